Source: an optimization exercise on an open RTL-to-GDS flow (aim: small area). Production flows keep margins and buffers that such runs may drop.
Only simulation tests tie the RTL to the original design; equivalence was not proved.
Order is by start time. A run may have started before the one above it ended, and the first run may already hold edits.
Not every run is shown, and edits may drop behaviour that the tests do not exercise.
No driver is modelled on the clock port, so clocking that relies on it looks cheaper here than on a real chip.
Power figures rest on the tool's default switching activity, not on a simulated workload.

**design/flow/run.sh**
```bash
#!/bin/bash
# synth_recipe.tcl (not shown) runs the flow's synth.tcl, then flattens the netlist and writes it again
# the make line also repeats each setting of config.mk as NAME=value (left out here)
make -C /OpenROAD-flow-scripts/flow DESIGN_CONFIG=/design/flow/config.mk WORK_HOME=/design/flow/orfs CLKGATE_MAP_FILE= SYNTH_SCRIPT=/design/flow/synth_recipe.tcl finish
```
**design/flow/design.v**
```verilog
`timescale 1ns / 1ps
module lcd_display #(parameter cnt1ms = 2)(
    input clk,
    input reset,
    input set_time,
    input [11:0] set_year,
    input [4:0] set_month,
    input [7:0] set_day,
    input [4:0] set_hour,
    input [5:0] set_min,
    input [5:0] set_sec,
    output reg lcd_e,
    output lcd_rs,
    output lcd_rw,
    output reg [7:0] lcd_data
    );
    reg   [31:0] cnt_clk;
    reg    [4:0] cnt_4ms, cnt_100ms, cnt_line;
    reg   [11:0] cnt_2sec;
    reg          tick_1ms, tick_4ms, tick_100ms, tick_2sec, tick_line;
    reg    [3:0] lcd_routine;
    reg          fast_tick1s;
    parameter delay_100ms      = 0;
    parameter function_set     = 1;
    parameter entry_mode       = 2;
    parameter disp_on          = 3;
    parameter disp_line1       = 4;
    parameter disp_line2       = 5;
    parameter disp_line3       = 6;
    parameter disp_line4       = 7;
    parameter start_clear      = 8;
    parameter address_line1=8'b1000_0000;
    parameter address_line2=8'b1100_0000;
    parameter address_line3=8'b1000_0000;
    parameter address_line4=8'b1100_0000;
    always @(posedge clk)begin
        if(!reset)begin
            cnt_clk<=32'b0;
            tick_1ms<=1'b0;
        end
        else begin
            if(cnt_clk==cnt1ms-1)begin
                cnt_clk<=0;
                tick_1ms<=1;
            end
            else begin
                cnt_clk<=cnt_clk+1;
                tick_1ms<=0;
            end
        end
    end
    always @(posedge clk)begin
        if(!reset)begin
            cnt_4ms<=0;
            tick_4ms<=0;
        end
        else begin
            if(tick_1ms)begin
                if(cnt_4ms==3)begin
                    cnt_4ms<=0;
                    tick_4ms<=1;
                end
                else begin
                    cnt_4ms<=cnt_4ms+1;
                end
            end
            else tick_4ms<=0;
        end
    end
    always @(posedge clk)begin
        if(!reset)begin
            cnt_100ms<=0;
            tick_100ms<=0;
        end
        else begin
            if(lcd_routine==delay_100ms)begin
                if(tick_4ms)begin
                    if(cnt_100ms==24)begin
                        cnt_100ms<=0;
                        tick_100ms<=1;
                    end
                    else begin
                        cnt_100ms<=cnt_100ms+1;
                    end
                end
            end
            else tick_100ms<=0;
        end
    end
    always @(posedge clk)begin
        if(!reset)begin
            cnt_line<=0;
            tick_line<=0;
        end
        else begin
            if((lcd_routine==disp_line1)||(lcd_routine==disp_line2)||(lcd_routine==disp_line3)||(lcd_routine==disp_line4))begin
                if(tick_4ms)begin
                    if(cnt_line==16)begin
                        cnt_line<=0;
                        tick_line<=1;
                    end
                    else begin
                        cnt_line<=cnt_line+1;
                    end
                end
                else tick_line<=0;
            end
            else begin
                cnt_line<=0;
                tick_line<=0;
            end
        end
    end
    always @(posedge clk)begin
        if(!reset) lcd_routine<=start_clear;
        else begin
            case(lcd_routine)
                delay_100ms     :  if(tick_100ms)  lcd_routine<=function_set;     
                function_set    :  if(tick_4ms)    lcd_routine<=entry_mode;       
                entry_mode      :  if(tick_4ms)    lcd_routine<=disp_on;          
                disp_on         :  if(tick_4ms)    lcd_routine<=disp_line1;       
                disp_line1      :  if(tick_line)   lcd_routine<=disp_line2;       
                disp_line2      :  if(tick_line)   lcd_routine<=disp_line3;       
                disp_line3      :  if(tick_line)   lcd_routine<=disp_line4;       
                disp_line4      :  if(tick_line)   lcd_routine<=disp_line1;     
                start_clear     :  if(tick_4ms)    lcd_routine<=delay_100ms;      
            endcase
        end
    end
    assign lcd_rw=0;
    assign lcd_rs=(cnt_line!=0)&&((lcd_routine==disp_line1)||(lcd_routine==disp_line2)||(lcd_routine==disp_line3)||(lcd_routine==disp_line4));
    always @(posedge clk)begin
        if(!reset)begin
            lcd_data<=8'b0000_0000;
            lcd_e<=0;
        end
        else begin
            if(tick_1ms)begin
                case(lcd_routine)
                    start_clear : begin
                        lcd_data<=8'b0000_0001;
                        if(cnt_4ms==1) lcd_e<=1;
                        else lcd_e<=0;
                    end
                    delay_100ms : begin
                        lcd_data<=8'b0000_0000;
                        if(cnt_4ms==1) lcd_e<=1;
                        else lcd_e<=0;
                    end
                    function_set : begin
                        lcd_data<=8'b0011_1000;
                        if(cnt_4ms==1) lcd_e<=1;
                        else lcd_e<=0;
                    end
                    entry_mode : begin
                        lcd_data<=8'b0000_0110;
                        if(cnt_4ms==1) lcd_e<=1;
                        else lcd_e<=0;
                    end
                    disp_on : begin
                        lcd_data<=8'b0000_1100;
                        if(cnt_4ms==1) lcd_e<=1;
                        else lcd_e<=0;
                    end
                    disp_line1 : begin
                        if(!cnt_line) lcd_data<=address_line1;
                        else lcd_data<=get_char(0,cnt_line-1);
                        if(cnt_4ms==1) lcd_e<=1;
                        else lcd_e<=0;
                    end
                    disp_line2 : begin
                        if(!cnt_line) lcd_data<=address_line2;
                        else lcd_data<=get_char(1,cnt_line-1);
                        if(cnt_4ms==1) lcd_e<=1;
                        else lcd_e<=0;
                    end
                    disp_line3 : begin
                        if(!cnt_line) lcd_data<=address_line3;
                        else lcd_data<=get_char(0,cnt_line-1);
                        if(cnt_4ms==1) lcd_e<=1;
                        else lcd_e<=0;
                    end
                    disp_line4 : begin
                        if(!cnt_line) lcd_data<=address_line4;
                        else lcd_data<=get_char(1,cnt_line-1);
                        if(cnt_4ms==1) lcd_e<=1;
                        else lcd_e<=0;
                    end
                endcase
            end
        end
    end
    reg [11:0] year;
    reg [4:0]  month;
    reg [7:0]  day;
    reg [4:0]  hour;
    reg [5:0]  min;
    reg [5:0]  sec;
    always @(posedge clk) begin
        if (!reset) begin
            year  <= 12'd2024;
            month <= 5'd1;
            day   <= 8'd1;
            hour  <= 5'd0;
            min   <= 6'd0;
            sec   <= 6'd0;
        end else if (set_time) begin
            year  <= set_year;
            month <= set_month;
            day   <= set_day;
            hour  <= set_hour;
            min   <= set_min;
            sec   <= set_sec;
        end else if (fast_tick1s) begin                  
            if (sec == 59) begin sec <= 0;
                if (min == 59) begin min <= 0;
                    if (hour == 23) begin hour <= 0;
                        if (day == days_in_month(month)) begin day <= 1;
                            if (month == 12) begin month <= 1; year <= year + 1; end
                            else month <= month + 1;
                        end else day <= day + 1;
                    end else hour <= hour + 1;
                end else min <= min + 1;
            end else sec <= sec + 1;
        end
    end
    function [7:0] days_in_month;
        input [4:0] m;
        begin
            case (m)
                1,3,5,7,8,10,12: days_in_month = 31;
                4,6,9,11:        days_in_month = 30;
                2:               days_in_month = 28;
                default:         days_in_month = 31;
            endcase
        end
    endfunction
    localparam [7:0] CG_SPACE  = 8'h20;  
    localparam [7:0] CG_DIGIT0 = 8'h30;  
    localparam [7:0] CG_SLASH  = 8'h2F;  
    localparam [7:0] CG_COLON  = 8'h3A;  
    function [7:0] get_char;
        input        line;        
        input [4:0]  idx;         
        begin
            if (!line) begin
                case (idx)
                    0:  get_char = CG_DIGIT0 + (year / 1000);
                    1:  get_char = CG_DIGIT0 + ((year / 100)   % 10);
                    2:  get_char = CG_DIGIT0 + ((year / 10)    % 10);
                    3:  get_char = CG_DIGIT0 + (year           % 10);
                    4:  get_char = CG_SLASH;
                    5:  get_char = CG_DIGIT0 + (month / 10);
                    6:  get_char = CG_DIGIT0 + (month % 10);
                    7:  get_char = CG_SLASH;
                    8:  get_char = CG_DIGIT0 + (day   / 10);
                    9:  get_char = CG_DIGIT0 + (day   % 10);
                    10: get_char = CG_SPACE;
                    11: get_char = CG_SPACE;
                    12: get_char = CG_SPACE;
                    13: get_char = CG_SPACE;
                    14: get_char = CG_SPACE;
                    15: get_char = CG_SPACE;                 
                    default: get_char = CG_SPACE;
                endcase
            end else begin
                case (idx)
                    0:  get_char = CG_DIGIT0 + (hour  / 10);
                    1:  get_char = CG_DIGIT0 + (hour  % 10);
                    2:  get_char = CG_COLON;
                    3:  get_char = CG_DIGIT0 + (min   / 10);
                    4:  get_char = CG_DIGIT0 + (min   % 10);
                    5:  get_char = CG_COLON;
                    6:  get_char = CG_DIGIT0 + (sec   / 10);
                    7:  get_char = CG_DIGIT0 + (sec   % 10);
                    8: get_char = CG_SPACE;
                    9: get_char = CG_SPACE;
                    10: get_char = CG_SPACE;
                    11: get_char = CG_SPACE;              
                    12: get_char = CG_SPACE;
                    13: get_char = CG_SPACE;
                    14: get_char = CG_SPACE;
                    15: get_char = CG_SPACE;
                    default: get_char = CG_SPACE;
                endcase
            end
        end
    endfunction
    reg [17:0] fast_sec_cnt;  
    always @(posedge clk) begin
      if (!reset) begin
        fast_sec_cnt  <= 0;
        fast_tick1s   <= 0;
      end else if (fast_sec_cnt == 100-1) begin
        fast_sec_cnt  <= 0;
        fast_tick1s   <= 1;    
      end else begin
        fast_sec_cnt  <= fast_sec_cnt + 1;
        fast_tick1s   <= 0;
      end
    end
endmodule
```
**design/flow/constraint.sdc**
```tcl
create_clock -name core_clock -period 15.0 [get_ports {clk}]
set_input_delay 3.0000 -clock core_clock [delete_from_list [all_inputs] [get_ports {clk}]]
set_output_delay 3.0000 -clock core_clock [all_outputs]
set_load 0.01 [all_outputs]
```
**design/flow/config.mk**
```make
export PLATFORM = sky130hd
export DESIGN_NAME = lcd_display
export DESIGN_NICKNAME = lcd_display
export VERILOG_FILES = /design/flow/design.v
export SDC_FILE = /design/flow/constraint.sdc
export NUM_CORES = 4
export LEC_CHECK = 0
export CAP_MARGIN = 20
export CORE_MARGIN = 2
export CORE_UTILIZATION = 40
export SLEW_MARGIN = 20
```
==> metrics.md, run 1 <==
| Metric | Value |
|---|---|
| Top_reg_cell synth | `dfxtp_1` |
| Mapped Area | `14300 µm²` |
| Die area | `37400 µm²` |
| Post-synth EDFFs | `0` |
| Setup TNS | `0 ns` |
| Largest net degree at the start of global routing | `43` |
| Std cell rows | `69` |
| Drt pass-1 iters | `8` |
| Status | `timing/DRC/antenna clean` |
| Top delay family on crit path | `compound AO/OA/AOI/OAI gates` |
| Total Routing Usage GR | `22.4%` |
| Layout area overhead | `8.69%` |
| RePlAce Congestion | `0.927` |
| CP bufs+invs | `2` |
| Synth cell types | `116` |
| Pleak | `5.59 nW` |
| Filler cells | `3665` |
| Routed vias/inst | `6.11` |
| Register area share after synthesis | `17.7%` |
| Antenna violations before repair | `0` |
| Worst min path class | `flip-flop to flip-flop` |
| Final Max Slew Viols | `0` |
| # diodes | `0` |
| Clock network fraction of design power | `31.2%` |
| Slowest-stage cell, CP | `dfxtp_1` |
| Synth warn | `1` |
| Top fanout value on the critical path | `23` |
| Max transition margin | `29.4%` |
| Avg Inst Size Synth | `7.02 µm²` |
| Logic gate share of total power | `41.1%` |
| Register area | `2540 µm²` |
| Clock Path Buffers | `2` |
| RSZ-0062 raised after global routing | `no` |
| Seq cells post-synth | `127` |
| Delay of the slowest critical-path stage | `0.89 ns` |
| TritonCTS Buffers | `17` |
| Internal Power | `0.793 mW` |
| Sw frac | `39.7%` |
| Worst Max-Slew Pin Slew | `1.04 ns` |
| Ys async rst share | `0%` |
| Root Buffer | `clkbuf_16` |
| Initial core utilization | `40.5%` |
| Avg WL per Cell | `17.3 µm` |
| HPWL Detailed | `31800 µm` |
| Kind of critical path | `flip-flop to flip-flop` |
| Htree depth | `4` |
| IO Count | `56` |
| CTS tree | `built` |
| Reg clk slew, reported paths | `0.06 ns` |
| Final setup vio count | `0` |
| Clock Latency Late Sink | `0.43 ns` |
| Most frequent cells in the layout | `nor2_1 (258), nand2_1 (186), a21oi_1 (153), dfxtp_1 (127), o21ai_0 (119)` |
| CP startpoint kind | `flip-flop` |
| Die height | `193 µm` |
| Commonest non-fill, non-tap cell in the layout | `nor2_1` |
| Final Hold Viols | `0` |
| Mapped Cells | `2043` |
| Syn_nets | `2149` |
| Cell area after placement | `15000 µm²` |
| First-pass GRT wire length | `71100 µm` |
| Max VDD drop | `0.0000694 V` |
| Grt ovf | `0` |
| Vias in the first global route | `13.9k` |
| Via count | `15.2k` |
| CP required | `15.32 ns` |
| Setup crit end kind | `flip-flop` |
| Max Fclk | `0.124 GHz` |
| Fin nets | `2115` |
| Pwr/cell area | `84.4 nW/µm²` |
| Post-route clock skew | `0.0130 ns` |
| Sink Count | `127` |
| Footprint of the multi-input gates | `11000 µm²` |
| Hold buffers post-CTS | `0` |
| Post-CTS setup buffers | `0` |
| Fin area | `15600 µm²` |
| Max_cap viols | `0` |
| Worst endpoint data arrival time | `8.37 ns` |
| ANT nets after route | `0` |
| Starting DRC count in detailed routing | `1101` |
| Routed WL | `42900 µm` |
| Sequential Power Share | `27.7%` |
| Tmin final | `8.05 ns` |
| Resize count post-CTS | `0` |
| P_sw | `0.522 mW` |
| Remaining DRCs | `0` |
| Port bufs | `54` |
| Tcrit/Tclk final | `53.7%` |
| Share of cells above drive strength 1 | `6.28%` |
| CORE AREA | `35400 µm²` |
| Die Wd | `193 µm` |
-- power by group through the flow --
stage               combinational (mW)  clock, mW  sequential (mW)
global route                     0.599      0.435            0.366
global placement                 0.526          0            0.371
detailed placement               0.527          0            0.371
floorplan                        0.425          0            0.360
CTS                              0.531      0.420            0.363
finish                           0.541      0.411            0.364
-- cells in the mapped netlist, drive strengths merged (26+ instances only) --
master  number  share of area [%]
a211oi      37                2.1
a21oi      155                5.5
a31oi       29                1.4
and3        31                1.4
buf         36                1.6
clkbuf      86                2.3
dfxtp      127                 18
ha          61                5.3
inv         70                1.8
nand2      188                5.0
nand2b      29                1.3
nand3       91                3.2
nand4       38                1.7
nor2       262                7.0
nor3        60                2.2
o211ai      39                2.1
o21ai      131                4.6
o22ai       26                1.1
xnor2       67                4.1
xor2        56                3.4
-- state kept, by name (all words and copies together) (netlist names), 4 cells and up, named ones only --
signal        cells
sec               6
cnt_4ms           5
fast_sec_cnt     18
month             5
lcd_data          8
hour              5
cnt_clk          32
cnt_line          5
min               6
day               8
year             12
cnt_100ms         5
lcd_routine       4
-- worst reg2reg max path, cell delays in order (launching register included) --
cell and delay (ns):
dfxtp_1 0.89, nor2_1 0.22, inv_2 0.15, ha_1 0.33
and2b_1 0.28, a21oi_1 0.14, a211o_1 0.33, a221o_1 0.43
nor3_2 0.47, a31oi_1 0.16, or2_1 0.33, o31ai_1 0.60
a221o_2 0.54, nor3_1 0.09, o311ai_1 0.31, o21a_1 0.36
o211ai_2 0.22, nor2_4 0.24, inv_1 0.11, ha_1 0.20
o21bai_1 0.15, a21oi_1 0.17, mux2_2 0.37, a2111o_1 0.46
a21o_1 0.17, a32o_1 0.24
-- metal layers --
metal / vias to the layer above / wire, µm / GRT usage, %
met3: 73 / 2180 / 3.03
met2: 464 / 19300 / 35.9
li1: 7537 / - / -
met4: 0 / 1120 / 7.63
met1: 7085 / 20300 / 30.8
met5: - / 0 / 0
-- final timing paths --
check	start	endpoint	slack (ns)	cells past startpoint
hold reg to reg	fast_sec_cnt[0]	fast_sec_cnt[0]	0.46	1
setup / recovery	year[10]	lcd_data[7]	6.95	25
setup reg to reg	year[10]	lcd_data[7]	6.95	25
hold / removal	fast_sec_cnt[0]	fast_sec_cnt[0]	0.46	1
-- layout make-up --
type                            count  area share (%)
Sequential cell                   127            16.3
Inverter                           74            1.78
Multi-Input combinational cell   1720            70.4
Timing Repair Buffer               69            4.13
Clock inverter                     13           0.883
Clock buffer                       18            2.75
Tap cell                          461            3.70
-- cell families after synthesis --
| group | count (synthesis) | share of synthesized area [%] |
|---|---|---|
| compound gates | 663 | 32.6 |
| xor+xnor | 123 | 7.51 |
| fa+ha+maj | 69 | 5.88 |
| buf+inv | 196 | 5.79 |
| flops | 127 | 17.7 |
| mux | 30 | 2.15 |
| other cells | 1 | 0.0262 |
| simple gates | 834 | 28.3 |
-- through the flow --
stage          instances  hold slack [ns]  worst slack [ns]  utilization (%)  total power [mW]
2_1_floorplan       2043            0.430              8.46                -             0.784
3_3_place_gp        2451            0.447              7.39             42.4             0.897
3_5_place_dp        2451            0.449              7.19             42.4             0.898
4_1_cts             2482            0.463              7.16             44.0              1.31
5_1_grt             2482            0.494              6.32             44.0              1.40
6_report            2482            0.457              6.95             44.0              1.32
==> inputs of run 2 (changes only) <==
==> design/flow/design.v (replaced) <==
`timescale 1ns / 1ps
module lcd_display #(parameter cnt1ms = 2)(
    input clk,
    input reset,
    input set_time,
    input [11:0] set_year,
    input [4:0] set_month,
    input [7:0] set_day,
    input [4:0] set_hour,
    input [5:0] set_min,
    input [5:0] set_sec,
    output lcd_e,
    output lcd_rs,
    output lcd_rw,
    output reg [7:0] lcd_data
    );
    reg [2:0] ph;
    reg [4:0] cnt;
    reg       lmode;
    reg       odd;
    reg [4:0] q;
    reg [11:0] year;
    reg [3:0]  month;
    reg [4:0]  day;
    reg [4:0]  hour;
    reg [5:0]  min;
    reg [5:0]  sec;
    assign lcd_rw = 1'b0;
    assign lcd_e  = (ph == 3'd2) || (ph == 3'd3);
    assign lcd_rs = lmode && (cnt != 5'd0);
    wire tick = (q == 5'd25) && (ph[1:0] == 2'b01);
    always @(posedge clk) begin
        if (!reset) begin
            ph    <= 3'd5;
            cnt   <= 5'd0;
            lmode <= 1'b0;
            odd   <= 1'b0;
            q     <= 5'd0;
        end else begin
            ph <= ph + 3'd1;
            if (ph == 3'd6) begin
                if (!lmode) begin
                    if (cnt == 5'd30) begin
                        lmode <= 1'b1;
                        cnt   <= 5'd1;
                    end else
                        cnt <= cnt + 5'd1;
                end else begin
                    if (cnt == 5'd16) cnt <= 5'd0;
                    else              cnt <= cnt + 5'd1;
                end
            end
            if (ph == 3'd7 && lmode && cnt == 5'd0)
                odd <= ~odd;
            if (ph[1:0] == 2'b00)
                q <= (q == 5'd25) ? 5'd1 : q + 5'd1;
        end
    end
    function [4:0] dim;
        input [3:0] m;
        begin
            case (m)
                4'd4, 4'd6, 4'd9, 4'd11: dim = 30;
                4'd2:                    dim = 28;
                default:                 dim = 31;
            endcase
        end
    endfunction
    always @(posedge clk) begin
        if (!reset) begin
            year  <= 12'd2024;
            month <= 4'd1;
            day   <= 5'd1;
            hour  <= 5'd0;
            min   <= 6'd0;
            sec   <= 6'd0;
        end else if (set_time) begin
            year  <= set_year;
            month <= set_month[3:0];
            day   <= set_day[4:0];
            hour  <= set_hour;
            min   <= set_min;
            sec   <= set_sec;
        end else if (tick) begin
            if (sec == 6'd59) begin sec <= 6'd0;
                if (min == 6'd59) begin min <= 6'd0;
                    if (hour == 5'd23) begin hour <= 5'd0;
                        if (day == dim(month)) begin day <= 5'd1;
                            if (month == 4'd12) begin month <= 4'd1; year <= year + 12'd1; end
                            else month <= month + 4'd1;
                        end else day <= day + 5'd1;
                    end else hour <= hour + 5'd1;
                end else min <= min + 6'd1;
            end else sec <= sec + 6'd1;
        end
    end
    wire [5:0] yhi = year / 7'd100;
    wire [6:0] ylo = year % 7'd100;
    reg [6:0] v;
    reg       units;
    wire [3:0] vt = v / 4'd10;
    wire [3:0] vu = v % 4'd10;
    reg       isdig;
    reg [7:0] ch;
    always @* begin
        v = 7'd0; units = 1'b0; isdig = 1'b0; ch = 8'h20;
        if (!odd) begin
            case (cnt)
                5'd1:  begin v = yhi;   units = 0; isdig = 1; end
                5'd2:  begin v = yhi;   units = 1; isdig = 1; end
                5'd3:  begin v = ylo;   units = 0; isdig = 1; end
                5'd4:  begin v = ylo;   units = 1; isdig = 1; end
                5'd5:  ch = 8'h2F;
                5'd6:  begin v = month; units = 0; isdig = 1; end
                5'd7:  begin v = month; units = 1; isdig = 1; end
                5'd8:  ch = 8'h2F;
                5'd9:  begin v = day;   units = 0; isdig = 1; end
                5'd10: begin v = day;   units = 1; isdig = 1; end
                default: ch = 8'h20;
            endcase
        end else begin
            case (cnt)
                5'd1:  begin v = hour;  units = 0; isdig = 1; end
                5'd2:  begin v = hour;  units = 1; isdig = 1; end
                5'd3:  ch = 8'h3A;
                5'd4:  begin v = min;   units = 0; isdig = 1; end
                5'd5:  begin v = min;   units = 1; isdig = 1; end
                5'd6:  ch = 8'h3A;
                5'd7:  begin v = sec;   units = 0; isdig = 1; end
                5'd8:  begin v = sec;   units = 1; isdig = 1; end
                default: ch = 8'h20;
            endcase
        end
        if (isdig)
            ch = {4'h3, units ? vu : vt};
    end
    reg [7:0] nd;
    always @* begin
        if (lmode) begin
            if (cnt == 5'd0) nd = {1'b1, odd, 6'd0};
            else             nd = ch;
        end else begin
            case (cnt)
                5'd1:  nd = 8'h01;
                5'd27: nd = (ph == 3'd7) ? 8'h00 : 8'h38;
                5'd28: nd = 8'h06;
                5'd29: nd = 8'h0C;
                5'd30: nd = 8'h80;
                default: nd = 8'h00;
            endcase
        end
    end
    always @(posedge clk) begin
        if (!reset)
            lcd_data <= 8'h00;
        else if (ph[0])
            lcd_data <= nd;
    end
endmodule
--- a/design/flow/config.mk
+++ b/design/flow/config.mk
@@ -6,4 +6,5 @@
 export NUM_CORES = 4
 export LEC_CHECK = 0
+export ABC_AREA = 1
 export CAP_MARGIN = 20
 export CORE_MARGIN = 2
==> run 2 against run 1 <==
  * Still clean
  * Routed wire length is 67% lower
  * Utilization is 4.2 points higher
  * Power is 59% lower
  * Combinational power is 74% lower
  * Non-clock buffer count is 16 lower
  * Critical path type is now input port to flip-flop
  * Highest routed layer unchanged
==> metrics.md, run 2 <==
| Metric | Value |
|---|---|
| Status | `timing/DRC/antenna clean` |
| Seq cells post-synth | `61 (-52%)` |
| Register area share after synthesis | `22.6% (+4.8 points)` |
| Delay of the slowest critical-path stage | `0.62 ns (-0.27 ns)` |
| Critical Path, Cell by Cell | `clkdlybuf4s50_1, buf_4, clkinv_1, nand2_1, inv_1, nor2_1, inv_1, nor2_1, clkinv_1, nor2_1, inv_1, nor2_1, inv_1, nor2_1, buf_4, clkinv_1, a21oi_1, o21ai_0, a21oi_1` |
| Kind of critical path | `input port to flip-flop` |
| Setup TNS | `0 ns (unchanged)` |
| ANT nets after route | `0 (unchanged)` |
| HPWL Detailed | `10500 µm (-67%)` |
| Die height | `120 µm (-38%)` |
| Layout area overhead | `18.0%` |
| Final Hold Viols | `0 (unchanged)` |
| Ys async rst share | `0% (unchanged)` |
| Slowest-stage cell, CP | `clkinv_1` |
| Worst hold slack | `0.484 ns (+0.0272 ns)` |
| Starting DRC count in detailed routing | `317 (-71%)` |
| Post-CTS setup buffers | `0 (unchanged)` |
| Htree depth | `3 (-1)` |
| Vias in the first global route | `4902 (-65%)` |
| Clock Path Buffers | `2 (unchanged)` |
| Most frequent cell after synthesis | `nand2_1` |
| Pleak | `2.82 nW (-50%)` |
| Endpoint, Worst Hold | `lcd_data[7]` |
| Fin area | `6380 µm² (-59%)` |
| Max VDD drop | `0.0000518 V (-25%)` |
| Post-synth EDFFs | `0 (unchanged)` |
| Total Routing Usage GR | `19.8% (-2.6 points)` |
| Final setup vio count | `0 (unchanged)` |
| Mapped Cells | `831 (-59%)` |
| Avg Inst Size Synth | `6.51 µm² (-7.3%)` |
| Antenna violations before repair | `0 (unchanged)` |
| Max reg flops | `12 (-63%)` |
| Worst Max-Slew Pin Slew | `0.800 ns (-0.245 ns)` |
| Worst R2R Start | `year[8]` |
| Die Wd | `120 µm (-38%)` |
| Routed vias/inst | `5.06 (-17%)` |
| RePlAce Congestion | `0.865 (-6.7%)` |
| Largest net degree at the start of global routing | `46 (+7.0%)` |
| Cell area after placement | `6070 µm² (-60%)` |
| Share of cells above drive strength 1 | `11.8% (+5.5 points)` |
| Most frequent cells in the layout | `nand2_1 (177), inv_1 (104), nor2_1 (81), dfxtp_1 (61), nand3_1 (52)` |
| CP bufs+invs | `10 (+8)` |
| Tcrit/Tclk final | `51.2% (-2.5 points)` |
| Top fanout value on the critical path | `45 (+96%)` |
| Initial core utilization | `40.8% (+0.33 points)` |
| CP required | `15.26 ns (-0.06 ns)` |
| Synth top area share | `22.6% (+4.8 points)` |
| Critical Path Source | `set_time` |
| Tmin final | `7.68 ns (-0.371 ns)` |
| Via count | `5341 (-65%)` |
| Port bufs | `50 (-7.4%)` |
| Die area | `14500 µm² (-61%)` |
| Hold Path Depth | `2 (+1)` |
| Final Max Slew Viols | `0 (unchanged)` |
| RR Endpoint | `lcd_data[1]` |
| Syn_nets | `900 (-58%)` |
| Max transition margin | `46.6% (+17 points)` |
| Worst min path class | `flip-flop to flip-flop` |
| Setup crit end kind | `flip-flop` |
| Total power | `0.536 mW (-59%)` |
| Root Buffer | `clkbuf_16` |
| Synth cell types | `51 (-56%)` |
| # diodes | `0 (unchanged)` |
| Top cells by count, synth | `nand2_1 (177), inv_1 (104), nor2_1 (81), dfxtp_1 (61), nand3_1 (52)` |
| Mapped Area | `5410 µm² (-62%)` |
| CP startpoint kind | `input port` |
| Avg WL per Cell | `13.2 µm (-24%)` |
| Synth warn | `1 (unchanged)` |
| Worst endpoint data arrival time | `7.94 ns (-0.43 ns)` |
| Top delay family on crit path | `buffers and inverters` |
| Post-route clock skew | `0.00557 ns (-0.00747 ns)` |
| Fin nets | `944 (-55%)` |
| Clock Latency Late Sink | `0.33 ns (-0.10 ns)` |
| Max Fclk | `0.130 GHz (+4.8%)` |
| Remaining DRCs | `0 (unchanged)` |
| Grt ovf | `0 (unchanged)` |
| R2R Setup Slk | `9.53 ns (+2.58 ns)` |
| RSZ-0062 raised after global routing | `no` |
| Reg clk slew, reported paths | `0.06 ns (about the same)` |
| Resize count post-CTS | `0 (unchanged)` |
| Util after Layout | `48.2% (+4.2 points)` |
| Pwr/cell area | `84.1 nW/µm² (-0.37%)` |
| Drt pass-1 iters | `5 (-3)` |
| Biggest regs | `year (12), lcd_data (8)` |
| Top_reg_cell synth | `dfxtp_1` |
| R2r worst-path depth | `50 (+100%)` |
| Std cell rows | `42 (-39%)` |
| Commonest non-fill, non-tap cell in the layout | `nand2_1` |
| Hold buffers post-CTS | `0 (unchanged)` |
| CP dominant cell by count | `nor2_1` |
| Yosys top cell by area | `dfxtp_1` |
| Biggest register | `year` |
| First-pass GRT wire length | `23600 µm (-67%)` |
| Max_cap viols | `0 (unchanged)` |
| CTS tree | `built` |
| CORE AREA | `13200 µm² (-63%)` |
| IO Count | `56 (unchanged)` |
| Hold Crit Start | `lcd_data[7]` |
| Area contributors post-synth | `dfxtp_1 (23%), nand2_1 (12%), inv_1 (7.2%), nor2_1 (5.6%), ha_1 (5.6%)` |
| TritonCTS Buffers | `9 (-8)` |
| Routed WL | `14000 µm (-67%)` |
| Sink Count | `61 (-52%)` |
-- run 2: power by group --
group | switching (mW) | internal [mW]
Combinational | 0.0880 | 0.0532
Sequential | 0.00735 | 0.169
Clock | 0.0770 | 0.142
Total | 0.172 | 0.364
-- run 2: worst reg2reg max path, delay by kind of cell, from the launching register on --
kind	cells	cell delay (ns)
adder cells (fa/ha/maj)	2	0.38
AND/OR/NAND/NOR	42	3.98
buffers and inverters	4	0.33
AO/OA/AOI/OAI	2	0.28
flip-flops	1	0.41
-- run 2: worst max path at each step --
stage	cells past startpoint	end	slack, ns
2_1_floorplan	17	year[11]	9.01
3_3_place_gp	17	year[9]	6.99
3_5_place_dp	19	year[11]	7.01
4_1_cts	19	year[11]	7.35
5_1_grt	17	year[9]	6.60
6_report	19	year[11]	7.32
-- run 2: layer usage --
metal | GRT usage, % | share of wire (%) | routed length, µm
met1 | 29.7 | 53 | 7390
met2 | 30.1 | 42 | 5910
met3 | 3.02 | 3.9 | 543
met4 | 3.71 | 0.77 | 108
met5 | 0 | 0 | 0
-- run 2: cell families after synthesis --
family	Yosys count	synth area share (%)
AND/OR/NAND/NOR	414	38.1
XOR/XNOR	26	4.21
buffers and inverters	139	9.85
AO/OA/AOI/OAI	166	19.6
flip-flops	61	22.6
other	1	0.0693
adder cells (fa/ha/maj)	24	5.55
-- run 2: area by class of cell --
class | count | area (µm²)
Clock buffer | 13 | 270
Tap cell | 176 | 220
Clock inverter | 3 | 42.5
Sequential cell | 61 | 1220
Multi-Input combinational cell | 631 | 3650
Timing Repair Buffer | 53 | 523
Fill cell | 1387 | 6860
Inverter | 119 | 449
-- run 2: metrics by stage --
stage	setup WS, ns	cells
after floorplan	9.01	831
after global placement	6.99	1040
after detailed placement	7.01	1040
after CTS	7.35	1056
after global routing	6.60	1056
final	7.32	1056
==> inputs of run 3 (changes only) <==
--- a/design/flow/config.mk
+++ b/design/flow/config.mk
@@ -10,3 +10,4 @@
 export CORE_MARGIN = 2
 export CORE_UTILIZATION = 40
+export CTS_BUF_LIST = sky130_fd_sc_hd__clkbuf_4
 export SLEW_MARGIN = 20
==> run 3 against run 2 <==
  * Clock skew is 0.011 ns higher
  * Power is 19% lower
  * Register-to-register slack hardly changed
  * Largest power group is now sequential cells
==> metrics.md, run 3 <==
| Metric | Value |
|---|---|
| Clock network fraction of design power | `26.9% (-14 points)` |
| Remaining DRCs | `0 (unchanged)` |
| Hold Crit Start | `lcd_data[7]` |
| Simple-gate share of the synthesized area | `38.1% (unchanged)` |
| Die Wd | `120 µm (unchanged)` |
| Kind of critical path | `input port to flip-flop` |
| Resize count post-CTS | `0 (unchanged)` |
| ANT nets after route | `0 (unchanged)` |
| Top_reg_cell synth | `dfxtp_1` |
| Final setup vio count | `0 (unchanged)` |
| Area contributors post-synth | `dfxtp_1 (23%), nand2_1 (12%), inv_1 (7.2%), nor2_1 (5.6%), ha_1 (5.6%)` |
| Clock Latency Late Sink | `0.41 ns (+0.08 ns)` |
| CTS tree | `built` |
| Seq cells post-synth | `61 (unchanged)` |
| RR Endpoint | `lcd_data[1]` |
| Tcrit/Tclk final | `50.8% (-0.43 points)` |
| Most frequent cell after synthesis | `nand2_1` |
| Max VDD drop | `0.0000330 V (-36%)` |
| Status | `timing/DRC/antenna clean` |
| CORE AREA | `13200 µm² (unchanged)` |
| CP startpoint kind | `input port` |
| Synth top area share | `22.6% (unchanged)` |
| Logic gate share of total power | `32.6% (+6.3 points)` |
| Routed vias/inst | `5.04 (-0.41%)` |
| Max transition margin | `44.8% (-1.8 points)` |
| Setup TNS | `0 ns (unchanged)` |
| Grt ovf | `0 (unchanged)` |
| Top cells by count, synth | `nand2_1 (177), inv_1 (104), nor2_1 (81), dfxtp_1 (61), nand3_1 (52)` |
| Post-synthesis compound-gate area fraction | `19.6% (unchanged)` |
| Avg WL per Cell | `13.2 µm (-0.40%)` |
| RSZ-0062 raised after global routing | `no` |
| Post-route clock skew | `0.0162 ns (+0.0106 ns)` |
| Routed WL | `13900 µm (-0.40%)` |
| Avg Inst Size Synth | `6.51 µm² (unchanged)` |
| Die height | `120 µm (unchanged)` |
| Post-Synth Adder-Cell Area | `5.55% (unchanged)` |
| Total Routing Usage GR | `19.6% (-0.20 points)` |
| Worst Max-Slew Pin Slew | `0.827 ns (+0.0269 ns)` |
| Largest family of logic cells by synthesized area | `simple AND/OR/NAND/NOR gates` |
| Port bufs | `50 (unchanged)` |
| Htree depth | `3 (unchanged)` |
| Setup crit end kind | `flip-flop` |
| Std cell rows | `42 (unchanged)` |
| IO Count | `56 (unchanged)` |
| Initial core utilization | `40.8% (unchanged)` |
| Register area share after synthesis | `22.6% (unchanged)` |
| Total power | `0.434 mW (-19%)` |
| Starting DRC count in detailed routing | `305 (-3.8%)` |
| Mapped Cells | `831 (unchanged)` |
| Sequential Power Share | `40.6% (+7.8 points)` |
| Worst min path class | `flip-flop to flip-flop` |
| Largest net degree at the start of global routing | `46 (unchanged)` |
| First-pass GRT wire length | `23500 µm (-0.67%)` |
| Root Buffer | `clkbuf_4` |
| Die area | `14500 µm² (unchanged)` |
| Most frequent cells in the layout | `nand2_1 (177), inv_1 (104), nor2_1 (81), dfxtp_1 (61), nand3_1 (52)` |
| Antenna violations before repair | `0 (unchanged)` |
| HPWL Detailed | `10500 µm (unchanged)` |
| Cell area after placement | `6070 µm² (unchanged)` |
| Fin nets | `944 (unchanged)` |
| Internal Power | `0.273 mW (-25%)` |
| Hold buffers post-CTS | `0 (unchanged)` |
| Mapped Area | `5410 µm² (unchanged)` |
| Via count | `5319 (-0.41%)` |
| Share of cells above drive strength 1 | `11.6% (-0.23 points)` |
| Biggest register | `year` |
| P_sw | `0.161 mW (-6.5%)` |
| Sw frac | `37.1% (+5.0 points)` |
| CP required | `15.34 ns (+0.08 ns)` |
| Ys async rst share | `0% (unchanged)` |
| Yosys top cell by area | `dfxtp_1` |
| Biggest regs | `year (12), lcd_data (8)` |
| Max Fclk | `0.131 GHz (+0.86%)` |
| Commonest non-fill, non-tap cell in the layout | `nand2_1` |
| R2R Setup Slk | `9.53 ns (about the same)` |
| XOR/XNOR share of the synthesized area | `4.21% (unchanged)` |
| Synth cell types | `51 (unchanged)` |
| Drt pass-1 iters | `5 (unchanged)` |
| R2r worst-path depth | `49 (-2.0%)` |
| Fin area | `6200 µm² (-2.9%)` |
| Pwr/cell area | `70.0 nW/µm² (-17%)` |
| Mux cell area share after synthesis | `0% (unchanged)` |
| Sink Count | `61 (unchanged)` |
| Final Max Slew Viols | `0 (unchanged)` |
| Hold Path Depth | `2 (unchanged)` |
| Top fanout value on the critical path | `45 (unchanged)` |
| Final Hold Viols | `0 (unchanged)` |
| Vias in the first global route | `4867 (-0.71%)` |
| Worst endpoint data arrival time | `7.95 ns (about the same)` |
| Post-synth EDFFs | `0 (unchanged)` |
| # diodes | `0 (unchanged)` |
| Endpoint, Worst Hold | `lcd_data[7]` |
| Max reg flops | `12 (unchanged)` |
| Worst R2R Start | `year[8]` |
| Syn_nets | `900 (unchanged)` |
| Clock Path Buffers | `2 (unchanged)` |
| Synth warn | `1 (unchanged)` |
| Tmin final | `7.62 ns (-0.0652 ns)` |
| Layout area overhead | `14.6%` |
| Worst hold slack | `0.491 ns (+0.00636 ns)` |
| RePlAce Congestion | `0.865 (unchanged)` |
| Pleak | `2.73 nW (-2.9%)` |
| Max_cap viols | `0 (unchanged)` |
| TritonCTS Buffers | `9 (unchanged)` |
| Post-CTS setup buffers | `0 (unchanged)` |
| Reg clk slew, reported paths | `0.11 ns (+0.05 ns)` |
## run 3: power groups by stage
stage / clock network (mW) / registers, mW / logic, mW
4_1_cts: 0.122 / 0.176 / 0.142
2_1_floorplan: 0 / 0.178 / 0.106
3_3_place_gp: 0 / 0.180 / 0.141
6_report: 0.117 / 0.176 / 0.141
3_5_place_dp: 0 / 0.180 / 0.141
5_1_grt: 0.129 / 0.177 / 0.161
## run 3: worst max-delay path by stage
stage	start	to	slack, ns	cells past startpoint
floorplan	set_time	year[11]	9.01	17
global placement	set_time	year[9]	6.99	17
detailed placement	set_time	year[11]	7.01	19
CTS	set_time	year[11]	7.45	19
global route	set_time	year[9]	6.71	17
finish	set_time	year[11]	7.38	19
## run 3: final cells by class
class / instances / area, µm²
fill: 1418 / 7050
multi-input combinational: 631 / 3650
sequential: 61 / 1220
timing repair buffer: 53 / 523
inverter: 119 / 449
tap: 176 / 220
clock buffer: 10 / 75.1
clock inverter: 6 / 53.8
## run 3: routing by layer
layer | up-vias | part of all wire [%] | global-route usage [%]
li1 | 2859 | - | -
met1 | 2341 | 52 | 29.6
met3 | 8 | 4.0 | 2.74
met4 | 0 | 0.71 | 3.49
met2 | 111 | 43 | 29.9
met5 | - | 0 | 0
## run 3: per-stage QoR
stage / setup slack, ns / util, % / cells
final: 7.38 / 46.8 / 1056
after detailed placement: 7.01 / 45.8 / 1040
after floorplan: 9.01 / - / 831
after global routing: 6.71 / 46.8 / 1056
after CTS: 7.45 / 46.8 / 1056
after global placement: 6.99 / 45.8 / 1040
## run 3: cells by family after synthesis
family / after synthesis
and+or+nand+nor: 414
AOI/OAI and AO/OA: 166
other: 1
xor gates and xnor gates: 26
buffers and inverters: 139
adders and majority gates: 24
DFF: 61
## run 3: worst max-delay path, cell delays in order
cell and delay (ns):
clkdlybuf4s50_1 0.45, buf_4 0.41, clkinv_1 0.62, nand2_1 0.44, inv_1 0.11, nor2_1 0.42
inv_1 0.17, nor2_1 0.20, clkinv_1 0.26, nor2_1 0.28, inv_1 0.19, nor2_1 0.20
inv_1 0.15, nor2_1 0.13, buf_4 0.22, clkinv_1 0.26, a21oi_1 0.19, o21ai_0 0.09
a21oi_1 0.13
==> inputs of run 4 (changes only) <==
--- a/design/flow/config.mk
+++ b/design/flow/config.mk
@@ -10,4 +10,4 @@
 export CORE_MARGIN = 2
 export CORE_UTILIZATION = 40
-export CTS_BUF_LIST = sky130_fd_sc_hd__clkbuf_4
+export CTS_BUF_LIST = sky130_fd_sc_hd__clkbuf_8
 export SLEW_MARGIN = 20
==> run 4 against run 3 <==
  * Area after synthesis unchanged
  * Clock-buffer cell count up 2
  * Highest routed layer unchanged
  * Die area unchanged
  * Register-to-register slack about the same
  * Clock power up 38%
  * Sequential share of layout area down 0.26 points
  * Maximum frequency down 0.94%
  * Flip-flop and latch count unchanged
  * Worst setup slack worse by 0.072 ns
  * Utilization up 0.62 points
==> metrics.md, run 4 <==
| Metric | Value |
|---|---|
| Reg clk slew, reported paths | `0.07 ns (-0.04 ns)` |
| Worst R2R Start | `year[8]` |
| Htree depth | `3 (unchanged)` |
| Pleak | `2.77 nW (+1.5%)` |
| Pwr/cell area | `76.1 nW/µm² (+8.7%)` |
| Final Max Slew Viols | `0 (unchanged)` |
| Tcrit/Tclk final | `51.3% (+0.48 points)` |
| R2r worst-path depth | `50 (+2.0%)` |
| Final setup vio count | `0 (unchanged)` |
| Most frequent cell after synthesis | `nand2_1` |
| Synth warn | `1 (unchanged)` |
| Mux cell area share after synthesis | `0% (unchanged)` |
| Worst endpoint data arrival time | `7.97 ns (+0.02 ns)` |
| Area contributors post-synth | `dfxtp_1 (23%), nand2_1 (12%), inv_1 (7.2%), nor2_1 (5.6%), ha_1 (5.6%)` |
| Starting DRC count in detailed routing | `329 (+7.9%)` |
| CP startpoint kind | `input port` |
| Hold buffers post-CTS | `0 (unchanged)` |
| Worst path depth | `19 (unchanged)` |
| Grt ovf | `0 (unchanged)` |
| Sink Count | `61 (unchanged)` |
| Remaining DRCs | `0 (unchanged)` |
| Slowest-stage cell, CP | `clkinv_1` |
| Register area share after synthesis | `22.6% (unchanged)` |
| CP required | `15.28 ns (-0.06 ns)` |
| Biggest register | `year` |
| Ys async rst share | `0% (unchanged)` |
| Worst Max-Slew Pin Slew | `0.809 ns (-0.0180 ns)` |
| Clock Path Buffers | `2 (unchanged)` |
| RR Endpoint | `lcd_data[1]` |
| Clock Latency Late Sink | `0.35 ns (-0.06 ns)` |
| Share of cells above drive strength 1 | `11.8% (+0.23 points)` |
| Biggest regs | `year (12), lcd_data (8)` |
| Critical Path, Cell by Cell | `clkdlybuf4s50_1, buf_4, clkinv_1, nand2_1, inv_1, nor2_1, inv_1, nor2_1, clkinv_1, nor2_1, inv_1, nor2_1, inv_1, nor2_1, buf_4, clkinv_1, a21oi_1, o21ai_0, a21oi_1` |
| Synth cell types | `51 (unchanged)` |
| Max Fclk | `0.130 GHz (-0.94%)` |
| Resize count post-CTS | `0 (unchanged)` |
| CORE AREA | `13200 µm² (unchanged)` |
| Die area | `14500 µm² (unchanged)` |
| Seq cells post-synth | `61 (unchanged)` |
| Max transition margin | `46.0% (+1.2 points)` |
| # diodes | `0 (unchanged)` |
| HPWL Detailed | `10500 µm (unchanged)` |
| Layout area overhead | `16.1%` |
| Setup TNS | `0 ns (unchanged)` |
| Synth top area share | `22.6% (unchanged)` |
| Top cells by count, synth | `nand2_1 (177), inv_1 (104), nor2_1 (81), dfxtp_1 (61), nand3_1 (52)` |
| Drt pass-1 iters | `5 (unchanged)` |
| Largest family of logic cells by synthesized area | `simple AND/OR/NAND/NOR gates` |
| CTS tree | `built` |
| Mapped Area | `5410 µm² (unchanged)` |
| End of the critical path | `year[11]` |
| RePlAce Congestion | `0.865 (unchanged)` |
| Final Hold Viols | `0 (unchanged)` |
| First-pass GRT wire length | `23500 µm (about the same)` |
| RSZ-0062 raised after global routing | `no` |
| TritonCTS Buffers | `9 (unchanged)` |
| Post-route clock skew | `0.00870 ns (-0.00746 ns)` |
| Delay of the slowest critical-path stage | `0.63 ns (about the same)` |
| Avg Inst Size Synth | `6.51 µm² (unchanged)` |
| Routed vias/inst | `5.02 (-0.43%)` |
| Total Routing Usage GR | `19.7% (+0.10 points)` |
| Port bufs | `50 (unchanged)` |
| Tmin final | `7.69 ns (+0.0723 ns)` |
| Worst min path class | `flip-flop to flip-flop` |
| Worst hold slack | `0.484 ns (-0.00632 ns)` |
| Antenna violations before repair | `0 (unchanged)` |
| Post-synth EDFFs | `0 (unchanged)` |
| IO Count | `56 (unchanged)` |
| Largest net degree at the start of global routing | `46 (unchanged)` |
| Die Wd | `120 µm (unchanged)` |
| Die height | `120 µm (unchanged)` |
| CP bufs+invs | `10 (unchanged)` |
| Syn_nets | `900 (unchanged)` |
| Setup crit end kind | `flip-flop` |
| ANT nets after route | `0 (unchanged)` |
| Initial core utilization | `40.8% (unchanged)` |
| CP dominant cell by count | `nor2_1` |
| Post-CTS setup buffers | `0 (unchanged)` |
| Root Buffer | `clkbuf_8` |
| Max VDD drop | `0.0000429 V (+30%)` |
| Critical Path Source | `set_time` |
| Yosys top cell by area | `dfxtp_1` |
| Top fanout value on the critical path | `45 (unchanged)` |
| Status | `timing/DRC/antenna clean` |
| Post-Synth Adder-Cell Area | `5.55% (unchanged)` |
| Fin nets | `944 (unchanged)` |
| Max reg flops | `12 (unchanged)` |
| Most frequent cells in the layout | `nand2_1 (177), inv_1 (105), nor2_1 (81), dfxtp_1 (61), nand3_1 (52)` |
| Top delay family on crit path | `buffers and inverters` |
| Std cell rows | `42 (unchanged)` |
| Top_reg_cell synth | `dfxtp_1` |
| Vias in the first global route | `4883 (+0.33%)` |
| Post-synthesis compound-gate area fraction | `19.6% (unchanged)` |
| Simple-gate share of the synthesized area | `38.1% (unchanged)` |
| Max_cap viols | `0 (unchanged)` |
| Routed WL | `13900 µm (+0.22%)` |
| Mapped Cells | `831 (unchanged)` |
| Via count | `5296 (-0.43%)` |
| Avg WL per Cell | `13.2 µm (+0.22%)` |
| Kind of critical path | `input port to flip-flop` |
| XOR/XNOR share of the synthesized area | `4.21% (unchanged)` |
| Commonest non-fill, non-tap cell in the layout | `nand2_1` |
| R2R Setup Slk | `9.53 ns (about the same)` |
run 4: cell counts after synthesis:
No cell type changed its count.
run 4: worst min-delay path by stage:
stage	endpoint	slack, ns	cells after the start	from
6_report	lcd_data[7]	0.48	2	lcd_data[7]
3_3_place_gp	lcd_data[7]	0.46	2	lcd_data[7]
2_1_floorplan	min[2]	0.47	2	min[2]
5_1_grt	lcd_data[7]	0.50	2	lcd_data[7]
4_1_cts	lcd_data[7]	0.49	2	lcd_data[7]
3_5_place_dp	lcd_data[7]	0.47	2	lcd_data[7]
run 4: metrics by stage:
stage | cell area (µm²) | cells | total power, mW | utilization [%] | setup WS, ns
detailed placement | 6070 | 1040 | 0.321 | 45.8 | 7.01
global route | 6280 | 1056 | 0.512 | 47.4 | 6.63
floorplan | 5410 | 831 | 0.284 | - | 9.01
finish | 6280 | 1056 | 0.478 | 47.4 | 7.31
global placement | 6070 | 1040 | 0.320 | 45.8 | 6.99
CTS | 6280 | 1056 | 0.484 | 47.4 | 7.38
run 4: worst register-to-register path, delay by kind of cell (launching register included):
family | cells | cell delay [ns]
buffers and inverters | 4 | 0.33
AO/OA/AOI/OAI | 2 | 0.28
adder cells (fa/ha/maj) | 2 | 0.38
AND/OR/NAND/NOR | 42 | 3.96
flip-flops | 1 | 0.42
run 4: logic make-up after synthesis:
kind of cell    after synthesis
xor+xnor                     26
flops                        61
simple gates                414
fa+ha+maj                    24
other cells                   1
buf+inv                     139
compound gates              166
run 4: final cells by class:
| class | count | area, µm² |
|---|---|---|
| multi-input cells | 631 | 3650 |
| clock buffers | 12 | 165 |
| inverters | 119 | 449 |
| repair buffers | 53 | 523 |
| well taps | 176 | 220 |
| fillers | 1401 | 6960 |
| flip-flops and latches | 61 | 1220 |
| clock inverters | 4 | 46.3 |
run 4: metal layers:
| metal | up-vias | track usage, % | part of all wire (%) |
|---|---|---|---|
| li1 | 2856 | - | - |
| met1 | 2336 | 29.4 | 53 |
| met2 | 96 | 30.2 | 43 |
| met3 | 8 | 2.74 | 3.0 |
| met4 | 0 | 4.00 | 0.73 |
| met5 | - | 0 | 0 |
run 4: report_power, final:
group / switching (mW) / internal, mW / leakage [nW]
clock network: 0.0711 / 0.0896 / 0.110
logic: 0.0881 / 0.0532 / 2.17
registers: 0.00737 / 0.169 / 0.498
==> inputs of run 5 (changes only) <==
==> design/flow/flow/run.sh (new file) <==
#!/bin/bash
# Own flow: the standard layout, with two changes.
#  1. Synthesis: the standard flow's synthesis script, but ABC maps the combinational
#     logic with a stronger area script (flow/area.abc) and Yosys's
#     full/half-adder extraction is skipped so ABC sees all the logic.
#     Registers are untouched (ABC runs without -dff), so their names,
#     count and cell types are those of the standard synthesis.
#  2. Port buffers are sky130_fd_sc_hd__buf_1 instead of the default choice.
set -euo pipefail
W=$(pwd)
F=$W/flow
cat > $W/own_synth.tcl <<EOT
proc abc {args} {
  set i [lsearch -exact \$args -script]
  if {\$i >= 0} { lset args [expr {\$i+1}] $F/area.abc }
  yosys abc {*}\$args
}
proc extract_fa {args} { }
source $W/synth_recipe.tcl
EOT
sed "s|SYNTH_SCRIPT=[^ ]*synth_recipe.tcl|SYNTH_SCRIPT=$W/own_synth.tcl|" $W/standard.sh > $W/own.sh
grep -q own_synth.tcl $W/own.sh
export BUFFER_PORTS_ARGS="-buffer_cell sky130_fd_sc_hd__buf_1"
bash $W/own.sh > $W/flow_make.log 2>&1
==> design/flow/flow/area.abc (new file) <==
strash
&get -n
&deepsyn -T 60
&put
dch -f
&get -n
&nf -R 1000
&put
topo
stime -c
==> design/flow/standard.sh (new file) <==
#!/bin/bash
# synth_recipe.tcl (not shown) runs the flow's synth.tcl, then flattens the netlist and writes it again
# the make line also repeats each setting of config.mk as NAME=value (left out here)
make -C /OpenROAD-flow-scripts/flow DESIGN_CONFIG=/design/flow/config.mk WORK_HOME=/design/flow/orfs CLKGATE_MAP_FILE= SYNTH_SCRIPT=/design/flow/synth_recipe.tcl "${@:-finish}"
removed: design/flow/run.sh
==> run 5 against run 4 <==
  * Still clean on timing, DRC and antenna
  * Synthesized cell count shrank 41%
  * Hold slack lost 0.011 ns
  * Worst setup slack lost 0.73 ns
  * Sequential power grew 3%
  * Maximum frequency shrank 8.7%
  * Combinational power shrank 34%
  * Die area shrank 33%
  * Clock power shrank 6%
  * Register-to-register slack lost 3.0 ns
  * Area after synthesis shrank 34%
  * Clock skew grew 0.0019 ns
  * Highest routed layer unchanged
==> metrics.md, run 5 <==
| Metric | Value |
|---|---|
| Status | `timing/DRC/antenna clean` |
| Largest net degree at the start of global routing | `23 (-50%)` |
| Post-route clock skew | `0.0106 ns (+0.00188 ns)` |
| CORE AREA | `8680 µm² (-34%)` |
| Die Wd | `98.4 µm (-18%)` |
| Max reg flops | `12 (unchanged)` |
| Setup TNS | `0 ns (unchanged)` |
| Seq cells post-synth | `61 (unchanged)` |
| Synth warn | `1 (unchanged)` |
| Grt ovf | `0 (unchanged)` |
| Fin nets | `597 (-37%)` |
| Reg clk slew, reported paths | `0.08 ns (about the same)` |
| RSZ-0062 raised after global routing | `no` |
| Area contributors post-synth | `dfxtp_1 (34%), nand2_1 (8.7%), nor2_1 (7.1%), a21oi_1 (5.5%), o21ai_0 (4.8%)` |
| R2R Setup Slk | `6.58 ns (-2.95 ns)` |
| Clock Latency Late Sink | `0.35 ns (about the same)` |
| Worst R2R Start | `year[6]` |
| Hold buffers post-CTS | `0 (unchanged)` |
| Starting DRC count in detailed routing | `188 (-43%)` |
| Max VDD drop | `0.0000406 V (-5.5%)` |
| CP required | `15.22 ns (-0.06 ns)` |
| Kind of critical path | `flip-flop to flip-flop` |
| Root Buffer | `clkbuf_8` |
| Biggest regs | `year (12), lcd_data (8)` |
| Top fanout value on the critical path | `8 (-82%)` |
| Worst endpoint data arrival time | `8.64 ns (+0.67 ns)` |
| Pleak | `1.47 nW (-47%)` |
| Worst min path class | `flip-flop to flip-flop` |
| Yosys top cell by area | `dfxtp_1` |
| Post-synth EDFFs | `0 (unchanged)` |
| Tcrit/Tclk final | `56.1% (+4.9 points)` |
| Final Hold Viols | `0 (unchanged)` |
| Most frequent cell after synthesis | `nand2_1` |
| Biggest register | `year` |
| CTS tree | `built` |
| Ys async rst share | `0% (unchanged)` |
| # diodes | `0 (unchanged)` |
| Fin area | `4100 µm² (-35%)` |
| TritonCTS Buffers | `9 (unchanged)` |
| Filler cells | `923 (-34%)` |
| Share of cells above drive strength 1 | `3.23% (-8.6 points)` |
| Die area | `9680 µm² (-33%)` |
| IO Count | `56 (unchanged)` |
| Htree depth | `3 (unchanged)` |
| Syn_nets | `534 (-41%)` |
| Port bufs | `50 (unchanged)` |
| Synth top area share | `34.3% (+12 points)` |
| R2r worst-path depth | `37 (-26%)` |
| Final setup vio count | `0 (unchanged)` |
| Post-CTS setup buffers | `0 (unchanged)` |
| Routed WL | `9100 µm (-35%)` |
| Vias in the first global route | `3450 (-29%)` |
| Via count | `3693 (-30%)` |
| Avg WL per Cell | `13.7 µm (+3.7%)` |
| Final Max Slew Viols | `0 (unchanged)` |
| Setup crit end kind | `flip-flop` |
| First-pass GRT wire length | `15700 µm (-33%)` |
| Top_reg_cell synth | `dfxtp_1` |
| Routed vias/inst | `5.55 (+11%)` |
| Worst Max-Slew Pin Slew | `0.957 ns (+0.148 ns)` |
| Util after Layout | `47.3% (-0.15 points)` |
| Clock Path Buffers | `2 (unchanged)` |
| Avg Inst Size Synth | `7.29 µm² (+12%)` |
| Cell area after placement | `3900 µm² (-36%)` |
| Max Fclk | `0.119 GHz (-8.7%)` |
| Critical Path Source | `year[6]` |
| Initial core utilization | `41.1% (+0.23 points)` |
| Remaining DRCs | `0 (unchanged)` |
| Layout area overhead | `15.1%` |
| Most frequent cells in the layout | `nand2_1 (83), nor2_1 (67), dfxtp_1 (61), buf_1 (50), a21oi_1 (39)` |
| Placed insts | `649 (-38%)` |
| Post-Layout Cell Count | `665 (-37%)` |
| Total power | `0.426 mW (-11%)` |
| Tmin final | `8.42 ns (+0.733 ns)` |
| Max transition margin | `34.6% (-11 points)` |
| ANT nets after route | `0 (unchanged)` |
| Sink Count | `61 (unchanged)` |
| Drt pass-1 iters | `4 (-1)` |
| RePlAce Congestion | `0.839 (-3.0%)` |
| Register area share after synthesis | `34.3% (+12 points)` |
| CP startpoint kind | `flip-flop` |
| Pwr/cell area | `104 nW/µm² (+37%)` |
| Total Routing Usage GR | `19.5% (-0.19 points)` |
| Die height | `98.4 µm (-18%)` |
| Resize count post-CTS | `0 (unchanged)` |
| Top cells by count, synth | `nand2_1 (83), nor2_1 (67), dfxtp_1 (61), a21oi_1 (39), o21ai_0 (34)` |
| End of the critical path | `lcd_data[2]` |
| HPWL Detailed | `6890 µm (-35%)` |
| Commonest non-fill, non-tap cell in the layout | `nand2_1` |
| Mapped Area | `3560 µm² (-34%)` |
| Max_cap viols | `0 (unchanged)` |
| CP dominant cell by count | `nor2_1` |
| Mapped Cells | `489 (-41%)` |
| Antenna violations before repair | `0 (unchanged)` |
| Synth cell types | `51 (unchanged)` |
| Slowest-stage cell, CP | `a2111oi_0` |
| Std cell rows | `34 (-19%)` |
| RR Endpoint | `lcd_data[2]` |
| Delay of the slowest critical-path stage | `0.64 ns (about the same)` |
-- run 5: changes by cell type in the layout (fill, tap and decap cells not counted), sizes merged, moves of 11 or more --
cell / before / now
a21oi: 52 / 39
and2: 0 / 11
and3: 0 / 18
buf: 3 / 53
clkdlybuf4s50: 50 / 0
ha: 24 / 0
inv: 115 / 2
nand2: 218 / 83
nand3: 65 / 12
nand4: 21 / 3
nor2: 87 / 67
o21ai: 46 / 34
-- run 5: layout make-up --
cell class | count | area, µm² | area share [%]
clock inverters | 6 | 62.6 | 1.52
clock buffers | 10 | 138 | 3.35
flip-flops and latches | 61 | 1220 | 29.8
inverters | 12 | 45.0 | 1.10
well taps | 108 | 135 | 3.29
repair buffers | 53 | 210 | 5.12
multi-input cells | 415 | 2290 | 55.8
-- run 5: worst min-delay path by stage --
stage | start | to | cells past startpoint
2_1_floorplan | hour[3] | hour[4] | 2
3_3_place_gp | lcd_data[6] | lcd_data[6] | 2
3_5_place_dp | lcd_data[2] | lcd_data[2] | 2
4_1_cts | lcd_data[2] | lcd_data[2] | 2
5_1_grt | lcd_data[2] | lcd_data[2] | 2
6_report | lcd_data[2] | lcd_data[2] | 2
-- run 5: logic make-up (layout without fill, tap and decap cells) --
family / Yosys count / in the layout / share of synthesized area [%]
compound gates: 146 / 146 / 26.5
xor+xnor: 23 / 23 / 5.65
buf+inv: 13 / 81 / 1.47
flops: 61 / 61 / 34.3
other cells: 1 / 1 / 0.105
simple gates: 245 / 245 / 32.0
-- run 5: worst max-delay path: cells and delay by family (launching register included) --
family          cells  cell delay, ns
simple gates       23            4.84
compound gates      9            2.43
xor+xnor            3            0.47
flops               1            0.40
buf+inv             2            0.14
-- run 5: stage by stage --
step / hold WS, ns / setup WS [ns]
global placement: 0.440 / 6.70
CTS: 0.477 / 6.60
finish: 0.474 / 6.58
global route: 0.513 / 5.80
detailed placement: 0.456 / 6.64
floorplan: 0.474 / 7.86
-- run 5: per-layer routing --
metal	vias up	global-route usage (%)	wire length, µm
met3	14	4.29	386
met2	78	31.0	4010
met4	0	6.43	154
met5	-	0	0
met1	1691	26.4	4550
li1	1910	-	-
-- run 5: report_power, final --
part	internal, mW	total (mW)	leakage (nW)	switching [mW]
clock	0.0810	0.152	0.100	0.0713
sequential	0.170	0.181	0.501	0.0111
combinational	0.0369	0.0929	0.867	0.0561
==> inputs of run 6 (changes only) <==
--- a/design/flow/config.mk
+++ b/design/flow/config.mk
@@ -10,4 +10,4 @@
 export CORE_MARGIN = 2
 export CORE_UTILIZATION = 40
-export CTS_BUF_LIST = sky130_fd_sc_hd__clkbuf_8
+export CTS_BUF_LIST = sky130_fd_sc_hd__clkbuf_2 sky130_fd_sc_hd__clkbuf_4
 export SLEW_MARGIN = 20
==> run 6 against run 5 <==
  * Worst setup slack improved by 0.013 ns
  * Critical path depth unchanged
  * Routed wire length decreased by 0.78%
  * Utilization decreased by 0.72 points
  * Synthesized cell count unchanged
  * Hold slack improved by 0.0063 ns
  * Sequential power about the same
  * Flip-flop and latch count unchanged
  * Critical endpoint unchanged
  * Largest power group unchanged
==> metrics.md, run 6 <==
| Metric | Value |
|---|---|
| Status | `timing/DRC/antenna clean` |
| Fin area | `4040 µm² (-1.5%)` |
| CP dominant cell by count | `nor2_1` |
| Endpoint, Worst Hold | `lcd_data[2]` |
| Register area | `1220 µm² (unchanged)` |
| # diodes | `0 (unchanged)` |
| Synth cell types | `51 (unchanged)` |
| Worst min path class | `flip-flop to flip-flop` |
| First-pass GRT wire length | `15600 µm (-0.22%)` |
| R2R Setup Slk | `6.59 ns (about the same)` |
| CORE AREA | `8680 µm² (unchanged)` |
| RR Endpoint | `lcd_data[2]` |
| Worst R2R Start | `year[6]` |
| Drt pass-1 iters | `4 (unchanged)` |
| Top_reg_cell synth | `dfxtp_1` |
| Post-CTS setup buffers | `0 (unchanged)` |
| Most frequent cells in the layout | `nand2_1 (83), nor2_1 (67), dfxtp_1 (61), buf_1 (50), a21oi_1 (39)` |
| Register area share after synthesis | `34.3% (unchanged)` |
| Final Max Slew Viols | `0 (unchanged)` |
| CTS tree | `built` |
| DR WL met3 | `527 µm (+37%)` |
| Synth warn | `1 (unchanged)` |
| Pleak | `1.44 nW (-2.0%)` |
| Commonest non-fill, non-tap cell in the layout | `nand2_1` |
| Met1 WL | `4370 µm (-3.8%)` |
| Final Hold Viols | `0 (unchanged)` |
| Share of cells above drive strength 1 | `3.23% (unchanged)` |
| CP required | `15.30 ns (+0.08 ns)` |
| Post-synth EDFFs | `0 (unchanged)` |
| Max Fclk | `0.119 GHz (+0.15%)` |
| Yosys top cell by area | `dfxtp_1` |
| Sink Count | `61 (unchanged)` |
| Slowest-stage cell, CP | `a2111oi_0` |
| Vias in the first global route | `3430 (-0.58%)` |
| Kind of critical path | `flip-flop to flip-flop` |
| Worst hold slack | `0.480 ns (+0.00629 ns)` |
| Post-Layout Cell Count | `665 (unchanged)` |
| Synth top area share | `34.3% (unchanged)` |
| Avg WL per Cell | `13.6 µm (-0.78%)` |
| Tcrit/Tclk final | `56.1% (-0.084 points)` |
| Mapped Cells | `489 (unchanged)` |
| Htree depth | `3 (unchanged)` |
| Mapped Area | `3560 µm² (unchanged)` |
| Hold Crit Start | `lcd_data[2]` |
| Max VDD drop | `0.0000410 V (+1.2%)` |
| Largest net degree at the start of global routing | `23 (unchanged)` |
| Footprint of the multi-input gates | `2290 µm² (unchanged)` |
| Routed vias/inst | `5.58 (+0.43%)` |
| Max transition margin | `34.4% (-0.13 points)` |
| TritonCTS Buffers | `9 (unchanged)` |
| Hold Path Depth | `2 (unchanged)` |
| Reg clk slew, reported paths | `0.12 ns (+0.04 ns)` |
| Post-route clock skew | `0.0226 ns (+0.0120 ns)` |
| Fin nets | `597 (unchanged)` |
| Cell area after placement | `3900 µm² (unchanged)` |
| Area contributors post-synth | `dfxtp_1 (34%), nand2_1 (8.7%), nor2_1 (7.1%), a21oi_1 (5.5%), o21ai_0 (4.8%)` |
| ANT nets after route | `0 (unchanged)` |
| Total power | `0.393 mW (-7.8%)` |
| Die Wd | `98.4 µm (unchanged)` |
| RSZ-0062 raised after global routing | `no` |
| Syn_nets | `534 (unchanged)` |
| Layout area overhead | `13.3%` |
| Worst Max-Slew Pin Slew | `0.959 ns (+0.00189 ns)` |
| Placed insts | `649 (unchanged)` |
| Biggest regs | `year (12), lcd_data (8)` |
| Max reg flops | `12 (unchanged)` |
| Std cell rows | `34 (unchanged)` |
| Delay of the slowest critical-path stage | `0.64 ns (about the same)` |
| Most frequent cell after synthesis | `nand2_1` |
| WL met2 | `3970 µm (-0.90%)` |
| Top routing layer in use | `met4` |
| Total Routing Usage GR | `19.5% (-0.060 points)` |
| Routed WL | `9030 µm (-0.78%)` |
| Via count | `3709 (+0.43%)` |
| R2r worst-path depth | `37 (unchanged)` |
| Root Buffer | `clkbuf_4` |
| IO Count | `56 (unchanged)` |
| Setup crit end kind | `flip-flop` |
| Max_cap viols | `0 (unchanged)` |
| Pwr/cell area | `97.2 nW/µm² (-6.4%)` |
| HPWL Detailed | `6890 µm (unchanged)` |
| Top cells by count, synth | `nand2_1 (83), nor2_1 (67), dfxtp_1 (61), a21oi_1 (39), o21ai_0 (34)` |
| Resize count post-CTS | `0 (unchanged)` |
| Port bufs | `50 (unchanged)` |
| Clock Latency Late Sink | `0.42 ns (+0.07 ns)` |
| CP startpoint kind | `flip-flop` |
| Grt ovf | `0 (unchanged)` |
| Final setup vio count | `0 (unchanged)` |
| Tmin final | `8.41 ns (-0.0126 ns)` |
| Remaining DRCs | `0 (unchanged)` |
| Initial core utilization | `41.1% (unchanged)` |
| Die area | `9680 µm² (unchanged)` |
| Antenna violations before repair | `0 (unchanged)` |
| Hold buffers post-CTS | `0 (unchanged)` |
| Worst endpoint data arrival time | `8.71 ns (+0.07 ns)` |
| Setup TNS | `0 ns (unchanged)` |
| Die height | `98.4 µm (unchanged)` |
| Ys async rst share | `0% (unchanged)` |
| Starting DRC count in detailed routing | `175 (-6.9%)` |
| Clock Path Buffers | `2 (unchanged)` |
| Filler cells | `935 (+1.3%)` |
| Biggest register | `year` |
| RePlAce Congestion | `0.839 (unchanged)` |
| Avg Inst Size Synth | `7.29 µm² (unchanged)` |
| Top fanout value on the critical path | `8 (unchanged)` |
| Seq cells post-synth | `61 (unchanged)` |
## run 6: cell counts after synthesis
Identical to the previous run, type by type.
## run 6: where the power goes
group | switching (mW) | internal, mW
registers | 0.0110 | 0.170
clock network | 0.0666 | 0.0524
logic | 0.0560 | 0.0369
total | 0.134 | 0.259
## run 6: cell families after synthesis
| group | share of synthesized area, % |
|---|---|
| AND/OR/NAND/NOR | 32.0 |
| AO/OA/AOI/OAI | 26.5 |
| flip-flops | 34.3 |
| XOR/XNOR | 5.65 |
| buffers and inverters | 1.47 |
| other | 0.105 |
## run 6: stage by stage
stage,util [%],setup slack (ns)
floorplan,-,7.86
global placement,45.0,6.70
detailed placement,45.0,6.64
CTS,46.6,6.60
global route,46.6,5.79
finish,46.6,6.59
## run 6: worst max-delay path by stage
stage | from | endpoint
2_1_floorplan | year[6] | lcd_data[2]
3_3_place_gp | year[6] | lcd_data[2]
3_5_place_dp | year[6] | lcd_data[2]
4_1_cts | year[6] | lcd_data[2]
5_1_grt | year[6] | lcd_data[2]
6_report | year[6] | lcd_data[2]
## run 6: critical path: cells and delay by family (launching register included)
kind	cells	cell delay (ns)
simple gates	23	4.84
compound gates	9	2.43
xor+xnor	3	0.47
flops	1	0.40
buf+inv	2	0.14
## run 6: layout make-up
class,instances,share of cell area [%]
tap,108,3.34
sequential,61,30.2
clock inverter,6,1.55
multi-input combinational,415,56.7
timing repair buffer,53,5.20
inverter,12,1.11
clock buffer,10,1.86
## run 6: layer usage
layer | global-route usage (%) | up-vias
li1 | - | 1912
met1 | 26.7 | 1677
met2 | 30.6 | 108
met3 | 3.44 | 12
met4 | 7.38 | 0
met5 | 0 | -
==> inputs of run 7 (changes only) <==
--- a/design/flow/config.mk
+++ b/design/flow/config.mk
@@ -10,4 +10,4 @@
 export CORE_MARGIN = 2
 export CORE_UTILIZATION = 40
-export CTS_BUF_LIST = sky130_fd_sc_hd__clkbuf_2 sky130_fd_sc_hd__clkbuf_4
+export CTS_BUF_LIST = sky130_fd_sc_hd__clkbuf_4
 export SLEW_MARGIN = 20
==> run 7 against run 6 <==
  * Still clean
  * Sequential share of layout area unchanged
  * Register-to-register slack about the same
  * Worst setup slack did not move
  * Final area unchanged
  * Synthesized cell count did not move
  * Clock skew did not move
  * Largest cell class unchanged
  * Largest power group unchanged
==> metrics.md, run 7 <==
| Metric | Value |
|---|---|
| Share of cells above drive strength 1 | `3.23% (unchanged)` |
| Final Max Slew Viols | `0 (unchanged)` |
| Fin nets | `597 (unchanged)` |
| Worst R2R Start | `year[6]` |
| CTS tree | `built` |
| Synth top area share | `34.3% (unchanged)` |
| Post-synth EDFFs | `0 (unchanged)` |
| Simple-gate share of the synthesized area | `32.0% (unchanged)` |
| Antenna violations before repair | `0 (unchanged)` |
| Register area share after synthesis | `34.3% (unchanged)` |
| Hold Path Depth | `2 (unchanged)` |
| Mapped Cells | `489 (unchanged)` |
| Worst min path class | `flip-flop to flip-flop` |
| Post-CTS setup buffers | `0 (unchanged)` |
| Resize count post-CTS | `0 (unchanged)` |
| Initial core utilization | `41.1% (unchanged)` |
| # diodes | `0 (unchanged)` |
| CP required | `15.30 ns (about the same)` |
| Cell area after placement | `3900 µm² (unchanged)` |
| Synth warn | `1 (unchanged)` |
| Die height | `98.4 µm (unchanged)` |
| Tcrit/Tclk final | `56.1% (unchanged)` |
| First-pass GRT wire length | `15600 µm (unchanged)` |
| Fin area | `4040 µm² (unchanged)` |
| Yosys top cell by area | `dfxtp_1` |
| IO Count | `56 (unchanged)` |
| CP startpoint kind | `flip-flop` |
| Die Wd | `98.4 µm (unchanged)` |
| Clock Path Buffers | `2 (unchanged)` |
| DR WL met3 | `527 µm (unchanged)` |
| Max reg flops | `12 (unchanged)` |
| XOR/XNOR share of the synthesized area | `5.65% (unchanged)` |
| Starting DRC count in detailed routing | `175 (unchanged)` |
| Setup crit end kind | `flip-flop` |
| Setup TNS | `0 ns (unchanged)` |
| R2r worst-path depth | `37 (unchanged)` |
| Sink Count | `61 (unchanged)` |
| Max VDD drop | `0.0000410 V (unchanged)` |
| Most frequent cells in the layout | `nand2_1 (83), nor2_1 (67), dfxtp_1 (61), buf_1 (50), a21oi_1 (39)` |
| Met1 WL | `4370 µm (unchanged)` |
| Port bufs | `50 (unchanged)` |
| Vias in the first global route | `3430 (unchanged)` |
| Final Hold Viols | `0 (unchanged)` |
| Clock Latency Late Sink | `0.42 ns (about the same)` |
| Layout area overhead | `13.3% (unchanged)` |
| Worst hold slack | `0.480 ns (unchanged)` |
| Post-Layout Cell Count | `665 (unchanged)` |
| Remaining DRCs | `0 (unchanged)` |
| Final setup vio count | `0 (unchanged)` |
| Post-synthesis compound-gate area fraction | `26.5% (unchanged)` |
| Avg WL per Cell | `13.6 µm (unchanged)` |
| Area contributors post-synth | `dfxtp_1 (34%), nand2_1 (8.7%), nor2_1 (7.1%), a21oi_1 (5.5%), o21ai_0 (4.8%)` |
| Placed insts | `649 (unchanged)` |
| Grt ovf | `0 (unchanged)` |
| Pleak | `1.44 nW (unchanged)` |
| Post-route clock skew | `0.0226 ns (unchanged)` |
| Top routing layer in use | `met4` |
| Routed WL | `9030 µm (unchanged)` |
| Tmin final | `8.41 ns (unchanged)` |
| Via count | `3709 (unchanged)` |
| ANT nets after route | `0 (unchanged)` |
| Post-Synth Adder-Cell Area | `0% (unchanged)` |
| HPWL Detailed | `6890 µm (unchanged)` |
| Root Buffer | `clkbuf_4` |
| Filler cells | `935 (unchanged)` |
| Top delay family on crit path | `simple AND/OR/NAND/NOR gates` |
| Delay of the slowest critical-path stage | `0.64 ns (about the same)` |
| Total Routing Usage GR | `19.5% (unchanged)` |
| Avg Inst Size Synth | `7.29 µm² (unchanged)` |
| Routed vias/inst | `5.58 (unchanged)` |
| Most frequent cell after synthesis | `nand2_1` |
| Synth cell types | `51 (unchanged)` |
| TritonCTS Buffers | `9 (unchanged)` |
| Seq cells post-synth | `61 (unchanged)` |
| RSZ-0062 raised after global routing | `no` |
| Pwr/cell area | `97.2 nW/µm² (unchanged)` |
| Reg clk slew, reported paths | `0.12 ns (about the same)` |
| Max transition margin | `34.4% (unchanged)` |
| Top fanout value on the critical path | `8 (unchanged)` |
| Mapped Area | `3560 µm² (unchanged)` |
| Top_reg_cell synth | `dfxtp_1` |
| Largest family of logic cells by synthesized area | `simple AND/OR/NAND/NOR gates` |
| Slowest-stage cell, CP | `a2111oi_0` |
| Status | `timing/DRC/antenna clean` |
| Kind of critical path | `flip-flop to flip-flop` |
| Std cell rows | `34 (unchanged)` |
| Worst endpoint data arrival time | `8.71 ns (about the same)` |
| Die area | `9680 µm² (unchanged)` |
| CORE AREA | `8680 µm² (unchanged)` |
| Endpoint, Worst Hold | `lcd_data[2]` |
| Top cells by count, synth | `nand2_1 (83), nor2_1 (67), dfxtp_1 (61), a21oi_1 (39), o21ai_0 (34)` |
| Worst Max-Slew Pin Slew | `0.959 ns (unchanged)` |
| Footprint of the multi-input gates | `2290 µm² (unchanged)` |
| Hold Crit Start | `lcd_data[2]` |
| Mux cell area share after synthesis | `0% (unchanged)` |
| Hold buffers post-CTS | `0 (unchanged)` |
| Max_cap viols | `0 (unchanged)` |
| CP dominant cell by count | `nor2_1` |
| R2R Setup Slk | `6.59 ns (about the same)` |
| Largest net degree at the start of global routing | `23 (unchanged)` |
| Syn_nets | `534 (unchanged)` |
| Max Fclk | `0.119 GHz (unchanged)` |
| Commonest non-fill, non-tap cell in the layout | `nand2_1` |
| RR Endpoint | `lcd_data[2]` |
| CP bufs+invs | `2 (unchanged)` |
| Biggest regs | `year (12), lcd_data (8)` |
| Drt pass-1 iters | `4 (unchanged)` |
| WL met2 | `3970 µm (unchanged)` |
| Htree depth | `3 (unchanged)` |
| Ys async rst share | `0% (unchanged)` |
| RePlAce Congestion | `0.839 (unchanged)` |
| Biggest register | `year` |
| Register area | `1220 µm² (unchanged)` |
run 7: cell counts after synthesis:
No cell type changed its count.
run 7: kinds of logic (layout without fill, tap and decap cells):
group | after synthesis | after routing
flip-flops | 61 | 61
AO/OA/AOI/OAI | 146 | 146
AND/OR/NAND/NOR | 245 | 245
XOR/XNOR | 23 | 23
other | 1 | 1
buffers and inverters | 13 | 81
run 7: how the worst max path moves through the flow:
| stage | start | slack [ns] | to | depth (start not counted) |
|---|---|---|---|---|
| CTS | year[6] | 6.60 | lcd_data[2] | 37 |
| finish | year[6] | 6.59 | lcd_data[2] | 37 |
| global placement | year[6] | 6.70 | lcd_data[2] | 37 |
| floorplan | year[6] | 7.86 | lcd_data[2] | 37 |
| detailed placement | year[6] | 6.64 | lcd_data[2] | 37 |
| global route | year[6] | 5.79 | lcd_data[2] | 37 |
run 7: cell type report:
type	instances	share of cell area (%)
Tap cell	108	3.34
Sequential cell	61	30.2
Timing Repair Buffer	53	5.20
Clock buffer	10	1.86
Multi-Input combinational cell	415	56.7
Clock inverter	6	1.55
Inverter	12	1.11
run 7: per-stage QoR:
step	utilization [%]	worst slack (ns)	total power, mW
final	46.6	6.59	0.393
after global routing	46.6	5.79	0.419
after CTS	46.6	6.60	0.397
after detailed placement	45.0	6.64	0.277
after global placement	45.0	6.70	0.275
after floorplan	-	7.86	0.254
run 7: worst min-delay path, cell delays in order, from the launching register on:
cell and delay (ns):
dfxtp_1 0.33, nand2_1 0.05, nand3_1 0.06
run 7: layer usage:
layer	up-vias	GRT usage (%)
li1	1912	-
met3	12	3.44
met4	0	7.38
met1	1677	26.7
met2	108	30.6
met5	-	0
run 7: power breakdown:
group | internal, mW | total [mW] | switching (mW)
Sequential | 0.170 | 0.181 | 0.0110
Clock | 0.0524 | 0.119 | 0.0666
Combinational | 0.0369 | 0.0929 | 0.0560
Total | 0.259 | 0.393 | 0.134
==> inputs of run 8 (changes only) <==
--- a/design/flow/flow/run.sh
+++ b/design/flow/flow/run.sh
@@ -7,4 +7,5 @@
 #     count and cell types are those of the standard synthesis.
 #  2. Port buffers are sky130_fd_sc_hd__buf_1 instead of the default choice.
+#  3. If flow/cts_args exists, it replaces the clock_tree_synthesis arguments.
 set -euo pipefail
 W=$(pwd)
@@ -22,3 +23,4 @@
 grep -q own_synth.tcl $W/own.sh
 export BUFFER_PORTS_ARGS="-buffer_cell sky130_fd_sc_hd__buf_1"
+if [[ -f $F/cts_args ]]; then export CTS_ARGS="$(cat $F/cts_args)"; fi
 bash $W/own.sh > $W/flow_make.log 2>&1
==> design/flow/flow/cts_args (new file) <==
-sink_clustering_enable -repair_clock_nets -buf_list sky130_fd_sc_hd__clkbuf_8 -sink_clustering_size 16 -sink_clustering_max_diameter 200 -dont_use_dummy_load
--- a/design/flow/config.mk
+++ b/design/flow/config.mk
@@ -10,4 +10,4 @@
 export CORE_MARGIN = 2
 export CORE_UTILIZATION = 40
-export CTS_BUF_LIST = sky130_fd_sc_hd__clkbuf_4
+export CTS_BUF_LIST = sky130_fd_sc_hd__clkbuf_8
 export SLEW_MARGIN = 20
==> run 8 against run 7 <==
  * Still clean on timing, DRC and antenna
  * Final area decreased by 0.34%
  * Routed wire length about the same
  * Register-to-register slack about the same
  * Sequential share of layout area increased by 0.10 points
  * Global-route usage decreased by 0.060 points
  * Maximum frequency increased by 0.18%
  * Via count decreased by 1.2%
  * Clock power decreased by 7%
  * Critical path type unchanged
  * Highest routed layer unchanged
==> metrics.md, run 8 <==
| Metric | Value |
|---|---|
| R2R Setup Slk | `6.61 ns (about the same)` |
| Final Max Slew Viols | `0 (unchanged)` |
| CP startpoint kind | `flip-flop` |
| PnR worst setup slack | `6.61 ns (+0.0148 ns)` |
| Hold buffers post-CTS | `0 (unchanged)` |
| Syn_nets | `534 (unchanged)` |
| Mapped Cells | `489 (unchanged)` |
| Hold Path Depth | `2 (unchanged)` |
| CP required | `15.20 ns (-0.10 ns)` |
| Starting DRC count in detailed routing | `195 (+11%)` |
| Max_cap viols | `0 (unchanged)` |
| Pleak | `1.43 nW (-0.40%)` |
| Tcrit/Tclk final | `56.0% (-0.099 points)` |
| Layout area overhead | `13.0%` |
| Biggest register | `year` |
| Post-CTS setup buffers | `0 (unchanged)` |
| Top delay family on crit path | `simple AND/OR/NAND/NOR gates` |
| Vias in the first global route | `3420 (-0.29%)` |
| Setup crit end kind | `flip-flop` |
| Cell area after placement | `3900 µm² (unchanged)` |
| Synth cell types | `51 (unchanged)` |
| Synth top area share | `34.3% (unchanged)` |
| Register area | `1220 µm² (unchanged)` |
| Avg Inst Size Synth | `7.29 µm² (unchanged)` |
| Clock Latency Late Sink | `0.34 ns (-0.08 ns)` |
| Worst endpoint data arrival time | `8.59 ns (-0.12 ns)` |
| Post-synth EDFFs | `0 (unchanged)` |
| Max reg flops | `12 (unchanged)` |
| Yosys top cell by area | `dfxtp_1` |
| Remaining DRCs | `0 (unchanged)` |
| Setup TNS | `0 ns (unchanged)` |
| Avg WL per Cell | `13.7 µm (+1.1%)` |
| Die area | `9680 µm² (unchanged)` |
| Die Wd | `98.4 µm (unchanged)` |
| Std cell rows | `34 (unchanged)` |
| Reg clk slew, reported paths | `0.06 ns (-0.06 ns)` |
| Mapped Area | `3560 µm² (unchanged)` |
| Fin nets | `597 (unchanged)` |
| TritonCTS Buffers | `9 (unchanged)` |
| CP dominant cell by count | `nor2_1` |
| Share of cells above drive strength 1 | `2.18% (-1.0 points)` |
| Die height | `98.4 µm (unchanged)` |
| Worst path depth | `37 (unchanged)` |
| Most frequent cell after synthesis | `nand2_1` |
| Top_reg_cell synth | `dfxtp_1` |
| Via count | `3664 (-1.2%)` |
| Biggest regs | `year (12), lcd_data (8)` |
| Commonest non-fill, non-tap cell in the layout | `nand2_1` |
| HPWL Detailed | `6890 µm (unchanged)` |
| ANT nets after route | `0 (unchanged)` |
| Most frequent cells in the layout | `nand2_1 (83), nor2_1 (67), dfxtp_1 (61), buf_1 (50), a21oi_1 (39)` |
| Total Routing Usage GR | `19.4% (-0.060 points)` |
| Drt pass-1 iters | `4 (unchanged)` |
| Register area share after synthesis | `34.3% (unchanged)` |
| Footprint of the multi-input gates | `2290 µm² (unchanged)` |
| CORE AREA | `8680 µm² (unchanged)` |
| Tmin final | `8.39 ns (-0.0148 ns)` |
| Initial core utilization | `41.1% (unchanged)` |
| Seq cells post-synth | `61 (unchanged)` |
| Worst Max-Slew Pin Slew | `0.938 ns (-0.0204 ns)` |
| Routed vias/inst | `5.57 (-0.16%)` |
| RSZ-0062 raised after global routing | `no` |
| IO Count | `56 (unchanged)` |
| Grt ovf | `0 (unchanged)` |
| Top cells by count, synth | `nand2_1 (83), nor2_1 (67), dfxtp_1 (61), a21oi_1 (39), o21ai_0 (34)` |
| Final setup vio count | `0 (unchanged)` |
| Final Hold Viols | `0 (unchanged)` |
| Largest net degree at the start of global routing | `23 (unchanged)` |
| Worst hold slack | `0.468 ns (-0.0118 ns)` |
| Status | `timing/DRC/antenna clean` |
| Max transition margin | `35.8% (+1.4 points)` |
| Slowest-stage cell, CP | `a2111oi_0` |
| Worst slack at placement | `6.64 ns (unchanged)` |
| Fin area | `4030 µm² (-0.34%)` |
| First-pass GRT wire length | `15500 µm (-0.53%)` |
| Max Fclk | `0.119 GHz (+0.18%)` |
| Port bufs | `50 (unchanged)` |
| Routed WL | `9030 µm (about the same)` |
| RePlAce Congestion | `0.839 (unchanged)` |
| Area contributors post-synth | `dfxtp_1 (34%), nand2_1 (8.7%), nor2_1 (7.1%), a21oi_1 (5.5%), o21ai_0 (4.8%)` |
| Filler cells | `935 (unchanged)` |
| Ys async rst share | `0% (unchanged)` |
| Top fanout value on the critical path | `8 (unchanged)` |
| Delay of the slowest critical-path stage | `0.63 ns (about the same)` |
| Antenna violations before repair | `0 (unchanged)` |
| Kind of critical path | `flip-flop to flip-flop` |
| Max VDD drop | `0.0000348 V (-15%)` |
| # diodes | `0 (unchanged)` |
| CTS tree | `built` |
| Synth warn | `1 (unchanged)` |
| CP bufs+invs | `2 (unchanged)` |
| Worst min path class | `flip-flop to flip-flop` |
| Resize count post-CTS | `0 (unchanged)` |
| R2r worst-path depth | `37 (unchanged)` |
| Sink Count | `61 (unchanged)` |
| Pwr/cell area | `95.6 nW/µm² (-1.7%)` |
| Post-route clock skew | `0.0270 ns (+0.00440 ns)` |
==> run 8: cell counts after synthesis <==
Identical to the previous run, type by type.
==> run 8: cell type report <==
class | instances | share of cell area (%)
multi-input cells | 415 | 56.9
flip-flops and latches | 61 | 30.3
repair buffers | 53 | 5.22
well taps | 108 | 3.36
clock buffers | 9 | 3.08
inverters | 12 | 1.12
==> run 8: power by group <==
group,switching (mW),leakage (nW),total (mW),internal [mW]
clock network,0.0575,0.0647,0.111,0.0533
registers,0.0111,0.501,0.181,0.170
logic,0.0561,0.867,0.0930,0.0369
==> run 8: per-stage QoR <==
| step | util [%] | cells | power (mW) |
|---|---|---|---|
| floorplan | - | 489 | 0.254 |
| global placement | 45.0 | 649 | 0.275 |
| detailed placement | 45.0 | 649 | 0.277 |
| CTS | 46.4 | 658 | 0.388 |
| global route | 46.4 | 658 | 0.412 |
| finish | 46.4 | 658 | 0.385 |
==> run 8: logic make-up after synthesis <==
group	count (synthesis)	share of synthesized area [%]
compound gates	146	26.5
simple gates	245	32.0
other cells	1	0.105
flops	61	34.3
xor+xnor	23	5.65
buf+inv	13	1.47
==> run 8: path summary, 6_finish.rpt <==
path / from / to
worst max register to register: year[6] / lcd_data[2]
worst min-delay path: lcd_data[6] / lcd_data[6]
worst max-delay path: year[6] / lcd_data[2]
worst min register to register: lcd_data[6] / lcd_data[6]
==> run 8: worst min-delay path, delay by kind of cell (launching register included) <==
kind            cells  cell delay [ns]
flops               1             0.33
simple gates        1             0.04
compound gates      1             0.06
==> run 8: per-layer routing <==
metal	vias up	track usage (%)	routed length [µm]	part of all wire, %
met5	-	0	0	0
met4	0	5.48	134	1.5
met3	12	4.51	421	4.7
met2	90	31.0	3940	44
met1	1658	26.3	4540	50
li1	1904	-	-	-
==> inputs of run 9 (changes only) <==
==> design/flow/flow/cts_args (replaced) <==
-sink_clustering_enable -repair_clock_nets -buf_list sky130_fd_sc_hd__clkbuf_8 -root_buf sky130_fd_sc_hd__clkbuf_4 -sink_clustering_size 16 -sink_clustering_max_diameter 200 -dont_use_dummy_load
==> run 9 against run 8 <==
  * Critical path depth did not move
  * Combinational power barely moved
  * Worst setup slack got worse by 0.078 ns
  * Sequential share of layout area rose by 0.43 points
  * Power fell by 7.7%
  * Non-clock buffer count did not move
  * Area after synthesis did not move
  * Clock-buffer cell count did not move
  * Highest routed layer unchanged
==> metrics.md, run 9 <==
| Metric | Value |
|---|---|
| Synth top area share | `34.3% (unchanged)` |
| Largest net degree at the start of global routing | `23 (unchanged)` |
| Post-synthesis compound-gate area fraction | `26.5% (unchanged)` |
| Worst min path class | `flip-flop to flip-flop` |
| Routed WL | `9000 µm (-0.40%)` |
| Clock Latency Late Sink | `0.41 ns (+0.07 ns)` |
| HPWL Detailed | `6890 µm (unchanged)` |
| Syn_nets | `534 (unchanged)` |
| Post-route clock skew | `0.0451 ns (+0.0180 ns)` |
| Max VDD drop | `0.0000346 V (-0.65%)` |
| RSZ-0062 raised after global routing | `no` |
| IO Count | `56 (unchanged)` |
| Post-Layout Cell Count | `658 (unchanged)` |
| CP required | `15.25 ns (+0.05 ns)` |
| Sink Count | `61 (unchanged)` |
| PnR worst setup slack | `6.53 ns (-0.0776 ns)` |
| Post-Synth Adder-Cell Area | `0% (unchanged)` |
| Final Max Slew Viols | `0 (unchanged)` |
| Post-synth EDFFs | `0 (unchanged)` |
| Final setup vio count | `0 (unchanged)` |
| Grt ovf | `0 (unchanged)` |
| XOR/XNOR share of the synthesized area | `5.65% (unchanged)` |
| Synth cell types | `51 (unchanged)` |
| Max reg flops | `12 (unchanged)` |
| Routed vias/inst | `5.62 (+0.98%)` |
| First-pass GRT wire length | `15500 µm (about the same)` |
| Max_cap viols | `0 (unchanged)` |
| Sequential Power Share | `50.9% (+3.8 points)` |
| Worst slack at placement | `6.64 ns (unchanged)` |
| Biggest regs | `year (12), lcd_data (8)` |
| Share of cells above drive strength 1 | `2.18% (unchanged)` |
| CTS tree | `built` |
| CORE AREA | `8680 µm² (unchanged)` |
| Kind of critical path | `flip-flop to flip-flop` |
| Die area | `9680 µm² (unchanged)` |
| Delay of the slowest critical-path stage | `0.67 ns (+0.04 ns)` |
| Avg Inst Size Synth | `7.29 µm² (unchanged)` |
| Sw frac | `34.0% (+1.6 points)` |
| Total power | `0.355 mW (-7.7%)` |
| GR Util met1 | `26.5% (+0.18 points)` |
| Clock network fraction of design power | `22.9% (-5.9 points)` |
| Area contributors post-synth | `dfxtp_1 (34%), nand2_1 (8.7%), nor2_1 (7.1%), a21oi_1 (5.5%), o21ai_0 (4.8%)` |
| Resize count post-CTS | `0 (unchanged)` |
| Yosys top cell by area | `dfxtp_1` |
| Final Hold Viols | `0 (unchanged)` |
| Setup crit end kind | `flip-flop` |
| Layout area overhead | `11.4%` |
| Worst Max-Slew Pin Slew | `0.958 ns (+0.0201 ns)` |
| Total Routing Usage GR | `19.3% (-0.15 points)` |
| Reg clk slew, reported paths | `0.09 ns (+0.03 ns)` |
| Vias in the first global route | `3409 (-0.32%)` |
| Global Route met3 Usage | `3.44% (-1.1 points)` |
| Pwr/cell area | `89.5 nW/µm² (-6.4%)` |
| Tmin final | `8.47 ns (+0.0776 ns)` |
| Tcrit/Tclk final | `56.5% (+0.52 points)` |
| Met2 GRT Util | `30.4% (-0.58 points)` |
| Die height | `98.4 µm (unchanged)` |
| # diodes | `0 (unchanged)` |
| Port bufs | `50 (unchanged)` |
| Largest family of logic cells by synthesized area | `simple AND/OR/NAND/NOR gates` |
| Pleak | `1.41 nW (-1.6%)` |
| Top_reg_cell synth | `dfxtp_1` |
| Mux cell area share after synthesis | `0% (unchanged)` |
| Drt pass-1 iters | `4 (unchanged)` |
| Setup TNS | `0 ns (unchanged)` |
| Register area share after synthesis | `34.3% (unchanged)` |
| GRT Max-Usage Layer | `met2` |
| Via count | `3700 (+0.98%)` |
| RePlAce Congestion | `0.839 (unchanged)` |
| Initial core utilization | `41.1% (unchanged)` |
| Starting DRC count in detailed routing | `174 (-11%)` |
| Antenna violations before repair | `0 (unchanged)` |
| Simple-gate share of the synthesized area | `32.0% (unchanged)` |
| P_sw | `0.121 mW (-3.2%)` |
| Max Fclk | `0.118 GHz (-0.92%)` |
| Biggest register | `year` |
| ANT nets after route | `0 (unchanged)` |
| Hold buffers post-CTS | `0 (unchanged)` |
| Die Wd | `98.4 µm (unchanged)` |
| Synth warn | `1 (unchanged)` |
| Slowest-stage cell, CP | `a2111oi_0` |
| Mapped Area | `3560 µm² (unchanged)` |
| Critical Path Source | `year[6]` |
| Hold Crit Start | `lcd_data[6]` |
| Mapped Cells | `489 (unchanged)` |
| Placed insts | `649 (unchanged)` |
| Std cell rows | `34 (unchanged)` |
| Worst R2R Start | `year[6]` |
| Top fanout value on the critical path | `8 (unchanged)` |
| Remaining DRCs | `0 (unchanged)` |
| CP startpoint kind | `flip-flop` |
| CP dominant cell by count | `nor2_1` |
| Most frequent cells in the layout | `nand2_1 (83), nor2_1 (67), dfxtp_1 (61), buf_1 (50), a21oi_1 (39)` |
| Ys async rst share | `0% (unchanged)` |
| Seq cells post-synth | `61 (unchanged)` |
| Internal Power | `0.235 mW (-9.8%)` |
| Post-CTS setup buffers | `0 (unchanged)` |
| Worst endpoint data arrival time | `8.72 ns (+0.13 ns)` |
| Status | `timing/DRC/antenna clean` |
| Fin nets | `597 (unchanged)` |
| Avg WL per Cell | `13.7 µm (-0.40%)` |
| Top cells by count, synth | `nand2_1 (83), nor2_1 (67), dfxtp_1 (61), a21oi_1 (39), o21ai_0 (34)` |
| Most frequent cell after synthesis | `nand2_1` |
| Max transition margin | `34.5% (-1.4 points)` |
| Commonest non-fill, non-tap cell in the layout | `nand2_1` |
| TritonCTS Buffers | `9 (unchanged)` |
| Logic gate share of total power | `26.2% (+2.1 points)` |
run 9: cell counts after synthesis:
Identical to the previous run, type by type.
run 9: worst paths after layout:
path,cells past startpoint,endpoint,slack [ns]
worst min-delay path,2,lcd_data[6],0.47
worst max register to register,37,lcd_data[2],6.53
worst min register to register,2,lcd_data[6],0.47
worst max-delay path,37,lcd_data[2],6.53
run 9: area by class of cell:
class,instances,area (µm²)
fill,939,4710
clock buffer,9,67.6
multi-input combinational,415,2290
sequential,61,1220
inverter,12,45.0
tap,108,135
timing repair buffer,53,210
run 9: logic make-up after synthesis:
kind of cell    after synthesis
compound gates              146
xor+xnor                     23
buf+inv                      13
flops                        61
other cells                   1
simple gates                245
run 9: power by group through the flow:
stage	Sequential [mW]	Clock, mW	Combinational [mW]
after CTS	0.181	0.0849	0.0934
after detailed placement	0.184	0	0.0930
after global routing	0.182	0.0904	0.108
after global placement	0.184	0	0.0908
after floorplan	0.181	0	0.0729
final	0.181	0.0814	0.0930
run 9: layer usage:
| layer | part of all wire (%) | vias up |
|---|---|---|
| met2 | 44 | 95 |
| li1 | - | 1909 |
| met4 | 1.7 | 0 |
| met1 | 50 | 1680 |
| met5 | 0 | - |
| met3 | 4.2 | 16 |
run 9: worst max-delay path, delay by kind of cell, from the launching register on:
family	cells	cell delay [ns]
AOI/OAI and AO/OA	9	2.47
DFF	1	0.40
and+or+nand+nor	23	4.85
buffers and inverters	2	0.14
xor gates and xnor gates	3	0.47
run 9: through the flow:
| stage | instance area, µm² | hold WS (ns) | util, % |
|---|---|---|---|
| 2_1_floorplan | 3560 | 0.474 | - |
| 3_3_place_gp | 3900 | 0.440 | 45.0 |
| 3_5_place_dp | 3900 | 0.456 | 45.0 |
| 4_1_cts | 3970 | 0.479 | 45.7 |
| 5_1_grt | 3970 | 0.515 | 45.7 |
| 6_report | 3970 | 0.475 | 45.7 |
==> inputs of run 10 (changes only) <==
==> design/flow/flow/cts_args (replaced) <==
-sink_clustering_enable -repair_clock_nets -buf_list sky130_fd_sc_hd__clkbuf_8 -root_buf sky130_fd_sc_hd__clkbuf_4 -sink_clustering_size 32 -sink_clustering_max_diameter 200 -dont_use_dummy_load
==> run 10 against run 9 <==
  * Still clean on timing, DRC and antenna
  * Sequential share of layout area unchanged
  * Non-clock buffer count unchanged
  * Routed wire length unchanged
  * Worst setup slack unchanged
  * Power unchanged
  * Maximum frequency unchanged
  * Cell count unchanged
  * Area after synthesis unchanged
==> metrics.md, run 10 <==
| Metric | Value |
|---|---|
| Status | `timing/DRC/antenna clean` |
| Worst endpoint data arrival time | `8.72 ns (about the same)` |
| Simple-gate share of the synthesized area | `32.0% (unchanged)` |
| Drt pass-1 iters | `4 (unchanged)` |
| Area contributors post-synth | `dfxtp_1 (34%), nand2_1 (8.7%), nor2_1 (7.1%), a21oi_1 (5.5%), o21ai_0 (4.8%)` |
| Share of cells above drive strength 1 | `2.18% (unchanged)` |
| ANT nets after route | `0 (unchanged)` |
| Synth cell types | `51 (unchanged)` |
| Routed WL | `9000 µm (unchanged)` |
| Post-CTS setup buffers | `0 (unchanged)` |
| RR Endpoint | `lcd_data[2]` |
| Register area share after synthesis | `34.3% (unchanged)` |
| First-pass GRT wire length | `15500 µm (unchanged)` |
| Top fanout value on the critical path | `8 (unchanged)` |
| Placed insts | `649 (unchanged)` |
| IO Count | `56 (unchanged)` |
| Synth top area share | `34.3% (unchanged)` |
| Endpoint, Worst Hold | `lcd_data[6]` |
| Commonest non-fill, non-tap cell in the layout | `nand2_1` |
| Starting DRC count in detailed routing | `174 (unchanged)` |
| CORE AREA | `8680 µm² (unchanged)` |
| Die height | `98.4 µm (unchanged)` |
| Max VDD drop | `0.0000346 V (unchanged)` |
| Post-Layout Cell Count | `658 (unchanged)` |
| Hold Crit Start | `lcd_data[6]` |
| Worst min path class | `flip-flop to flip-flop` |
| Setup TNS | `0 ns (unchanged)` |
| Final setup vio count | `0 (unchanged)` |
| Biggest register | `year` |
| Std cell rows | `34 (unchanged)` |
| HPWL Detailed | `6890 µm (unchanged)` |
| XOR/XNOR share of the synthesized area | `5.65% (unchanged)` |
| Kind of critical path | `flip-flop to flip-flop` |
| Largest family of logic cells by synthesized area | `simple AND/OR/NAND/NOR gates` |
| Pwr/cell area | `89.5 nW/µm² (unchanged)` |
| Reg clk slew, reported paths | `0.09 ns (about the same)` |
| Post-synthesis compound-gate area fraction | `26.5% (unchanged)` |
| PnR worst setup slack | `6.53 ns (unchanged)` |
| Post-Synth Adder-Cell Area | `0% (unchanged)` |
| Final Max Slew Viols | `0 (unchanged)` |
| CTS tree | `built` |
| Tmin final | `8.47 ns (unchanged)` |
| Mapped Cells | `489 (unchanged)` |
| # diodes | `0 (unchanged)` |
| Biggest regs | `year (12), lcd_data (8)` |
| Ys async rst share | `0% (unchanged)` |
| Slowest-stage cell, CP | `a2111oi_0` |
| RePlAce Congestion | `0.839 (unchanged)` |
| Worst slack at placement | `6.64 ns (unchanged)` |
| TritonCTS Buffers | `9 (unchanged)` |
| Remaining DRCs | `0 (unchanged)` |
| Top_reg_cell synth | `dfxtp_1` |
| Max Fclk | `0.118 GHz (unchanged)` |
| Synth warn | `1 (unchanged)` |
| Largest net degree at the start of global routing | `23 (unchanged)` |
| Delay of the slowest critical-path stage | `0.67 ns (about the same)` |
| Mux cell area share after synthesis | `0% (unchanged)` |
| Routed vias/inst | `5.62 (unchanged)` |
| Sink Count | `61 (unchanged)` |
| Hold Path Depth | `2 (unchanged)` |
| Avg Inst Size Synth | `7.29 µm² (unchanged)` |
| Syn_nets | `534 (unchanged)` |
| Yosys top cell by area | `dfxtp_1` |
| Total Routing Usage GR | `19.3% (unchanged)` |
| Hold buffers post-CTS | `0 (unchanged)` |
| Vias in the first global route | `3409 (unchanged)` |
| CP dominant cell by count | `nor2_1` |
| RSZ-0062 raised after global routing | `no` |
| Top cells by count, synth | `nand2_1 (83), nor2_1 (67), dfxtp_1 (61), a21oi_1 (39), o21ai_0 (34)` |
| CP required | `15.25 ns (about the same)` |
| Via count | `3700 (unchanged)` |
| Top delay family on crit path | `simple AND/OR/NAND/NOR gates` |
| Clock Latency Late Sink | `0.41 ns (about the same)` |
| Port bufs | `50 (unchanged)` |
| Die area | `9680 µm² (unchanged)` |
| Grt ovf | `0 (unchanged)` |
| Die Wd | `98.4 µm (unchanged)` |
| Post-synth EDFFs | `0 (unchanged)` |
| R2r worst-path depth | `37 (unchanged)` |
| Most frequent cell after synthesis | `nand2_1` |
| Worst hold slack | `0.475 ns (unchanged)` |
| CP bufs+invs | `2 (unchanged)` |
| Layout area overhead | `11.4% (unchanged)` |
| Max_cap viols | `0 (unchanged)` |
| Resize count post-CTS | `0 (unchanged)` |
| Pleak | `1.41 nW (unchanged)` |
| Max transition margin | `34.5% (unchanged)` |
| Antenna violations before repair | `0 (unchanged)` |
| Worst Max-Slew Pin Slew | `0.958 ns (unchanged)` |
| Worst path depth | `37 (unchanged)` |
| Worst R2R Start | `year[6]` |
| Post-route clock skew | `0.0451 ns (unchanged)` |
| Setup crit end kind | `flip-flop` |
| Mapped Area | `3560 µm² (unchanged)` |
| Tcrit/Tclk final | `56.5% (unchanged)` |
| Final Hold Viols | `0 (unchanged)` |
| Seq cells post-synth | `61 (unchanged)` |
| CP startpoint kind | `flip-flop` |
| Max reg flops | `12 (unchanged)` |
| Avg WL per Cell | `13.7 µm (unchanged)` |
| Fin nets | `597 (unchanged)` |
| Most frequent cells in the layout | `nand2_1 (83), nor2_1 (67), dfxtp_1 (61), buf_1 (50), a21oi_1 (39)` |
| R2R Setup Slk | `6.53 ns (about the same)` |
| Initial core utilization | `41.1% (unchanged)` |
run 10: cell counts in the layout (fill, tap and decap cells not counted):
No cell type changed its count.
run 10: how the worst max path moves through the flow:
stage / from / slack, ns / endpoint
finish: year[6] / 6.53 / lcd_data[2]
global route: year[6] / 5.79 / lcd_data[2]
CTS: year[6] / 6.59 / lcd_data[2]
detailed placement: year[6] / 6.64 / lcd_data[2]
global placement: year[6] / 6.70 / lcd_data[2]
floorplan: year[6] / 7.86 / lcd_data[2]
run 10: where the power goes:
part / total [mW] / internal (mW) / switching [mW]
Clock: 0.0814 / 0.0279 / 0.0535
Combinational: 0.0930 / 0.0369 / 0.0561
Sequential: 0.181 / 0.170 / 0.0111
run 10: cells by family after synthesis:
group	Yosys count
buffers and inverters	13
AOI/OAI and AO/OA	146
xor gates and xnor gates	23
DFF	61
and+or+nand+nor	245
other	1
run 10: per-stage QoR:
stage	cell area, µm²	util, %	power, mW
floorplan	3560	-	0.254
global placement	3900	45.0	0.275
detailed placement	3900	45.0	0.277
CTS	3970	45.7	0.359
global route	3970	45.7	0.381
finish	3970	45.7	0.355
run 10: final cells by class:
type | instances | area (µm²)
Clock buffer | 9 | 67.6
Sequential cell | 61 | 1220
Fill cell | 939 | 4710
Inverter | 12 | 45.0
Multi-Input combinational cell | 415 | 2290
Timing Repair Buffer | 53 | 210
Tap cell | 108 | 135
run 10: worst min-delay path, stage by stage (launching register included):
cell and delay (ns):
dfxtp_1 0.34, nand2_1 0.04, o21ai_0 0.06
run 10: routing by layer:
layer / vias up / share of wire (%) / track usage [%]
met5: - / 0 / 0
met2: 95 / 44 / 30.4
li1: 1909 / - / -
met4: 0 / 1.7 / 6.74
met3: 16 / 4.2 / 3.44
met1: 1680 / 50 / 26.5
==> inputs of run 11 (changes only) <==
==> design/flow/flow/cts_args (replaced) <==
-sink_clustering_enable -repair_clock_nets -buf_list sky130_fd_sc_hd__clkbuf_4 -root_buf sky130_fd_sc_hd__clkbuf_4 -sink_clustering_size 20 -sink_clustering_max_diameter 200 -dont_use_dummy_load
==> run 11 against run 10 <==
  * Global-route usage did not move
  * Sequential power about the same
  * Largest cell class unchanged
  * Hold slack unchanged
  * Non-clock buffer count unchanged
  * Final area unchanged
  * First-iteration DRC count stayed put
  * Still clean
  * Worst setup slack unchanged
==> metrics.md, run 11 <==
| Metric | Value |
|---|---|
| Status | `timing/DRC/antenna clean` |
| Sink Count | `61 (unchanged)` |
| Critical Path Source | `year[6]` |
| Yosys top cell by area | `dfxtp_1` |
| Synth cell types | `51 (unchanged)` |
| CP dominant cell by count | `nor2_1` |
| R2R Setup Slk | `6.53 ns (about the same)` |
| Mapped Cells | `489 (unchanged)` |
| Starting DRC count in detailed routing | `174 (unchanged)` |
| Post-route clock skew | `0.0451 ns (unchanged)` |
| Pwr/cell area | `89.5 nW/µm² (unchanged)` |
| Mapped Area | `3560 µm² (unchanged)` |
| Placed insts | `649 (unchanged)` |
| # diodes | `0 (unchanged)` |
| RSZ-0062 raised after global routing | `no` |
| Setup crit end kind | `flip-flop` |
| Clock Latency Late Sink | `0.41 ns (about the same)` |
| RePlAce Congestion | `0.839 (unchanged)` |
| Worst hold slack | `0.475 ns (unchanged)` |
| Die height | `98.4 µm (unchanged)` |
| Max Fclk | `0.118 GHz (unchanged)` |
| Share of cells above drive strength 1 | `2.18% (unchanged)` |
| HPWL Detailed | `6890 µm (unchanged)` |
| Vias in the first global route | `3409 (unchanged)` |
| Total Routing Usage GR | `19.3% (unchanged)` |
| Worst endpoint data arrival time | `8.72 ns (about the same)` |
| Delay of the slowest critical-path stage | `0.67 ns (about the same)` |
| TritonCTS Buffers | `9 (unchanged)` |
| Hold buffers post-CTS | `0 (unchanged)` |
| Syn_nets | `534 (unchanged)` |
| Drt pass-1 iters | `4 (unchanged)` |
| Most frequent cells in the layout | `nand2_1 (83), nor2_1 (67), dfxtp_1 (61), buf_1 (50), a21oi_1 (39)` |
| Synth warn | `1 (unchanged)` |
| Setup TNS | `0 ns (unchanged)` |
| Port bufs | `50 (unchanged)` |
| Worst min path class | `flip-flop to flip-flop` |
| Area contributors post-synth | `dfxtp_1 (34%), nand2_1 (8.7%), nor2_1 (7.1%), a21oi_1 (5.5%), o21ai_0 (4.8%)` |
| Tmin final | `8.47 ns (unchanged)` |
| Top fanout value on the critical path | `8 (unchanged)` |
| Kind of critical path | `flip-flop to flip-flop` |
| Resize count post-CTS | `0 (unchanged)` |
| Avg WL per Cell | `13.7 µm (unchanged)` |
| Post-Layout Cell Count | `658 (unchanged)` |
| Worst path depth | `37 (unchanged)` |
| CP startpoint kind | `flip-flop` |
| Seq cells post-synth | `61 (unchanged)` |
| Post-synth EDFFs | `0 (unchanged)` |
| Pleak | `1.41 nW (unchanged)` |
| Reg clk slew, reported paths | `0.09 ns (about the same)` |
| Commonest non-fill, non-tap cell in the layout | `nand2_1` |
| Register area share after synthesis | `34.3% (unchanged)` |
| Max reg flops | `12 (unchanged)` |
| IO Count | `56 (unchanged)` |
| Largest net degree at the start of global routing | `23 (unchanged)` |
| Max transition margin | `34.5% (unchanged)` |
| Std cell rows | `34 (unchanged)` |
| Top cells by count, synth | `nand2_1 (83), nor2_1 (67), dfxtp_1 (61), a21oi_1 (39), o21ai_0 (34)` |
| Layout area overhead | `11.4% (unchanged)` |
| Routed WL | `9000 µm (unchanged)` |
| Worst Max-Slew Pin Slew | `0.958 ns (unchanged)` |
| CP required | `15.25 ns (about the same)` |
| Max VDD drop | `0.0000346 V (unchanged)` |
| Tcrit/Tclk final | `56.5% (unchanged)` |
| Avg Inst Size Synth | `7.29 µm² (unchanged)` |
| Most frequent cell after synthesis | `nand2_1` |
| CP bufs+invs | `2 (unchanged)` |
| Die area | `9680 µm² (unchanged)` |
| Final setup vio count | `0 (unchanged)` |
| Antenna violations before repair | `0 (unchanged)` |
| Via count | `3700 (unchanged)` |
| Top_reg_cell synth | `dfxtp_1` |
| Biggest regs | `year (12), lcd_data (8)` |
| RR Endpoint | `lcd_data[2]` |
| Final Max Slew Viols | `0 (unchanged)` |
| Filler cells | `939 (unchanged)` |
| Die Wd | `98.4 µm (unchanged)` |
| Initial core utilization | `41.1% (unchanged)` |
| First-pass GRT wire length | `15500 µm (unchanged)` |
| Ys async rst share | `0% (unchanged)` |
| Synth top area share | `34.3% (unchanged)` |
| Slowest-stage cell, CP | `a2111oi_0` |
| Max_cap viols | `0 (unchanged)` |
| CTS tree | `built` |
| Final Hold Viols | `0 (unchanged)` |
| ANT nets after route | `0 (unchanged)` |
| Post-CTS setup buffers | `0 (unchanged)` |
| R2r worst-path depth | `37 (unchanged)` |
| Routed vias/inst | `5.62 (unchanged)` |
| Worst R2R Start | `year[6]` |
| CORE AREA | `8680 µm² (unchanged)` |
| Fin nets | `597 (unchanged)` |
| Remaining DRCs | `0 (unchanged)` |
| Top delay family on crit path | `simple AND/OR/NAND/NOR gates` |
| Biggest register | `year` |
| End of the critical path | `lcd_data[2]` |
| Grt ovf | `0 (unchanged)` |
## run 11: cell counts in the layout (fill, tap and decap cells not counted)
No cell type changed its count.
## run 11: layer usage
metal  global-route usage, %  vias to the layer above  share of wire (%)
met1                    26.5                     1680                 50
li1                        -                     1909                  -
met3                    3.44                       16                4.2
met4                    6.74                        0                1.7
met2                    30.4                       95                 44
met5                       0                        -                  0
## run 11: worst min-delay path by stage
stage,cells past startpoint,slack [ns],from,to
after global routing,2,0.51,lcd_data[2],lcd_data[2]
after floorplan,2,0.47,hour[3],hour[4]
after global placement,2,0.44,lcd_data[6],lcd_data[6]
final,2,0.47,lcd_data[6],lcd_data[6]
after CTS,2,0.48,lcd_data[2],lcd_data[2]
after detailed placement,2,0.46,lcd_data[2],lcd_data[2]
## run 11: cells by family after synthesis
logic type,synth area share (%)
XOR/XNOR,5.65
AND/OR/NAND/NOR,32.0
buffers and inverters,1.47
other,0.105
AO/OA/AOI/OAI,26.5
flip-flops,34.3
## run 11: cell type report
class | count | area [µm²] | area share (%)
multi-input combinational | 415 | 2290 | 57.7
tap | 108 | 135 | 3.40
inverter | 12 | 45.0 | 1.13
sequential | 61 | 1220 | 30.8
timing repair buffer | 53 | 210 | 5.29
clock buffer | 9 | 67.6 | 1.70
## run 11: worst reg2reg max path, delay by kind of cell (launching register included)
| kind | cells | cell delay [ns] |
|---|---|---|
| simple gates | 23 | 4.86 |
| compound gates | 9 | 2.47 |
| xor+xnor | 3 | 0.47 |
| flops | 1 | 0.40 |
| buf+inv | 2 | 0.14 |
## run 11: through the flow
stage / cell area (µm²) / worst slack [ns] / power [mW] / util, %
after floorplan: 3560 / 7.86 / 0.254 / -
after global placement: 3900 / 6.70 / 0.275 / 45.0
after detailed placement: 3900 / 6.64 / 0.277 / 45.0
after CTS: 3970 / 6.59 / 0.359 / 45.7
after global routing: 3970 / 5.79 / 0.381 / 45.7
final: 3970 / 6.53 / 0.355 / 45.7
## run 11: power breakdown
group / leakage, nW / switching, mW / internal, mW / total [mW]
Clock: 0.0414 / 0.0535 / 0.0279 / 0.0814
Sequential: 0.501 / 0.0111 / 0.170 / 0.181
Combinational: 0.867 / 0.0561 / 0.0369 / 0.0930
Total: 1.41 / 0.121 / 0.235 / 0.355
==> inputs of run 12 (changes only) <==
==> design/flow/flow/cts_args (replaced) <==
-sink_clustering_enable -repair_clock_nets -buf_list sky130_fd_sc_hd__clkbuf_4 -root_buf sky130_fd_sc_hd__clkbuf_8 -dont_use_dummy_load
==> run 12 against run 11 <==
  * Clock-buffer cell count unchanged
  * Final area rose by 1.4%
  * Power is 8.3% higher
  * Synthesized cell count unchanged
  * Sequential power about the same
  * Non-clock buffer count did not move
  * Area after synthesis did not move
  * Register-to-register slack better by 0.08 ns
  * Via count decreased by 0.97%
  * Maximum frequency rose by 0.92%
  * Largest cell class unchanged
  * Highest routed layer unchanged
==> metrics.md, run 12 <==
| Metric | Value |
|---|---|
| Std cell rows | `34 (unchanged)` |
| Drt pass-1 iters | `4 (unchanged)` |
| Final Max Slew Viols | `0 (unchanged)` |
| CP required | `15.20 ns (-0.05 ns)` |
| Max VDD drop | `0.0000348 V (+0.65%)` |
| Hold Path Depth | `2 (unchanged)` |
| Max transition margin | `35.8% (+1.4 points)` |
| Post-synth EDFFs | `0 (unchanged)` |
| Starting DRC count in detailed routing | `195 (+12%)` |
| Avg Inst Size Synth | `7.29 µm² (unchanged)` |
| Fin area | `4030 µm² (+1.4%)` |
| Syn_nets | `534 (unchanged)` |
| Top cells by count, synth | `nand2_1 (83), nor2_1 (67), dfxtp_1 (61), a21oi_1 (39), o21ai_0 (34)` |
| Fin nets | `597 (unchanged)` |
| Port bufs | `50 (unchanged)` |
| Final Hold Viols | `0 (unchanged)` |
| Avg WL per Cell | `13.7 µm (+0.40%)` |
| Internal Power | `0.260 mW (+11%)` |
| Mapped Cells | `489 (unchanged)` |
| Register area share after synthesis | `34.3% (unchanged)` |
| Reg clk slew, reported paths | `0.06 ns (-0.03 ns)` |
| Worst Max-Slew Pin Slew | `0.938 ns (-0.0201 ns)` |
| CP dominant cell by count | `nor2_1` |
| Grt ovf | `0 (unchanged)` |
| Kind of critical path | `flip-flop to flip-flop` |
| Yosys top cell by area | `dfxtp_1` |
| Setup TNS | `0 ns (unchanged)` |
| Slowest-stage cell, CP | `a2111oi_0` |
| Initial core utilization | `41.1% (unchanged)` |
| RSZ-0062 raised after global routing | `no` |
| Clock Latency Late Sink | `0.34 ns (-0.07 ns)` |
| TritonCTS Buffers | `9 (unchanged)` |
| Post-route clock skew | `0.0270 ns (-0.0180 ns)` |
| Hold buffers post-CTS | `0 (unchanged)` |
| Hold Crit Start | `lcd_data[6]` |
| Total Routing Usage GR | `19.4% (+0.15 points)` |
| Ys async rst share | `0% (unchanged)` |
| Die area | `9680 µm² (unchanged)` |
| Sink Count | `61 (unchanged)` |
| Synth warn | `1 (unchanged)` |
| Die Wd | `98.4 µm (unchanged)` |
| Max_cap viols | `0 (unchanged)` |
| Antenna violations before repair | `0 (unchanged)` |
| Worst endpoint data arrival time | `8.59 ns (-0.13 ns)` |
| Sw frac | `32.4% (-1.6 points)` |
| Biggest regs | `year (12), lcd_data (8)` |
| Synth top area share | `34.3% (unchanged)` |
| Pwr/cell area | `95.6 nW/µm² (+6.8%)` |
| ANT nets after route | `0 (unchanged)` |
| Max Fclk | `0.119 GHz (+0.92%)` |
| Die height | `98.4 µm (unchanged)` |
| Top_reg_cell synth | `dfxtp_1` |
| Routed WL | `9030 µm (+0.40%)` |
| Logic gate share of total power | `24.1% (-2.1 points)` |
| Sequential Power Share | `47.1% (-3.8 points)` |
| CORE AREA | `8680 µm² (unchanged)` |
| R2r worst-path depth | `37 (unchanged)` |
| Area contributors post-synth | `dfxtp_1 (34%), nand2_1 (8.7%), nor2_1 (7.1%), a21oi_1 (5.5%), o21ai_0 (4.8%)` |
| IO Count | `56 (unchanged)` |
| Worst min path class | `flip-flop to flip-flop` |
| HPWL Detailed | `6890 µm (unchanged)` |
| Top fanout value on the critical path | `8 (unchanged)` |
| Biggest register | `year` |
| Largest net degree at the start of global routing | `23 (unchanged)` |
| RePlAce Congestion | `0.839 (unchanged)` |
| Via count | `3664 (-0.97%)` |
| Synth cell types | `51 (unchanged)` |
| CTS tree | `built` |
| R2R Setup Slk | `6.61 ns (+0.08 ns)` |
| Resize count post-CTS | `0 (unchanged)` |
| Delay of the slowest critical-path stage | `0.63 ns (-0.04 ns)` |
| Final setup vio count | `0 (unchanged)` |
| Setup crit end kind | `flip-flop` |
| Max reg flops | `12 (unchanged)` |
| Commonest non-fill, non-tap cell in the layout | `nand2_1` |
| Endpoint, Worst Hold | `lcd_data[6]` |
| Worst R2R Start | `year[6]` |
| Post-CTS setup buffers | `0 (unchanged)` |
| Clock network fraction of design power | `28.8% (+5.9 points)` |
| Routed vias/inst | `5.57 (-0.97%)` |
| Seq cells post-synth | `61 (unchanged)` |
| # diodes | `0 (unchanged)` |
| First-pass GRT wire length | `15500 µm (about the same)` |
| Layout area overhead | `13.0%` |
| CP startpoint kind | `flip-flop` |
| Mapped Area | `3560 µm² (unchanged)` |
| Tmin final | `8.39 ns (-0.0776 ns)` |
| Most frequent cell after synthesis | `nand2_1` |
| Filler cells | `935 (-0.43%)` |
| Util after Layout | `46.4% (+0.65 points)` |
| Remaining DRCs | `0 (unchanged)` |
| P_sw | `0.125 mW (+3.3%)` |
| Tcrit/Tclk final | `56.0% (-0.52 points)` |
| Pleak | `1.43 nW (+1.7%)` |
| Most frequent cells in the layout | `nand2_1 (83), nor2_1 (67), dfxtp_1 (61), buf_1 (50), a21oi_1 (39)` |
| RR Endpoint | `lcd_data[2]` |
| Status | `timing/DRC/antenna clean` |
| Vias in the first global route | `3420 (+0.32%)` |
| Cell area after placement | `3900 µm² (unchanged)` |
| Share of cells above drive strength 1 | `2.18% (unchanged)` |
==> run 12: area by class of cell <==
class	instances	area (µm²)	area share, %
timing repair buffer	53	210	5.22
clock buffer	9	124	3.08
inverter	12	45.0	1.12
sequential	61	1220	30.3
tap	108	135	3.36
multi-input combinational	415	2290	56.9
==> run 12: logic make-up after synthesis <==
| logic type | Yosys count | share of synthesized area (%) |
|---|---|---|
| AND/OR/NAND/NOR | 245 | 32.0 |
| AO/OA/AOI/OAI | 146 | 26.5 |
| flip-flops | 61 | 34.3 |
| XOR/XNOR | 23 | 5.65 |
| buffers and inverters | 13 | 1.47 |
| other | 1 | 0.105 |
==> run 12: how the worst max path moves through the flow <==
stage | start | to | slack (ns) | depth (start not counted)
floorplan | year[6] | lcd_data[2] | 7.86 | 37
global placement | year[6] | lcd_data[2] | 6.70 | 37
detailed placement | year[6] | lcd_data[2] | 6.64 | 37
CTS | year[6] | lcd_data[2] | 6.59 | 37
global route | year[6] | lcd_data[2] | 5.79 | 37
finish | year[6] | lcd_data[2] | 6.61 | 37
==> run 12: power groups by stage <==
stage                     sequential (mW)  combinational (mW)  clock [mW]
after floorplan                     0.181              0.0729           0
after global placement              0.184              0.0908           0
after detailed placement            0.184              0.0930           0
after CTS                           0.181              0.0934       0.114
after global routing                0.182               0.108       0.121
final                               0.181              0.0930       0.111
==> run 12: metal layers <==
| layer | track usage, % | part of all wire (%) | wire length [µm] |
|---|---|---|---|
| met1 | 26.3 | 50 | 4540 |
| met2 | 31.0 | 44 | 3940 |
| met3 | 4.51 | 4.7 | 421 |
| met4 | 5.48 | 1.5 | 134 |
| met5 | 0 | 0 | 0 |
==> run 12: worst max-delay path: cells and delay by family, from the launching register on <==
| family | cells | cell delay, ns |
|---|---|---|
| flip-flops | 1 | 0.39 |
| buffers and inverters | 2 | 0.14 |
| XOR/XNOR | 3 | 0.47 |
| AND/OR/NAND/NOR | 23 | 4.84 |
| AO/OA/AOI/OAI | 9 | 2.39 |
==> run 12: stage by stage <==
stage               hold slack [ns]  std cells  setup slack [ns]  total power, mW
CTS                           0.473        658              6.59            0.388
detailed placement            0.456        649              6.64            0.277
global placement              0.440        649              6.70            0.275
floorplan                     0.474        489              7.86            0.254
finish                        0.468        658              6.61            0.385
global route                  0.510        658              5.79            0.412
==> inputs of run 13 (changes only) <==
==> design/flow/flow/cts_args (replaced) <==
-sink_clustering_enable -repair_clock_nets -buf_list sky130_fd_sc_hd__clkbuf_4 -dont_use_dummy_load
==> run 13 against run 12 <==
  * Maximum frequency shrank 0.92%
  * Global-route usage shrank 0.15 points
  * Register-to-register slack lost 0.08 ns
  * Routed wire length shrank 0.40%
  * Sequential share of layout area grew 0.43 points
  * Critical path depth is the same
  * Cell count is the same
  * Hold slack gained 0.0066 ns
  * Via count grew 0.98%
  * Worst setup slack lost 0.078 ns
  * Synthesized cell count is the same
  * Flip-flop and latch count is the same
  * Largest cell class unchanged
==> metrics.md, run 13 <==
| Metric | Value |
|---|---|
| Status | `timing/DRC/antenna clean` |
| Final Hold Viols | `0 (unchanged)` |
| Pleak | `1.41 nW (-1.6%)` |
| Mapped Area | `3560 µm² (unchanged)` |
| Die area | `9680 µm² (unchanged)` |
| CP dominant cell by count | `nor2_1` |
| Biggest regs | `year (12), lcd_data (8)` |
| Synth warn | `1 (unchanged)` |
| Resize count post-CTS | `0 (unchanged)` |
| Slowest-stage cell, CP | `a2111oi_0` |
| Remaining DRCs | `0 (unchanged)` |
| ANT nets after route | `0 (unchanged)` |
| Post-synthesis compound-gate area fraction | `26.5% (unchanged)` |
| Mux cell area share after synthesis | `0% (unchanged)` |
| Hold Path Depth | `2 (unchanged)` |
| Syn_nets | `534 (unchanged)` |
| Footprint of the multi-input gates | `2290 µm² (unchanged)` |
| Drt pass-1 iters | `4 (unchanged)` |
| HPWL Detailed | `6890 µm (unchanged)` |
| Seq cells post-synth | `61 (unchanged)` |
| Max_cap viols | `0 (unchanged)` |
| Worst R2R Start | `year[6]` |
| Register area | `1220 µm² (unchanged)` |
| Routed vias/inst | `5.62 (+0.98%)` |
| First-pass GRT wire length | `15500 µm (about the same)` |
| IO Count | `56 (unchanged)` |
| Worst hold slack | `0.475 ns (+0.00655 ns)` |
| Yosys top cell by area | `dfxtp_1` |
| Initial core utilization | `41.1% (unchanged)` |
| Ys async rst share | `0% (unchanged)` |
| CORE AREA | `8680 µm² (unchanged)` |
| Antenna violations before repair | `0 (unchanged)` |
| Largest family of logic cells by synthesized area | `simple AND/OR/NAND/NOR gates` |
| Layout area overhead | `11.4%` |
| Post-route clock skew | `0.0451 ns (+0.0180 ns)` |
| Filler cells | `939 (+0.43%)` |
| R2r worst-path depth | `37 (unchanged)` |
| Synth top area share | `34.3% (unchanged)` |
| Total Routing Usage GR | `19.3% (-0.15 points)` |
| Area contributors post-synth | `dfxtp_1 (34%), nand2_1 (8.7%), nor2_1 (7.1%), a21oi_1 (5.5%), o21ai_0 (4.8%)` |
| Post-Synth Adder-Cell Area | `0% (unchanged)` |
| Max Fclk | `0.118 GHz (-0.92%)` |
| Largest net degree at the start of global routing | `23 (unchanged)` |
| Final Max Slew Viols | `0 (unchanged)` |
| Max VDD drop | `0.0000346 V (-0.65%)` |
| Post-CTS setup buffers | `0 (unchanged)` |
| Simple-gate share of the synthesized area | `32.0% (unchanged)` |
| Cell area after placement | `3900 µm² (unchanged)` |
| Commonest non-fill, non-tap cell in the layout | `nand2_1` |
| Avg WL per Cell | `13.7 µm (-0.40%)` |
| CTS tree | `built` |
| Hold buffers post-CTS | `0 (unchanged)` |
| Final setup vio count | `0 (unchanged)` |
| Fin nets | `597 (unchanged)` |
| Die height | `98.4 µm (unchanged)` |
| Max reg flops | `12 (unchanged)` |
| Reg clk slew, reported paths | `0.09 ns (+0.03 ns)` |
| PnR worst setup slack | `6.53 ns (-0.0776 ns)` |
| Std cell rows | `34 (unchanged)` |
| RePlAce Congestion | `0.839 (unchanged)` |
| Pwr/cell area | `89.5 nW/µm² (-6.4%)` |
| Biggest register | `year` |
| Total power | `0.355 mW (-7.7%)` |
| CP startpoint kind | `flip-flop` |
| Avg Inst Size Synth | `7.29 µm² (unchanged)` |
| R2R Setup Slk | `6.53 ns (-0.08 ns)` |
| Die Wd | `98.4 µm (unchanged)` |
| Tmin final | `8.47 ns (+0.0776 ns)` |
| Share of cells above drive strength 1 | `2.18% (unchanged)` |
| RR Endpoint | `lcd_data[2]` |
| # diodes | `0 (unchanged)` |
| Most frequent cell after synthesis | `nand2_1` |
| Top fanout value on the critical path | `8 (unchanged)` |
| Top_reg_cell synth | `dfxtp_1` |
| Register area share after synthesis | `34.3% (unchanged)` |
| Worst Max-Slew Pin Slew | `0.958 ns (+0.0201 ns)` |
| XOR/XNOR share of the synthesized area | `5.65% (unchanged)` |
| Clock Latency Late Sink | `0.41 ns (+0.07 ns)` |
| Delay of the slowest critical-path stage | `0.67 ns (+0.04 ns)` |
| Tcrit/Tclk final | `56.5% (+0.52 points)` |
| Via count | `3700 (+0.98%)` |
| Kind of critical path | `flip-flop to flip-flop` |
| Max transition margin | `34.5% (-1.4 points)` |
| RSZ-0062 raised after global routing | `no` |
| TritonCTS Buffers | `9 (unchanged)` |
| Setup TNS | `0 ns (unchanged)` |
| Setup crit end kind | `flip-flop` |
| Vias in the first global route | `3409 (-0.32%)` |
| Most frequent cells in the layout | `nand2_1 (83), nor2_1 (67), dfxtp_1 (61), buf_1 (50), a21oi_1 (39)` |
| Port bufs | `50 (unchanged)` |
| CP required | `15.25 ns (+0.05 ns)` |
| Synth cell types | `51 (unchanged)` |
| Hold Crit Start | `lcd_data[6]` |
| Worst slack at placement | `6.64 ns (unchanged)` |
| Routed WL | `9000 µm (-0.40%)` |
| Worst min path class | `flip-flop to flip-flop` |
| Mapped Cells | `489 (unchanged)` |
| Grt ovf | `0 (unchanged)` |
| Post-synth EDFFs | `0 (unchanged)` |
| Fin area | `3970 µm² (-1.4%)` |
| Sink Count | `61 (unchanged)` |
| Top cells by count, synth | `nand2_1 (83), nor2_1 (67), dfxtp_1 (61), a21oi_1 (39), o21ai_0 (34)` |
| Endpoint, Worst Hold | `lcd_data[6]` |
| Starting DRC count in detailed routing | `174 (-11%)` |
| Worst endpoint data arrival time | `8.72 ns (+0.13 ns)` |
[run 13: routing by layer]
layer,part of all wire [%],GRT usage (%),up-vias
li1,-,-,1909
met1,50,26.5,1680
met2,44,30.4,95
met3,4.2,3.44,16
met4,1.7,6.74,0
met5,0,0,-
[run 13: cell families after synthesis]
group / after synthesis
xor gates and xnor gates: 23
and+or+nand+nor: 245
DFF: 61
other: 1
buffers and inverters: 13
AOI/OAI and AO/OA: 146
[run 13: final cells by class]
type                    instances  share of cell area, %
multi-input cells             415                   57.7
flip-flops and latches         61                   30.8
inverters                      12                   1.13
well taps                     108                   3.40
clock buffers                   9                   1.70
repair buffers                 53                   5.29
[run 13: power by group]
group | internal [mW] | total (mW) | switching [mW]
clock network | 0.0279 | 0.0814 | 0.0535
registers | 0.170 | 0.181 | 0.0111
logic | 0.0369 | 0.0930 | 0.0561
[run 13: critical path, delay by kind of cell (launching register included)]
| kind | cells | cell delay (ns) |
|---|---|---|
| AND/OR/NAND/NOR | 23 | 4.85 |
| AO/OA/AOI/OAI | 9 | 2.47 |
| XOR/XNOR | 3 | 0.47 |
| flip-flops | 1 | 0.40 |
| buffers and inverters | 2 | 0.14 |
[run 13: worst max path at each step]
stage	cells after the start	end	startpoint	slack, ns
after floorplan	37	lcd_data[2]	year[6]	7.86
after global routing	37	lcd_data[2]	year[6]	5.79
final	37	lcd_data[2]	year[6]	6.53
after global placement	37	lcd_data[2]	year[6]	6.70
after detailed placement	37	lcd_data[2]	year[6]	6.64
after CTS	37	lcd_data[2]	year[6]	6.59
[run 13: metrics by stage]
| stage | utilization, % | instances |
|---|---|---|
| after CTS | 45.7 | 658 |
| after global placement | 45.0 | 649 |
| after detailed placement | 45.0 | 649 |
| after floorplan | - | 489 |
| after global routing | 45.7 | 658 |
| final | 45.7 | 658 |
==> inputs of run 14 (changes only) <==
==> design/flow/flow/area.abc (replaced) <==
strash
&get -n
&deepsyn -J 100 -T 600
&put
dch -f
&get -n
&nf -R 1000
&put
topo
stime -c
--- a/design/flow/config.mk
+++ b/design/flow/config.mk
@@ -10,4 +10,3 @@
 export CORE_MARGIN = 2
 export CORE_UTILIZATION = 40
-export CTS_BUF_LIST = sky130_fd_sc_hd__clkbuf_8
 export SLEW_MARGIN = 20
==> run 14 against run 13 <==
  * Via count unchanged
  * Utilization unchanged
  * Worst setup slack unchanged
  * Die area unchanged
  * Clock skew unchanged
  * Global-route usage unchanged
  * Cell count unchanged
  * Still clean on timing, DRC and antenna
  * Sequential power about the same
  * Flip-flop and latch count unchanged
  * First-iteration DRC count unchanged
  * Hold slack unchanged
==> metrics.md, run 14 <==
| Metric | Value |
|---|---|
| RePlAce Congestion | `0.839 (unchanged)` |
| Max transition margin | `34.5% (unchanged)` |
| Post-synth EDFFs | `0 (unchanged)` |
| Drt pass-1 iters | `4 (unchanged)` |
| Kind of critical path | `flip-flop to flip-flop` |
| Max_cap viols | `0 (unchanged)` |
| Avg WL per Cell | `13.7 µm (unchanged)` |
| Layout area overhead | `11.4% (unchanged)` |
| CP startpoint kind | `flip-flop` |
| Hold buffers post-CTS | `0 (unchanged)` |
| Tcrit/Tclk final | `56.5% (unchanged)` |
| Die height | `98.4 µm (unchanged)` |
| Max reg flops | `12 (unchanged)` |
| # diodes | `0 (unchanged)` |
| Pwr/cell area | `89.5 nW/µm² (unchanged)` |
| Avg Inst Size Synth | `7.29 µm² (unchanged)` |
| Final Max Slew Viols | `0 (unchanged)` |
| Synth top area share | `34.3% (unchanged)` |
| Status | `timing/DRC/antenna clean` |
| Routed WL | `9000 µm (unchanged)` |
| Worst hold slack | `0.475 ns (unchanged)` |
| Biggest register | `year` |
| Std cell rows | `34 (unchanged)` |
| Resize count post-CTS | `0 (unchanged)` |
| Ys async rst share | `0% (unchanged)` |
| Synth cell types | `51 (unchanged)` |
| Worst Max-Slew Pin Slew | `0.958 ns (unchanged)` |
| TritonCTS Buffers | `9 (unchanged)` |
| Seq cells post-synth | `61 (unchanged)` |
| Routed vias/inst | `5.62 (unchanged)` |
| Via count | `3700 (unchanged)` |
| Synth warn | `1 (unchanged)` |
| Mapped Area | `3560 µm² (unchanged)` |
| Share of cells above drive strength 1 | `2.18% (unchanged)` |
| CP dominant cell by count | `nor2_1` |
| Slowest-stage cell, CP | `a2111oi_0` |
| ANT nets after route | `0 (unchanged)` |
| IO Count | `56 (unchanged)` |
| Post-route clock skew | `0.0451 ns (unchanged)` |
| Filler cells | `939 (unchanged)` |
| Final setup vio count | `0 (unchanged)` |
| Max Fclk | `0.118 GHz (unchanged)` |
| Worst slack at placement | `6.64 ns (unchanged)` |
| HPWL Detailed | `6890 µm (unchanged)` |
| Setup TNS | `0 ns (unchanged)` |
| Port bufs | `50 (unchanged)` |
| Most frequent cell after synthesis | `nand2_1` |
| Top cells by count, synth | `nand2_1 (83), nor2_1 (67), dfxtp_1 (61), a21oi_1 (39), o21ai_0 (34)` |
| Final Hold Viols | `0 (unchanged)` |
| Worst min path class | `flip-flop to flip-flop` |
| Remaining DRCs | `0 (unchanged)` |
| Top fanout value on the critical path | `8 (unchanged)` |
| Post-CTS setup buffers | `0 (unchanged)` |
| Total Routing Usage GR | `19.3% (unchanged)` |
| Util after Layout | `45.7% (unchanged)` |
| Most frequent cells in the layout | `nand2_1 (83), nor2_1 (67), dfxtp_1 (61), buf_1 (50), a21oi_1 (39)` |
| Register area share after synthesis | `34.3% (unchanged)` |
| First-pass GRT wire length | `15500 µm (unchanged)` |
| Area contributors post-synth | `dfxtp_1 (34%), nand2_1 (8.7%), nor2_1 (7.1%), a21oi_1 (5.5%), o21ai_0 (4.8%)` |
| Grt ovf | `0 (unchanged)` |
| PnR worst setup slack | `6.53 ns (unchanged)` |
| Delay of the slowest critical-path stage | `0.67 ns (about the same)` |
| Sink Count | `61 (unchanged)` |
| Biggest regs | `year (12), lcd_data (8)` |
| Yosys top cell by area | `dfxtp_1` |
| Top_reg_cell synth | `dfxtp_1` |
| CORE AREA | `8680 µm² (unchanged)` |
| Fin nets | `597 (unchanged)` |
| RSZ-0062 raised after global routing | `no` |
| Starting DRC count in detailed routing | `174 (unchanged)` |
| Mapped Cells | `489 (unchanged)` |
| Tmin final | `8.47 ns (unchanged)` |
| Pleak | `1.41 nW (unchanged)` |
| Antenna violations before repair | `0 (unchanged)` |
| Clock Latency Late Sink | `0.41 ns (about the same)` |
| Largest net degree at the start of global routing | `23 (unchanged)` |
| CTS tree | `built` |
| Initial core utilization | `41.1% (unchanged)` |
| Vias in the first global route | `3409 (unchanged)` |
| CP required | `15.25 ns (about the same)` |
| Syn_nets | `534 (unchanged)` |
| Reg clk slew, reported paths | `0.09 ns (about the same)` |
| Max VDD drop | `0.0000346 V (unchanged)` |
| Die Wd | `98.4 µm (unchanged)` |
| Die area | `9680 µm² (unchanged)` |
| Commonest non-fill, non-tap cell in the layout | `nand2_1` |
| Setup crit end kind | `flip-flop` |
| Worst endpoint data arrival time | `8.72 ns (about the same)` |
run 14: critical path, delay by kind of cell (launching register included):
| kind | cells | cell delay, ns |
|---|---|---|
| AND/OR/NAND/NOR | 23 | 4.85 |
| AO/OA/AOI/OAI | 9 | 2.47 |
| XOR/XNOR | 3 | 0.47 |
| flip-flops | 1 | 0.40 |
| buffers and inverters | 2 | 0.14 |
run 14: cells by family after synthesis:
group,count (synthesis),synth area share [%]
other,1,0.105
AO/OA/AOI/OAI,146,26.5
buffers and inverters,13,1.47
XOR/XNOR,23,5.65
flip-flops,61,34.3
AND/OR/NAND/NOR,245,32.0
run 14: metrics by stage:
stage	std cells	power [mW]	area, µm²
finish	658	0.355	3970
global route	658	0.381	3970
CTS	658	0.359	3970
detailed placement	649	0.277	3900
global placement	649	0.275	3900
floorplan	489	0.254	3560
run 14: area by class of cell:
type	count	area, µm²	area share, %
well taps	108	135	3.40
clock buffers	9	67.6	1.70
inverters	12	45.0	1.13
flip-flops and latches	61	1220	30.8
multi-input cells	415	2290	57.7
repair buffers	53	210	5.29
run 14: path summary, 6_finish.rpt:
path	startpoint	to	slack, ns	cells after the start
worst max-delay path	year[6]	lcd_data[2]	6.53	37
worst min register to register	lcd_data[6]	lcd_data[6]	0.47	2
worst min-delay path	lcd_data[6]	lcd_data[6]	0.47	2
worst max register to register	year[6]	lcd_data[2]	6.53	37
run 14: routing by layer:
| metal | share of wire, % | vias to the layer above | GRT usage [%] |
|---|---|---|---|
| met5 | 0 | - | 0 |
| met4 | 1.7 | 0 | 6.74 |
| met3 | 4.2 | 16 | 3.44 |
| met2 | 44 | 95 | 30.4 |
| met1 | 50 | 1680 | 26.5 |
| li1 | - | 1909 | - |
run 14: where the power goes:
group / switching, mW / leakage [nW] / total, mW / internal [mW]
combinational: 0.0561 / 0.867 / 0.0930 / 0.0369
sequential: 0.0111 / 0.501 / 0.181 / 0.170
clock: 0.0535 / 0.0414 / 0.0814 / 0.0279
==> inputs of run 15 (changes only) <==
--- a/design/flow/config.mk
+++ b/design/flow/config.mk
@@ -9,4 +9,4 @@
 export CAP_MARGIN = 20
 export CORE_MARGIN = 2
-export CORE_UTILIZATION = 40
+export CORE_UTILIZATION = 65
 export SLEW_MARGIN = 20
==> run 15 against run 14 <==
  * Critical path depth did not move
  * Cell count fell by 5.8%
  * Flip-flop and latch count did not move
  * Power rose by 0.81%
==> metrics.md, run 15 <==
| Metric | Value |
|---|---|
| Via count | `3787 (+2.4%)` |
| Top_reg_cell synth | `dfxtp_1` |
| Hold buffers post-CTS | `0 (unchanged)` |
| Routed WL | `8900 µm (-1.0%)` |
| Synth warn | `1 (unchanged)` |
| Post-Layout Cell Count | `620 (-5.8%)` |
| Synth cell types | `51 (unchanged)` |
| TritonCTS Buffers | `9 (unchanged)` |
| Max Fclk | `0.115 GHz (-2.8%)` |
| Initial core utilization | `68.5% (+27 points)` |
| Post-synthesis compound-gate area fraction | `26.5% (unchanged)` |
| Tmin final | `8.71 ns (+0.243 ns)` |
| Final Hold Viols | `0 (unchanged)` |
| Tcrit/Tclk final | `58.1% (+1.6 points)` |
| Std cell rows | `26 (-24%)` |
| Avg Inst Size Synth | `7.29 µm² (unchanged)` |
| Sink Count | `61 (unchanged)` |
| PnR worst setup slack | `6.29 ns (-0.243 ns)` |
| First-pass GRT wire length | `14900 µm (-4.0%)` |
| Final Max Slew Viols | `0 (unchanged)` |
| Worst Max-Slew Pin Slew | `1.06 ns (+0.106 ns)` |
| Biggest register | `year` |
| Ys async rst share | `0% (unchanged)` |
| Share of cells above drive strength 1 | `2.18% (unchanged)` |
| CP dominant cell by count | `nor2_1` |
| Grt ovf | `0 (unchanged)` |
| Layout area overhead | `10.0%` |
| Mapped Cells | `489 (unchanged)` |
| Slowest-stage cell, CP | `a2111oi_0` |
| Setup crit end kind | `flip-flop` |
| Synth top area share | `34.3% (unchanged)` |
| Die height | `78.1 µm (-21%)` |
| CP startpoint kind | `flip-flop` |
| Sequential Power Share | `50.5% (-0.4 points)` |
| Status | `timing/DRC/antenna clean` |
| Syn_nets | `534 (unchanged)` |
| Worst endpoint data arrival time | `9.01 ns (+0.29 ns)` |
| Internal Power | `0.235 mW (about the same)` |
| Reg clk slew, reported paths | `0.10 ns (about the same)` |
| Resize count post-CTS | `0 (unchanged)` |
| Total power | `0.358 mW (+0.81%)` |
| Fin nets | `597 (unchanged)` |
| Clock network fraction of design power | `22.5% (-0.4 points)` |
| Routed vias/inst | `6.11 (+8.6%)` |
| Placed insts | `611 (-5.9%)` |
| Worst slack at placement | `6.50 ns (-0.139 ns)` |
| Post-route clock skew | `0.0273 ns (-0.0178 ns)` |
| Register area share after synthesis | `34.3% (unchanged)` |
| IO Count | `56 (unchanged)` |
| Worst min path class | `flip-flop to flip-flop` |
| Post-CTS setup buffers | `0 (unchanged)` |
| CP required | `15.30 ns (+0.05 ns)` |
| Most frequent cell after synthesis | `nand2_1` |
| Antenna violations before repair | `0 (unchanged)` |
| Avg WL per Cell | `14.4 µm (+5.0%)` |
| Top fanout value on the critical path | `8 (unchanged)` |
| Pwr/cell area | `91.4 nW/µm² (+2.0%)` |
| RePlAce Congestion | `0.849 (+1.2%)` |
| CTS tree | `built` |
| Largest net degree at the start of global routing | `23 (unchanged)` |
| Yosys top cell by area | `dfxtp_1` |
| CORE AREA | `5200 µm² (-40%)` |
| Most frequent cells in the layout | `nand2_1 (83), nor2_1 (67), dfxtp_1 (61), buf_1 (50), a21oi_1 (39)` |
| Vias in the first global route | `3400 (-0.26%)` |
| Die Wd | `78.1 µm (-21%)` |
| XOR/XNOR share of the synthesized area | `5.65% (unchanged)` |
| Biggest regs | `year (12), lcd_data (8)` |
| Simple-gate share of the synthesized area | `32.0% (unchanged)` |
| Sw frac | `34.5% (+0.57 points)` |
| Max_cap viols | `0 (unchanged)` |
| Logic gate share of total power | `27.1% (+0.9 points)` |
| Mux cell area share after synthesis | `0% (unchanged)` |
| Remaining DRCs | `0 (unchanged)` |
| Clock Latency Late Sink | `0.42 ns (about the same)` |
| Drt pass-1 iters | `5 (+1)` |
| Max reg flops | `12 (unchanged)` |
| Die area | `6090 µm² (-37%)` |
| Mapped Area | `3560 µm² (unchanged)` |
| Max VDD drop | `0.0000524 V (+51%)` |
| Post-synth EDFFs | `0 (unchanged)` |
| # diodes | `0 (unchanged)` |
| Setup TNS | `0 ns (unchanged)` |
| Total Routing Usage GR | `30.3% (+11 points)` |
| ANT nets after route | `0 (unchanged)` |
| Post-Synth Adder-Cell Area | `0% (unchanged)` |
| Port bufs | `50 (unchanged)` |
| HPWL Detailed | `6690 µm (-3.0%)` |
| Kind of critical path | `flip-flop to flip-flop` |
| Largest family of logic cells by synthesized area | `simple AND/OR/NAND/NOR gates` |
| Pleak | `1.41 nW (unchanged)` |
| Top cells by count, synth | `nand2_1 (83), nor2_1 (67), dfxtp_1 (61), a21oi_1 (39), o21ai_0 (34)` |
| P_sw | `0.124 mW (+2.5%)` |
| Final setup vio count | `0 (unchanged)` |
| Max transition margin | `27.2% (-7.3 points)` |
| Delay of the slowest critical-path stage | `0.65 ns (-0.02 ns)` |
| Starting DRC count in detailed routing | `300 (+72%)` |
| Area contributors post-synth | `dfxtp_1 (34%), nand2_1 (8.7%), nor2_1 (7.1%), a21oi_1 (5.5%), o21ai_0 (4.8%)` |
| RSZ-0062 raised after global routing | `no` |
| Seq cells post-synth | `61 (unchanged)` |
| Commonest non-fill, non-tap cell in the layout | `nand2_1` |
==> run 15: cell counts in the layout (fill, tap and decap cells not counted) <==
Identical to the previous run, type by type.
==> run 15: worst paths after layout <==
kind	endpoint	startpoint	cells after the start	slack [ns]
hold / removal	lcd_data[2]	lcd_data[2]	2	0.48
hold reg to reg	lcd_data[2]	lcd_data[2]	2	0.48
setup / recovery	lcd_data[2]	year[6]	37	6.29
setup reg to reg	lcd_data[2]	year[6]	37	6.29
==> run 15: cell type report <==
| class | instances | area, µm² |
|---|---|---|
| clock buffers | 9 | 67.6 |
| inverters | 12 | 45.0 |
| repair buffers | 53 | 210 |
| well taps | 70 | 87.6 |
| fillers | 442 | 1280 |
| multi-input cells | 415 | 2290 |
| flip-flops and latches | 61 | 1220 |
==> run 15: routing by layer <==
metal | track usage (%) | part of all wire (%) | wire length (µm)
met1 | 40.5 | 46 | 4130
met2 | 48.4 | 46 | 4070
met3 | 7.47 | 6.3 | 564
met4 | 9.12 | 1.5 | 132
met5 | 0 | 0 | 0
==> run 15: power groups by stage <==
stage | logic, mW | registers, mW | clock network [mW]
2_1_floorplan | 0.0729 | 0.181 | 0
3_3_place_gp | 0.0894 | 0.184 | 0
3_5_place_dp | 0.0942 | 0.184 | 0
4_1_cts | 0.0950 | 0.181 | 0.0806
5_1_grt | 0.108 | 0.182 | 0.0877
6_report | 0.0969 | 0.181 | 0.0805
==> run 15: stage by stage <==
| step | area, µm² | hold slack [ns] | util (%) |
|---|---|---|---|
| floorplan | 3560 | 0.474 | - |
| global placement | 3850 | 0.437 | 74.1 |
| global route | 3920 | 0.502 | 75.4 |
| detailed placement | 3850 | 0.459 | 74.1 |
| CTS | 3920 | 0.483 | 75.4 |
| finish | 3920 | 0.478 | 75.4 |
==> run 15: critical path, delay by kind of cell (launching register included) <==
family	cells	cell delay [ns]
and+or+nand+nor	23	4.95
AOI/OAI and AO/OA	9	2.61
xor gates and xnor gates	3	0.51
DFF	1	0.39
buffers and inverters	2	0.15
==> run 15: kinds of logic after synthesis <==
kind of cell | Yosys count
AOI/OAI and AO/OA | 146
xor gates and xnor gates | 23
buffers and inverters | 13
DFF | 61
other | 1
and+or+nand+nor | 245
==> inputs of run 16 (changes only) <==
--- a/design/flow/config.mk
+++ b/design/flow/config.mk
@@ -9,4 +9,4 @@
 export CAP_MARGIN = 20
 export CORE_MARGIN = 2
-export CORE_UTILIZATION = 65
+export CORE_UTILIZATION = 80
 export SLEW_MARGIN = 20
==> run 16 against run 15 <==
  * The flow now stops in global placement (3_3_place_gp)
  * Area after synthesis unchanged
  * Synthesized cell count unchanged
==> metrics.md, run 16 <==
| Metric | Value |
|---|---|
| IO Count | `56 (unchanged)` |
| Top cells by count, synth | `nand2_1 (83), nor2_1 (67), dfxtp_1 (61), a21oi_1 (39), o21ai_0 (34)` |
| Synth warn | `1 (unchanged)` |
| Die Wd | `70.8 µm (-9.4%)` |
| Seq cells post-synth | `61 (unchanged)` |
| Avg Inst Size Synth | `7.29 µm² (unchanged)` |
| Initial core utilization | `82.4% (+14 points)` |
| Halt Stage | `global placement (3_3_place_gp)` |
| Die height | `70.8 µm (-9.4%)` |
| Post-synth EDFFs | `0 (unchanged)` |
| Area contributors post-synth | `dfxtp_1 (34%), nand2_1 (8.7%), nor2_1 (7.1%), a21oi_1 (5.5%), o21ai_0 (4.8%)` |
| Most frequent cell after synthesis | `nand2_1` |
| Top_reg_cell synth | `dfxtp_1` |
| Std cell rows | `24 (-7.7%)` |
| Synth cell types | `51 (unchanged)` |
| Register area share after synthesis | `34.3% (unchanged)` |
| Ys async rst share | `0% (unchanged)` |
| Mapped Area | `3560 µm² (unchanged)` |
| Mapped Cells | `489 (unchanged)` |
| Port bufs | `50 (unchanged)` |
| Syn_nets | `534 (unchanged)` |
| Status | `did not finish` |
| Yosys top cell by area | `dfxtp_1` |
| First error | `[ERROR GPL-0301] Utilization 101.028 % exceeds 100%.` |
| Synth top area share | `34.3% (unchanged)` |
run 16: cell counts after synthesis:
Identical to the previous run, type by type.
run 16: logic make-up after synthesis:
group	count (synthesis)	synth area share (%)
xor gates and xnor gates	23	5.65
buffers and inverters	13	1.47
and+or+nand+nor	245	32.0
AOI/OAI and AO/OA	146	26.5
DFF	61	34.3
other	1	0.105
==> inputs of run 17 (changes only) <==
==> design/flow/flow/cts_args (replaced) <==
-repair_clock_nets -buf_list sky130_fd_sc_hd__clkbuf_4 -dont_use_dummy_load
--- a/design/flow/config.mk
+++ b/design/flow/config.mk
@@ -9,4 +9,4 @@
 export CAP_MARGIN = 20
 export CORE_MARGIN = 2
-export CORE_UTILIZATION = 80
+export CORE_UTILIZATION = 65
 export SLEW_MARGIN = 20
==> run 17 against run 16 <==
  * The run now finishes clean
  * Synthesized cell count unchanged
  * Area after synthesis unchanged
==> metrics.md, run 17 <==
| Metric | Value |
|---|---|
| Status | `timing/DRC/antenna clean` |
| Max reg flops | `12` |
| RePlAce Congestion | `0.849` |
| RSZ-0062 raised after global routing | `no` |
| Register area share after synthesis | `34.3% (unchanged)` |
| Setup crit end kind | `flip-flop` |
| Sink Count | `61` |
| Tcrit/Tclk final | `58.1%` |
| Post-synth EDFFs | `0 (unchanged)` |
| Post-CTS setup buffers | `0` |
| Most frequent cells in the layout | `nand2_1 (83), nor2_1 (67), dfxtp_1 (61), buf_1 (50), a21oi_1 (39)` |
| Post-route clock skew | `0.0273 ns` |
| Max transition margin | `27.2%` |
| Worst path depth | `37` |
| Worst R2R Start | `year[6]` |
| Die Wd | `78.1 µm (+10%)` |
| Vias in the first global route | `3400` |
| Setup TNS | `0 ns` |
| Final Hold Viols | `0` |
| Drt pass-1 iters | `5` |
| ANT nets after route | `0` |
| Critical Path Source | `year[6]` |
| Placed insts | `611` |
| Top fanout value on the critical path | `8` |
| CP bufs+invs | `2` |
| Area contributors post-synth | `dfxtp_1 (34%), nand2_1 (8.7%), nor2_1 (7.1%), a21oi_1 (5.5%), o21ai_0 (4.8%)` |
| Grt ovf | `0` |
| Syn_nets | `534 (unchanged)` |
| Ys async rst share | `0% (unchanged)` |
| Total power | `0.358 mW` |
| Worst endpoint data arrival time | `9.01 ns` |
| Top_reg_cell synth | `dfxtp_1` |
| Worst Max-Slew Pin Slew | `1.06 ns` |
| Avg WL per Cell | `14.4 µm` |
| Die height | `78.1 µm (+10%)` |
| Most frequent cell after synthesis | `nand2_1` |
| Slowest-stage cell, CP | `a2111oi_0` |
| Initial core utilization | `68.5% (-14 points)` |
| PnR worst setup slack | `6.29 ns` |
| Die area | `6090 µm²` |
| Yosys top cell by area | `dfxtp_1` |
| Final setup vio count | `0` |
| Total Routing Usage GR | `30.3%` |
| Worst hold slack | `0.478 ns` |
| Top delay family on crit path | `simple AND/OR/NAND/NOR gates` |
| Seq cells post-synth | `61 (unchanged)` |
| Tmin final | `8.71 ns` |
| Remaining DRCs | `0` |
| Starting DRC count in detailed routing | `300` |
| IO Count | `56 (unchanged)` |
| CTS tree | `built` |
| Max_cap viols | `0` |
| Reg clk slew, reported paths | `0.10 ns` |
| Port bufs | `50 (unchanged)` |
| End of the critical path | `lcd_data[2]` |
| First-pass GRT wire length | `14900 µm` |
| HPWL Detailed | `6690 µm` |
| Worst slack at placement | `6.50 ns` |
| Mapped Cells | `489 (unchanged)` |
| Mapped Area | `3560 µm² (unchanged)` |
| CP required | `15.30 ns` |
| CP startpoint kind | `flip-flop` |
| Std cell rows | `26 (+8.3%)` |
| Avg Inst Size Synth | `7.29 µm² (unchanged)` |
| Biggest regs | `year (12), lcd_data (8)` |
| Layout area overhead | `10.0%` |
| Pleak | `1.41 nW` |
| Kind of critical path | `flip-flop to flip-flop` |
| Synth warn | `1 (unchanged)` |
| Via count | `3787` |
| Pwr/cell area | `91.4 nW/µm²` |
| Synth cell types | `51 (unchanged)` |
| Routed vias/inst | `6.11` |
| Largest net degree at the start of global routing | `23` |
| Max Fclk | `0.115 GHz` |
| Final Max Slew Viols | `0` |
| Resize count post-CTS | `0` |
| R2r worst-path depth | `37` |
| Biggest register | `year` |
| Synth top area share | `34.3% (unchanged)` |
| Clock Latency Late Sink | `0.42 ns` |
| Delay of the slowest critical-path stage | `0.65 ns` |
| RR Endpoint | `lcd_data[2]` |
| Share of cells above drive strength 1 | `2.18%` |
| Commonest non-fill, non-tap cell in the layout | `nand2_1` |
| R2R Setup Slk | `6.29 ns` |
| Max VDD drop | `0.0000524 V` |
| CORE AREA | `5200 µm²` |
| Worst min path class | `flip-flop to flip-flop` |
| TritonCTS Buffers | `9` |
| Fin nets | `597` |
| Antenna violations before repair | `0` |
| # diodes | `0` |
| CP dominant cell by count | `nor2_1` |
| Hold buffers post-CTS | `0` |
| Top cells by count, synth | `nand2_1 (83), nor2_1 (67), dfxtp_1 (61), a21oi_1 (39), o21ai_0 (34)` |
| Post-Layout Cell Count | `620` |
| Routed WL | `8900 µm` |
| Filler cells | `442` |
==> run 17: cell counts after synthesis <==
Identical to the previous run, type by type.
==> run 17: layout make-up <==
class                   instances  area [µm²]  area share, %
clock buffers                   9        67.6           1.72
well taps                      70        87.6           2.23
inverters                      12        45.0           1.15
repair buffers                 53         210           5.36
multi-input cells             415        2290           58.4
flip-flops and latches         61        1220           31.1
==> run 17: worst min-delay path, cell delays in order, from the launching register on <==
cell	delay, ns
dfxtp_1	0.32
nand2_1	0.05
nand3_1	0.06
==> run 17: routing by layer <==
layer	track usage (%)	vias to the layer above	wire [µm]
met5	0	-	0
met4	9.12	0	132
met3	7.47	18	564
met2	48.4	132	4070
met1	40.5	1728	4130
li1	-	1909	-
==> run 17: stage by stage <==
| step | utilization (%) | area, µm² |
|---|---|---|
| 3_5_place_dp | 74.1 | 3850 |
| 2_1_floorplan | - | 3560 |
| 3_3_place_gp | 74.1 | 3850 |
| 4_1_cts | 75.4 | 3920 |
| 6_report | 75.4 | 3920 |
| 5_1_grt | 75.4 | 3920 |
==> run 17: cell families (layout without fill, tap and decap cells) <==
kind of cell	count (synthesis)	in the layout	synth area share [%]
DFF	61	61	34.3
and+or+nand+nor	245	245	32.0
buffers and inverters	13	74	1.47
AOI/OAI and AO/OA	146	146	26.5
xor gates and xnor gates	23	23	5.65
other	1	1	0.105
==> run 17: worst min path at each step <==
stage / start / depth (start not counted) / slack (ns) / endpoint
6_report: lcd_data[2] / 2 / 0.48 / lcd_data[2]
5_1_grt: lcd_data[1] / 2 / 0.50 / lcd_data[1]
4_1_cts: lcd_data[2] / 2 / 0.48 / lcd_data[2]
3_5_place_dp: lcd_data[2] / 2 / 0.46 / lcd_data[2]
3_3_place_gp: lcd_data[6] / 2 / 0.44 / lcd_data[6]
2_1_floorplan: hour[3] / 2 / 0.47 / hour[4]
==> run 17: power by group <==
part,switching (mW),internal [mW]
registers,0.0110,0.170
clock network,0.0527,0.0278
logic,0.0600,0.0369
total,0.124,0.235
==> inputs of run 18 (changes only) <==
--- a/design/flow/design.v
+++ b/design/flow/design.v
@@ -13,5 +13,5 @@
     output lcd_rs,
     output lcd_rw,
-    output reg [7:0] lcd_data
+    output [7:0] lcd_data
     );
     reg [2:0] ph;
@@ -135,17 +135,17 @@
             ch = {4'h3, units ? vu : vt};
     end
-    reg [7:0] nd;
+    reg [3:0] ln;
+    reg [3:0] nl;
     always @* begin
         if (lmode) begin
-            if (cnt == 5'd0) nd = {1'b1, odd, 6'd0};
-            else             nd = ch;
+            if (cnt == 5'd0) nl = 4'h0;
+            else             nl = ch[3:0];
         end else begin
             case (cnt)
-                5'd1:  nd = 8'h01;
-                5'd27: nd = (ph == 3'd7) ? 8'h00 : 8'h38;
-                5'd28: nd = 8'h06;
-                5'd29: nd = 8'h0C;
-                5'd30: nd = 8'h80;
-                default: nd = 8'h00;
+                5'd1:  nl = 4'h1;
+                5'd27: nl = (ph == 3'd7) ? 4'h0 : 4'h8;
+                5'd28: nl = 4'h6;
+                5'd29: nl = 4'hC;
+                default: nl = 4'h0;
             endcase
         end
@@ -153,7 +153,35 @@
     always @(posedge clk) begin
         if (!reset)
-            lcd_data <= 8'h00;
+            ln <= 4'h0;
         else if (ph[0])
-            lcd_data <= nd;
+            ln <= nl;
     end
+    reg [4:0] ec;       
+    reg       eodd;
+    reg       elm;
+    reg       early;    
+    reg [3:0] hn;
+    always @* begin
+        ec = cnt; eodd = odd; elm = lmode; early = 1'b0;
+        if (ph == 3'd7) begin
+            if (lmode && cnt == 5'd1) begin ec = 5'd0; elm = 1'b1; end
+            else if (lmode && cnt == 5'd0) ec = 5'd16;
+            else ec = cnt - 5'd1;
+        end else if (ph[2:1] == 2'b00) begin
+            early = 1'b1;
+            if (lmode && cnt == 5'd0) eodd = ~odd;
+        end
+        if (elm) begin
+            if (ec == 5'd0)      hn = {1'b1, eodd, 2'b00};
+            else if (!eodd)      hn = (ec == 5'd5 || ec == 5'd8 || ec > 5'd10) ? 4'h2 : 4'h3;
+            else                 hn = (ec > 5'd8) ? 4'h2 : 4'h3;
+        end else begin
+            case (ec)
+                5'd27:   hn = early ? 4'h0 : 4'h3;
+                5'd30:   hn = 4'h8;
+                default: hn = 4'h0;
+            endcase
+        end
+    end
+    assign lcd_data = {hn, ln};
 endmodule
==> design/flow/flow/cts_args (replaced) <==
-sink_clustering_enable -repair_clock_nets -buf_list sky130_fd_sc_hd__clkbuf_4 -dont_use_dummy_load
==> run 18 against run 17 <==
  * Still clean
  * Non-clock buffer count fell by 2
  * Critical endpoint is now ln[2]
  * Cell count rose by 2.7%
  * Combinational power down about 10%
==> metrics.md, run 18 <==
| Metric | Value |
|---|---|
| Status | `timing/DRC/antenna clean` |
| Antenna violations before repair | `0 (unchanged)` |
| Synth warn | `1 (unchanged)` |
| Port bufs | `50 (unchanged)` |
| Worst endpoint data arrival time | `8.79 ns (-0.22 ns)` |
| Slowest-stage cell, CP | `a41oi_1` |
| Drt pass-1 iters | `7 (+2)` |
| Fin area | `3910 µm² (-0.35%)` |
| Mapped Area | `3570 µm² (about the same)` |
| WL met2 | `4030 µm (-1.1%)` |
| Via count | `3861 (+2.0%)` |
| HPWL Detailed | `6570 µm (-1.8%)` |
| TritonCTS Buffers | `9 (unchanged)` |
| Starting DRC count in detailed routing | `402 (+34%)` |
| CP required | `15.27 ns (-0.03 ns)` |
| Max reg flops | `12 (unchanged)` |
| RSZ-0062 raised after global routing | `no` |
| Most frequent cells in the layout | `nand2_1 (96), nor2_1 (63), dfxtp_1 (57), a21oi_1 (53), buf_1 (50)` |
| Clock Latency Late Sink | `0.41 ns (about the same)` |
| Commonest non-fill, non-tap cell in the layout | `nand2_1` |
| Std cell rows | `26 (unchanged)` |
| Max transition margin | `35.8% (+8.6 points)` |
| Ys async rst share | `0% (unchanged)` |
| Syn_nets | `553 (+3.6%)` |
| Max Fclk | `0.117 GHz (+2.3%)` |
| Post-synth EDFFs | `0 (unchanged)` |
| Share of cells above drive strength 1 | `1.76% (-0.42 points)` |
| Post-route clock skew | `0.0322 ns (+0.00494 ns)` |
| Biggest register | `year` |
| Largest net degree at the start of global routing | `22 (-4.3%)` |
| Top cells by count, synth | `nand2_1 (96), nor2_1 (63), dfxtp_1 (57), a21oi_1 (53), o21ai_0 (43)` |
| Layout area overhead | `9.61%` |
| Max_cap viols | `0 (unchanged)` |
| First-pass GRT wire length | `15100 µm (+1.2%)` |
| CORE AREA | `5200 µm² (unchanged)` |
| Hold buffers post-CTS | `0 (unchanged)` |
| Routed vias/inst | `6.06 (-0.77%)` |
| Register area share after synthesis | `32.0% (-2.3 points)` |
| Routed WL | `8820 µm (-0.94%)` |
| Worst min path class | `flip-flop to flip-flop` |
| Die Wd | `78.1 µm (about the same)` |
| CTS tree | `built` |
| Max VDD drop | `0.0000680 V (+30%)` |
| RePlAce Congestion | `0.880 (+3.7%)` |
| Seq cells post-synth | `57 (-6.6%)` |
| Total Routing Usage GR | `30.4% (+0.11 points)` |
| Synth cell types | `48 (-5.9%)` |
| Pleak | `1.44 nW (+2.3%)` |
| CP startpoint kind | `flip-flop` |
| Final Hold Viols | `0 (unchanged)` |
| Mapped Cells | `508 (+3.9%)` |
| Total power | `0.335 mW (-6.4%)` |
| Avg Inst Size Synth | `7.02 µm² (-3.7%)` |
| Footprint of the multi-input gates | `2380 µm² (+3.9%)` |
| Setup TNS | `0 ns (unchanged)` |
| Tcrit/Tclk final | `56.8% (-1.3 points)` |
| Final Max Slew Viols | `0 (unchanged)` |
| Sink Count | `57 (-6.6%)` |
| Yosys top cell by area | `dfxtp_1` |
| # diodes | `0 (unchanged)` |
| Top routing layer in use | `met4` |
| Most frequent cell after synthesis | `nand2_1` |
| Avg WL per Cell | `13.8 µm (-3.6%)` |
| CP dominant cell by count | `xnor2_1` |
| Kind of critical path | `flip-flop to flip-flop` |
| Filler cells | `435 (-1.6%)` |
| Top fanout value on the critical path | `9 (+1)` |
| DR WL met3 | `576 µm (+2.1%)` |
| Grt ovf | `0 (unchanged)` |
| ANT nets after route | `0 (unchanged)` |
| Vias in the first global route | `3390 (-0.29%)` |
| Remaining DRCs | `0 (unchanged)` |
| Setup crit end kind | `flip-flop` |
| Area contributors post-synth | `dfxtp_1 (32%), nand2_1 (10%), a21oi_1 (7.4%), nor2_1 (6.6%), o21ai_0 (6.0%)` |
| Register area | `1140 µm² (-6.6%)` |
| Worst Max-Slew Pin Slew | `0.961 ns (-0.104 ns)` |
| Die area | `6090 µm² (about the same)` |
| Reg clk slew, reported paths | `0.07 ns (-0.03 ns)` |
| Post-CTS setup buffers | `0 (unchanged)` |
| Fin nets | `614 (+2.8%)` |
| Synth top area share | `32.0% (-2.3 points)` |
| Top_reg_cell synth | `dfxtp_1` |
| Biggest regs | `year (12), min (6), sec (6)` |
| Pwr/cell area | `85.8 nW/µm² (-6.1%)` |
| Final setup vio count | `0 (unchanged)` |
| Met1 WL | `4150 µm (+0.46%)` |
| Cell area after placement | `3840 µm² (-0.36%)` |
| IO Count | `56 (unchanged)` |
| Tmin final | `8.52 ns (-0.198 ns)` |
| Die height | `78.1 µm (about the same)` |
| Resize count post-CTS | `0 (unchanged)` |
| Initial core utilization | `68.5% (about the same)` |
| Delay of the slowest critical-path stage | `0.48 ns (-0.17 ns)` |
## run 18: changes by cell type after synthesis, moves of 7 or more
cell,change
xor2_1,-9
o21ai_0,+9
a21oi_1,+14
nor3b_1,+7
nand2_1,+13
xnor2_1,+7
## run 18: layer usage
layer | up-vias | global-route usage [%]
met4 | 0 | 7.37
met1 | 1756 | 41.2
met3 | 5 | 8.16
met2 | 131 | 48.4
li1 | 1969 | -
met5 | - | 0
## run 18: logic make-up (layout without fill, tap and decap cells)
| logic type | Yosys count | count (layout) | share of synthesized area, % |
|---|---|---|---|
| AND/OR/NAND/NOR | 260 | 260 | 34.0 |
| XOR/XNOR | 21 | 21 | 5.16 |
| adder cells (fa/ha/maj) | 2 | 2 | 0.561 |
| AO/OA/AOI/OAI | 154 | 154 | 26.3 |
| flip-flops | 57 | 57 | 32.0 |
| buffers and inverters | 11 | 70 | 1.26 |
| multiplexers | 2 | 2 | 0.561 |
| other | 1 | 1 | 0.105 |
## run 18: cell type report
class / count / area share (%)
Multi-Input combinational cell: 440 / 60.9
Sequential cell: 57 / 29.2
Timing Repair Buffer: 51 / 4.99
Tap cell: 70 / 2.24
Clock buffer: 9 / 1.73
Inverter: 10 / 0.960
## run 18: worst max-delay path: cells and delay by family (launching register included)
| kind | cells | cell delay [ns] |
|---|---|---|
| buf+inv | 2 | 0.19 |
| flops | 1 | 0.40 |
| xor+xnor | 6 | 1.18 |
| simple gates | 20 | 3.61 |
| compound gates | 10 | 2.31 |
| fa+ha+maj | 2 | 0.74 |
## run 18: where the power goes
group          internal (mW)  total, mW  switching [mW]  leakage, nW
sequential             0.159      0.171          0.0122        0.468
clock                 0.0278     0.0766          0.0488       0.0414
combinational         0.0354     0.0872          0.0518        0.932
## run 18: worst paths after layout
check | slack [ns] | endpoint | start | cells after the start
max reg2reg | 6.48 | ln[2] | year[7] | 40
max | 6.48 | ln[2] | year[7] | 40
min | 0.48 | ln[3] | ln[3] | 2
min reg2reg | 0.48 | ln[3] | ln[3] | 2
## run 18: metrics by stage
stage          setup slack (ns)  std cells  hold WS, ns  util [%]
2_1_floorplan              7.62        508        0.467         -
3_3_place_gp               6.78        628        0.439      73.8
3_5_place_dp               6.57        628        0.468      73.8
4_1_cts                    6.53        637        0.484      75.1
5_1_grt                    5.62        637        0.513      75.1
6_report                   6.48        637        0.481      75.1
==> inputs of run 19 (changes only) <==
--- a/design/flow/flow/run.sh
+++ b/design/flow/flow/run.sh
@@ -1,4 +1,4 @@
 #!/bin/bash
-# Own flow: the standard layout, with two changes.
+# Own flow: the standard layout, with these changes.
 #  1. Synthesis: the standard flow's synthesis script, but ABC maps the combinational
 #     logic with a stronger area script (flow/area.abc) and Yosys's
==> run 19 against run 18 <==
  * Sequential power about the same
  * Area after synthesis unchanged
  * Final area unchanged
  * Maximum frequency unchanged
  * Largest power group unchanged
  * First-iteration DRC count unchanged
  * Worst setup slack unchanged
  * Clock skew unchanged
  * Still clean
  * Flip-flop and latch count unchanged
  * Routed wire length unchanged
  * Utilization unchanged
  * Cell count unchanged
==> metrics.md, run 19 <==
| Metric | Value |
|---|---|
| Status | `timing/DRC/antenna clean` |
| Share of cells above drive strength 1 | `1.76% (unchanged)` |
| Area contributors post-synth | `dfxtp_1 (32%), nand2_1 (10%), a21oi_1 (7.4%), nor2_1 (6.6%), o21ai_0 (6.0%)` |
| Pleak | `1.44 nW (unchanged)` |
| Routed WL | `8820 µm (unchanged)` |
| Seq cells post-synth | `57 (unchanged)` |
| Worst endpoint data arrival time | `8.79 ns (about the same)` |
| Sink Count | `57 (unchanged)` |
| Max reg flops | `12 (unchanged)` |
| First-pass GRT wire length | `15100 µm (unchanged)` |
| Filler cells | `435 (unchanged)` |
| Worst Max-Slew Pin Slew | `0.961 ns (unchanged)` |
| TritonCTS Buffers | `9 (unchanged)` |
| Post-CTS setup buffers | `0 (unchanged)` |
| Biggest regs | `year (12), min (6), sec (6)` |
| Worst min path class | `flip-flop to flip-flop` |
| Grt ovf | `0 (unchanged)` |
| Starting DRC count in detailed routing | `402 (unchanged)` |
| Clock Latency Late Sink | `0.41 ns (about the same)` |
| Via count | `3861 (unchanged)` |
| Routed vias/inst | `6.06 (unchanged)` |
| Tmin final | `8.52 ns (unchanged)` |
| Std cell rows | `26 (unchanged)` |
| Max transition margin | `35.8% (unchanged)` |
| ANT nets after route | `0 (unchanged)` |
| Setup TNS | `0 ns (unchanged)` |
| Register area share after synthesis | `32.0% (unchanged)` |
| Hold buffers post-CTS | `0 (unchanged)` |
| Commonest non-fill, non-tap cell in the layout | `nand2_1` |
| CTS tree | `built` |
| Post-synth EDFFs | `0 (unchanged)` |
| Fin nets | `614 (unchanged)` |
| Port bufs | `50 (unchanged)` |
| Mapped Area | `3570 µm² (unchanged)` |
| Pwr/cell area | `85.8 nW/µm² (unchanged)` |
| Max Fclk | `0.117 GHz (unchanged)` |
| Ys async rst share | `0% (unchanged)` |
| Avg Inst Size Synth | `7.02 µm² (unchanged)` |
| Top_reg_cell synth | `dfxtp_1` |
| Kind of critical path | `flip-flop to flip-flop` |
| Post-route clock skew | `0.0322 ns (unchanged)` |
| Mapped Cells | `508 (unchanged)` |
| Largest net degree at the start of global routing | `22 (unchanged)` |
| Initial core utilization | `68.5% (unchanged)` |
| RSZ-0062 raised after global routing | `no` |
| Final setup vio count | `0 (unchanged)` |
| Top fanout value on the critical path | `9 (unchanged)` |
| Layout area overhead | `9.61% (unchanged)` |
| Slowest-stage cell, CP | `a41oi_1` |
| Most frequent cell after synthesis | `nand2_1` |
| Die Wd | `78.1 µm (unchanged)` |
| Setup crit end kind | `flip-flop` |
| Remaining DRCs | `0 (unchanged)` |
| Total power | `0.335 mW (unchanged)` |
| Final Hold Viols | `0 (unchanged)` |
| CP required | `15.27 ns (about the same)` |
| CORE AREA | `5200 µm² (unchanged)` |
| Die height | `78.1 µm (unchanged)` |
| RePlAce Congestion | `0.880 (unchanged)` |
| CP dominant cell by count | `xnor2_1` |
| Vias in the first global route | `3390 (unchanged)` |
| Drt pass-1 iters | `7 (unchanged)` |
| Most frequent cells in the layout | `nand2_1 (96), nor2_1 (63), dfxtp_1 (57), a21oi_1 (53), buf_1 (50)` |
| HPWL Detailed | `6570 µm (unchanged)` |
| CP startpoint kind | `flip-flop` |
| Avg WL per Cell | `13.8 µm (unchanged)` |
| Max VDD drop | `0.0000680 V (unchanged)` |
| Biggest register | `year` |
| Yosys top cell by area | `dfxtp_1` |
| Antenna violations before repair | `0 (unchanged)` |
| Syn_nets | `553 (unchanged)` |
| Tcrit/Tclk final | `56.8% (unchanged)` |
| Die area | `6090 µm² (unchanged)` |
| Synth warn | `1 (unchanged)` |
| Synth top area share | `32.0% (unchanged)` |
| Resize count post-CTS | `0 (unchanged)` |
| Total Routing Usage GR | `30.4% (unchanged)` |
| Final Max Slew Viols | `0 (unchanged)` |
| Synth cell types | `48 (unchanged)` |
| IO Count | `56 (unchanged)` |
| Max_cap viols | `0 (unchanged)` |
| Worst hold slack | `0.481 ns (unchanged)` |
| # diodes | `0 (unchanged)` |
| Delay of the slowest critical-path stage | `0.48 ns (about the same)` |
| Reg clk slew, reported paths | `0.07 ns (about the same)` |
| Top cells by count, synth | `nand2_1 (96), nor2_1 (63), dfxtp_1 (57), a21oi_1 (53), o21ai_0 (43)` |
## run 19: cell counts in the layout (fill, tap and decap cells not counted)
Identical to the previous run, type by type.
## run 19: metal layers
metal / track usage (%) / vias to the layer above / wire length (µm)
met1: 41.2 / 1756 / 4150
li1: - / 1969 / -
met3: 8.16 / 5 / 576
met2: 48.4 / 131 / 4030
met4: 7.37 / 0 / 64
met5: 0 / - / 0
## run 19: where the power goes
part | switching (mW) | internal (mW)
Combinational | 0.0518 | 0.0354
Sequential | 0.0122 | 0.159
Clock | 0.0488 | 0.0278
## run 19: metrics by stage
step | setup slack (ns) | std cells | cell area (µm²) | util (%)
final | 6.48 | 637 | 3910 | 75.1
after global routing | 5.62 | 637 | 3910 | 75.1
after CTS | 6.53 | 637 | 3910 | 75.1
after detailed placement | 6.57 | 628 | 3840 | 73.8
after global placement | 6.78 | 628 | 3840 | 73.8
after floorplan | 7.62 | 508 | 3570 | -
## run 19: kinds of logic (layout without fill, tap and decap cells)
| kind of cell | Yosys count | in the layout | synth area share, % |
|---|---|---|---|
| adders and majority gates | 2 | 2 | 0.561 |
| buffers and inverters | 11 | 70 | 1.26 |
| DFF | 57 | 57 | 32.0 |
| muxes | 2 | 2 | 0.561 |
| AOI/OAI and AO/OA | 154 | 154 | 26.3 |
| xor gates and xnor gates | 21 | 21 | 5.16 |
| other | 1 | 1 | 0.105 |
| and+or+nand+nor | 260 | 260 | 34.0 |
## run 19: worst paths after layout
kind,start,end,slack (ns),cells past startpoint
setup / recovery,year[7],ln[2],6.48,40
hold / removal,ln[3],ln[3],0.48,2
setup reg to reg,year[7],ln[2],6.48,40
hold reg to reg,ln[3],ln[3],0.48,2
## run 19: area by class of cell
cell class                 count  area, µm²  share of cell area, %
tap                           70       87.6                   2.24
timing repair buffer          51        195                   4.99
clock buffer                   9       67.6                   1.73
inverter                      10       37.5                  0.960
sequential                    57       1140                   29.2
multi-input combinational    440       2380                   60.9
## run 19: critical path, delay by kind of cell (launching register included)
family / cells / cell delay (ns)
compound gates: 10 / 2.31
xor+xnor: 6 / 1.18
fa+ha+maj: 2 / 0.74
buf+inv: 2 / 0.19
flops: 1 / 0.40
simple gates: 20 / 3.61

[afterwards: timing with drivers on the ports]
Ports are ideal in the flow. The routed layouts listed here were re-timed in OpenROAD.
Step 1 assumes that a clkbuf_16 drives the clock port and a buf_2 every other input.
Step 2 adds t to the input delays and takes it off the output delays; t is the mean of the earliest and latest rising clock arrival at the registers after step 1. Input paths then give back, and output paths get back, about the clock's delay inside the block.
Three values: ideal, step 1, step 2; two values: the first two.
run | t (ns) | setup slack, ns | latest minus earliest clock arrival (ns) | cell pins on the clock port's net
run 1 | 0.477 | 6.948 / 6.948 / 6.948 | 0.013 / 0.013 | 1
run 2 | 0.362 | 7.319 / 7.334 / 6.972 | 0.006 / 0.006 | 1
run 3 | 0.430 | 7.384 / 7.393 / 6.963 | 0.016 / 0.016 | 1
run 4 | 0.377 | 7.312 / 7.323 / 6.947 | 0.008 / 0.009 | 1
run 5 | 0.372 | 6.579 / 6.579 / 6.579 | 0.010 / 0.011 | 1
run 6 | 0.437 | 6.591 / 6.591 / 6.591 | 0.023 / 0.022 | 1
run 7 | 0.437 | 6.591 / 6.591 / 6.591 | 0.023 / 0.022 | 1
run 8 | 0.359 | 6.606 / 6.606 / 6.606 | 0.027 / 0.027 | 1
run 9 | 0.412 | 6.529 / 6.529 / 6.529 | 0.045 / 0.046 | 1
run 10 | 0.412 | 6.529 / 6.529 / 6.529 | 0.045 / 0.046 | 1
run 11 | 0.412 | 6.529 / 6.529 / 6.529 | 0.045 / 0.046 | 1
run 12 | 0.359 | 6.606 / 6.606 / 6.606 | 0.027 / 0.027 | 1
run 13 | 0.412 | 6.529 / 6.529 / 6.529 | 0.045 / 0.046 | 1
run 14 | 0.412 | 6.529 / 6.529 / 6.529 | 0.045 / 0.046 | 1
run 15 | 0.435 | 6.286 / 6.286 / 6.286 | 0.027 / 0.027 | 1
run 17 | 0.435 | 6.286 / 6.286 / 6.286 | 0.027 / 0.027 | 1
run 18 | 0.417 | 6.483 / 6.483 / 6.483 | 0.032 / 0.033 | 1
run 19 | 0.417 | 6.483 / 6.483 / 6.483 | 0.032 / 0.033 | 1
After both steps setup and hold are still met in every run listed. The setup slack of run 3, which loses most, moves by +0.009 ns with the drivers and by -0.421 ns with both steps.
